This design comes from an exercise in tuning for small area on the open sky130 flow, not from production work.
At most, simulation tests tie the RTL to the original design; equivalence was not proved.
Order is by start time. A run may have started before the one above it ended, and the first run may already hold edits.
The series may have gaps, and a smaller design here may also do less where the tests do not look.
Only the layout flow was run in runs 6 and 7; the RTL was not checked for function there.
In runs 4 to 10 and 12 to 18 the design's own scripts or RTL, not TritonCTS, make the clock network.
The clock port is modelled as an ideal driver, which makes a skipped or thinned clock tree look cheaper than it is; a real chip needs a root buffer or a tree.

**flow/config.mk**
```make
export PLATFORM = sky130hd
export DESIGN_NAME = top
export DESIGN_NICKNAME = top
export VERILOG_FILES = /design/flow/design.v
export SDC_FILE = /design/flow/constraint.sdc
export NUM_CORES = 4
export LEC_CHECK = 0
export CAP_MARGIN = 20
export CORE_MARGIN = 2
export CORE_UTILIZATION = 40
export SLEW_MARGIN = 20
```
**flow/constraint.sdc**
```tcl
create_clock -name core_clock -period 10.0 [get_ports {clk}]
set_input_delay 2.0000 -clock core_clock [delete_from_list [all_inputs] [get_ports {clk}]]
set_output_delay 2.0000 -clock core_clock [all_outputs]
set_load 0.01 [all_outputs]
```
**flow/design.v**
```verilog
module baud #(parameter N = 100_000_000) (
    input clk ,
    input rst ,
    input [1:0] baud_fix,
    output reg clk_out1,
    output reg clk_out2 
);
 parameter  baud_rate_tx_9600 =N /9600;
 parameter baud_rate_rx_9600  =N/(9600*16);
 parameter  baud_rate_tx_19200 =N /19200;
 parameter baud_rate_rx_19200  =N/(19200*16);
 parameter  baud_rate_tx_57600 =N /57600;
 parameter baud_rate_rx_57600  =N/(57600*16);
 parameter  baud_rate_tx_115200 =N /115200;
 parameter baud_rate_rx_115200  =N/(115200*16);
 reg [31:0] baud_rate_tx;
 reg [31:0]baud_rate_rx;
always @(posedge clk )
begin
  case (baud_fix)
  2'b00 :begin
       baud_rate_tx =  baud_rate_tx_9600;
       baud_rate_rx =  baud_rate_rx_9600;
  end
  2'b01 : begin
    baud_rate_tx =  baud_rate_tx_19200;
    baud_rate_rx =  baud_rate_rx_19200;
  end
  2'b10 : begin
    baud_rate_tx =  baud_rate_tx_57600;
    baud_rate_rx =  baud_rate_rx_57600;
  end
  2'b11 : begin
    baud_rate_tx =  baud_rate_tx_115200;
    baud_rate_rx =  baud_rate_rx_115200;
  end
  endcase
end
  reg [31:0] counter1 ;
  reg [31:0] counter2 ;
  always @(posedge clk or posedge rst )
  begin
    if (rst)
    begin
      counter1 <= 0;
      clk_out1 <= 1'b0;
    end
    else if(counter1 == (baud_rate_tx-1))
    begin
      counter1 <= 0;
       clk_out1 <= 1'b1;
    end
    else 
    begin
     counter1 <= counter1+1'b1;
     clk_out1 <= 1'b0;
    end
  end
always @(posedge clk or posedge rst)
  begin
     if (rst)
    begin
      counter2 <= 0;
      clk_out2 <= 1'b0;
     end
   else if(counter2 == (baud_rate_rx -1))
    begin
      counter2 <= 0;
       clk_out2 <= 1'b1;
    end
    else 
    begin
     counter2 <= counter2+1'b1;
     clk_out2 <= 1'b0;
    end
  end
endmodule
module tx (
    input clk,
    input rst,
    input clk_out1,
    input [7:0] data_in,
    input sbtn,
    output reg tx,
    output reg tx_busy
);
parameter idle = 2'b00;
parameter start = 2'b01;
parameter data = 2'b10;
parameter stop = 2'b11; 
reg [7:0] shift_reg ;
reg [2:0] bitpos ;
reg [1:0] state;
always @(posedge clk or posedge rst )
begin
  if (rst)
  begin
      tx <=1'b1;
      state <= idle;
      tx_busy <= 1'b0;
      shift_reg <= 8'b0;
      bitpos <= 3'b0;
  end
  else 
  begin
    case (state)
      idle : begin
        tx <= 1'b1;
        tx_busy <= 1'b0;
        if(sbtn)
        begin
            state <= start ;
            shift_reg <= data_in;
            tx_busy <= 1'b1;
        end
        else 
        state <= idle ;
      end
      start : begin
        if ((clk_out1)&&(!sbtn))
        begin
            tx <= 1'b0;
            state <= data ;
            bitpos <= 3'b0;
        end
        else 
        begin
        tx <= 1'b1;
        state <= start;
        end
      end
      data : begin
        if (clk_out1)
        begin
            tx <= shift_reg [bitpos];
            if(bitpos == 3'd7)
            begin
                state <= stop;
            end
            else 
            begin
                bitpos <=bitpos + 1'b1;
            end
        end
      end
      stop :begin
        if(clk_out1)
        begin
            state <= idle ;
            tx <= 1'b1;
            tx_busy <= 1'b0;
        end
      end
      default :begin
        tx <= 1'b1;
        state <= idle ;
        tx_busy <= 1'b0;
      end
    endcase
  end
end
endmodule
module rx (
    input clk,
    input clk_out2,
    input rx,
    input rst,
    output reg rx_done,
    output reg [7:0] data_out
);
  reg [2:0]bit_pos ;
  reg [3:0] samp_cnt ;
  reg [1:0] state;
  reg [7:0] shift;
parameter rx_idle = 2'b00;
parameter rx_start = 2'b01;
parameter rx_data = 2'b10;
parameter rx_stop = 2'b11;  
always @(posedge clk or posedge rst)
begin
if (rst)
begin
     rx_done <=0;
     data_out <= 0;
     bit_pos <=0;
     samp_cnt <= 0;
     state <= rx_idle;
     shift <=0;
end
else 
begin
    rx_done <=1'b0;
    if (clk_out2)
    begin
       case(state)
           rx_idle :begin
                if(!rx)
                begin
                    state <= rx_start;
                    samp_cnt <= 1'b0;
                end
           end
           rx_start :begin
                if (samp_cnt == 4'd7)
                begin
                    if (!rx)
                begin
                     samp_cnt<=4'b0;
                     state <= rx_data;
                     bit_pos <= 3'b0;
                end
                else begin
                    state <= rx_idle;
                    samp_cnt <= 4'b0;
                end
                end
                else 
                begin
                    samp_cnt <= samp_cnt +1'b1;
                end
           end
           rx_data :begin
             if (samp_cnt == 4'd15) 
             begin
                   samp_cnt <=4'b0;
                   shift[bit_pos] <= rx;
                if (bit_pos == 3'd7)
                   begin
                      state <= rx_stop ;
                      bit_pos <= 3'b0;
                   end
                else 
                   begin
                       bit_pos <= bit_pos + 1'b1;
                   end
             end 
             else 
             begin
                samp_cnt <= samp_cnt +1'b1;
             end
           end
           rx_stop : begin
            if (samp_cnt == 4'd15)
            begin
                if (rx)
            begin
                data_out <= shift ;
                rx_done <= 1'b1;
            end
               state <= rx_idle; 
                samp_cnt <= 4'b0;
            end
            else 
             begin
                samp_cnt <= samp_cnt +1'b1;
             end
           end
           default : begin
            state <= rx_idle;
           end
       endcase
    end
end
end
endmodule
module top (
    input clk,
    input rst,
    input [1:0]baud_fix,
    input [7:0] data_in,
    input sbtn,
    input rx_pin,
    input loopback_en,     
    output tx,
    output [7:0] data_out
);
wire  clk_out1;
wire  clk_out2;
wire  rx_done;
wire  tx_busy;
wire  rx_int;
assign rx_int = loopback_en ? tx : rx_pin;
tx inst1 ( .clk(clk),
    .rst(rst),
    .clk_out1(clk_out1),
    .data_in(data_in),
    .sbtn(sbtn),
    .tx(tx),
    .tx_busy(tx_busy));
rx inst2 ( .clk(clk),
    .rst(rst),
    .clk_out2(clk_out2),
    .rx(rx_int),
    .rx_done(rx_done),
    .data_out(data_out))  ;
 baud inst3 (.clk(clk) ,
    .rst(rst) ,
    .baud_fix(baud_fix),
    .clk_out1(clk_out1),
    .clk_out2(clk_out2) )  ;   
endmodule
```
**flow/run.sh**
```bash
#!/bin/bash
# synth_recipe.tcl (not shown) runs the flow's synth.tcl, then flattens the netlist and writes it again
# the make line also repeats each setting of config.mk as NAME=value (left out here)
make -C /OpenROAD-flow-scripts/flow DESIGN_CONFIG=/design/flow/config.mk WORK_HOME=/design/flow/orfs CLKGATE_MAP_FILE= SYNTH_SCRIPT=/design/flow/synth_recipe.tcl finish
```
==> summary.txt, run 1 <==
================================================================================
Number of maximum-capacitance violations                                       0
FF/Latch Area                                                          2810 um^2
Antenna diode count                                                            0
Data required, critical path                                            10.28 ns
Area used by multi-input combinational logic                           3340 um^2
Min-Delay Path Class                                                register to register
Total overflow reported by the global router                                   0
Height of the chip                                                        130 um
Least-Margin Pin Slew                                                   0.864 ns
Number of antenna violations at the first check in global routing              0
Setup TNS                                                                   0 ns
Net Count, Synth                                                             701
Avg Inst Size Synth                                                    9.57 um^2
HPWL after detailed placement                                            9.16 mm
Cell at the root of the clock tree                                  sky130_fd_sc_hd__clkbuf_16
First drt pass iteration count                                                 4
Gpl congestion                                                             0.879
Layout Utilization                                                         0.472
Final critical path time including I/O delays and setup                  4.18 ns
Gr usage total                                                             0.168
Hold Crit Start                                                     inst3.counter1[0]$_DFF_PP0_
Final setup violation count                                                    0
Worst R2R End                                                       inst3.counter1[18]$_DFF_PP0_
Combined area of all synthesized cells                                 6350 um^2
Net count, final                                                             726
Wire length of the first global-routing pass                             22.5 mm
Clock buffer count from CTS                                                   17
Routed Wire Length                                                       13.0 mm
Worst Setup Slack post-DPL                                               5.74 ns
Post-synthesis to final-layout area growth                                 16.8%
Max Slew Vio Count                                                             0
Number of global-route vias before repair                                   4690
Largest net degree at the start of global routing                             82
Number of gates resized after CTS                                              0
Path depth of the worst reg2reg path                                          10
Row cnt                                                                       46
Clock Sinks                                                                  114
Hold Path Depth                                                                1
Register-to-register setup slack                                         5.82 ns
Leading cell type in the layout, fill and taps excluded             sky130_fd_sc_hd__dfrtp_1
Clock Skews                                                           0.00815 ns
Post-cts hold buffer count                                                     0
Post-CTS setup-driven buffer insertion count                                   0
Final critical-path setup slack                                          5.82 ns
DR vias/cell                                                                5.23
Fmax                                                                     239 MHz
Count of distinct cell types in the synthesized netlist                       56
Final worst path period share                                              0.418
Cells after Synth                                                            663
Fillcell total                                                              1454
Element type at the critical path end                                   register
Most used cells in the layout excluding fill and tap cells          sky130_fd_sc_hd__dfrtp_1 (104), sky130_fd_sc_hd__nor2_1 (93), sky130_fd_sc_hd__nand2_1 (52)
Final hold violation count                                                     0
Critical path type                                                  register to register
Crit path arrival time                                                   4.47 ns
Post-detailed-route count of antenna-violating nets                            0
Portion of the post-synthesis area used by sequential elements             0.443
Number of port buffers                                                        23
Routed wire length per instance                                          14.2 um
Status                                                              complete, no violations
Placeable core region                                                 15700 um^2
Critical R2R Launch                                                 inst3.baud_rate_tx[8]$_DFF_P_
Initial Util                                                               0.404
Launching element type of the critical path                             register
Seq cells post-synth                                                         114
Most common flop cell mapped by yosys                               sky130_fd_sc_hd__dfrtp_1
Number of synthesized flops with an enable pin                                 0
Clk Latency, worst-skew pair                                             0.41 ns
Iteration-0 DRC Markers                                                      298
Die boundary width                                                        130 um
Total die area                                                        16900 um^2
Proportion of layout cells with a drive suffix above 1                     0.100
Asr flop ratio synth                                                       0.921
Relative slew margins                                                      0.419
TritonCTS clock tree                                                        done
Number of remaining DRC errors                                                 0
Warnings, synthesis                                                            3
Maximum level of the CTS H-tree                                                4
Clock buffer depth                                                             2
Endpoint with the worst hold slack                                  inst3.counter1[0]$_DFF_PP0_
Worst-path clk slew                                                      0.05 ns
Io pins                                                                       24
Setup repair after global routing missed its margin                        false
CP Max Fanout                                                                 23
Via count                                                                   4792
================================================================================
[worst max path at each step]
stage                                        startpoint                             to  slack (ns)  cells after the start
after floorplan                                     rst                      async pin        5.24                      1
after detailed placement                    loopback_en  inst2.data_out[4]$_DFFE_PP0P_        5.74                      4
final                     inst3.baud_rate_tx[8]$_DFF_P_   inst3.counter1[18]$_DFF_PP0_        5.82                     10
after global routing      inst3.baud_rate_tx[8]$_DFF_P_   inst3.counter1[12]$_DFF_PP0_        5.47                     10
after global placement                      loopback_en  inst2.data_out[0]$_DFFE_PP0P_        5.84                      4
after CTS                 inst3.baud_rate_tx[8]$_DFF_P_   inst3.counter1[12]$_DFF_PP0_        5.80                     10
[layer usage]
metal	GRT usage	up-vias	routed length (um)
li1	-	2368	-
met1	0.224	2328	6250
met2	0.269	84	6180
met3	0.0332	12	397
met4	0.0715	0	171
met5	0	-	0
[synth_stat cells (3+ instances only)]
cell type,instances,area [um^2]
sky130_fd_sc_hd__dfrtp_1,104,2600
sky130_fd_sc_hd__nor2_1,93,349
sky130_fd_sc_hd__nand2_1,52,195
sky130_fd_sc_hd__xor2_1,48,420
sky130_fd_sc_hd__xnor2_1,36,315
sky130_fd_sc_hd__nand3_1,33,165
sky130_fd_sc_hd__nand4_1,29,181
sky130_fd_sc_hd__nor3_1,27,135
sky130_fd_sc_hd__inv_1,26,97.6
sky130_fd_sc_hd__ha_1,23,288
sky130_fd_sc_hd__mux2_2,19,214
sky130_fd_sc_hd__o21ai_0,18,90.1
sky130_fd_sc_hd__clkbuf_1,16,60.1
sky130_fd_sc_hd__nor4_1,15,93.8
sky130_fd_sc_hd__a21oi_1,14,70.1
sky130_fd_sc_hd__and3_1,13,81.3
sky130_fd_sc_hd__dfxtp_1,9,180
sky130_fd_sc_hd__or3_1,7,43.8
sky130_fd_sc_hd__a22o_1,6,52.6
sky130_fd_sc_hd__mux2i_1,6,60.1
sky130_fd_sc_hd__nand2b_1,6,37.5
sky130_fd_sc_hd__a31oi_1,5,31.3
sky130_fd_sc_hd__nor2b_1,5,31.3
sky130_fd_sc_hd__or2_2,5,31.3
sky130_fd_sc_hd__buf_6,4,45.0
sky130_fd_sc_hd__nand3b_1,3,22.5
sky130_fd_sc_hd__o41ai_1,3,26.3
sky130_fd_sc_hd__xnor3_1,3,67.6
[cells by family after synthesis]
logic type / after synthesis / synth area share
and+or+nand+nor: 303 / 0.239
AOI/OAI and AO/OA: 61 / 0.0633
muxes: 27 / 0.0503
xor gates and xnor gates: 87 / 0.127
DFF: 114 / 0.443
adders and majority gates: 23 / 0.0453
buffers and inverters: 48 / 0.0333
[area by class of cell]
cell class                 instances  share of cell area
clock buffer                      22              0.0667
tap                              216              0.0365
timing repair buffer              28              0.0366
multi-input combinational        501               0.450
clock inverter                     9              0.0172
sequential                       114               0.379
inverter                          26              0.0135
[metrics by stage]
step / std cells / hold slack (ns) / cell area [um^2]
2_1_floorplan: 663 / 0.444 / 6350
3_3_place_gp: 885 / 0.471 / 6780
3_5_place_dp: 885 / 0.473 / 6780
4_1_cts: 916 / 0.480 / 7400
5_1_grt: 916 / 0.517 / 7410
6_report: 916 / 0.476 / 7410
[worst max-delay path: stages, from the launching register on]
cell	delay, ns
sky130_fd_sc_hd__dfxtp_1	0.41
sky130_fd_sc_hd__or4_1	0.71
sky130_fd_sc_hd__nor3_1	0.51
sky130_fd_sc_hd__ha_1	0.34
sky130_fd_sc_hd__xor2_1	0.14
sky130_fd_sc_hd__nand3_1	0.11
sky130_fd_sc_hd__a2111o_1	0.35
sky130_fd_sc_hd__or4b_4	0.49
sky130_fd_sc_hd__nor4b_4	0.54
sky130_fd_sc_hd__buf_4	0.36
sky130_fd_sc_hd__nor2_1	0.09
Power of run 1 is not shown: the default activity estimate is doubtful for this run.
==> run 2, diff against run 1 <==
==> flow/design.v (replaced) <==
module baud (
    input clk,
    input rst,
    input [1:0] baud_fix,
    output reg clk_out1,
    output reg clk_out2
);
  reg [13:0] counter1;
  reg [9:0]  counter2;
  reg [13:0] last1;
  reg [9:0]  last2;
  always @* begin
    case (baud_fix)
      2'b00: begin last1 = 14'd10415; last2 = 10'd650; end
      2'b01: begin last1 = 14'd5207;  last2 = 10'd324; end
      2'b10: begin last1 = 14'd1735;  last2 = 10'd107; end
      default: begin last1 = 14'd867; last2 = 10'd53; end
    endcase
  end
  wire end1 = &(counter1 | ~last1);
  wire end2 = &(counter2 | ~last2);
  always @(posedge clk) begin
    if (rst | end1) counter1 <= 14'd0;
    else            counter1 <= counter1 + 14'd1;
    clk_out1 <= ~rst & end1;
  end
  always @(posedge clk) begin
    if (rst | end2) counter2 <= 10'd0;
    else            counter2 <= counter2 + 10'd1;
    clk_out2 <= ~rst & end2;
  end
endmodule
module tx (
    input clk,
    input rst,
    input clk_out1,
    input [7:0] data_in,
    input sbtn,
    output reg tx
);
  reg [7:0] shift_reg;
  reg [2:0] bitpos;
  reg [1:0] state;
  always @(posedge clk) begin
    if (state == 2'b00) shift_reg <= data_in;
  end
  always @(posedge clk) begin
    if (rst) begin
      state  <= 2'b00;
      bitpos <= 3'd0;
    end else begin
      case (state)
        2'b00: if (sbtn) state <= 2'b01;
        2'b01: if (clk_out1 & ~sbtn) state <= 2'b10;
        2'b10: if (clk_out1) begin
                 bitpos <= bitpos + 3'd1;
                 if (bitpos == 3'd7) state <= 2'b11;
               end
        2'b11: if (clk_out1) state <= 2'b00;
      endcase
    end
  end
  always @(posedge clk or posedge rst) begin
    if (rst) tx <= 1'b1;
    else if (clk_out1)
      case (state)
        2'b01: tx <= sbtn;
        2'b10: tx <= shift_reg[bitpos];
        default: tx <= 1'b1;
      endcase
  end
endmodule
module rx (
    input clk,
    input clk_out2,
    input rx,
    input rst,
    output reg [7:0] data_out
);
  reg [7:0] cnt;
  reg [7:0] shift;
  wire check = (cnt[7:4] == 4'd0) & (cnt[2:0] == 3'd0);
  wire stop  = cnt[7] & cnt[4] & cnt[3];
  wire samp  = (cnt[3:0] == 4'd8);
  always @(posedge clk) begin
    if (rst) cnt <= 8'd0;
    else if (clk_out2) begin
      if ((check & rx) | stop) cnt <= 8'd0;
      else                     cnt <= cnt + 8'd1;
    end
  end
  always @(posedge clk) begin
    if (clk_out2 & samp) shift <= {rx, shift[7:1]};
  end
  always @(posedge clk or posedge rst) begin
    if (rst) data_out <= 8'd0;
    else if (clk_out2 & stop & rx) data_out <= shift;
  end
endmodule
module top (
    input clk,
    input rst,
    input [1:0] baud_fix,
    input [7:0] data_in,
    input sbtn,
    input rx_pin,
    input loopback_en,
    output tx,
    output [7:0] data_out
);
  wire clk_out1;
  wire clk_out2;
  wire rx_int = loopback_en ? tx : rx_pin;
  tx inst1 (.clk(clk), .rst(rst), .clk_out1(clk_out1), .data_in(data_in),
            .sbtn(sbtn), .tx(tx));
  rx inst2 (.clk(clk), .rst(rst), .clk_out2(clk_out2), .rx(rx_int),
            .data_out(data_out));
  baud inst3 (.clk(clk), .rst(rst), .baud_fix(baud_fix),
              .clk_out1(clk_out1), .clk_out2(clk_out2));
endmodule
--- a/flow/config.mk
+++ b/flow/config.mk
@@ -7,2 +7,3 @@
 export LEC_CHECK = 0
+export ABC_AREA = 1
 export CAP_MARGIN = 20
==> run 2 against run 1 <==
  * Still clean on timing, DRC and antenna
  * Worst setup slack improved by 0.65 ns
  * Sequential cell count decreased by 50
  * Wire length decreased by 60%
  * Clock skew increased by 0.00089 ns
  * Synthesized cell count decreased by 48%
  * Utilization increased by 1.3 points
  * Critical path type is now primary input to register
==> summary.txt, run 2 <==
================================================================================
Proportion of layout cells with a drive suffix above 1                    0.0725   was 0.100
Net count, final                                                             411   was 726
Row cnt                                                                       31   was 46
TritonCTS clock tree                                                        done   unchanged
Asr flop ratio synth                                                       0.141   was 0.921
Number of port buffers                                                        23   unchanged
Max Slew Vio Count                                                             0   unchanged
Launching element type of the critical path                         primary input   was register
Most used cells in the layout excluding fill and tap cells          sky130_fd_sc_hd__nand2_1 (70), sky130_fd_sc_hd__nor2_1 (58), sky130_fd_sc_hd__inv_1 (50)   was sky130_fd_sc_hd__dfrtp_1 (104), sky130_fd_sc_hd__nor2_1 (93), sky130_fd_sc_hd__nand2_1 (52)
Maximum level of the CTS H-tree                                                3   was 4
Data required, critical path                                            10.21 ns   was 10.28 ns
Io pins                                                                       24   unchanged
Leading cell type in the layout, fill and taps excluded             sky130_fd_sc_hd__nand2_1   was sky130_fd_sc_hd__dfrtp_1
Slowest cell delay on critical path                                      0.56 ns   was 0.71 ns
Crit path arrival time                                                   3.75 ns   was 4.47 ns
Element type at the critical path end                                   register   unchanged
Library cell with the highest instance count after synthesis        sky130_fd_sc_hd__nand2_1   was sky130_fd_sc_hd__dfrtp_1
Top post-synthesis cells by area                                    sky130_fd_sc_hd__dfxtp_1 (26%), sky130_fd_sc_hd__edfxtp_1 (16%), sky130_fd_sc_hd__nand2_1 (8.9%)   was sky130_fd_sc_hd__dfrtp_1 (41%), sky130_fd_sc_hd__xor2_1 (6.6%), sky130_fd_sc_hd__nor2_1 (5.5%)
Cell at the root of the clock tree                                  sky130_fd_sc_hd__clkbuf_8   was sky130_fd_sc_hd__clkbuf_16
Clock Skews                                                           0.00904 ns   was 0.00815 ns
Placeable core region                                                  7180 um^2   was 15700 um^2
Routed Wire Length                                                       5.13 mm   was 13.0 mm
Clock Sinks                                                                   64   was 114
Min-Delay Path Class                                                register to register   unchanged
Gpl congestion                                                             0.800   was 0.879
Final worst path period share                                              0.354   was 0.418
Avg Inst Size Synth                                                    8.47 um^2   was 9.57 um^2
Final hold violation count                                                     0   unchanged
Antenna diode count                                                            0   unchanged
Seq cells post-synth                                                          64   was 114
Number of synthesized flops with an enable pin                                16   was 0
Final critical-path setup slack                                          6.46 ns   was 5.82 ns
Post-cts hold buffer count                                                     0   unchanged
Number of global-route vias before repair                                   2110   was 4690
Clock buffer depth                                                             2   unchanged
Die boundary width                                                       89.8 um   was 130 um
Post-synthesis to final-layout area growth                                 17.9%   was 16.8%
Cells after Synth                                                            348   was 663
Clock buffer count from CTS                                                    9   was 17
Kind of cell adding the most delay to the critical path             simple AND/OR/NAND/NOR gates   unchanged
Routed wire length per instance                                          10.6 um   was 14.2 um
Fraction of synthesized cell area taken by the top area cell type          0.265   was 0.410
Via count                                                                   2152   was 4792
Iteration-0 DRC Markers                                                       71   was 298
Layout Utilization                                                         0.484   was 0.472
Final critical path time including I/O delays and setup                  3.54 ns   was 4.18 ns
Warnings, synthesis                                                            3   unchanged
Number of remaining DRC errors                                                 0   unchanged
Final setup violation count                                                    0   unchanged
Wire length of the first global-routing pass                             9.10 mm   was 22.5 mm
Fmax                                                                     283 MHz   was 239 MHz
Register with the most flip-flops                                   inst3.counter1
Post-CTS setup-driven buffer insertion count                                   0   unchanged
Clk Latency, worst-skew pair                                             0.34 ns   was 0.41 ns
Smallest hold slack                                                     0.456 ns   was 0.476 ns
Number of antenna violations at the first check in global routing              0   unchanged
Combined area of all synthesized cells                                 2950 um^2   was 6350 um^2
Portion of the post-synthesis area used by sequential elements             0.505   was 0.443
Net Count, Synth                                                             378   was 701
Crit path cell chain                                                clkdlybuf4s50_1 > inv_1 > ha_1 > nand2_1 > o21ai_1 > nor3b_1 > nand2_1 > nand2_2 > nor2_1   was or4_1 > nor3_1 > ha_1 > xor2_1 > nand3_1 > a2111o_1 > or4b_4 > nor4b_4 > buf_4 > nor2_1
Least-Margin Pin Slew                                                   0.597 ns   was 0.864 ns
Number of gates resized after CTS                                              0   unchanged
CP Max Fanout                                                                 14   was 23
Post-detailed-route count of antenna-violating nets                            0   unchanged
Setup repair after global routing missed its margin                        false   unchanged
Critical path buffer and inverter count                                        2   was 1
Total die area                                                         8070 um^2   was 16900 um^2
Initial Util                                                               0.411   was 0.404
Number of flip-flops under the largest register name                          14
Worst-path clk slew                                                      0.07 ns   was 0.05 ns
Gr usage total                                                             0.139   was 0.168
Master of the slowest instance on the critical path                 sky130_fd_sc_hd__clkdlybuf4s50_1   was sky130_fd_sc_hd__or4_1
Worst Setup Slack post-DPL                                               6.11 ns   was 5.74 ns
Cell taking the most area after synthesis                           sky130_fd_sc_hd__dfxtp_1   was sky130_fd_sc_hd__dfrtp_1
Cell repeated most along the worst path                             sky130_fd_sc_hd__nand2_1
Largest net degree at the start of global routing                             18   was 82
DR vias/cell                                                                4.44   was 5.23
Status                                                              complete, no violations   unchanged
Most common flop cell mapped by yosys                               sky130_fd_sc_hd__dfxtp_1   was sky130_fd_sc_hd__dfrtp_1
Count of distinct cell types in the synthesized netlist                       30   was 56
First drt pass iteration count                                                 4   unchanged
Total overflow reported by the global router                                   0   unchanged
Height of the chip                                                       89.8 um   was 130 um
Critical path type                                                  primary input to register   was register to register
Relative slew margins                                                      0.600   was 0.419
Top cells by count, synth                                           sky130_fd_sc_hd__nand2_1 (70), sky130_fd_sc_hd__nor2_1 (58), sky130_fd_sc_hd__inv_1 (50)   was sky130_fd_sc_hd__dfrtp_1 (104), sky130_fd_sc_hd__nor2_1 (93), sky130_fd_sc_hd__nand2_1 (52)
HPWL after detailed placement                                            3.71 mm   was 9.16 mm
Setup TNS                                                                   0 ns   unchanged
Number of maximum-capacitance violations                                       0   unchanged
================================================================================
[run 2: stage by stage]
stage,instances,instance area [um^2]
2_1_floorplan,348,2950
3_3_place_gp,469,3290
3_5_place_dp,469,3290
4_1_cts,485,3470
5_1_grt,485,3470
6_report,485,3470
[run 2: final timing paths]
path	start	endpoint	slack, ns	cells past startpoint
min in group asynchronous	rst	inst2.data_out[3]$_DFFE_PP0P_	2.07	2
worst max-delay path	baud_fix[0]	inst3.counter1[6]$_SDFF_PP0_	6.46	9
worst min-delay path	inst2.shift[2]$_DFFE_PP_	inst2.shift[1]$_DFFE_PP_	0.46	0
max in group asynchronous	rst	inst1.tx$_DFFE_PP1P_	7.59	2
worst min register to register	inst2.shift[2]$_DFFE_PP_	inst2.shift[1]$_DFFE_PP_	0.46	0
worst max register to register	inst1.state[0]$_SDFFE_PP0P_	inst1.state[0]$_SDFFE_PP0P_	8.44	9
[run 2: cells by family (layout without fill, tap and decap cells)]
family,after synthesis,after routing,synth area share
flip-flops,64,64,0.505
XOR/XNOR,22,22,0.0654
adder cells (fa/ha/maj),15,15,0.0637
AO/OA/AOI/OAI,28,28,0.0501
AND/OR/NAND/NOR,164,164,0.241
buffers and inverters,55,93,0.0751
[run 2: final cells by class]
type / count / area, um^2
clock buffer: 10 / 128
clock inverter: 6 / 60.1
fill: 716 / 3700
inverter: 53 / 199
multi-input combinational: 229 / 1240
sequential: 64 / 1490
tap: 99 / 124
timing repair buffer: 24 / 238
[run 2: routing by layer]
| metal | vias to the layer above | GRT usage | wire length, um |
|---|---|---|---|
| met4 | 0 | 0.0808 | 76 |
| met2 | 25 | 0.223 | 2370 |
| met3 | 5 | 0.0310 | 161 |
| li1 | 1158 | - | - |
| met1 | 964 | 0.172 | 2530 |
| met5 | - | 0 | 0 |
Power of run 2 is not shown: the default activity estimate is doubtful for this run.
==> run 3, diff against run 2 <==
==> flow/flow/run.sh (new file) <==
#!/bin/bash
# Standard ORFS layout, with plain buf_1 port buffers and a clock tree
# without dummy balancing loads. Each step's full output goes to its own log here.
set -euo pipefail
cd "$(dirname "$0")/.."
bash standard.sh \
  BUFFER_PORTS_ARGS="-buffer_cell sky130_fd_sc_hd__buf_1" \
  CTS_ARGS="-sink_clustering_enable -repair_clock_nets -dont_use_dummy_load" \
  finish > flow_make.log 2>&1
==> flow/standard.sh (new file) <==
#!/bin/bash
# synth_recipe.tcl (not shown) runs the flow's synth.tcl, then flattens the netlist and writes it again
# the make line also repeats each setting of config.mk as NAME=value (left out here)
make -C /OpenROAD-flow-scripts/flow DESIGN_CONFIG=/design/flow/config.mk WORK_HOME=/design/flow/orfs CLKGATE_MAP_FILE= SYNTH_SCRIPT=/design/flow/synth_recipe.tcl "${@:-finish}"
removed: flow/run.sh
==> run 3 against run 2 <==
  * Clock skew is 0.0035 ns higher
  * Largest cell class unchanged
  * Worst hold slack got worse by 0.0083 ns
  * Critical endpoint is now inst3.counter2[1]$_SDFF_PP0_
  * First-iteration DRC count down 21%
  * Highest routed layer unchanged
  * Still clean on timing, DRC and antenna
  * Utilization decreased by 2.9 points
  * Via count fell by 1.4%
  * Critical path depth is the same
  * Worst setup slack gained 0.39 ns
  * Wire length down 1.7%
==> summary.txt, run 3 <==
================================================================================
Status                                                              complete, no violations   unchanged
Hold Crit Start                                                     inst2.shift[6]$_DFFE_PP_   was inst2.shift[2]$_DFFE_PP_
TritonCTS clock tree                                                        done   unchanged
Hold Path Depth                                                                0   unchanged
Final critical path time including I/O delays and setup                  3.15 ns   was 3.54 ns
Post-CTS setup-driven buffer insertion count                                   0   unchanged
Die boundary width                                                       89.8 um   unchanged
Clock buffer count from CTS                                                    9   unchanged
Number of gates resized after CTS                                              0   unchanged
Min-Delay Path Class                                                register to register   unchanged
Io pins                                                                       24   unchanged
Number of port buffers                                                        23   unchanged
Total die area                                                         8070 um^2   unchanged
Critical R2R Launch                                                 inst1.state[0]$_SDFFE_PP0P_   unchanged
Worst R2R End                                                       inst1.state[1]$_SDFFE_PP0P_   was inst1.state[0]$_SDFFE_PP0P_
Count of distinct cell types in the synthesized netlist                       30   unchanged
Worst-path clk slew                                                      0.07 ns   about the same
Element type at the critical path end                                   register   unchanged
Area used by multi-input combinational logic                           1240 um^2   unchanged
Register with the most flip-flops                                   inst3.counter1   unchanged
Gr usage total                                                             0.143   was 0.139
Fmax                                                                     318 MHz   was 283 MHz
Launching element type of the critical path                         primary input   unchanged
Post-synthesis to final-layout area growth                                 10.8%   was 17.9%
Combined area of all synthesized cells                                 2950 um^2   unchanged
FF/Latch Area                                                          1490 um^2   unchanged
Final setup violation count                                                    0   unchanged
Clock Skews                                                            0.0125 ns   was 0.00904 ns
Number of maximum-capacitance violations                                       0   unchanged
Setup repair after global routing missed its margin                        false   unchanged
DR vias/cell                                                                4.44   about the same
Number of remaining DRC errors                                                 0   unchanged
Proportion of layout cells with a drive suffix above 1                    0.0580   was 0.0725
Fraction of synthesized cell area taken by the top area cell type          0.265   unchanged
Relative slew margins                                                      0.641   was 0.600
Number of global-route vias before repair                                   2144   was 2110
Placeable core region                                                  7180 um^2   unchanged
Row cnt                                                                       31   unchanged
Least-Margin Pin Slew                                                   0.535 ns   was 0.597 ns
Top post-synthesis cells by area                                    sky130_fd_sc_hd__dfxtp_1 (26%), sky130_fd_sc_hd__edfxtp_1 (16%), sky130_fd_sc_hd__nand2_1 (8.9%)   unchanged
Post-layout instance count excluding filler cells                            478   was 485
Iteration-0 DRC Markers                                                       56   was 71
Dpl cell area                                                          3140 um^2   was 3290 um^2
Antenna diode count                                                            0   unchanged
Clk Latency, worst-skew pair                                             0.33 ns   was 0.34 ns
Register-to-register setup slack                                         8.47 ns   was 8.44 ns
Final critical-path setup slack                                          6.85 ns   was 6.46 ns
Top cells by count, synth                                           sky130_fd_sc_hd__nand2_1 (70), sky130_fd_sc_hd__nor2_1 (58), sky130_fd_sc_hd__inv_1 (50)   unchanged
Warnings, synthesis                                                            3   unchanged
Maximum level of the CTS H-tree                                                3   unchanged
Cell taking the most area after synthesis                           sky130_fd_sc_hd__dfxtp_1   unchanged
Via count                                                                   2122   was 2152
Routed wire length per instance                                          10.6 um   about the same
Max Slew Vio Count                                                             0   unchanged
Gpl congestion                                                             0.794   was 0.800
Leading cell type in the layout, fill and taps excluded             sky130_fd_sc_hd__nand2_1   unchanged
Endpoint with the worst hold slack                                  inst2.shift[5]$_DFFE_PP_   was inst2.shift[1]$_DFFE_PP_
Number of antenna violations at the first check in global routing              0   unchanged
Clock Sinks                                                                   64   unchanged
Largest net degree at the start of global routing                             18   unchanged
CP Max Fanout                                                                 10   was 14
Number of synthesized flops with an enable pin                                16   unchanged
Portion of the post-synthesis area used by sequential elements             0.505   unchanged
Most used cells in the layout excluding fill and tap cells          sky130_fd_sc_hd__nand2_1 (70), sky130_fd_sc_hd__nor2_1 (58), sky130_fd_sc_hd__inv_1 (50)   unchanged
Worst Setup Slack post-DPL                                               6.47 ns   was 6.11 ns
Initial Util                                                               0.411   unchanged
Crit path arrival time                                                   3.35 ns   was 3.75 ns
Height of the chip                                                       89.8 um   unchanged
Routed Wire Length                                                       5.05 mm   was 5.13 mm
Final hold violation count                                                     0   unchanged
HPWL after detailed placement                                            3.78 mm   was 3.71 mm
Setup TNS                                                                   0 ns   unchanged
Final worst path period share                                              0.315   was 0.354
Data required, critical path                                            10.20 ns   was 10.21 ns
Library cell with the highest instance count after synthesis        sky130_fd_sc_hd__nand2_1   unchanged
Avg Inst Size Synth                                                    8.47 um^2   unchanged
Asr flop ratio synth                                                       0.141   unchanged
First drt pass iteration count                                                 4   unchanged
Net count, final                                                             411   unchanged
Number of flip-flops under the largest register name                          14   unchanged
Post-detailed-route count of antenna-violating nets                            0   unchanged
Cell at the root of the clock tree                                  sky130_fd_sc_hd__clkbuf_8   unchanged
Most common flop cell mapped by yosys                               sky130_fd_sc_hd__dfxtp_1   unchanged
Critical path type                                                  primary input to register   unchanged
Post-cts hold buffer count                                                     0   unchanged
Path depth of the worst reg2reg path                                           8   was 9
Net Count, Synth                                                             378   unchanged
Total instance count after detailed placement                                469   unchanged
Finished Cell Area                                                     3270 um^2   was 3470 um^2
Wire length of the first global-routing pass                             9.21 mm   was 9.10 mm
Cells after Synth                                                            348   unchanged
Total overflow reported by the global router                                   0   unchanged
Seq cells post-synth                                                          64   unchanged
Fillcell total                                                               724   was 716
Clock buffer depth                                                             2   unchanged
================================================================================
==> run 3: cell type report <==
class | count | share of cell area
sequential | 64 | 0.455
multi-input combinational | 229 | 0.379
clock buffer | 9 | 0.0379
inverter | 53 | 0.0609
tap | 99 | 0.0379
timing repair buffer | 24 | 0.0287
==> run 3: worst max path at each step <==
stage,start,endpoint,slack (ns),cells past startpoint
after floorplan,baud_fix[0],inst3.counter1[12]$_SDFF_PP0_,6.88,9
after global placement,baud_fix[0],inst3.counter2[0]$_SDFF_PP0_,6.53,9
after detailed placement,baud_fix[0],inst3.counter2[1]$_SDFF_PP0_,6.47,9
after CTS,baud_fix[0],inst3.counter2[1]$_SDFF_PP0_,6.83,9
after global routing,baud_fix[0],inst3.counter1[6]$_SDFF_PP0_,6.60,9
final,baud_fix[0],inst3.counter2[1]$_SDFF_PP0_,6.85,9
==> run 3: critical path, cell delays in order <==
cell,delay [ns]
sky130_fd_sc_hd__buf_1,0.17
sky130_fd_sc_hd__inv_1,0.12
sky130_fd_sc_hd__ha_1,0.34
sky130_fd_sc_hd__inv_1,0.06
sky130_fd_sc_hd__o21ai_0,0.06
sky130_fd_sc_hd__nor2_1,0.10
sky130_fd_sc_hd__nand4_1,0.13
sky130_fd_sc_hd__nand2_1,0.29
sky130_fd_sc_hd__nor2_1,0.08
==> run 3: cell families after synthesis <==
group	after synthesis	share of synthesized area
fa+ha+maj	15	0.0637
buf+inv	55	0.0751
compound gates	28	0.0501
flops	64	0.505
xor+xnor	22	0.0654
simple gates	164	0.241
==> run 3: per-layer routing <==
layer / vias to the layer above / GRT usage / share of wire
met5: - / 0 / 0
li1: 1150 / - / -
met2: 28 / 0.241 / 0.48
met4: 0 / 0.0692 / 0.024
met3: 13 / 0.0444 / 0.040
met1: 931 / 0.165 / 0.46
==> run 3: stage by stage <==
| step | hold slack, ns | utilization |
|---|---|---|
| 5_1_grt | 0.452 | 0.455 |
| 4_1_cts | 0.451 | 0.455 |
| 6_report | 0.448 | 0.455 |
| 3_3_place_gp | 0.436 | 0.438 |
| 3_5_place_dp | 0.438 | 0.438 |
| 2_1_floorplan | 0.423 | - |
Power of run 3 is not shown: the default activity estimate is doubtful for this run.
==> run 4, diff against run 3 <==
==> flow/flow/run.sh (replaced) <==
#!/bin/bash
# Own layout flow: the standard ORFS flow (standard.sh) with
#  - synthesis: the standard flow's script, but abc maps with an area-oriented script,
#  - port buffers: sky130_fd_sc_hd__buf_1,
#  - clock: a few hand-placed clock buffers instead of TritonCTS's tree.
# make's full output goes to flow_make.log here; each ORFS step also keeps
# its own log under orfs/logs/.
set -euo pipefail
F="$(cd "$(dirname "$0")" && pwd)"
cd "$F/.."
bash standard.sh \
  SYNTH_SCRIPT="$F/synth.tcl" \
  BUFFER_PORTS_ARGS="-buffer_cell sky130_fd_sc_hd__buf_1" \
  PRE_CTS_TCL="$F/cts_pre.tcl" \
  MANUAL_CLKBUF_COUNT=4 MANUAL_CLKBUF_CELL=sky130_fd_sc_hd__clkbuf_8 \
  finish > flow_make.log 2>&1
==> flow/flow/abc_min.script (new file) <==
strash
&get -n
&deepsyn -T 30
&put
dch -f
amap
topo
==> flow/flow/clkbuf.tcl (new file) <==
# Drive the clock's register pins through CLKBUF_K buffers of type CLKBUF_CELL,
# one per cluster of registers (k-means on their positions), each placed
# at its cluster's centre; the clock port then drives only those buffers.
proc my_manual_clock_buffers {k cell} {
  set block [ord::get_db_block]
  set master [[ord::get_db] findMaster $cell]
  set clk [$block findNet clk]
  set pts {}
  set iterms {}
  foreach iterm [$clk getITerms] {
    set bb [[$iterm getInst] getBBox]
    lappend pts [list [expr {([$bb xMin] + [$bb xMax]) / 2.0}] [expr {([$bb yMin] + [$bb yMax]) / 2.0}]]
    lappend iterms $iterm
  }
  set n [llength $pts]
  # initial centres: spread along sorted x+y order
  set order [lsort -real -indices [lmap p $pts {expr {[lindex $p 0] + [lindex $p 1]}}]]
  set cs {}
  for {set j 0} {$j < $k} {incr j} {
    lappend cs [lindex $pts [lindex $order [expr {int(($j + 0.5) * $n / $k)}]]]
  }
  for {set it 0} {$it < 50} {incr it} {
    set asg {}
    foreach p $pts {
      set best 0; set bd 1e30
      for {set j 0} {$j < $k} {incr j} {
        set c [lindex $cs $j]
        set d [expr {abs([lindex $p 0] - [lindex $c 0]) + abs([lindex $p 1] - [lindex $c 1])}]
        if {$d < $bd} { set bd $d; set best $j }
      }
      lappend asg $best
    }
    set ncs {}
    for {set j 0} {$j < $k} {incr j} {
      set sx 0.0; set sy 0.0; set m 0
      foreach p $pts a $asg { if {$a == $j} { set sx [expr {$sx + [lindex $p 0]}]; set sy [expr {$sy + [lindex $p 1]}]; incr m } }
      if {$m > 0} { lappend ncs [list [expr {$sx / $m}] [expr {$sy / $m}]] } else { lappend ncs [lindex $cs $j] }
    }
    set cs $ncs
  }
  for {set j 0} {$j < $k} {incr j} {
    set inst [odb::dbInst_create $block $master clkbuf_manual_$j]
    set net [odb::dbNet_create $block clknet_manual_$j]
    $net setSigType CLOCK
    foreach iterm $iterms a $asg { if {$a == $j} { $iterm disconnect; $iterm connect $net } }
    [$inst findITerm A] connect $clk
    [$inst findITerm X] connect $net
    set c [lindex $cs $j]
    $inst setLocation [expr {int([lindex $c 0])}] [expr {int([lindex $c 1])}]
    $inst setPlacementStatus PLACED
  }
}
==> flow/flow/cts_pre.tcl (new file) <==
# Clock tree: instead of TritonCTS's H-tree, the clock port drives a few
# buffers, each feeding one cluster of registers (see clkbuf.tcl).
source [file join [file dirname [info script]] clkbuf.tcl]
my_manual_clock_buffers $::env(MANUAL_CLKBUF_COUNT) $::env(MANUAL_CLKBUF_CELL)
rename clock_tree_synthesis ""
proc clock_tree_synthesis {args} { puts "clock_tree_synthesis skipped: clock buffers placed by hand" }
==> flow/flow/synth.tcl (new file) <==
# The standard flow's synthesis script, with abc's mapping script replaced by the
# area-oriented one in abc_min.script beside this file.
proc synth {args} { yosys synth -nofsm -noshare {*}$args }
set ::my_abc_script [file join [file dirname [info script]] abc_min.script]
if {[info exists ::env(ABC_SCRIPT_OVERRIDE)]} { set ::my_abc_script $::env(ABC_SCRIPT_OVERRIDE) }
proc abc {args} {
  set i [lsearch -exact $args -script]
  if {$i >= 0} { lset args [expr {$i + 1}] $::my_abc_script }
  yosys abc {*}$args
}
source $::env(SCRIPTS_DIR)/synth.tcl
# left out here: clear keep_hierarchy, flatten, clean up, hide names made inside functions, write 1_2_yosys.v
==> run 4 against run 3 <==
  * Fmax decreased by 18%
  * Sequential share of layout area grew 6.8 points
  * Cell count shrank 24%
  * Utilization decreased by 0.48 points
  * Global-route usage is 1.2 points lower
  * Worst hold slack improved by 0.015 ns
  * Clock skew increased by 0.015 ns
  * First-iteration DRC count shrank 23%
  * Critical path depth decreased by 1
  * Synthesized area fell by 12%
  * Via count fell by 12%
  * Sequential cell count unchanged
==> summary.txt, run 4 <==
================================================================================
Status                                                              complete, no violations   unchanged
Asr flop ratio synth                                                       0.141   unchanged
Slowest cell delay on critical path                                      0.44 ns   was 0.34 ns
Clock Skews                                                            0.0273 ns   was 0.0125 ns
Top post-synthesis cells by area                                    sky130_fd_sc_hd__dfxtp_1 (30%), sky130_fd_sc_hd__edfxtp_1 (18%), sky130_fd_sc_hd__dfrtp_1 (7.7%)   was sky130_fd_sc_hd__dfxtp_1 (26%), sky130_fd_sc_hd__edfxtp_1 (16%), sky130_fd_sc_hd__nand2_1 (8.9%)
Worst R2R End                                                       inst3.counter1[13]$_SDFF_PP0_   was inst1.state[1]$_SDFFE_PP0P_
Master of the slowest instance on the critical path                 sky130_fd_sc_hd__a2111oi_0   was sky130_fd_sc_hd__ha_1
Number of flip-flops under the largest register name                          14   unchanged
Crit path arrival time                                                   3.88 ns   was 3.35 ns
Launching element type of the critical path                         primary input   unchanged
Final hold violation count                                                     0   unchanged
HPWL after detailed placement                                            3.40 mm   was 3.78 mm
Most used cells in the layout excluding fill and tap cells          sky130_fd_sc_hd__dfxtp_1 (39), sky130_fd_sc_hd__nor2_1 (38), sky130_fd_sc_hd__clkinv_1 (31)   was sky130_fd_sc_hd__nand2_1 (70), sky130_fd_sc_hd__nor2_1 (58), sky130_fd_sc_hd__inv_1 (50)
Seq cells post-synth                                                          64   unchanged
Total overflow reported by the global router                                   0   unchanged
Antenna diode count                                                            0   unchanged
Wire length of the first global-routing pass                             8.07 mm   was 9.21 mm
DR vias/cell                                                                5.18   was 4.44
Fraction of synthesized cell area taken by the top area cell type          0.300   was 0.265
Cell repeated most along the worst path                             sky130_fd_sc_hd__clkinv_1
Final critical path time including I/O delays and setup                  3.86 ns   was 3.15 ns
Number of synthesized flops with an enable pin                                16   unchanged
Largest net degree at the start of global routing                             22   was 18
Count of distinct cell types in the synthesized netlist                       28   was 30
Final worst path period share                                              0.386   was 0.315
Leading cell type in the layout, fill and taps excluded             sky130_fd_sc_hd__dfxtp_1   was sky130_fd_sc_hd__nand2_1
Setup TNS                                                                   0 ns   unchanged
Final setup violation count                                                    0   unchanged
Crit path cell chain                                                buf_1 > clkinv_1 > ha_1 > clkinv_1 > a2111oi_0 > o2111ai_1 > nand2_1 > a211oi_1   was buf_1 > inv_1 > ha_1 > inv_1 > o21ai_0 > nor2_1 > nand4_1 > nand2_1 > nor2_1
Total die area                                                         7160 um^2   was 8070 um^2
Number of maximum-capacitance violations                                       0   unchanged
Fillcell total                                                               631   was 724
Die boundary width                                                       84.6 um   was 89.8 um
Iteration-0 DRC Markers                                                       43   was 56
Clk Latency, worst-skew pair                                             0.17 ns   was 0.33 ns
Element type at the critical path end                                   register   unchanged
Worst-path clk slew                                                      0.12 ns   was 0.07 ns
Setup repair after global routing missed its margin                        false   unchanged
Gr usage total                                                             0.131   was 0.143
Number of global-route vias before repair                                   1752   was 2144
Warnings, synthesis                                                            3   unchanged
Register-to-register setup slack                                         8.07 ns   was 8.47 ns
Number of port buffers                                                        23   unchanged
Combined area of all synthesized cells                                 2600 um^2   was 2950 um^2
Critical R2R Launch                                                 inst3.counter1[2]$_SDFF_PP0_   was inst1.state[0]$_SDFFE_PP0P_
First drt pass iteration count                                                 4   unchanged
Height of the chip                                                       84.6 um   was 89.8 um
Io pins                                                                       24   unchanged
CP Max Fanout                                                                 14   was 10
Path depth of the worst reg2reg path                                          12   was 8
Post-CTS setup-driven buffer insertion count                                   0   unchanged
Proportion of layout cells with a drive suffix above 1                    0.0211   was 0.0580
Endpoint with the worst hold slack                                  inst3.counter1[0]$_SDFF_PP0_   was inst2.shift[5]$_DFFE_PP_
Top cells by count, synth                                           sky130_fd_sc_hd__dfxtp_1 (39), sky130_fd_sc_hd__nor2_1 (38), sky130_fd_sc_hd__clkinv_1 (31)   was sky130_fd_sc_hd__nand2_1 (70), sky130_fd_sc_hd__nor2_1 (58), sky130_fd_sc_hd__inv_1 (50)
Cells after Synth                                                            257   was 348
Data required, critical path                                            10.03 ns   was 10.20 ns
Net count, final                                                             316   was 411
Max Slew Vio Count                                                             0   unchanged
Number of remaining DRC errors                                                 0   unchanged
Number of gates resized after CTS                                              0   unchanged
Placeable core region                                                  6310 um^2   was 7180 um^2
Least-Margin Pin Slew                                                   0.625 ns   was 0.535 ns
Post-cts hold buffer count                                                     0   unchanged
Library cell with the highest instance count after synthesis        sky130_fd_sc_hd__dfxtp_1   was sky130_fd_sc_hd__nand2_1
Routed wire length per instance                                          12.7 um   was 10.6 um
Cell taking the most area after synthesis                           sky130_fd_sc_hd__dfxtp_1   unchanged
Hold Path Depth                                                                1   was 0
Portion of the post-synthesis area used by sequential elements             0.572   was 0.505
Via count                                                                   1869   was 2122
Fmax                                                                     259 MHz   was 318 MHz
Register with the most flip-flops                                   inst3.counter1   unchanged
Gpl congestion                                                             0.775   was 0.794
Post-synthesis to final-layout area growth                                 9.33%   was 10.8%
Routed Wire Length                                                       4.59 mm   was 5.05 mm
Post-detailed-route count of antenna-violating nets                            0   unchanged
Net Count, Synth                                                             287   was 378
Row cnt                                                                       29   was 31
Relative slew margins                                                      0.581   was 0.641
Number of antenna violations at the first check in global routing              0   unchanged
Critical path type                                                  primary input to register   unchanged
Min-Delay Path Class                                                register to register   unchanged
Avg Inst Size Synth                                                    10.1 um^2   was 8.47 um^2
Most common flop cell mapped by yosys                               sky130_fd_sc_hd__dfxtp_1   unchanged
Hold Crit Start                                                     inst3.counter1[0]$_SDFF_PP0_   was inst2.shift[6]$_DFFE_PP_
Initial Util                                                               0.412   was 0.411
================================================================================
-- run 4: metal layers --
layer	share of wire	GRT usage
met1	0.49	0.191
met2	0.45	0.220
met3	0.037	0.00885
met4	0.017	0.0173
met5	0	0
-- run 4: logic make-up after synthesis --
kind of cell | count (synthesis) | share of synthesized area
buffers and inverters | 31 | 0.0447
flip-flops | 64 | 0.572
AO/OA/AOI/OAI | 65 | 0.176
AND/OR/NAND/NOR | 82 | 0.136
adder cells (fa/ha/maj) | 15 | 0.0722
-- run 4: through the flow --
stage	setup slack, ns	util	hold WS, ns	std cells	area (um^2)
6_report	6.14	0.450	0.463	361	2840
5_1_grt	5.79	0.450	0.476	361	2840
4_1_cts	5.97	0.450	0.440	361	2840
3_5_place_dp	5.97	0.441	0.444	357	2780
3_3_place_gp	6.07	0.441	0.429	357	2780
2_1_floorplan	6.48	-	0.403	257	2600
-- run 4: how the worst max path moves through the flow --
| stage | start | endpoint |
|---|---|---|
| floorplan | baud_fix[0] | inst3.counter1[10]$_SDFF_PP0_ |
| global placement | baud_fix[0] | inst3.counter1[10]$_SDFF_PP0_ |
| detailed placement | baud_fix[0] | inst3.counter1[10]$_SDFF_PP0_ |
| CTS | baud_fix[0] | inst3.counter1[10]$_SDFF_PP0_ |
| global route | baud_fix[0] | inst3.counter1[7]$_SDFF_PP0_ |
| finish | baud_fix[0] | inst3.counter1[7]$_SDFF_PP0_ |
-- run 4: layout make-up --
class,instances,area [um^2],area share
buffer,4,55.1,0.0194
inverter,31,116,0.0409
timing repair buffer,23,86.3,0.0304
tap,77,96.3,0.0339
multi-input combinational,162,1000,0.352
sequential,64,1490,0.523
-- run 4: worst max-delay path: cells and delay by family --
family	cells	cell delay, ns
adders and majority gates	1	0.31
AOI/OAI and AO/OA	3	0.74
buffers and inverters	3	0.40
and+or+nand+nor	1	0.43
Power of run 4 is not shown: the default activity estimate is doubtful for this run.
==> run 5, diff against run 4 <==
--- a/flow/flow/run.sh
+++ b/flow/flow/run.sh
@@ -14,3 +14,3 @@
   PRE_CTS_TCL="$F/cts_pre.tcl" \
-  MANUAL_CLKBUF_COUNT=4 MANUAL_CLKBUF_CELL=sky130_fd_sc_hd__clkbuf_8 \
+  MANUAL_CLKBUF_COUNT=3 MANUAL_CLKBUF_CELL=sky130_fd_sc_hd__clkbuf_16 \
   finish > flow_make.log 2>&1
==> run 5 against run 4 <==
  * Cell count shrank 0.28%
  * Via count shrank 0.54%
  * Wire length shrank 0.22%
  * First-iteration DRC count grew 93%
  * Cell area grew 0.70%
  * Highest routed layer unchanged
  * Critical endpoint is now inst3.counter1[10]$_SDFF_PP0_
  * Synthesized cell count is the same
  * Sequential cell count is the same
  * Worst setup slack gained 0.019 ns
  * Fmax grew 0.49%
==> summary.txt, run 5 <==
================================================================================
Net count, final                                                             315   was 316
Placeable core region                                                  6310 um^2   unchanged
Height of the chip                                                       84.6 um   unchanged
Worst-path clk slew                                                      0.09 ns   was 0.12 ns
Gr usage total                                                             0.132   was 0.131
Clk Latency, worst-skew pair                                             0.15 ns   was 0.17 ns
Initial Util                                                               0.412   unchanged
Seq cells post-synth                                                          64   unchanged
Library cell with the highest instance count after synthesis        sky130_fd_sc_hd__dfxtp_1   unchanged
Dpl cell area                                                          2780 um^2   unchanged
Total die area                                                         7160 um^2   unchanged
Die boundary width                                                       84.6 um   unchanged
Number of flip-flops under the largest register name                          14   unchanged
Post-detailed-route count of antenna-violating nets                            0   unchanged
Most common flop cell mapped by yosys                               sky130_fd_sc_hd__dfxtp_1   unchanged
Routed Wire Length                                                       4.58 mm   was 4.59 mm
Asr flop ratio synth                                                       0.141   unchanged
Fillcell total                                                               630   was 631
Proportion of layout cells with a drive suffix above 1                    0.0177   was 0.0211
Crit path arrival time                                                   3.87 ns   was 3.88 ns
Setup repair after global routing missed its margin                        false   unchanged
Critical path type                                                  primary input to register   unchanged
Setup TNS                                                                   0 ns   unchanged
HPWL after detailed placement                                            3.40 mm   unchanged
Area used by multi-input combinational logic                           1000 um^2   unchanged
Min-Delay Path Class                                                register to register   unchanged
Gpl congestion                                                             0.775   unchanged
Element type at the critical path end                                   register   unchanged
FF/Latch Area                                                          1490 um^2   unchanged
Number of port buffers                                                        23   unchanged
Register with the most flip-flops                                   inst3.counter1   unchanged
Portion of the post-synthesis area used by sequential elements             0.572   unchanged
Post-cts hold buffer count                                                     0   unchanged
Most used cells in the layout excluding fill and tap cells          sky130_fd_sc_hd__dfxtp_1 (39), sky130_fd_sc_hd__nor2_1 (38), sky130_fd_sc_hd__clkinv_1 (31)   unchanged
Number of maximum-capacitance violations                                       0   unchanged
Top cells by count, synth                                           sky130_fd_sc_hd__dfxtp_1 (39), sky130_fd_sc_hd__nor2_1 (38), sky130_fd_sc_hd__clkinv_1 (31)   unchanged
Count of distinct cell types in the synthesized netlist                       28   unchanged
Cells after Synth                                                            257   unchanged
CP Max Fanout                                                                 14   unchanged
Post-synthesis to final-layout area growth                                 10.1%   was 9.33%
Warnings, synthesis                                                            3   unchanged
Net Count, Synth                                                             287   unchanged
Number of global-route vias before repair                                   1744   was 1752
Iteration-0 DRC Markers                                                       83   was 43
Top post-synthesis cells by area                                    sky130_fd_sc_hd__dfxtp_1 (30%), sky130_fd_sc_hd__edfxtp_1 (18%), sky130_fd_sc_hd__dfrtp_1 (7.7%)   unchanged
Cell taking the most area after synthesis                           sky130_fd_sc_hd__dfxtp_1   unchanged
Final worst path period share                                              0.384   was 0.386
Antenna diode count                                                            0   unchanged
Combined area of all synthesized cells                                 2600 um^2   unchanged
Launching element type of the critical path                         primary input   unchanged
Relative slew margins                                                      0.586   was 0.581
Max Slew Vio Count                                                             0   unchanged
Least-Margin Pin Slew                                                   0.617 ns   was 0.625 ns
Number of antenna violations at the first check in global routing              0   unchanged
Finished Cell Area                                                     2860 um^2   was 2840 um^2
Wire length of the first global-routing pass                             8.10 mm   was 8.07 mm
DR vias/cell                                                                5.16   was 5.18
Data required, critical path                                            10.03 ns   about the same
Post-CTS setup-driven buffer insertion count                                   0   unchanged
Total overflow reported by the global router                                   0   unchanged
First drt pass iteration count                                                 4   unchanged
Number of gates resized after CTS                                              0   unchanged
Final hold violation count                                                     0   unchanged
Status                                                              complete, no violations   unchanged
Io pins                                                                       24   unchanged
Smallest hold slack                                                     0.454 ns   was 0.463 ns
Routed wire length per instance                                          12.7 um   about the same
Number of remaining DRC errors                                                 0   unchanged
Leading cell type in the layout, fill and taps excluded             sky130_fd_sc_hd__dfxtp_1   unchanged
Fmax                                                                     261 MHz   was 259 MHz
Row cnt                                                                       29   unchanged
Avg Inst Size Synth                                                    10.1 um^2   unchanged
Fraction of synthesized cell area taken by the top area cell type          0.300   unchanged
Number of synthesized flops with an enable pin                                16   unchanged
Final setup violation count                                                    0   unchanged
Largest net degree at the start of global routing                             24   was 22
Final critical path time including I/O delays and setup                  3.84 ns   was 3.86 ns
Via count                                                                   1859   was 1869
Clock Skews                                                            0.0100 ns   was 0.0273 ns
================================================================================
==> run 5: cell count changes in the layout (fill, tap and decap cells not counted) <==
cell	before	now
sky130_fd_sc_hd__clkbuf_16	0	3
sky130_fd_sc_hd__clkbuf_8	4	0
==> run 5: cell type report <==
cell class / instances / area share
plain buffers: 3 / 0.0262
inverters: 31 / 0.0406
multi-input cells: 162 / 0.350
flip-flops and latches: 64 / 0.519
well taps: 77 / 0.0336
repair buffers: 23 / 0.0301
==> run 5: per-stage QoR <==
stage               utilization  std cells  setup WS (ns)
detailed placement        0.441        357           5.97
global route              0.454        360           5.77
global placement          0.441        357           6.07
floorplan                     -        257           6.48
CTS                       0.453        360           5.97
finish                    0.454        360           6.16
==> run 5: metal layers <==
| metal | track usage | vias up | wire [um] |
|---|---|---|---|
| li1 | - | 978 | - |
| met1 | 0.195 | 848 | 2280 |
| met2 | 0.218 | 29 | 2070 |
| met3 | 0.0128 | 4 | 169 |
| met4 | 0.0115 | 0 | 51 |
| met5 | 0 | - | 0 |
==> run 5: worst max-delay path: stages <==
cell and delay (ns):
sky130_fd_sc_hd__buf_1 0.15, sky130_fd_sc_hd__clkinv_1 0.16, sky130_fd_sc_hd__ha_1 0.31, sky130_fd_sc_hd__clkinv_1 0.09, sky130_fd_sc_hd__a2111oi_0 0.42, sky130_fd_sc_hd__o2111ai_1 0.20, sky130_fd_sc_hd__nand2_1 0.42, sky130_fd_sc_hd__nor3_1 0.11
==> run 5: worst paths after layout <==
check                                        startpoint                       endpoint  slack, ns  depth (start not counted)
hold / removal             inst3.counter1[0]$_SDFF_PP0_   inst3.counter1[0]$_SDFF_PP0_       0.45                          1
hold reg to reg            inst3.counter1[0]$_SDFF_PP0_   inst3.counter1[0]$_SDFF_PP0_       0.45                          1
setup reg to reg           inst3.counter1[0]$_SDFF_PP0_  inst3.counter1[12]$_SDFF_PP0_       8.09                         12
setup / recovery                            baud_fix[0]  inst3.counter1[10]$_SDFF_PP0_       6.16                          8
min in group asynchronous                           rst  inst2.data_out[7]$_DFFE_PP0P_       1.91                          2
max in group asynchronous                           rst           inst1.tx$_DFFE_PP1P_       7.79                          2
==> run 5: cells by family (layout without fill, tap and decap cells) <==
kind of cell    after synthesis  after routing  synth area share
flops                        64             64             0.572
buf+inv                      31             57            0.0447
fa+ha+maj                    15             15            0.0722
compound gates               65             65             0.176
simple gates                 82             82             0.136
Power of run 5 is not shown: the default activity estimate is doubtful for this run.
==> run 6, diff against run 5 <==
--- a/flow/design.v
+++ b/flow/design.v
@@ -4,28 +4,36 @@
     input [1:0] baud_fix,
-    output reg clk_out1,
-    output reg clk_out2
+    output clk_out1,
+    output clk_out2
 );
-  reg [13:0] counter1;
-  reg [9:0]  counter2;
-  reg [13:0] last1;
-  reg [9:0]  last2;
+  reg [13:0] lfsr1;
+  reg [13:0] lfsr1_end;
   always @* begin
     case (baud_fix)
-      2'b00: begin last1 = 14'd10415; last2 = 10'd650; end
-      2'b01: begin last1 = 14'd5207;  last2 = 10'd324; end
-      2'b10: begin last1 = 14'd1735;  last2 = 10'd107; end
-      default: begin last1 = 14'd867; last2 = 10'd53; end
+      2'b00: lfsr1_end = 14'd2097;
+      2'b01: lfsr1_end = 14'd7697;
+      2'b10: lfsr1_end = 14'd3616;
+      default: lfsr1_end = 14'd7168;
     endcase
   end
-  wire end1 = &(counter1 | ~last1);
-  wire end2 = &(counter2 | ~last2);
+  assign clk_out1 = (lfsr1 == lfsr1_end);
   always @(posedge clk) begin
-    if (rst | end1) counter1 <= 14'd0;
-    else            counter1 <= counter1 + 14'd1;
-    clk_out1 <= ~rst & end1;
+    if (rst)        lfsr1 <= 14'd447;
+    else if (clk_out1) lfsr1 <= 14'd895;
+    else            lfsr1 <= {lfsr1[12:0], ~(lfsr1[13] ^ lfsr1[1] ^ lfsr1[6] ^ lfsr1[8])};
   end
+  reg [9:0] lfsr2;
+  reg [9:0] lfsr2_end;
+  always @* begin
+    case (baud_fix)
+      2'b00: lfsr2_end = 10'd850;
+      2'b01: lfsr2_end = 10'd840;
+      2'b10: lfsr2_end = 10'd338;
+      default: lfsr2_end = 10'd268;
+    endcase
+  end
+  assign clk_out2 = (lfsr2 == lfsr2_end);
   always @(posedge clk) begin
-    if (rst | end2) counter2 <= 10'd0;
-    else            counter2 <= counter2 + 10'd1;
-    clk_out2 <= ~rst & end2;
+    if (rst)        lfsr2 <= 10'd5;
+    else if (clk_out2) lfsr2 <= 10'd11;
+    else            lfsr2 <= {lfsr2[8:0], (lfsr2[9] ^ lfsr2[2])};
   end
--- a/flow/flow/run.sh
+++ b/flow/flow/run.sh
@@ -14,3 +14,3 @@
   PRE_CTS_TCL="$F/cts_pre.tcl" \
-  MANUAL_CLKBUF_COUNT=3 MANUAL_CLKBUF_CELL=sky130_fd_sc_hd__clkbuf_16 \
+  MANUAL_CLKBUF_COUNT=4 MANUAL_CLKBUF_CELL=sky130_fd_sc_hd__clkbuf_8 \
   finish > flow_make.log 2>&1
--- a/flow/config.mk
+++ b/flow/config.mk
@@ -7,6 +7,5 @@
 export LEC_CHECK = 0
-export ABC_AREA = 1
 export CAP_MARGIN = 20
 export CORE_MARGIN = 2
-export CORE_UTILIZATION = 40
+export CORE_UTILIZATION = 65
 export SLEW_MARGIN = 20
==> run 6 against run 5 <==
  * Still clean on timing, DRC and antenna
  * Cell area fell by 7.5%
  * Wire length decreased by 13%
  * Synthesized area is 6.4% lower
  * Global-route usage up 7.0 points
  * Die area fell by 41%
==> summary.txt, run 6 <==
================================================================================
Status                                                              complete, no violations   unchanged
Post-cts hold buffer count                                                     0   unchanged
Critical path type                                                  primary input to register   unchanged
Via count                                                                   1700   was 1859
Most common flop cell mapped by yosys                               sky130_fd_sc_hd__dfxtp_1   unchanged
Library cell with the highest instance count after synthesis        sky130_fd_sc_hd__clkinv_1   was sky130_fd_sc_hd__dfxtp_1
Fillcell total                                                               275   was 630
Final worst path period share                                              0.461   was 0.384
First drt pass iteration count                                                 4   unchanged
HPWL after detailed placement                                            3.01 mm   was 3.40 mm
Top cells by count, synth                                           sky130_fd_sc_hd__clkinv_1 (38), sky130_fd_sc_hd__dfxtp_1 (37), sky130_fd_sc_hd__nor2_1 (33)   was sky130_fd_sc_hd__dfxtp_1 (39), sky130_fd_sc_hd__nor2_1 (38), sky130_fd_sc_hd__clkinv_1 (31)
Proportion of layout cells with a drive suffix above 1                    0.0266   was 0.0177
Wire length of the first global-routing pass                             6.94 mm   was 8.10 mm
Number of antenna violations at the first check in global routing              0   unchanged
Clk Latency, worst-skew pair                                             0.15 ns   about the same
Net count, final                                                             292   was 315
Data required, critical path                                            10.07 ns   was 10.03 ns
Slowest cell delay on critical path                                      0.50 ns   was 0.42 ns
Seq cells post-synth                                                          62   was 64
Antenna diode count                                                            0   unchanged
Crit path cell chain                                                buf_1 > clkinv_1 > ha_1 > or2_0 > a221oi_1 > o221ai_1 > nor3_1 > or4b_1 > a221o_1 > a211oi_1   was buf_1 > clkinv_1 > ha_1 > clkinv_1 > a2111oi_0 > o2111ai_1 > nand2_1 > nor3_1
Post-synthesis to final-layout area growth                                 8.89%   was 10.1%
Final setup violation count                                                    0   unchanged
Fraction of synthesized cell area taken by the top area cell type          0.304   was 0.300
Final critical path time including I/O delays and setup                  4.61 ns   was 3.84 ns
Count of distinct cell types in the synthesized netlist                       35   was 28
Post-detailed-route count of antenna-violating nets                            0   unchanged
Number of maximum-capacitance violations                                       0   unchanged
Cell taking the most area after synthesis                           sky130_fd_sc_hd__dfxtp_1   unchanged
Io pins                                                                       24   unchanged
Fmax                                                                     217 MHz   was 261 MHz
Post-layout instance count excluding filler cells                            311   was 360
Master of the slowest instance on the critical path                 sky130_fd_sc_hd__or4b_1   was sky130_fd_sc_hd__a2111oi_0
Largest net degree at the start of global routing                             19   was 24
Launching element type of the critical path                         primary input   unchanged
Warnings, synthesis                                                            3   unchanged
Total overflow reported by the global router                                   0   unchanged
Setup TNS                                                                   0 ns   unchanged
Total die area                                                         4250 um^2   was 7160 um^2
Most used cells in the layout excluding fill and tap cells          sky130_fd_sc_hd__clkinv_1 (38), sky130_fd_sc_hd__dfxtp_1 (37), sky130_fd_sc_hd__nor2_1 (33)   was sky130_fd_sc_hd__dfxtp_1 (39), sky130_fd_sc_hd__nor2_1 (38), sky130_fd_sc_hd__clkinv_1 (31)
Number of port buffers                                                        23   unchanged
DR vias/cell                                                                5.47   was 5.16
Row cnt                                                                       22   was 29
Kind of cell adding the most delay to the critical path             compound AO/OA/AOI/OAI gates   unchanged
Setup repair after global routing missed its margin                        false   unchanged
Die boundary width                                                       65.2 um   was 84.6 um
Min-Delay Path Class                                                register to register   unchanged
Post-CTS setup-driven buffer insertion count                                   0   unchanged
Height of the chip                                                       65.2 um   was 84.6 um
Dpl cell area                                                          2590 um^2   was 2780 um^2
Clock Skews                                                            0.0110 ns   was 0.0100 ns
Number of remaining DRC errors                                                 0   unchanged
Net Count, Synth                                                             261   was 287
Cells after Synth                                                            234   was 257
Element type at the critical path end                                   register   unchanged
Initial Util                                                               0.670   was 0.412
Gr usage total                                                             0.201   was 0.132
Avg Inst Size Synth                                                    10.4 um^2   was 10.1 um^2
Final hold violation count                                                     0   unchanged
Crit path arrival time                                                   4.68 ns   was 3.87 ns
Asr flop ratio synth                                                       0.145   was 0.141
Portion of the post-synthesis area used by sequential elements             0.595   was 0.572
Number of synthesized flops with an enable pin                                16   unchanged
Number of global-route vias before repair                                   1596   was 1744
Critical path buffer and inverter count                                        2   was 3
Number of flip-flops under the largest register name                          14   unchanged
Gpl congestion                                                             0.867   was 0.775
Placeable core region                                                  3630 um^2   was 6310 um^2
Routed Wire Length                                                       3.98 mm   was 4.58 mm
Smallest hold slack                                                     0.434 ns   was 0.454 ns
Number of gates resized after CTS                                              0   unchanged
Max Slew Vio Count                                                             0   unchanged
Top post-synthesis cells by area                                    sky130_fd_sc_hd__dfxtp_1 (30%), sky130_fd_sc_hd__edfxtp_1 (20%), sky130_fd_sc_hd__dfrtp_1 (8.2%)   was sky130_fd_sc_hd__dfxtp_1 (30%), sky130_fd_sc_hd__edfxtp_1 (18%), sky130_fd_sc_hd__dfrtp_1 (7.7%)
Least-Margin Pin Slew                                                   0.755 ns   was 0.617 ns
Leading cell type in the layout, fill and taps excluded             sky130_fd_sc_hd__clkinv_1   was sky130_fd_sc_hd__dfxtp_1
Register with the most flip-flops                                    inst3.lfsr1   was inst3.counter1
Relative slew margins                                                      0.491   was 0.586
Routed wire length per instance                                          12.8 um   was 12.7 um
CP Max Fanout                                                                  5   was 14
Combined area of all synthesized cells                                 2430 um^2   was 2600 um^2
Total instance count after detailed placement                                307   was 357
Iteration-0 DRC Markers                                                      100   was 83
Finished Cell Area                                                     2650 um^2   was 2860 um^2
Worst-path clk slew                                                      0.09 ns   about the same
================================================================================
## run 6: cell count changes after synthesis, moves of 5 or more
cell | before | now
sky130_fd_sc_hd__a21oi_1 | 12 | 3
sky130_fd_sc_hd__o22a_1 | 9 | 0
sky130_fd_sc_hd__a22o_1 | 0 | 8
sky130_fd_sc_hd__a211oi_1 | 14 | 7
sky130_fd_sc_hd__clkinv_1 | 31 | 38
sky130_fd_sc_hd__a221oi_1 | 0 | 5
sky130_fd_sc_hd__nand2_1 | 20 | 15
sky130_fd_sc_hd__nor2_1 | 38 | 33
## run 6: worst min-delay path: cells and delay by family, from the launching register on
kind / cells / cell delay (ns)
simple gates: 1 / 0.04
flops: 1 / 0.31
buf+inv: 1 / 0.04
## run 6: path summary, 6_finish.rpt
check / endpoint / slack (ns) / depth (start not counted) / start
min in group asynchronous: inst2.data_out[5]$_DFFE_PP0P_ / 2.08 / 2 / rst
max reg2reg: inst2.data_out[2]$_DFFE_PP0P_ / 7.19 / 10 / inst3.lfsr2[8]$_SDFF_PP0_
min reg2reg: inst3.lfsr2[9]$_SDFF_PP0_ / 0.43 / 2 / inst3.lfsr2[8]$_SDFF_PP0_
min: inst3.lfsr2[9]$_SDFF_PP0_ / 0.43 / 2 / inst3.lfsr2[8]$_SDFF_PP0_
max: inst1.state[1]$_SDFFE_PP0P_ / 5.39 / 10 / baud_fix[0]
max in group asynchronous: inst1.tx$_DFFE_PP1P_ / 7.59 / 2 / rst
## run 6: logic make-up after synthesis
kind of cell	synth area share
simple gates	0.139
flops	0.595
compound gates	0.146
buf+inv	0.0586
fa+ha+maj	0.0617
## run 6: cell type report
type	instances	area, um^2	area share
sequential	62	1450	0.546
tap	48	60.1	0.0227
inverter	38	143	0.0538
buffer	4	55.1	0.0208
multi-input combinational	134	843	0.318
timing repair buffer	25	101	0.0382
## run 6: stage by stage
| stage | util | setup WS, ns |
|---|---|---|
| after detailed placement | 0.714 | 5.27 |
| after floorplan | - | 5.17 |
| final | 0.729 | 5.39 |
| after CTS | 0.729 | 5.24 |
| after global placement | 0.714 | 5.27 |
| after global routing | 0.729 | 4.92 |
## run 6: layer usage
metal,part of all wire,vias to the layer above,GRT usage
met5,0,-,0
met4,0.0060,0,0.0182
met3,0.038,2,0.0171
met2,0.45,33,0.347
met1,0.50,778,0.290
li1,-,887,-
Power of run 6 is not shown: the default activity estimate is doubtful for this run.
==> run 7, diff against run 6 <==
--- a/flow/config.mk
+++ b/flow/config.mk
@@ -9,3 +9,3 @@
 export CORE_MARGIN = 2
-export CORE_UTILIZATION = 65
+export CORE_UTILIZATION = 40
 export SLEW_MARGIN = 20
==> run 7 against run 6 <==
  * Still clean on timing, DRC and antenna
  * Worst hold slack barely moved
  * Register-to-register slack barely moved
  * Utilization fell by 27 points
  * Die area rose by 58%
  * Global-route usage fell by 8.1 points
  * Clock skew rose by 0.0077 ns
  * Critical path depth did not move
  * Synthesized area did not move
  * Critical path type unchanged
  * Largest cell class unchanged
==> summary.txt, run 7 <==
================================================================================
Final critical path time including I/O delays and setup                  4.57 ns   was 4.61 ns
Cell taking the most area after synthesis                           sky130_fd_sc_hd__dfxtp_1   unchanged
Met2 track utilization from global routing                                 0.185   was 0.347
Combined area of all synthesized cells                                 2430 um^2   unchanged
Worst-path clk slew                                                      0.10 ns   was 0.09 ns
Min-Delay Path Class                                                register to register   unchanged
Max Slew Vio Count                                                             0   unchanged
Number of antenna violations at the first check in global routing              0   unchanged
Layout Utilization                                                         0.456   was 0.729
Final setup violation count                                                    0   unchanged
Kind of cell adding the most delay to the critical path             compound AO/OA/AOI/OAI gates   unchanged
Status                                                              complete, no violations   unchanged
Crit path arrival time                                                   4.64 ns   was 4.68 ns
Number of global-route vias before repair                                   1473   was 1596
Most used cells in the layout excluding fill and tap cells          sky130_fd_sc_hd__clkinv_1 (38), sky130_fd_sc_hd__dfxtp_1 (37), sky130_fd_sc_hd__nor2_1 (33)   unchanged
Fmax                                                                     219 MHz   was 217 MHz
First drt pass iteration count                                                 4   unchanged
FF/Latch Area                                                          1450 um^2   unchanged
Count of distinct cell types in the synthesized netlist                       35   unchanged
Final hold violation count                                                     0   unchanged
Launching element type of the critical path                         primary input   unchanged
Asr flop ratio synth                                                       0.145   unchanged
Dpl cell area                                                          2630 um^2   was 2590 um^2
Seq cells post-synth                                                          62   unchanged
Avg Inst Size Synth                                                    10.4 um^2   unchanged
Number of remaining DRC errors                                                 0   unchanged
Finished Cell Area                                                     2680 um^2   was 2650 um^2
Post-cts hold buffer count                                                     0   unchanged
Largest net degree at the start of global routing                             19   unchanged
Setup TNS                                                                   0 ns   unchanged
Met3 Resource Use GR                                                      0.0143   was 0.0171
Initial Util                                                               0.413   was 0.670
Critical path type                                                  primary input to register   unchanged
Iteration-0 DRC Markers                                                       65   was 100
Via count                                                                   1662   was 1700
Critical path buffer and inverter count                                        2   unchanged
Warnings, synthesis                                                            3   unchanged
Area used by multi-input combinational logic                            843 um^2   unchanged
Cells after Synth                                                            234   unchanged
Global route hottest layer                                                  met2   unchanged
Clock Skews                                                            0.0187 ns   was 0.0110 ns
Routed Wire Length                                                       4.10 mm   was 3.98 mm
Post-synthesis to final-layout area growth                                 10.3%   was 8.89%
Library cell with the highest instance count after synthesis        sky130_fd_sc_hd__clkinv_1   unchanged
Io pins                                                                       24   unchanged
Met1 capacity usage during global routing                                  0.184   was 0.290
Top cells by count, synth                                           sky130_fd_sc_hd__clkinv_1 (38), sky130_fd_sc_hd__dfxtp_1 (37), sky130_fd_sc_hd__nor2_1 (33)   unchanged
Setup repair after global routing missed its margin                        false   unchanged
Placeable core region                                                  5890 um^2   was 3630 um^2
Number of synthesized flops with an enable pin                                16   unchanged
Number of gates resized after CTS                                              0   unchanged
Clk Latency, worst-skew pair                                             0.16 ns   was 0.15 ns
Portion of the post-synthesis area used by sequential elements             0.595   unchanged
Number of port buffers                                                        23   unchanged
Leading cell type in the layout, fill and taps excluded             sky130_fd_sc_hd__clkinv_1   unchanged
Wire length of the first global-routing pass                             6.54 mm   was 6.94 mm
Net count, final                                                             292   unchanged
Fillcell total                                                               579   was 275
Register with the most flip-flops                                    inst3.lfsr1   unchanged
Row cnt                                                                       28   was 22
Slowest cell delay on critical path                                      0.49 ns   was 0.50 ns
Total overflow reported by the global router                                   0   unchanged
DR vias/cell                                                                4.92   was 5.47
Number of flip-flops under the largest register name                          14   unchanged
Gpl congestion                                                             0.791   was 0.867
Top post-synthesis cells by area                                    sky130_fd_sc_hd__dfxtp_1 (30%), sky130_fd_sc_hd__edfxtp_1 (20%), sky130_fd_sc_hd__dfrtp_1 (8.2%)   unchanged
Element type at the critical path end                                   register   unchanged
Die boundary width                                                         82 um   was 65.2 um
Fraction of synthesized cell area taken by the top area cell type          0.304   unchanged
Data required, critical path                                            10.07 ns   about the same
Total die area                                                         6720 um^2   was 4250 um^2
Post-detailed-route count of antenna-violating nets                            0   unchanged
Height of the chip                                                         82 um   was 65.2 um
Proportion of layout cells with a drive suffix above 1                    0.0266   unchanged
Gr usage total                                                             0.120   was 0.201
Antenna diode count                                                            0   unchanged
HPWL after detailed placement                                            3.10 mm   was 3.01 mm
Final worst path period share                                              0.457   was 0.461
Routed wire length per instance                                          12.1 um   was 12.8 um
Least-Margin Pin Slew                                                   0.675 ns   was 0.755 ns
Master of the slowest instance on the critical path                 sky130_fd_sc_hd__or4b_1   unchanged
Most common flop cell mapped by yosys                               sky130_fd_sc_hd__dfxtp_1   unchanged
CP Max Fanout                                                                  5   unchanged
Crit path cell chain                                                buf_1 > clkinv_1 > ha_1 > or2_0 > a221oi_1 > o221ai_1 > nor3_1 > or4b_1 > a221o_1 > a211oi_1   unchanged
Post-CTS setup-driven buffer insertion count                                   0   unchanged
Number of maximum-capacitance violations                                       0   unchanged
Net Count, Synth                                                             261   unchanged
Relative slew margins                                                      0.545   was 0.491
================================================================================
## run 7: per-stage QoR
step | cells | hold WS (ns) | setup WS [ns]
floorplan | 234 | 0.398 | 5.17
global placement | 334 | 0.423 | 5.24
detailed placement | 334 | 0.416 | 5.25
CTS | 338 | 0.421 | 5.24
global route | 338 | 0.458 | 5.18
finish | 338 | 0.434 | 5.43
## run 7: cell families after synthesis
kind of cell,Yosys count,share of synthesized area
and+or+nand+nor,75,0.139
DFF,62,0.595
AOI/OAI and AO/OA,47,0.146
buffers and inverters,38,0.0586
adders and majority gates,12,0.0617
## run 7: path summary, 6_finish.rpt
check | from | to | slack, ns | depth (start not counted)
setup / recovery | baud_fix[0] | inst1.state[1]$_SDFFE_PP0P_ | 5.43 | 10
hold / removal | inst3.lfsr2[8]$_SDFF_PP0_ | inst3.lfsr2[9]$_SDFF_PP0_ | 0.43 | 2
setup reg to reg | inst3.lfsr2[8]$_SDFF_PP0_ | inst2.data_out[0]$_DFFE_PP0P_ | 7.20 | 10
hold reg to reg | inst3.lfsr2[8]$_SDFF_PP0_ | inst3.lfsr2[9]$_SDFF_PP0_ | 0.43 | 2
max in group asynchronous | rst | inst1.tx$_DFFE_PP1P_ | 7.55 | 2
min in group asynchronous | rst | inst2.data_out[0]$_DFFE_PP0P_ | 2.11 | 2
## run 7: final cells by class
type	instances	share of cell area
multi-input cells	134	0.314
plain buffers	4	0.0205
inverters	38	0.0531
flip-flops and latches	62	0.539
well taps	75	0.0350
repair buffers	25	0.0378
## run 7: routing by layer
metal	up-vias	share of wire
met1	746	0.54
met4	0	0.012
met2	20	0.41
li1	893	-
met3	3	0.037
met5	-	0
## run 7: worst reg2reg max path, cell delays in order (launching register included)
cell and delay, ns:
sky130_fd_sc_hd__dfxtp_1 0.33, sky130_fd_sc_hd__clkinv_1 0.07, sky130_fd_sc_hd__or4_1 0.54, sky130_fd_sc_hd__nor3_1 0.21, sky130_fd_sc_hd__o21ai_0 0.29, sky130_fd_sc_hd__clkinv_1 0.22
sky130_fd_sc_hd__nand2_1 0.12, sky130_fd_sc_hd__nor4_1 0.24, sky130_fd_sc_hd__buf_4 0.21, sky130_fd_sc_hd__clkinv_1 0.20, sky130_fd_sc_hd__a22o_1 0.29
Power of run 7 is not shown: the default activity estimate is doubtful for this run.
==> run 8, diff against run 7 <==
--- a/flow/design.v
+++ b/flow/design.v
@@ -48,23 +48,18 @@
 );
+  localparam [3:0] IDLE = 4'b0000, START = 4'b0001, STOP = 4'b0010;
   reg [7:0] shift_reg;
-  reg [2:0] bitpos;
-  reg [1:0] state;
+  reg [3:0] state;
   always @(posedge clk) begin
-    if (state == 2'b00) shift_reg <= data_in;
+    if (state == IDLE) shift_reg <= data_in;
   end
   always @(posedge clk) begin
-    if (rst) begin
-      state  <= 2'b00;
-      bitpos <= 3'd0;
-    end else begin
-      case (state)
-        2'b00: if (sbtn) state <= 2'b01;
-        2'b01: if (clk_out1 & ~sbtn) state <= 2'b10;
-        2'b10: if (clk_out1) begin
-                 bitpos <= bitpos + 3'd1;
-                 if (bitpos == 3'd7) state <= 2'b11;
-               end
-        2'b11: if (clk_out1) state <= 2'b00;
-      endcase
-    end
+    if (rst) state <= IDLE;
+    else if (state[3]) begin
+      if (clk_out1) state <= (state == 4'b1111) ? STOP : state + 4'd1;
+    end else case (state)
+      IDLE:  if (sbtn) state <= START;
+      START: if (clk_out1 & ~sbtn) state <= 4'b1000;
+      STOP:  if (clk_out1) state <= IDLE;
+      default: state <= IDLE;
+    endcase
   end
@@ -72,8 +67,7 @@
     if (rst) tx <= 1'b1;
-    else if (clk_out1)
-      case (state)
-        2'b01: tx <= sbtn;
-        2'b10: tx <= shift_reg[bitpos];
-        default: tx <= 1'b1;
-      endcase
+    else if (clk_out1) begin
+      if (state[3])           tx <= shift_reg[state[2:0]];
+      else if (state == START) tx <= sbtn;
+      else                     tx <= 1'b1;
+    end
   end
--- a/flow/config.mk
+++ b/flow/config.mk
@@ -9,3 +9,3 @@
 export CORE_MARGIN = 2
-export CORE_UTILIZATION = 40
+export CORE_UTILIZATION = 65
 export SLEW_MARGIN = 20
==> run 8 against run 7 <==
  * Wire length shrank 1.6%
  * Sequential cell count shrank 1
  * Synthesized cell count grew 0.85%
  * Still clean on timing, DRC and antenna
  * Cell count shrank 7.1%
  * Fmax shrank 4.5%
  * Critical path depth grew 2
  * First-iteration DRC count grew 94%
  * Cell area shrank 1.8%
  * Die area shrank 38%
  * Worst hold slack lost 0.0062 ns
  * Via count grew 5.0%
  * Utilization grew 28 points
  * Largest cell class unchanged
  * Critical path type unchanged
==> summary.txt, run 8 <==
================================================================================
Status                                                              complete, no violations   unchanged
Net Count, Synth                                                             261   unchanged
Number of remaining DRC errors                                                 0   unchanged
Number of gates resized after CTS                                              0   unchanged
DR vias/cell                                                                5.56   was 4.92
Finished Cell Area                                                     2640 um^2   was 2680 um^2
Number of antenna violations at the first check in global routing              0   unchanged
Element type at the critical path end                                   register   unchanged
Critical path buffer and inverter count                                        5   was 2
Row cnt                                                                       22   was 28
Data required, critical path                                            10.10 ns   was 10.07 ns
Seq cells post-synth                                                          61   was 62
Cell repeated most along the worst path                             sky130_fd_sc_hd__clkinv_1
Post-synthesis to final-layout area growth                                 9.68%   was 10.3%
Clk Latency, worst-skew pair                                             0.16 ns   about the same
Worst-path clk slew                                                      0.11 ns   was 0.10 ns
Register with the most flip-flops                                    inst3.lfsr1   unchanged
CP Max Fanout                                                                  9   was 5
Number of flip-flops under the largest register name                          14   unchanged
Cells after Synth                                                            236   was 234
Post-cts hold buffer count                                                     0   unchanged
Die boundary width                                                       64.8 um   was 82 um
Relative slew margins                                                      0.481   was 0.545
Fmax                                                                     209 MHz   was 219 MHz
Crit path cell chain                                                buf_1 > clkinv_1 > ha_1 > clkinv_1 > a221o_1 > or4_1 > a2111oi_1 > buf_4 > clkinv_1 > nor4b_1 > nor2_1 > o22ai_1   was buf_1 > clkinv_1 > ha_1 > or2_0 > a221oi_1 > o221ai_1 > nor3_1 > or4b_1 > a221o_1 > a211oi_1
Dpl cell area                                                          2570 um^2   was 2630 um^2
Clock Skews                                                            0.0519 ns   was 0.0187 ns
Post-CTS setup-driven buffer insertion count                                   0   unchanged
Top post-synthesis cells by area                                    sky130_fd_sc_hd__dfxtp_1 (30%), sky130_fd_sc_hd__edfxtp_1 (20%), sky130_fd_sc_hd__dfrtp_1 (8.3%)   was sky130_fd_sc_hd__dfxtp_1 (30%), sky130_fd_sc_hd__edfxtp_1 (20%), sky130_fd_sc_hd__dfrtp_1 (8.2%)
Placeable core region                                                  3610 um^2   was 5890 um^2
Initial Util                                                               0.667   was 0.413
Gpl congestion                                                             0.851   was 0.791
Top cells by count, synth                                           sky130_fd_sc_hd__nor2_1 (40), sky130_fd_sc_hd__clkinv_1 (39), sky130_fd_sc_hd__dfxtp_1 (36)   was sky130_fd_sc_hd__clkinv_1 (38), sky130_fd_sc_hd__dfxtp_1 (37), sky130_fd_sc_hd__nor2_1 (33)
Routed wire length per instance                                          12.9 um   was 12.1 um
Final hold violation count                                                     0   unchanged
Register-to-register setup slack                                         6.98 ns   was 7.20 ns
Crit path arrival time                                                   4.88 ns   was 4.64 ns
Kind of cell adding the most delay to the critical path             simple AND/OR/NAND/NOR gates   was compound AO/OA/AOI/OAI gates
Fillcell total                                                               299   was 579
Launching element type of the critical path                         primary input   unchanged
Most used cells in the layout excluding fill and tap cells          sky130_fd_sc_hd__nor2_1 (40), sky130_fd_sc_hd__clkinv_1 (39), sky130_fd_sc_hd__dfxtp_1 (36)   was sky130_fd_sc_hd__clkinv_1 (38), sky130_fd_sc_hd__dfxtp_1 (37), sky130_fd_sc_hd__nor2_1 (33)
Final worst path period share                                              0.479   was 0.457
Met2 track utilization from global routing                                 0.371   was 0.185
Most common flop cell mapped by yosys                               sky130_fd_sc_hd__dfxtp_1   unchanged
Setup repair after global routing missed its margin                        false   unchanged
Count of distinct cell types in the synthesized netlist                       30   was 35
Met1 capacity usage during global routing                                  0.281   was 0.184
Master of the slowest instance on the critical path                 sky130_fd_sc_hd__or4_1   was sky130_fd_sc_hd__or4b_1
Min-Delay Path Class                                                register to register   unchanged
Total instance count after detailed placement                                310   was 334
Final critical-path setup slack                                          5.21 ns   was 5.43 ns
Height of the chip                                                       64.8 um   was 82 um
Cell taking the most area after synthesis                           sky130_fd_sc_hd__dfxtp_1   unchanged
Antenna diode count                                                            0   unchanged
Wire length of the first global-routing pass                             7.13 mm   was 6.54 mm
Number of maximum-capacitance violations                                       0   unchanged
Final setup violation count                                                    0   unchanged
Slowest cell delay on critical path                                      0.53 ns   was 0.49 ns
Via count                                                                   1745   was 1662
Routed Wire Length                                                       4.04 mm   was 4.10 mm
FF/Latch Area                                                          1430 um^2   was 1450 um^2
Asr flop ratio synth                                                       0.148   was 0.145
Portion of the post-synthesis area used by sequential elements             0.594   was 0.595
Proportion of layout cells with a drive suffix above 1                    0.0338   was 0.0266
Total overflow reported by the global router                                   0   unchanged
Met3 Resource Use GR                                                      0.0226   was 0.0143
Iteration-0 DRC Markers                                                      126   was 65
Leading cell type in the layout, fill and taps excluded             sky130_fd_sc_hd__nor2_1   was sky130_fd_sc_hd__clkinv_1
Setup TNS                                                                   0 ns   unchanged
First drt pass iteration count                                                 4   unchanged
Library cell with the highest instance count after synthesis        sky130_fd_sc_hd__nor2_1   was sky130_fd_sc_hd__clkinv_1
Global route hottest layer                                                  met2   unchanged
Avg Inst Size Synth                                                    10.2 um^2   was 10.4 um^2
Post-detailed-route count of antenna-violating nets                            0   unchanged
HPWL after detailed placement                                            2.98 mm   was 3.10 mm
Final critical path time including I/O delays and setup                  4.79 ns   was 4.57 ns
Fraction of synthesized cell area taken by the top area cell type          0.300   was 0.304
Max Slew Vio Count                                                             0   unchanged
Post-layout instance count excluding filler cells                            314   was 338
Worst Setup Slack post-DPL                                               4.81 ns   was 5.25 ns
Combined area of all synthesized cells                                 2400 um^2   was 2430 um^2
Area used by multi-input combinational logic                            838 um^2   was 843 um^2
Gr usage total                                                             0.209   was 0.120
Least-Margin Pin Slew                                                   0.771 ns   was 0.675 ns
Number of synthesized flops with an enable pin                                16   unchanged
Net count, final                                                             293   was 292
Critical path type                                                  primary input to register   unchanged
Largest net degree at the start of global routing                             23   was 19
Number of global-route vias before repair                                   1651   was 1473
Total die area                                                         4200 um^2   was 6720 um^2
Warnings, synthesis                                                            3   unchanged
Number of port buffers                                                        23   unchanged
Io pins                                                                       24   unchanged
================================================================================
[run 8: cell count changes after synthesis, sizes merged, moves of 5 or more]
cell,delta
a21oi,+6
a221oi,-5
a22o,-8
nand2,-7
nor2,+7
o22a,+8
[run 8: metrics by stage]
| stage | hold WS, ns | util |
|---|---|---|
| finish | 0.428 | 0.731 |
| global route | 0.447 | 0.731 |
| CTS | 0.411 | 0.729 |
| detailed placement | 0.411 | 0.714 |
| global placement | 0.408 | 0.714 |
| floorplan | 0.396 | - |
[run 8: final timing paths]
check	from	endpoint	cells past startpoint
min in group asynchronous	rst	inst2.data_out[5]$_DFFE_PP0P_	3
worst max register to register	inst3.lfsr1[2]$_SDFF_PP1_	inst1.state[3]$_SDFF_PP0_	9
worst min-delay path	inst3.lfsr1[3]$_SDFF_PP1_	inst3.lfsr1[4]$_SDFF_PP1_	1
max in group asynchronous	rst	inst1.tx$_DFFE_PP1N_	3
worst max-delay path	baud_fix[0]	inst1.state[3]$_SDFF_PP0_	12
worst min register to register	inst3.lfsr1[3]$_SDFF_PP1_	inst3.lfsr1[4]$_SDFF_PP1_	1
[run 8: final cells by class]
class	instances	area share
Sequential cell	61	0.542
Multi-Input combinational cell	136	0.318
Inverter	39	0.0555
Timing Repair Buffer	26	0.0413
Tap cell	48	0.0228
Buffer	4	0.0209
[run 8: cell families (layout without fill, tap and decap cells)]
group           after synthesis  in the layout  share of synthesized area
compound gates               49             49                      0.145
simple gates                 77             77                      0.148
buf+inv                      39             69                     0.0609
flops                        61             61                      0.594
fa+ha+maj                    10             10                     0.0521
[run 8: routing by layer]
| metal | up-vias | part of all wire |
|---|---|---|
| li1 | 905 | - |
| met1 | 808 | 0.49 |
| met2 | 28 | 0.46 |
| met3 | 4 | 0.038 |
| met4 | 0 | 0.0089 |
| met5 | - | 0 |
Power of run 8 is not shown: the default activity estimate is doubtful for this run.
==> run 9, diff against run 8 <==
--- a/flow/design.v
+++ b/flow/design.v
@@ -8,12 +8,13 @@
   reg [13:0] lfsr1;
-  reg [13:0] lfsr1_end;
+  reg [13:0] lfsr1_end;    
+  reg [13:0] lfsr1_care;   
   always @* begin
     case (baud_fix)
-      2'b00: lfsr1_end = 14'd2097;
-      2'b01: lfsr1_end = 14'd7697;
-      2'b10: lfsr1_end = 14'd3616;
-      default: lfsr1_end = 14'd7168;
+      2'b00: begin lfsr1_end = 14'b00100000110001; lfsr1_care = 14'b10110111111111; end   
+      2'b01: begin lfsr1_end = 14'b00101000010001; lfsr1_care = 14'b10101111011111; end   
+      2'b10: begin lfsr1_end = 14'b00100000100000; lfsr1_care = 14'b10100101111110; end   
+      default: begin lfsr1_end = 14'b00100000000000; lfsr1_care = 14'b10100101011110; end   
     endcase
   end
-  assign clk_out1 = (lfsr1 == lfsr1_end);
+  assign clk_out1 = ~|((lfsr1 ^ lfsr1_end) & lfsr1_care);
   always @(posedge clk) begin
@@ -24,16 +25,17 @@
   reg [9:0] lfsr2;
-  reg [9:0] lfsr2_end;
+  reg [9:0] lfsr2_end;    
+  reg [9:0] lfsr2_care;   
   always @* begin
     case (baud_fix)
-      2'b00: lfsr2_end = 10'd850;
-      2'b01: lfsr2_end = 10'd840;
-      2'b10: lfsr2_end = 10'd338;
-      default: lfsr2_end = 10'd268;
+      2'b00: begin lfsr2_end = 10'b0010010010; lfsr2_care = 10'b1111111010; end   
+      2'b01: begin lfsr2_end = 10'b1110000010; lfsr2_care = 10'b1111011010; end   
+      2'b10: begin lfsr2_end = 10'b0110000000; lfsr2_care = 10'b1111001000; end   
+      default: begin lfsr2_end = 10'b0110000010; lfsr2_care = 10'b1111000010; end   
     endcase
   end
-  assign clk_out2 = (lfsr2 == lfsr2_end);
+  assign clk_out2 = ~|((lfsr2 ^ lfsr2_end) & lfsr2_care);
   always @(posedge clk) begin
-    if (rst)        lfsr2 <= 10'd5;
-    else if (clk_out2) lfsr2 <= 10'd11;
-    else            lfsr2 <= {lfsr2[8:0], (lfsr2[9] ^ lfsr2[2])};
+    if (rst)        lfsr2 <= 10'd0;
+    else if (clk_out2) lfsr2 <= 10'd1;
+    else            lfsr2 <= {lfsr2[8:0], ~(lfsr2[9] ^ lfsr2[2])};
   end
@@ -51,4 +53,7 @@
   reg [3:0] state;
+  wire [2:0] q_next = {state[1:0], state[2] ^ state[0] ^ (state[1:0] == 2'b00)};
   always @(posedge clk) begin
-    if (state == IDLE) shift_reg <= data_in;
+    if (state == IDLE)
+      shift_reg <= {data_in[3], data_in[4], data_in[5], data_in[7],
+                    data_in[2], data_in[6], data_in[1], data_in[0]};
   end
@@ -57,3 +62,3 @@
     else if (state[3]) begin
-      if (clk_out1) state <= (state == 4'b1111) ? STOP : state + 4'd1;
+      if (clk_out1) state <= (state[2:0] == 3'b100) ? STOP : {1'b1, q_next};
     end else case (state)
@@ -68,3 +73,3 @@
     else if (clk_out1) begin
-      if (state[3])           tx <= shift_reg[state[2:0]];
+      if (state[3])            tx <= shift_reg[state[2:0]];
       else if (state == START) tx <= sbtn;
@@ -81,12 +86,25 @@
 );
-  reg [7:0] cnt;
+  reg [3:0] lo;
+  reg [3:0] hi;
   reg [7:0] shift;
-  wire check = (cnt[7:4] == 4'd0) & (cnt[2:0] == 3'd0);
-  wire stop  = cnt[7] & cnt[4] & cnt[3];
-  wire samp  = (cnt[3:0] == 4'd8);
+  wire lo_mid  = (lo == 4'd10);                  
+  wire lo_wrap = (lo == 4'd8);                   
+  wire hi_0    = ~hi[0] & ~hi[2];                
+  wire hi_9    = hi[3] & ~hi[2] & ~hi[1];        
+  wire check   = hi_0 & (lo_mid | (lo == 4'd0));
+  wire stop    = hi_9 & lo_mid;
+  wire [3:0] lo_next = {lo[2:0], lo[3] ^ lo[2] ^ (lo[2:0] == 3'd0)};
+  wire [3:0] hi_next = {hi[2:0], ~(hi[3] ^ hi[2])};
   always @(posedge clk) begin
-    if (rst) cnt <= 8'd0;
-    else if (clk_out2) begin
-      if ((check & rx) | stop) cnt <= 8'd0;
-      else                     cnt <= cnt + 8'd1;
+    if (rst) begin
+      lo <= 4'd0;
+      hi <= 4'd0;
+    end else if (clk_out2) begin
+      if ((check & rx) | stop) begin
+        lo <= 4'd0;
+        hi <= 4'd0;
+      end else begin
+        lo <= lo_next;
+        if (lo_wrap) hi <= hi_next;
+      end
     end
@@ -94,3 +112,3 @@
   always @(posedge clk) begin
-    if (clk_out2 & samp) shift <= {rx, shift[7:1]};
+    if (clk_out2 & lo_mid) shift <= {rx, shift[7:1]};
   end
==> run 9 against run 8 <==
  * Critical path depth fell by 2
  * Largest cell class unchanged
  * Critical endpoint is now inst2.data_out[2]$_DFFE_PP0P_
  * Utilization is 0.36 points higher
  * Clock skew shrank 0.033 ns
==> summary.txt, run 9 <==
================================================================================
Status                                                              complete, no violations   unchanged
Gr usage total                                                             0.208   was 0.209
Number of flip-flops under the largest register name                          14   unchanged
Portion of the post-synthesis area used by sequential elements             0.643   was 0.594
Critical path buffer and inverter count                                        3   was 5
Master of the slowest instance on the critical path                 sky130_fd_sc_hd__nor3_1   was sky130_fd_sc_hd__or4_1
Top cells by count, synth                                           sky130_fd_sc_hd__clkinv_1 (38), sky130_fd_sc_hd__dfxtp_1 (36), sky130_fd_sc_hd__nor2_1 (25)   was sky130_fd_sc_hd__nor2_1 (40), sky130_fd_sc_hd__clkinv_1 (39), sky130_fd_sc_hd__dfxtp_1 (36)
Proportion of layout cells with a drive suffix above 1                    0.0293   was 0.0338
Number of antenna violations at the first check in global routing              0   unchanged
Hold Path Depth                                                                2   was 1
Fraction of synthesized cell area taken by the top area cell type          0.325   was 0.300
Number of port buffers                                                        23   unchanged
Seq cells post-synth                                                          61   unchanged
Number of global-route vias before repair                                   1536   was 1651
Net Count, Synth                                                             229   was 261
Number of remaining DRC errors                                                 0   unchanged
Element type at the critical path end                                   register   unchanged
Cell repeated most along the worst path                             sky130_fd_sc_hd__clkinv_1   unchanged
Initial Util                                                               0.671   was 0.667
Post-synthesis to final-layout area growth                                 9.52%   was 9.68%
Total instance count after detailed placement                                281   was 310
Clk Latency, worst-skew pair                                             0.15 ns   was 0.16 ns
Number of synthesized flops with an enable pin                                16   unchanged
First drt pass iteration count                                                 4   unchanged
Die boundary width                                                       62.5 um   was 64.8 um
Final worst path period share                                              0.474   was 0.479
Relative slew margins                                                      0.371   was 0.481
Data required, critical path                                            10.05 ns   was 10.10 ns
Clock Skews                                                            0.0185 ns   was 0.0519 ns
Worst Setup Slack post-DPL                                               5.12 ns   was 4.81 ns
Avg Inst Size Synth                                                    10.5 um^2   was 10.2 um^2
Warnings, synthesis                                                            3   unchanged
Routed Wire Length                                                       3.79 mm   was 4.04 mm
CP Max Fanout                                                                 10   was 9
Post-layout instance count excluding filler cells                            285   was 314
Fmax                                                                     211 MHz   was 209 MHz
Hold Crit Start                                                     inst3.lfsr2[6]$_SDFF_PP0_   was inst3.lfsr1[3]$_SDFF_PP1_
Min-Delay Path Class                                                register to register   unchanged
Most common flop cell mapped by yosys                               sky130_fd_sc_hd__dfxtp_1   unchanged
Final critical-path setup slack                                          5.26 ns   was 5.21 ns
Net count, final                                                             259   was 293
Worst R2R End                                                       inst2.data_out[2]$_DFFE_PP0P_   was inst1.state[3]$_SDFF_PP0_
Path depth of the worst reg2reg path                                          10   was 9
Slowest cell delay on critical path                                      0.65 ns   was 0.53 ns
Register with the most flip-flops                                    inst3.lfsr1   unchanged
Io pins                                                                       24   unchanged
Gpl congestion                                                             0.891   was 0.851
Critical R2R Launch                                                 inst3.lfsr2[8]$_SDFF_PP0_   was inst3.lfsr1[2]$_SDFF_PP1_
Number of maximum-capacitance violations                                       0   unchanged
Launching element type of the critical path                         primary input   unchanged
Count of distinct cell types in the synthesized netlist                       33   was 30
Endpoint with the worst hold slack                                  inst3.lfsr2[7]$_SDFF_PP0_   was inst3.lfsr1[4]$_SDFF_PP1_
Iteration-0 DRC Markers                                                       92   was 126
Top post-synthesis cells by area                                    sky130_fd_sc_hd__dfxtp_1 (32%), sky130_fd_sc_hd__edfxtp_1 (22%), sky130_fd_sc_hd__dfrtp_1 (9.0%)   was sky130_fd_sc_hd__dfxtp_1 (30%), sky130_fd_sc_hd__edfxtp_1 (20%), sky130_fd_sc_hd__dfrtp_1 (8.3%)
Setup TNS                                                                   0 ns   unchanged
Cells after Synth                                                            211   was 236
Largest net degree at the start of global routing                             20   was 23
Leading cell type in the layout, fill and taps excluded             sky130_fd_sc_hd__clkinv_1   was sky130_fd_sc_hd__nor2_1
Post-detailed-route count of antenna-violating nets                            0   unchanged
Final hold violation count                                                     0   unchanged
Via count                                                                   1568   was 1745
Routed wire length per instance                                          13.3 um   was 12.9 um
Final setup violation count                                                    0   unchanged
Row cnt                                                                       21   was 22
Library cell with the highest instance count after synthesis        sky130_fd_sc_hd__clkinv_1   was sky130_fd_sc_hd__nor2_1
Post-CTS setup-driven buffer insertion count                                   0   unchanged
Total die area                                                         3900 um^2   was 4200 um^2
Cell taking the most area after synthesis                           sky130_fd_sc_hd__dfxtp_1   unchanged
Register-to-register setup slack                                         6.86 ns   was 6.98 ns
Final critical path time including I/O delays and setup                  4.74 ns   was 4.79 ns
Kind of cell adding the most delay to the critical path             simple AND/OR/NAND/NOR gates   unchanged
DR vias/cell                                                                5.50   was 5.56
HPWL after detailed placement                                            2.93 mm   was 2.98 mm
Layout Utilization                                                         0.735   was 0.731
Setup repair after global routing missed its margin                        false   unchanged
Most used cells in the layout excluding fill and tap cells          sky130_fd_sc_hd__clkinv_1 (38), sky130_fd_sc_hd__dfxtp_1 (36), sky130_fd_sc_hd__nor2_1 (25)   was sky130_fd_sc_hd__nor2_1 (40), sky130_fd_sc_hd__clkinv_1 (39), sky130_fd_sc_hd__dfxtp_1 (36)
Combined area of all synthesized cells                                 2220 um^2   was 2400 um^2
Asr flop ratio synth                                                       0.148   unchanged
Height of the chip                                                       62.5 um   was 64.8 um
Total overflow reported by the global router                                   0   unchanged
Antenna diode count                                                            0   unchanged
Max Slew Vio Count                                                             0   unchanged
Placeable core region                                                  3310 um^2   was 3610 um^2
Crit path cell chain                                                buf_1 > nor2b_1 > o22ai_1 > nor4_1 > o21ai_0 > nor2_1 > clkinv_1 > nor3_1 > clkinv_1 > a22o_1   was buf_1 > clkinv_1 > ha_1 > clkinv_1 > a221o_1 > or4_1 > a2111oi_1 > buf_4 > clkinv_1 > nor4b_1 > nor2_1 > o22ai_1
Critical path type                                                  primary input to register   unchanged
Wire length of the first global-routing pass                             6.76 mm   was 7.13 mm
Crit path arrival time                                                   4.78 ns   was 4.88 ns
Post-cts hold buffer count                                                     0   unchanged
Worst-path clk slew                                                      0.09 ns   was 0.11 ns
Critical path launch point                                           baud_fix[0]   unchanged
Number of gates resized after CTS                                              0   unchanged
Least-Margin Pin Slew                                                   0.933 ns   was 0.771 ns
================================================================================
-- run 9: cells by family after synthesis --
family	Yosys count	synth area share
XOR/XNOR	1	0.00394
flip-flops	61	0.643
buffers and inverters	38	0.0642
adder cells (fa/ha/maj)	3	0.0169
AND/OR/NAND/NOR	59	0.120
AO/OA/AOI/OAI	49	0.152
-- run 9: final cells by class --
| cell class | instances | area [um^2] |
|---|---|---|
| repair buffers | 24 | 93.8 |
| fillers | 258 | 878 |
| well taps | 46 | 57.6 |
| plain buffers | 4 | 55.1 |
| inverters | 38 | 143 |
| multi-input cells | 112 | 656 |
| flip-flops and latches | 61 | 1430 |
-- run 9: how the worst max path moves through the flow --
| stage | slack, ns | endpoint | cells after the start |
|---|---|---|---|
| floorplan | 5.75 | inst2.data_out[0]$_DFFE_PP0P_ | 9 |
| global placement | 5.31 | inst2.data_out[4]$_DFFE_PP0P_ | 10 |
| detailed placement | 5.12 | inst2.data_out[2]$_DFFE_PP0P_ | 10 |
| CTS | 5.11 | inst2.data_out[2]$_DFFE_PP0P_ | 10 |
| global route | 4.94 | inst2.data_out[6]$_DFFE_PP0P_ | 10 |
| finish | 5.26 | inst2.data_out[2]$_DFFE_PP0P_ | 10 |
-- run 9: routing by layer --
metal | track usage | up-vias | part of all wire
li1 | - | 796 | -
met2 | 0.372 | 22 | 0.51
met3 | 0.0180 | 3 | 0.035
met4 | 0.0194 | 0 | 0.0092
met1 | 0.289 | 747 | 0.44
met5 | 0 | - | 0
-- run 9: worst register-to-register path, cell delays in order, from the launching register on --
cell	delay, ns
sky130_fd_sc_hd__dfxtp_1	0.37
sky130_fd_sc_hd__clkinv_1	0.10
sky130_fd_sc_hd__nor2_1	0.13
sky130_fd_sc_hd__o22ai_1	0.09
sky130_fd_sc_hd__nor4_1	0.21
sky130_fd_sc_hd__o21ai_0	0.38
sky130_fd_sc_hd__nor2_1	0.26
sky130_fd_sc_hd__clkinv_1	0.11
sky130_fd_sc_hd__nor3_1	0.65
sky130_fd_sc_hd__clkinv_1	0.41
sky130_fd_sc_hd__a22o_1	0.32
-- run 9: stage by stage --
step                instance area (um^2)  hold WS, ns
floorplan                           2220        0.401
global placement                    2370        0.409
detailed placement                  2370        0.411
CTS                                 2430        0.411
global route                        2430        0.444
finish                              2430        0.420
Power of run 9 is not shown: the default activity estimate is doubtful for this run.
==> run 10, diff against run 9 <==
--- a/flow/design.v
+++ b/flow/design.v
@@ -48,5 +48,5 @@
     input sbtn,
-    output reg tx
+    output tx
 );
-  localparam [3:0] IDLE = 4'b0000, START = 4'b0001, STOP = 4'b0010;
+  localparam [3:0] IDLE = 4'b0000, START = 4'b0001, SBIT = 4'b0010;
   reg [7:0] shift_reg;
@@ -59,10 +59,10 @@
   end
-  always @(posedge clk) begin
+  always @(posedge clk or posedge rst) begin
     if (rst) state <= IDLE;
     else if (state[3]) begin
-      if (clk_out1) state <= (state[2:0] == 3'b100) ? STOP : {1'b1, q_next};
+      if (clk_out1) state <= (state[2:0] == 3'b100) ? IDLE : {1'b1, q_next};
     end else case (state)
       IDLE:  if (sbtn) state <= START;
-      START: if (clk_out1 & ~sbtn) state <= 4'b1000;
-      STOP:  if (clk_out1) state <= IDLE;
+      START: if (clk_out1 & ~sbtn) state <= SBIT;
+      SBIT:  if (clk_out1) state <= 4'b1000;
       default: state <= IDLE;
@@ -70,10 +70,3 @@
   end
-  always @(posedge clk or posedge rst) begin
-    if (rst) tx <= 1'b1;
-    else if (clk_out1) begin
-      if (state[3])            tx <= shift_reg[state[2:0]];
-      else if (state == START) tx <= sbtn;
-      else                     tx <= 1'b1;
-    end
-  end
+  assign tx = state[3] ? shift_reg[state[2:0]] : ~state[1];
 endmodule
==> flow/flow/abc_min1.script (new file) <==
strash
&get -n
&deepsyn -T 20 -S 3
&put
dch -f
amap
topo
==> flow/flow/abc_min2.script (new file) <==
strash
&get -n
&deepsyn -T 20 -S 3
&put
amap
topo
==> flow/flow/abc_min3.script (new file) <==
strash
&get -n
&deepsyn -T 20 -S 1
&put
dch -f
amap
topo
==> flow/flow/abc_min4.script (new file) <==
strash
&get -n
&deepsyn -T 20 -S 1
&put
amap
topo
==> flow/flow/synth.tcl (replaced) <==
# The standard flow's synthesis script, with abc's mapping script replaced: abc maps
# the logic once with each area-oriented script abc_min*.script beside this
# file, and the smallest result is kept.
proc synth {args} { yosys synth -nofsm -noshare {*}$args }
set ::my_abc_scripts [lsort [glob [file join [file dirname [info script]] abc_min*.script]]]
proc my_area {} {
  set libargs {}
  foreach lib $::env(LIB_FILES) { lappend libargs -liberty $lib }
  set s [tee -q -s result.string stat {*}$libargs]
  if {[regexp {Chip area for module[^:]*:\s*([0-9.]+)} $s -> a]} { return $a }
  return 1e30
}
proc abc {args} {
  set i [lsearch -exact $args -script]
  yosys design -save my_pre_abc
  set best 1e30
  foreach sc $::my_abc_scripts {
    yosys design -load my_pre_abc
    lset args [expr {$i + 1}] $sc
    if {[catch {yosys abc {*}$args} err]} {
      puts "abc script [file tail $sc] failed: $err"
      continue
    }
    set a [my_area]
    puts "abc script [file tail $sc]: area $a"
    if {$a < $best} { set best $a; yosys design -save my_best_abc }
  }
  if {$best >= 1e30} { error "no abc script succeeded" }
  yosys design -load my_best_abc
  puts "abc: kept area $best"
}
source $::env(SCRIPTS_DIR)/synth.tcl
# left out here: clear keep_hierarchy, flatten, clean up, hide names made inside functions, write 1_2_yosys.v
removed: flow/flow/abc_min.script
==> run 10 against run 9 <==
  * Still clean on timing, DRC and antenna
  * Clock skew increased by 0.0016 ns
  * Sequential cell count decreased by 1
  * Critical path depth decreased by 3
  * Worst hold slack improved by 0.012 ns
  * Global-route usage decreased by 0.53 points
  * Wire length about the same
  * Synthesized cell count decreased by 4.7%
==> summary.txt, run 10 <==
================================================================================
Status                                                              complete, no violations   unchanged
Number of synthesized flops with an enable pin                                16   unchanged
Total overflow reported by the global router                                   0   unchanged
Max Slew Vio Count                                                             0   unchanged
Worst Setup Slack post-DPL                                               5.87 ns   was 5.12 ns
Leading cell type in the layout, fill and taps excluded             sky130_fd_sc_hd__clkinv_1   unchanged
Most used cells in the layout excluding fill and tap cells          sky130_fd_sc_hd__clkinv_1 (35), sky130_fd_sc_hd__dfxtp_1 (32), sky130_fd_sc_hd__buf_1 (23)   was sky130_fd_sc_hd__clkinv_1 (38), sky130_fd_sc_hd__dfxtp_1 (36), sky130_fd_sc_hd__nor2_1 (25)
Proportion of layout cells with a drive suffix above 1                    0.0218   was 0.0293
Warnings, synthesis                                                            3   unchanged
Number of antenna violations at the first check in global routing              0   unchanged
Metal-1 WL                                                               1.69 mm   was 1.67 mm
Final setup violation count                                                    0   unchanged
Setup repair after global routing missed its margin                        false   unchanged
Number of port buffers                                                        23   unchanged
Fmax                                                                     249 MHz   was 211 MHz
Number of gates resized after CTS                                              0   unchanged
Post-synthesis to final-layout area growth                                 9.39%   was 9.52%
Routed wire length on met2                                               1.96 mm   was 1.95 mm
Routed wire length per instance                                          13.8 um   was 13.3 um
Relative slew margins                                                      0.545   was 0.371
CP Max Fanout                                                                 10   unchanged
Seq cells post-synth                                                          60   was 61
Largest net degree at the start of global routing                             20   unchanged
Cell taking the most area after synthesis                           sky130_fd_sc_hd__dfxtp_1   unchanged
Number of flip-flops under the largest register name                          14   unchanged
Element type at the critical path end                                   register   unchanged
Launching element type of the critical path                         primary input   unchanged
Net count, final                                                             249   was 259
Post-CTS setup-driven buffer insertion count                                   0   unchanged
Initial Util                                                               0.670   was 0.671
Final hold violation count                                                     0   unchanged
Fraction of synthesized cell area taken by the top area cell type          0.291   was 0.325
First drt pass iteration count                                                 4   unchanged
Post-cts hold buffer count                                                     0   unchanged
Clock Skews                                                            0.0201 ns   was 0.0185 ns
Io pins                                                                       24   unchanged
Asr flop ratio synth                                                       0.200   was 0.148
Routed Wire Length                                                       3.79 mm   about the same
Final critical-path setup slack                                          5.99 ns   was 5.26 ns
Count of distinct cell types in the synthesized netlist                       35   was 33
Smallest hold slack                                                     0.432 ns   was 0.420 ns
Register-to-register setup slack                                         7.38 ns   was 6.86 ns
Most common flop cell mapped by yosys                               sky130_fd_sc_hd__dfxtp_1   unchanged
Min-Delay Path Class                                                register to register   unchanged
Crit path arrival time                                                   4.03 ns   was 4.78 ns
Top post-synthesis cells by area                                    sky130_fd_sc_hd__dfxtp_1 (29%), sky130_fd_sc_hd__edfxtp_1 (22%), sky130_fd_sc_hd__dfrtp_1 (14%)   was sky130_fd_sc_hd__dfxtp_1 (32%), sky130_fd_sc_hd__edfxtp_1 (22%), sky130_fd_sc_hd__dfrtp_1 (9.0%)
DR vias/cell                                                                5.63   was 5.50
Antenna diode count                                                            0   unchanged
Height of the chip                                                       62.2 um   was 62.5 um
Library cell with the highest instance count after synthesis        sky130_fd_sc_hd__clkinv_1   unchanged
Total die area                                                         3870 um^2   was 3900 um^2
Critical path type                                                  primary input to register   unchanged
Net Count, Synth                                                             219   was 229
Post-detailed-route count of antenna-violating nets                            0   unchanged
Least-Margin Pin Slew                                                   0.680 ns   was 0.933 ns
Worst-path clk slew                                                      0.08 ns   was 0.09 ns
Wire length of the first global-routing pass                             6.53 mm   was 6.76 mm
Final critical path time including I/O delays and setup                  4.01 ns   was 4.74 ns
Final worst path period share                                              0.401   was 0.474
Number of remaining DRC errors                                                 0   unchanged
Routed wire length on met3                                                 91 um   was 131 um
Iteration-0 DRC Markers                                                       73   was 92
Placeable core region                                                  3280 um^2   was 3310 um^2
Cells after Synth                                                            201   was 211
Number of global-route vias before repair                                   1499   was 1536
Gpl congestion                                                             0.900   was 0.891
HPWL after detailed placement                                            2.81 mm   was 2.93 mm
Top cells by count, synth                                           sky130_fd_sc_hd__clkinv_1 (35), sky130_fd_sc_hd__dfxtp_1 (32), sky130_fd_sc_hd__nor2_1 (22)   was sky130_fd_sc_hd__clkinv_1 (38), sky130_fd_sc_hd__dfxtp_1 (36), sky130_fd_sc_hd__nor2_1 (25)
Clk Latency, worst-skew pair                                             0.15 ns   about the same
DR top layer                                                                met4   unchanged
Avg Inst Size Synth                                                    10.9 um^2   was 10.5 um^2
Data required, critical path                                            10.03 ns   was 10.05 ns
Die boundary width                                                       62.2 um   was 62.5 um
Portion of the post-synthesis area used by sequential elements             0.646   was 0.643
Combined area of all synthesized cells                                 2200 um^2   was 2220 um^2
Setup TNS                                                                   0 ns   unchanged
Number of maximum-capacitance violations                                       0   unchanged
Gr usage total                                                             0.203   was 0.208
Row cnt                                                                       21   unchanged
Register with the most flip-flops                                    inst3.lfsr1   unchanged
Via count                                                                   1549   was 1568
================================================================================
[run 10: path summary, 6_finish.rpt]
check / from / to / cells past startpoint
worst min-delay path: inst3.lfsr1[11]$_SDFF_PP0_ / inst3.lfsr1[12]$_SDFF_PP0_ / 2
max in group asynchronous: rst / inst2.data_out[6]$_DFFE_PP0P_ / 2
worst min register to register: inst3.lfsr1[11]$_SDFF_PP0_ / inst3.lfsr1[12]$_SDFF_PP0_ / 2
min in group asynchronous: rst / inst2.data_out[7]$_DFFE_PP0P_ / 2
worst max register to register: inst1.state[2]$_DFFE_PP0P_ / inst2.hi[3]$_SDFFE_PP0P_ / 10
worst max-delay path: baud_fix[0] / inst2.data_out[4]$_DFFE_PP0P_ / 7
[run 10: per-layer routing]
metal,up-vias,track usage
met5,-,0
met4,0,0.0278
met3,5,0.00906
met2,19,0.374
met1,742,0.276
li1,783,-
[run 10: worst max-delay path, cell delays in order]
cell,delay (ns)
sky130_fd_sc_hd__buf_1,0.22
sky130_fd_sc_hd__a211oi_1,0.13
sky130_fd_sc_hd__o2111ai_1,0.59
sky130_fd_sc_hd__clkinv_1,0.24
sky130_fd_sc_hd__nand3_1,0.33
sky130_fd_sc_hd__clkinv_1,0.29
sky130_fd_sc_hd__o22a_1,0.23
[run 10: cells by family (layout without fill, tap and decap cells)]
family          Yosys count  count (layout)  share of synthesized area
flops                    60              60                      0.646
fa+ha+maj                 3               3                     0.0171
buf+inv                  35              63                     0.0597
simple gates             51              51                      0.110
compound gates           52              52                      0.167
[run 10: stage by stage]
stage,utilization,instance area [um^2],std cells
after CTS,0.733,2410,275
after global placement,0.716,2350,271
after floorplan,-,2200,201
after detailed placement,0.716,2350,271
after global routing,0.733,2410,275
final,0.733,2410,275
[run 10: area by class of cell]
cell class	count	area (um^2)
plain buffers	4	55.1
fillers	251	878
inverters	35	131
multi-input cells	106	647
flip-flops and latches	60	1420
well taps	46	57.6
repair buffers	24	93.8
Power of run 10 is not shown: the default activity estimate is doubtful for this run.
==> run 11, diff against run 10 <==
--- a/flow/flow/run.sh
+++ b/flow/flow/run.sh
@@ -14,3 +14,3 @@
   PRE_CTS_TCL="$F/cts_pre.tcl" \
-  MANUAL_CLKBUF_COUNT=4 MANUAL_CLKBUF_CELL=sky130_fd_sc_hd__clkbuf_8 \
+  MANUAL_CLKBUF_COUNT=2 MANUAL_CLKBUF_CELL=sky130_fd_sc_hd__clkbuf_16 \
   finish > flow_make.log 2>&1
--- a/flow/config.mk
+++ b/flow/config.mk
@@ -9,3 +9,3 @@
 export CORE_MARGIN = 2
-export CORE_UTILIZATION = 65
+export CORE_UTILIZATION = 85
 export SLEW_MARGIN = 20
==> run 11 against run 10 <==
  * The flow now stops in clock tree synthesis
  * Synthesized cell count unchanged
  * Synthesized area unchanged
==> summary.txt, run 11 <==
================================================================================
Cell taking the most area after synthesis                           sky130_fd_sc_hd__dfxtp_1   unchanged
Cells after Synth                                                            201   unchanged
Count of distinct cell types in the synthesized netlist                       35   unchanged
Io pins                                                                       24   unchanged
Number of port buffers                                                        23   unchanged
Asr flop ratio synth                                                       0.200   unchanged
Library cell with the highest instance count after synthesis        sky130_fd_sc_hd__clkinv_1   unchanged
Total instance count after detailed placement                                255   was 271
Combined area of all synthesized cells                                 2200 um^2   unchanged
Gpl congestion                                                             0.929   was 0.900
Tool error                                                          [ERROR DPL-0033] detailed placement checks failed during check placement.
Top cells by count, synth                                           sky130_fd_sc_hd__clkinv_1 (35), sky130_fd_sc_hd__dfxtp_1 (32), sky130_fd_sc_hd__nor2_1 (22)   unchanged
Top post-synthesis cells by area                                    sky130_fd_sc_hd__dfxtp_1 (29%), sky130_fd_sc_hd__edfxtp_1 (22%), sky130_fd_sc_hd__dfrtp_1 (14%)   unchanged
Avg Inst Size Synth                                                    10.9 um^2   unchanged
Post-CTS setup-driven buffer insertion count                                   0   unchanged
Number of gates resized after CTS                                              0   unchanged
Height of the chip                                                       54.9 um   was 62.2 um
Net Count, Synth                                                             219   unchanged
HPWL after detailed placement                                            4.09 mm   was 2.81 mm
Post-cts hold buffer count                                                     0   unchanged
Number of synthesized flops with an enable pin                                16   unchanged
Fraction of synthesized cell area taken by the top area cell type          0.291   unchanged
Initial Util                                                               0.896   was 0.670
Die boundary width                                                       54.9 um   was 62.2 um
Warnings, synthesis                                                            3   unchanged
Row cnt                                                                       18   was 21
Status                                                              did not finish   was complete, no violations
Stage at which the run stopped                                      clock tree synthesis
Portion of the post-synthesis area used by sequential elements             0.646   unchanged
Most common flop cell mapped by yosys                               sky130_fd_sc_hd__dfxtp_1   unchanged
Seq cells post-synth                                                          60   unchanged
================================================================================
run 11: cells by family after synthesis:
logic type,share of synthesized area
DFF,0.646
AOI/OAI and AO/OA,0.167
and+or+nand+nor,0.110
buffers and inverters,0.0597
adders and majority gates,0.0171
run 11: worst min-delay path by stage:
stage | endpoint | slack [ns] | cells after the start
2_1_floorplan | inst3.lfsr1[12]$_SDFF_PP0_ | 0.40 | 2
3_5_place_dp | inst3.lfsr1[12]$_SDFF_PP0_ | 0.43 | 2
3_3_place_gp | inst3.lfsr1[4]$_SDFF_PP1_ | 0.41 | 1
run 11: stage by stage:
| step | worst slack (ns) | area, um^2 |
|---|---|---|
| 3_3_place_gp | 6.07 | 2330 |
| 3_5_place_dp | 5.77 | 2330 |
| 2_1_floorplan | 6.39 | 2200 |
==> run 12, diff against run 11 <==
--- a/flow/flow/run.sh
+++ b/flow/flow/run.sh
@@ -14,3 +14,3 @@
   PRE_CTS_TCL="$F/cts_pre.tcl" \
-  MANUAL_CLKBUF_COUNT=2 MANUAL_CLKBUF_CELL=sky130_fd_sc_hd__clkbuf_16 \
+  MANUAL_CLKBUF_COUNT=4 MANUAL_CLKBUF_CELL=sky130_fd_sc_hd__clkbuf_8 \
   finish > flow_make.log 2>&1
==> flow/flow/abc_min_1.script (new file) <==
strash
&get -n
&deepsyn -T 60 -S 1
&put
dch -f
amap
topo
==> flow/flow/abc_min_2.script (new file) <==
strash
&get -n
&deepsyn -T 60 -S 2
&put
dch -f
amap
topo
==> flow/flow/abc_min_3.script (new file) <==
strash
&get -n
&deepsyn -T 60 -S 3
&put
dch -f
amap
topo
==> flow/flow/abc_min_4.script (new file) <==
strash
&get -n
&deepsyn -T 60 -S 4
&put
dch -f
amap
topo
==> flow/flow/abc_min_5.script (new file) <==
strash
&get -n
&deepsyn -T 60 -S 5
&put
dch -f
amap
topo
==> flow/flow/abc_min_6.script (new file) <==
strash
&get -n
&deepsyn -T 60 -S 6
&put
dch -f
amap
topo
--- a/flow/config.mk
+++ b/flow/config.mk
@@ -9,3 +9,3 @@
 export CORE_MARGIN = 2
-export CORE_UTILIZATION = 85
+export CORE_UTILIZATION = 65
 export SLEW_MARGIN = 20
removed: flow/flow/abc_min1.script
removed: flow/flow/abc_min2.script
removed: flow/flow/abc_min3.script
removed: flow/flow/abc_min4.script
==> run 12 against run 11 <==
  * The run now finishes clean
  * Synthesized cell count is 0.50% lower
  * Synthesized area decreased by 0.63%
==> summary.txt, run 12 <==
================================================================================
Number of global-route vias before repair                                   1532
Wire length of the first global-routing pass                             6.39 mm
Io pins                                                                       24   unchanged
CP Max Fanout                                                                 10
Combined area of all synthesized cells                                 2190 um^2   was 2200 um^2
Master of the slowest instance on the critical path                 sky130_fd_sc_hd__nor3_1
Final hold violation count                                                     0
Number of gates resized after CTS                                              0   unchanged
Library cell with the highest instance count after synthesis        sky130_fd_sc_hd__dfxtp_1   was sky130_fd_sc_hd__clkinv_1
Fillcell total                                                               240
Final worst path period share                                              0.453
Placeable core region                                                  3280 um^2
Status                                                              complete, no violations   was did not finish
Height of the chip                                                       62.0 um   was 54.9 um
Fmax                                                                     221 MHz
Worst-path clk slew                                                      0.09 ns
Portion of the post-synthesis area used by sequential elements             0.650   was 0.646
Least-Margin Pin Slew                                                   0.857 ns
Number of flip-flops under the largest register name                          14
Top cells by count, synth                                           sky130_fd_sc_hd__dfxtp_1 (32), sky130_fd_sc_hd__clkinv_1 (31), sky130_fd_sc_hd__nor2_1 (22)   was sky130_fd_sc_hd__clkinv_1 (35), sky130_fd_sc_hd__dfxtp_1 (32), sky130_fd_sc_hd__nor2_1 (22)
Setup TNS                                                                   0 ns
Net Count, Synth                                                             218   was 219
Data required, critical path                                            10.03 ns
Die boundary width                                                       62.0 um   was 54.9 um
Cell taking the most area after synthesis                           sky130_fd_sc_hd__dfxtp_1   unchanged
Total die area                                                         3840 um^2
Clk Latency, worst-skew pair                                             0.16 ns
Via count                                                                   1549
Critical path type                                                  primary input to register
Final setup violation count                                                    0
Slowest cell delay on critical path                                      0.75 ns
FF/Latch Area                                                          1420 um^2
Routed Wire Length                                                       3.82 mm
Fraction of synthesized cell area taken by the top area cell type          0.293   was 0.291
Post-detailed-route count of antenna-violating nets                            0
Row cnt                                                                       21   was 18
Most common flop cell mapped by yosys                               sky130_fd_sc_hd__dfxtp_1   unchanged
Post-synthesis to final-layout area growth                                 9.44%
Min-Delay Path Class                                                register to register
Setup repair after global routing missed its margin                        false
Relative slew margins                                                      0.424
DR vias/cell                                                                5.65
Kind of cell adding the most delay to the critical path             simple AND/OR/NAND/NOR gates
Critical path buffer and inverter count                                        3
Max Slew Vio Count                                                             0
Area used by multi-input combinational logic                            648 um^2
Number of remaining DRC errors                                                 0
Final critical path time including I/O delays and setup                  4.53 ns
Iteration-0 DRC Markers                                                       86
Post-cts hold buffer count                                                     0   unchanged
HPWL after detailed placement                                            2.95 mm   was 4.09 mm
Count of distinct cell types in the synthesized netlist                       30   was 35
Path depth of the worst reg2reg path                                           9
Stages on the worst setup path                                                 8
Most used cells in the layout excluding fill and tap cells          sky130_fd_sc_hd__dfxtp_1 (32), sky130_fd_sc_hd__clkinv_1 (31), sky130_fd_sc_hd__buf_1 (23)
Cell repeated most along the worst path                             sky130_fd_sc_hd__clkinv_1
Top post-synthesis cells by area                                    sky130_fd_sc_hd__dfxtp_1 (29%), sky130_fd_sc_hd__edfxtp_1 (22%), sky130_fd_sc_hd__dfrtp_1 (14%)   unchanged
Initial Util                                                               0.666   was 0.896
Gr usage total                                                             0.216
Hold Path Depth                                                                2
Leading cell type in the layout, fill and taps excluded             sky130_fd_sc_hd__dfxtp_1
Gpl congestion                                                             0.810   was 0.929
Launching element type of the critical path                         primary input
Post-CTS setup-driven buffer insertion count                                   0   unchanged
Avg Inst Size Synth                                                    10.9 um^2   about the same
Seq cells post-synth                                                          60   unchanged
Warnings, synthesis                                                            3   unchanged
Routed wire length per instance                                          13.9 um
Number of antenna violations at the first check in global routing              0
Total overflow reported by the global router                                   0
First drt pass iteration count                                                 4
Net count, final                                                             248
Number of synthesized flops with an enable pin                                16   unchanged
Crit path cell chain                                                buf_1 > clkinv_1 > o21ai_0 > a31oi_1 > or3_1 > nor3_1 > clkinv_1 > a22o_1
Crit path arrival time                                                   4.56 ns
Antenna diode count                                                            0
Register with the most flip-flops                                    inst3.lfsr1
Clock Skews                                                            0.0339 ns
Number of maximum-capacitance violations                                       0
Proportion of layout cells with a drive suffix above 1                    0.0219
Register-to-register setup slack                                         6.82 ns
Element type at the critical path end                                   register
Asr flop ratio synth                                                       0.200   unchanged
Largest net degree at the start of global routing                             22
Cells after Synth                                                            200   was 201
Number of port buffers                                                        23   unchanged
================================================================================
## run 12: kinds of logic after synthesis
kind of cell / Yosys count / synth area share
compound gates: 49 / 0.155
fa+ha+maj: 3 / 0.0172
buf+inv: 31 / 0.0532
flops: 60 / 0.650
simple gates: 57 / 0.125
## run 12: layout make-up
| cell class | instances | share of cell area |
|---|---|---|
| flip-flops and latches | 60 | 0.594 |
| repair buffers | 24 | 0.0392 |
| multi-input cells | 109 | 0.271 |
| plain buffers | 4 | 0.0230 |
| inverters | 31 | 0.0486 |
| well taps | 46 | 0.0241 |
## run 12: through the flow
stage / util / hold WS (ns) / instance area (um^2) / setup slack (ns) / std cells
finish: 0.728 / 0.433 / 2390 / 5.47 / 274
detailed placement: 0.712 / 0.420 / 2340 / 5.31 / 270
global placement: 0.712 / 0.416 / 2340 / 5.52 / 270
CTS: 0.728 / 0.420 / 2390 / 5.31 / 274
floorplan: - / 0.401 / 2190 / 5.92 / 200
global route: 0.728 / 0.454 / 2390 / 5.21 / 274
## run 12: worst paths after layout
| path | startpoint | to |
|---|---|---|
| worst max register to register | inst1.state[2]$_DFFE_PP0P_ | inst2.data_out[7]$_DFFE_PP0P_ |
| worst max-delay path | baud_fix[1] | inst2.data_out[7]$_DFFE_PP0P_ |
| worst min-delay path | inst3.lfsr1[11]$_SDFF_PP0_ | inst3.lfsr1[12]$_SDFF_PP0_ |
| max in group asynchronous | rst | inst1.state[2]$_DFFE_PP0P_ |
| worst min register to register | inst3.lfsr1[11]$_SDFF_PP0_ | inst3.lfsr1[12]$_SDFF_PP0_ |
| min in group asynchronous | rst | inst2.data_out[4]$_DFFE_PP0P_ |
## run 12: worst reg2reg max path: stages, from the launching register on
cell	delay [ns]
sky130_fd_sc_hd__dfrtp_1	0.48
sky130_fd_sc_hd__clkinv_1	0.18
sky130_fd_sc_hd__or2_0	0.30
sky130_fd_sc_hd__nor2b_1	0.13
sky130_fd_sc_hd__a2111oi_0	0.07
sky130_fd_sc_hd__o21ai_0	0.24
sky130_fd_sc_hd__o22ai_1	0.19
sky130_fd_sc_hd__nor3_1	0.69
sky130_fd_sc_hd__clkinv_1	0.44
sky130_fd_sc_hd__a22o_1	0.36
## run 12: metal layers
layer / wire, um / share of wire / vias up / global-route usage
li1: - / - / 774 / -
met1: 1710 / 0.45 / 723 / 0.269
met2: 1890 / 0.49 / 43 / 0.397
met3: 149 / 0.039 / 9 / 0.0228
met4: 69 / 0.018 / 0 / 0.0547
met5: 0 / 0 / - / 0
Power of run 12 is not shown: the default activity estimate is doubtful for this run.
==> run 13, diff against run 12 <==
--- a/flow/flow/run.sh
+++ b/flow/flow/run.sh
@@ -14,3 +14,3 @@
   PRE_CTS_TCL="$F/cts_pre.tcl" \
-  MANUAL_CLKBUF_COUNT=4 MANUAL_CLKBUF_CELL=sky130_fd_sc_hd__clkbuf_8 \
+  MANUAL_CLKBUF_COUNT=2 MANUAL_CLKBUF_CELL=sky130_fd_sc_hd__clkbuf_16 \
   finish > flow_make.log 2>&1
==> run 13 against run 12 <==
  * Still clean
  * Sequential share of layout area grew 0.12 points
  * Sequential cell count is the same
  * Global-route usage shrank 0.12 points
  * Die area is the same
  * Via count shrank 0.77%
  * First-iteration DRC count grew 21%
==> summary.txt, run 13 <==
================================================================================
Status                                                              complete, no violations   unchanged
Die boundary width                                                       62.0 um   unchanged
Total overflow reported by the global router                                   0   unchanged
Final hold violation count                                                     0   unchanged
Number of maximum-capacitance violations                                       0   unchanged
Critical path type                                                  primary input to register   unchanged
Hold Crit Start                                                     inst3.lfsr1[11]$_SDFF_PP0_   unchanged
Warnings, synthesis                                                            3   unchanged
CP Max Fanout                                                                 10   unchanged
Kind of cell adding the most delay to the critical path             simple AND/OR/NAND/NOR gates   unchanged
Largest net degree at the start of global routing                             33   was 22
Post-synthesis to final-layout area growth                                 9.22%   was 9.44%
Io pins                                                                       24   unchanged
First drt pass iteration count                                                 5   was 4
Relative slew margins                                                      0.418   was 0.424
Avg Inst Size Synth                                                    10.9 um^2   unchanged
Number of synthesized flops with an enable pin                                16   unchanged
Cells after Synth                                                            200   unchanged
Proportion of layout cells with a drive suffix above 1                    0.0133   was 0.0219
Fraction of synthesized cell area taken by the top area cell type          0.293   unchanged
FF/Latch Area                                                          1420 um^2   unchanged
Number of antenna violations at the first check in global routing              0   unchanged
Via count                                                                   1537   was 1549
Setup repair after global routing missed its margin                        false   unchanged
Launching element type of the critical path                         primary input   unchanged
Number of port buffers                                                        23   unchanged
Number of remaining DRC errors                                                 0   unchanged
Top post-synthesis cells by area                                    sky130_fd_sc_hd__dfxtp_1 (29%), sky130_fd_sc_hd__edfxtp_1 (22%), sky130_fd_sc_hd__dfrtp_1 (14%)   unchanged
Clock Skews                                                           0.00823 ns   was 0.0339 ns
Count of distinct cell types in the synthesized netlist                       30   unchanged
Gpl congestion                                                             0.810   unchanged
Number of flip-flops under the largest register name                          14   unchanged
HPWL after detailed placement                                            2.95 mm   unchanged
Crit path arrival time                                                   4.56 ns   about the same
Routed wire length per instance                                          14.1 um   was 13.9 um
Placeable core region                                                  3280 um^2   unchanged
Combined area of all synthesized cells                                 2190 um^2   unchanged
Portion of the post-synthesis area used by sequential elements             0.650   unchanged
Master of the slowest instance on the critical path                 sky130_fd_sc_hd__nor3_1   unchanged
Wire length of the first global-routing pass                             6.32 mm   was 6.39 mm
Clk Latency, worst-skew pair                                             0.16 ns   about the same
Asr flop ratio synth                                                       0.200   unchanged
Initial Util                                                               0.666   unchanged
Final worst path period share                                              0.450   was 0.453
Routed Wire Length                                                       3.82 mm   about the same
Total die area                                                         3840 um^2   unchanged
Critical R2R Launch                                                 inst1.state[2]$_DFFE_PP0P_   unchanged
Data required, critical path                                            10.06 ns   was 10.03 ns
Layout Utilization                                                         0.727   was 0.728
Most common flop cell mapped by yosys                               sky130_fd_sc_hd__dfxtp_1   unchanged
Net Count, Synth                                                             218   unchanged
Register with the most flip-flops                                    inst3.lfsr1   unchanged
Post-detailed-route count of antenna-violating nets                            0   unchanged
Crit path cell chain                                                buf_1 > clkinv_1 > o21ai_0 > a31oi_1 > or3_1 > nor3_1 > clkinv_1 > a22o_1   unchanged
Fmax                                                                     222 MHz   was 221 MHz
Net count, final                                                             246   was 248
Final critical path time including I/O delays and setup                  4.50 ns   was 4.53 ns
Element type at the critical path end                                   register   unchanged
Antenna diode count                                                            0   unchanged
Final setup violation count                                                    0   unchanged
Top cells by count, synth                                           sky130_fd_sc_hd__dfxtp_1 (32), sky130_fd_sc_hd__clkinv_1 (31), sky130_fd_sc_hd__nor2_1 (22)   unchanged
Gr usage total                                                             0.215   was 0.216
Cell taking the most area after synthesis                           sky130_fd_sc_hd__dfxtp_1   unchanged
Critical path launch point                                           baud_fix[1]   unchanged
Cell repeated most along the worst path                             sky130_fd_sc_hd__clkinv_1   unchanged
Area used by multi-input combinational logic                            648 um^2   unchanged
Worst-path clk slew                                                      0.10 ns   was 0.09 ns
Most used cells in the layout excluding fill and tap cells          sky130_fd_sc_hd__dfxtp_1 (32), sky130_fd_sc_hd__clkinv_1 (31), sky130_fd_sc_hd__buf_1 (23)   unchanged
Post-CTS setup-driven buffer insertion count                                   0   unchanged
Slowest cell delay on critical path                                      0.75 ns   about the same
Critical path buffer and inverter count                                        3   unchanged
Row cnt                                                                       21   unchanged
Height of the chip                                                       62.0 um   unchanged
Number of gates resized after CTS                                              0   unchanged
Number of global-route vias before repair                                   1488   was 1532
DR vias/cell                                                                5.65   about the same
Fillcell total                                                               238   was 240
Seq cells post-synth                                                          60   unchanged
Max Slew Vio Count                                                             0   unchanged
Library cell with the highest instance count after synthesis        sky130_fd_sc_hd__dfxtp_1   unchanged
Iteration-0 DRC Markers                                                      104   was 86
Smallest hold slack                                                     0.434 ns   was 0.433 ns
Least-Margin Pin Slew                                                   0.866 ns   was 0.857 ns
Setup TNS                                                                   0 ns   unchanged
Post-cts hold buffer count                                                     0   unchanged
Leading cell type in the layout, fill and taps excluded             sky130_fd_sc_hd__dfxtp_1   unchanged
Min-Delay Path Class                                                register to register   unchanged
================================================================================
[run 13: cell counts after synthesis]
Identical to the previous run, type by type.
[run 13: final timing paths]
| path | endpoint | slack, ns | depth (start not counted) |
|---|---|---|---|
| worst max-delay path | inst2.data_out[7]$_DFFE_PP0P_ | 5.50 | 8 |
| worst min-delay path | inst3.lfsr1[12]$_SDFF_PP0_ | 0.43 | 2 |
| worst max register to register | inst2.data_out[7]$_DFFE_PP0P_ | 6.79 | 9 |
| worst min register to register | inst3.lfsr1[12]$_SDFF_PP0_ | 0.43 | 2 |
| max in group asynchronous | inst2.data_out[6]$_DFFE_PP0P_ | 7.65 | 2 |
| min in group asynchronous | inst1.state[0]$_DFFE_PP0P_ | 2.05 | 2 |
[run 13: worst min-delay path: cells and delay by family, from the launching register on]
family	cells	cell delay (ns)
flip-flops	1	0.31
buffers and inverters	1	0.05
AND/OR/NAND/NOR	1	0.04
[run 13: final cells by class]
| class | count | share of cell area |
|---|---|---|
| Tap cell | 46 | 0.0241 |
| Sequential cell | 60 | 0.595 |
| Buffer | 2 | 0.0210 |
| Multi-Input combinational cell | 109 | 0.271 |
| Inverter | 31 | 0.0487 |
| Timing Repair Buffer | 24 | 0.0393 |
[run 13: cell families (layout without fill, tap and decap cells)]
group / after synthesis / in the layout / synth area share
buf+inv: 31 / 57 / 0.0532
simple gates: 57 / 57 / 0.125
compound gates: 49 / 49 / 0.155
fa+ha+maj: 3 / 3 / 0.0172
flops: 60 / 60 / 0.650
[run 13: per-stage QoR]
stage | std cells | instance area, um^2 | setup slack [ns]
3_3_place_gp | 270 | 2340 | 5.52
2_1_floorplan | 200 | 2190 | 5.92
4_1_cts | 272 | 2390 | 5.31
3_5_place_dp | 270 | 2340 | 5.31
5_1_grt | 272 | 2390 | 5.25
6_report | 272 | 2390 | 5.50
[run 13: layer usage]
layer,vias up,wire [um],track usage
li1,769,-,-
met1,705,1720,0.283
met2,54,1860,0.381
met3,9,161,0.0166
met4,0,77,0.0578
met5,-,0,0
Power of run 13 is not shown: the default activity estimate is doubtful for this run.
==> run 14, diff against run 13 <==
--- a/flow/design.v
+++ b/flow/design.v
@@ -7,3 +7,5 @@
 );
-  reg [13:0] lfsr1;
+  reg [13:0] lfsr1_q;    
+  wire [13:0] lfsr1 = lfsr1_q ^ 14'd10922;
+  reg [13:0] lfsr1_d;
   reg [13:0] lfsr1_end;    
@@ -19,8 +21,11 @@
   assign clk_out1 = ~|((lfsr1 ^ lfsr1_end) & lfsr1_care);
-  always @(posedge clk) begin
-    if (rst)        lfsr1 <= 14'd447;
-    else if (clk_out1) lfsr1 <= 14'd895;
-    else            lfsr1 <= {lfsr1[12:0], ~(lfsr1[13] ^ lfsr1[1] ^ lfsr1[6] ^ lfsr1[8])};
+  always @* begin
+    if (rst)        lfsr1_d = 14'd447;
+    else if (clk_out1) lfsr1_d = 14'd895;
+    else            lfsr1_d = {lfsr1[12:0], ~(lfsr1[13] ^ lfsr1[1] ^ lfsr1[6] ^ lfsr1[8])};
   end
-  reg [9:0] lfsr2;
+  always @(posedge clk) lfsr1_q <= lfsr1_d ^ 14'd10922;
+  reg [9:0] lfsr2_q;    
+  wire [9:0] lfsr2 = lfsr2_q ^ 10'd341;
+  reg [9:0] lfsr2_d;
   reg [9:0] lfsr2_end;    
@@ -29,6 +34,6 @@
     case (baud_fix)
-      2'b00: begin lfsr2_end = 10'b0010010010; lfsr2_care = 10'b1111111010; end   
-      2'b01: begin lfsr2_end = 10'b1110000010; lfsr2_care = 10'b1111011010; end   
-      2'b10: begin lfsr2_end = 10'b0110000000; lfsr2_care = 10'b1111001000; end   
-      default: begin lfsr2_end = 10'b0110000010; lfsr2_care = 10'b1111000010; end   
+      2'b00: begin lfsr2_end = 10'b0111001010; lfsr2_care = 10'b0111111110; end   
+      2'b01: begin lfsr2_end = 10'b0110001011; lfsr2_care = 10'b0110111111; end   
+      2'b10: begin lfsr2_end = 10'b0110100010; lfsr2_care = 10'b0110110110; end   
+      default: begin lfsr2_end = 10'b0010100011; lfsr2_care = 10'b0010110011; end   
     endcase
@@ -36,7 +41,8 @@
   assign clk_out2 = ~|((lfsr2 ^ lfsr2_end) & lfsr2_care);
-  always @(posedge clk) begin
-    if (rst)        lfsr2 <= 10'd0;
-    else if (clk_out2) lfsr2 <= 10'd1;
-    else            lfsr2 <= {lfsr2[8:0], ~(lfsr2[9] ^ lfsr2[2])};
+  always @* begin
+    if (rst)        lfsr2_d = 10'd703;
+    else if (clk_out2) lfsr2_d = 10'd383;
+    else            lfsr2_d = {lfsr2[8:0], ~(lfsr2[9] ^ lfsr2[2])};
   end
+  always @(posedge clk) lfsr2_q <= lfsr2_d ^ 10'd341;
 endmodule
==> run 14 against run 13 <==
  * Still clean
  * Cell area decreased by 2.1%
  * Synthesized area decreased by 1.9%
  * Utilization increased by 2.6 points
  * Critical path type unchanged
  * Critical endpoint is now inst2.data_out[4]$_DFFE_PP0P_
  * Largest cell class unchanged
  * Highest routed layer unchanged
==> summary.txt, run 14 <==
================================================================================
Data required, critical path                                            10.05 ns   was 10.06 ns
Setup repair after global routing missed its margin                        false   unchanged
Setup TNS                                                                   0 ns   unchanged
CP Max Fanout                                                                  9   was 10
Routed wire length on met2                                               1.86 mm   about the same
Leading cell type in the layout, fill and taps excluded             sky130_fd_sc_hd__dfxtp_1   unchanged
Total die area                                                         3770 um^2   was 3840 um^2
Net Count, Synth                                                             216   was 218
Number of maximum-capacitance violations                                       0   unchanged
XOR/XNOR share of the synthesized area                                         0   unchanged
Post-CTS setup-driven buffer insertion count                                   0   unchanged
Combined area of all synthesized cells                                 2140 um^2   was 2190 um^2
Critical path type                                                  primary input to register   unchanged
Count of distinct cell types in the synthesized netlist                       27   was 30
Metal-1 WL                                                               1.67 mm   was 1.72 mm
Largest net degree at the start of global routing                             32   was 33
DR vias/cell                                                                5.64   was 5.65
Status                                                              complete, no violations   unchanged
Routed wire length per instance                                          13.8 um   was 14.1 um
Number of port buffers                                                        23   unchanged
Gpl congestion                                                             0.829   was 0.810
Worst-path clk slew                                                      0.11 ns   was 0.10 ns
Cell taking the most area after synthesis                           sky130_fd_sc_hd__dfxtp_1   unchanged
Min-Delay Path Class                                                register to register   unchanged
Crit path arrival time                                                   4.51 ns   was 4.56 ns
Smallest hold slack                                                     0.385 ns   was 0.434 ns
Largest family of logic cells by synthesized area                   compound AO/OA/AOI/OAI gates   unchanged
Warnings, synthesis                                                            3   unchanged
Launching element type of the critical path                         primary input   unchanged
Total overflow reported by the global router                                   0   unchanged
Clk Latency, worst-skew pair                                             0.17 ns   was 0.16 ns
Final setup violation count                                                    0   unchanged
Placeable core region                                                  3100 um^2   was 3280 um^2
Final hold violation count                                                     0   unchanged
Row cnt                                                                       20   was 21
Routed Wire Length                                                       3.68 mm   was 3.82 mm
Gr usage total                                                             0.203   was 0.215
Iteration-0 DRC Markers                                                       90   was 104
Via count                                                                   1507   was 1537
Initial Util                                                               0.691   was 0.666
Hold Path Depth                                                                1   was 2
Least-Margin Pin Slew                                                   0.954 ns   was 0.866 ns
Number of global-route vias before repair                                   1405   was 1488
Relative slew margins                                                      0.359   was 0.418
First drt pass iteration count                                                 4   was 5
Most used cells in the layout excluding fill and tap cells          sky130_fd_sc_hd__dfxtp_1 (32), sky130_fd_sc_hd__clkinv_1 (28), sky130_fd_sc_hd__buf_1 (23)   was sky130_fd_sc_hd__dfxtp_1 (32), sky130_fd_sc_hd__clkinv_1 (31), sky130_fd_sc_hd__buf_1 (23)
Element type at the critical path end                                   register   unchanged
Net count, final                                                             243   was 246
Number of antenna violations at the first check in global routing              0   unchanged
Post-detailed-route count of antenna-violating nets                            0   unchanged
Antenna diode count                                                            0   unchanged
Asr flop ratio synth                                                       0.200   unchanged
Cells after Synth                                                            198   was 200
Wire length of the first global-routing pass                             5.95 mm   was 6.32 mm
Die boundary width                                                       61.4 um   was 62.0 um
Number of gates resized after CTS                                              0   unchanged
Number of flip-flops under the largest register name                          14   unchanged
Top cells by count, synth                                           sky130_fd_sc_hd__dfxtp_1 (32), sky130_fd_sc_hd__clkinv_1 (28), sky130_fd_sc_hd__nor2_1 (22)   was sky130_fd_sc_hd__dfxtp_1 (32), sky130_fd_sc_hd__clkinv_1 (31), sky130_fd_sc_hd__nor2_1 (22)
Seq cells post-synth                                                          60   unchanged
Fraction of synthesized cell area taken by the top area cell type          0.299   was 0.293
Portion of netlist area occupied by mux cells                                  0   unchanged
Most common flop cell mapped by yosys                               sky130_fd_sc_hd__dfxtp_1   unchanged
Number of remaining DRC errors                                                 0   unchanged
Portion of the post-synthesis area used by sequential elements             0.663   was 0.650
Simple-gate area share of the yosys netlist                                0.121   was 0.125
Area share of fa/ha/maj cells after synthesis                             0.0175   was 0.0172
HPWL after detailed placement                                            2.84 mm   was 2.95 mm
Routed wire length on met3                                                122 um   was 161 um
Final critical path time including I/O delays and setup                  4.46 ns   was 4.50 ns
Avg Inst Size Synth                                                    10.8 um^2   was 10.9 um^2
Path depth of the worst reg2reg path                                          10   was 9
Register with the most flip-flops                                   inst3.lfsr1_q   was inst3.lfsr1
Max Slew Vio Count                                                             0   unchanged
Fmax                                                                     224 MHz   was 222 MHz
Top post-synthesis cells by area                                    sky130_fd_sc_hd__dfxtp_1 (30%), sky130_fd_sc_hd__edfxtp_1 (22%), sky130_fd_sc_hd__dfrtp_1 (14%)   was sky130_fd_sc_hd__dfxtp_1 (29%), sky130_fd_sc_hd__edfxtp_1 (22%), sky130_fd_sc_hd__dfrtp_1 (14%)
Number of synthesized flops with an enable pin                                16   unchanged
Post-cts hold buffer count                                                     0   unchanged
Clock Skews                                                            0.0108 ns   was 0.00823 ns
Proportion of layout cells with a drive suffix above 1                   0.00897   was 0.0133
Io pins                                                                       24   unchanged
Height of the chip                                                       61.4 um   was 62.0 um
Post-synthesis to final-layout area growth                                 8.93%   was 9.22%
Final worst path period share                                              0.446   was 0.450
Compound-Gate Fraction of Synth Area                                       0.149   was 0.155
Library cell with the highest instance count after synthesis        sky130_fd_sc_hd__dfxtp_1   unchanged
DR top layer                                                                met4   unchanged
================================================================================
-- run 14: cell type report --
class	instances	area, um^2
sequential	60	1420
tap	44	55.1
inverter	28	105
buffer	2	50.0
multi-input combinational	110	618
timing repair buffer	23	86.3
fill	236	767
-- run 14: critical path: stages --
cell and delay [ns]:
sky130_fd_sc_hd__buf_1 0.11, sky130_fd_sc_hd__clkinv_1 0.11, sky130_fd_sc_hd__a221oi_1 0.25, sky130_fd_sc_hd__nand2_1 0.08, sky130_fd_sc_hd__nor2_1 0.27, sky130_fd_sc_hd__clkinv_1 0.20
sky130_fd_sc_hd__nor3_1 0.75, sky130_fd_sc_hd__clkinv_1 0.46, sky130_fd_sc_hd__o22a_1 0.28
-- run 14: cells by family after synthesis --
logic type | count (synthesis)
buffers and inverters | 28
and+or+nand+nor | 60
AOI/OAI and AO/OA | 47
adders and majority gates | 3
DFF | 60
-- run 14: layer usage --
metal	vias up	GRT usage
li1	755	-
met4	0	0.0243
met5	-	0
met1	707	0.272
met3	5	0.0147
met2	40	0.375
-- run 14: stage by stage --
stage                     setup slack [ns]   util  area [um^2]  instances
final                                 5.54  0.753         2340        267
after global routing                  5.22  0.753         2340        267
after CTS                             5.35  0.753         2340        267
after detailed placement              5.36  0.737         2290        265
after global placement                5.52  0.737         2290        265
after floorplan                       5.97      -         2140        198
-- run 14: final timing paths --
kind	to	startpoint	slack, ns
min	inst3.lfsr1_q[13]$_DFF_P_	inst3.lfsr1_q[12]$_SDFF_PP0_	0.39
max reg2reg	inst2.data_out[4]$_DFFE_PP0P_	inst1.state[2]$_DFFE_PP0P_	6.84
max	inst2.data_out[4]$_DFFE_PP0P_	baud_fix[1]	5.54
max in group asynchronous	inst2.data_out[3]$_DFFE_PP0P_	rst	7.71
min in group asynchronous	inst1.state[1]$_DFFE_PP0P_	rst	1.99
min reg2reg	inst3.lfsr1_q[13]$_DFF_P_	inst3.lfsr1_q[12]$_SDFF_PP0_	0.39
Power of run 14 is not shown: the default activity estimate is doubtful for this run.
==> run 15, diff against run 14 <==
--- a/flow/design.v
+++ b/flow/design.v
@@ -85,4 +85,9 @@
 );
-  reg [3:0] lo;
-  reg [3:0] hi;
+  localparam [3:0] LO_POL = 4'b0101, HI_POL = 4'b0101;
+  reg [3:0] lo_q;
+  reg [3:0] hi_q;
+  wire [3:0] lo = lo_q ^ LO_POL;
+  wire [3:0] hi = hi_q ^ HI_POL;
+  reg [3:0] lo_d;
+  reg [3:0] hi_d;
   reg [7:0] shift;
@@ -96,15 +101,21 @@
   wire [3:0] hi_next = {hi[2:0], ~(hi[3] ^ hi[2])};
-  always @(posedge clk) begin
+  always @* begin
+    lo_d = lo;
+    hi_d = hi;
     if (rst) begin
-      lo <= 4'd0;
-      hi <= 4'd0;
+      lo_d = 4'd0;
+      hi_d = 4'd0;
     end else if (clk_out2) begin
       if ((check & rx) | stop) begin
-        lo <= 4'd0;
-        hi <= 4'd0;
+        lo_d = 4'd0;
+        hi_d = 4'd0;
       end else begin
-        lo <= lo_next;
-        if (lo_wrap) hi <= hi_next;
+        lo_d = lo_next;
+        if (lo_wrap) hi_d = hi_next;
       end
     end
+  end
+  always @(posedge clk) begin
+    lo_q <= lo_d ^ LO_POL;
+    hi_q <= hi_d ^ HI_POL;
   end
==> run 15 against run 14 <==
  * Clock skew decreased by 0.0049 ns
  * Worst setup slack improved by 0.12 ns
  * Worst hold slack got worse by 0.0072 ns
  * Via count fell by 0.86%
  * First-iteration DRC count up 94%
  * Register-to-register slack better by 0.43 ns
  * Largest cell class unchanged
  * Highest routed layer unchanged
==> summary.txt, run 15 <==
================================================================================
Status                                                              complete, no violations   unchanged
Die boundary width                                                       61.1 um   was 61.4 um
Gr usage total                                                             0.211   was 0.203
Endpoint with the worst hold slack                                  inst3.lfsr1_q[13]$_DFF_P_   unchanged
Proportion of layout cells with a drive suffix above 1                    0.0183   was 0.00897
Critical path launch point                                           baud_fix[1]   unchanged
Number of gates resized after CTS                                              0   unchanged
Relative slew margins                                                      0.589   was 0.359
Final worst path period share                                              0.433   was 0.446
Fraction of synthesized cell area taken by the top area cell type          0.303   was 0.299
Iteration-0 DRC Markers                                                      175   was 90
Fillcell total                                                               217   was 236
Post-layout instance count excluding filler cells                            263   was 267
Leading cell type in the layout, fill and taps excluded             sky130_fd_sc_hd__dfxtp_1   unchanged
Seq cells post-synth                                                          60   unchanged
Setup TNS                                                                   0 ns   unchanged
Min-Delay Path Class                                                register to register   unchanged
Routed wire length per instance                                          13.7 um   was 13.8 um
Top post-synthesis cells by area                                    sky130_fd_sc_hd__dfxtp_1 (30%), sky130_fd_sc_hd__edfxtp_1 (23%), sky130_fd_sc_hd__dfrtp_1 (14%)   was sky130_fd_sc_hd__dfxtp_1 (30%), sky130_fd_sc_hd__edfxtp_1 (22%), sky130_fd_sc_hd__dfrtp_1 (14%)
Most common flop cell mapped by yosys                               sky130_fd_sc_hd__dfxtp_1   unchanged
Largest net degree at the start of global routing                             32   unchanged
CP Max Fanout                                                                  9   unchanged
Worst Setup Slack post-DPL                                               5.07 ns   was 5.36 ns
Routed wire length on met3                                                149 um   was 122 um
Initial Util                                                               0.687   was 0.691
Post-synthesis to final-layout area growth                                 9.64%   was 8.93%
Area used by multi-input combinational logic                            609 um^2   was 618 um^2
Count of distinct cell types in the synthesized netlist                       26   was 27
Wire length of the first global-routing pass                             6.05 mm   was 5.95 mm
Portion of the post-synthesis area used by sequential elements             0.672   was 0.663
Path depth of the worst reg2reg path                                           9   was 10
Antenna diode count                                                            0   unchanged
Number of global-route vias before repair                                   1373   was 1405
Data required, critical path                                            10.05 ns   about the same
Final setup violation count                                                    0   unchanged
Most used cells in the layout excluding fill and tap cells          sky130_fd_sc_hd__dfxtp_1 (32), sky130_fd_sc_hd__nor2_1 (25), sky130_fd_sc_hd__clkinv_1 (24)   was sky130_fd_sc_hd__dfxtp_1 (32), sky130_fd_sc_hd__clkinv_1 (28), sky130_fd_sc_hd__buf_1 (23)
Total overflow reported by the global router                                   0   unchanged
Number of synthesized flops with an enable pin                                16   unchanged
Max Slew Vio Count                                                             0   unchanged
Total instance count after detailed placement                                261   was 265
Gpl congestion                                                             0.912   was 0.829
Routed wire length on met2                                               1.84 mm   was 1.86 mm
Critical R2R Launch                                                 inst1.state[0]$_DFFE_PP0P_   was inst1.state[2]$_DFFE_PP0P_
Asr flop ratio synth                                                       0.200   unchanged
Net Count, Synth                                                             211   was 216
Clk Latency, worst-skew pair                                             0.17 ns   about the same
Hold Path Depth                                                                1   unchanged
Cell taking the most area after synthesis                           sky130_fd_sc_hd__dfxtp_1   unchanged
Crit path arrival time                                                   4.39 ns   was 4.51 ns
Routed Wire Length                                                       3.61 mm   was 3.68 mm
Net count, final                                                             239   was 243
Row cnt                                                                       20   unchanged
Top cells by count, synth                                           sky130_fd_sc_hd__dfxtp_1 (32), sky130_fd_sc_hd__nor2_1 (25), sky130_fd_sc_hd__clkinv_1 (24)   was sky130_fd_sc_hd__dfxtp_1 (32), sky130_fd_sc_hd__clkinv_1 (28), sky130_fd_sc_hd__nor2_1 (22)
Critical path type                                                  primary input to register   unchanged
Io pins                                                                       24   unchanged
HPWL after detailed placement                                            2.80 mm   was 2.84 mm
Register with the most flip-flops                                   inst3.lfsr1_q   unchanged
Number of flip-flops under the largest register name                          14   unchanged
First drt pass iteration count                                                 5   was 4
Launching element type of the critical path                         primary input   unchanged
Metal-1 WL                                                               1.57 mm   was 1.67 mm
Least-Margin Pin Slew                                                   0.613 ns   was 0.954 ns
Number of port buffers                                                        23   unchanged
Library cell with the highest instance count after synthesis        sky130_fd_sc_hd__dfxtp_1   unchanged
Number of antenna violations at the first check in global routing              0   unchanged
Avg Inst Size Synth                                                    11.0 um^2   was 10.8 um^2
Final critical-path setup slack                                          5.67 ns   was 5.54 ns
Height of the chip                                                       61.1 um   was 61.4 um
Combined area of all synthesized cells                                 2120 um^2   was 2140 um^2
Final hold violation count                                                     0   unchanged
Element type at the critical path end                                   register   unchanged
Placeable core region                                                  3080 um^2   was 3100 um^2
Warnings, synthesis                                                            3   unchanged
Clock Skews                                                           0.00594 ns   was 0.0108 ns
DR vias/cell                                                                5.68   was 5.64
Post-CTS setup-driven buffer insertion count                                   0   unchanged
Cells after Synth                                                            193   was 198
Setup repair after global routing missed its margin                        false   unchanged
Number of maximum-capacitance violations                                       0   unchanged
Register-to-register setup slack                                         7.27 ns   was 6.84 ns
Total die area                                                         3730 um^2   was 3770 um^2
DR top layer                                                                met4   unchanged
Worst-path clk slew                                                      0.10 ns   was 0.11 ns
FF/Latch Area                                                          1420 um^2   unchanged
Fmax                                                                     231 MHz   was 224 MHz
Post-detailed-route count of antenna-violating nets                            0   unchanged
Worst R2R End                                                       inst2.data_out[1]$_DFFE_PP0P_   was inst2.data_out[4]$_DFFE_PP0P_
Number of remaining DRC errors                                                 0   unchanged
Post-cts hold buffer count                                                     0   unchanged
Hold Crit Start                                                     inst3.lfsr1_q[12]$_SDFF_PP0_   unchanged
Final critical path time including I/O delays and setup                  4.33 ns   was 4.46 ns
Via count                                                                   1494   was 1507
================================================================================
run 15: how the worst max path moves through the flow:
| stage | depth (start not counted) | slack (ns) | end |
|---|---|---|---|
| 3_5_place_dp | 9 | 5.07 | inst2.data_out[1]$_DFFE_PP0P_ |
| 2_1_floorplan | 8 | 5.71 | inst2.data_out[0]$_DFFE_PP0P_ |
| 4_1_cts | 9 | 5.11 | inst2.data_out[1]$_DFFE_PP0P_ |
| 6_report | 9 | 5.67 | inst2.data_out[1]$_DFFE_PP0P_ |
| 5_1_grt | 9 | 5.22 | inst2.data_out[3]$_DFFE_PP0P_ |
| 3_3_place_gp | 9 | 5.28 | inst2.data_out[2]$_DFFE_PP0P_ |
run 15: kinds of logic after synthesis:
group | count (synthesis) | share of synthesized area
flops | 60 | 0.672
simple gates | 59 | 0.117
compound gates | 47 | 0.151
buf+inv | 24 | 0.0426
fa+ha+maj | 3 | 0.0177
run 15: metrics by stage:
step	hold slack, ns	util	instance area (um^2)
2_1_floorplan	0.343	-	2120
6_report	0.378	0.754	2320
5_1_grt	0.394	0.754	2320
3_3_place_gp	0.349	0.736	2260
4_1_cts	0.358	0.752	2310
3_5_place_dp	0.358	0.736	2260
run 15: critical path: stages:
cell and delay [ns]:
sky130_fd_sc_hd__buf_1 0.07, sky130_fd_sc_hd__clkinv_1 0.10, sky130_fd_sc_hd__a221oi_1 0.30, sky130_fd_sc_hd__nand2_1 0.13
sky130_fd_sc_hd__nor3_2 0.53, sky130_fd_sc_hd__nand3_1 0.18, sky130_fd_sc_hd__nor2_1 0.47, sky130_fd_sc_hd__clkinv_1 0.35
sky130_fd_sc_hd__o22a_1 0.26
run 15: per-layer routing:
| metal | track usage | vias to the layer above |
|---|---|---|
| li1 | - | 736 |
| met2 | 0.381 | 51 |
| met5 | 0 | - |
| met4 | 0.0311 | 0 |
| met3 | 0.0105 | 5 |
| met1 | 0.290 | 702 |
run 15: area by class of cell:
class / count / area share
Sequential cell: 60 / 0.613
Multi-Input combinational cell: 109 / 0.263
Buffer: 2 / 0.0216
Inverter: 24 / 0.0388
Timing Repair Buffer: 24 / 0.0405
Tap cell: 44 / 0.0237
Power of run 15 is not shown: the default activity estimate is doubtful for this run.
==> run 16, diff against run 15 <==
==> flow/flow/abc_min_01.script (new file) <==
strash
&get -n
&deepsyn -T 60 -S 1
&put
dch -f
amap
topo
==> flow/flow/abc_min_02.script (new file) <==
strash
&get -n
&deepsyn -T 60 -S 2
&put
dch -f
amap
topo
==> flow/flow/abc_min_03.script (new file) <==
strash
&get -n
&deepsyn -T 60 -S 3
&put
dch -f
amap
topo
==> flow/flow/abc_min_04.script (new file) <==
strash
&get -n
&deepsyn -T 60 -S 4
&put
dch -f
amap
topo
==> flow/flow/abc_min_05.script (new file) <==
strash
&get -n
&deepsyn -T 60 -S 5
&put
dch -f
amap
topo
==> flow/flow/abc_min_06.script (new file) <==
strash
&get -n
&deepsyn -T 60 -S 6
&put
dch -f
amap
topo
==> flow/flow/abc_min_07.script (new file) <==
strash
&get -n
&deepsyn -T 60 -S 7
&put
dch -f
amap
topo
==> flow/flow/abc_min_08.script (new file) <==
strash
&get -n
&deepsyn -T 60 -S 8
&put
dch -f
amap
topo
==> flow/flow/abc_min_09.script (new file) <==
strash
&get -n
&deepsyn -T 60 -S 9
&put
dch -f
amap
topo
==> flow/flow/abc_min_10.script (new file) <==
strash
&get -n
&deepsyn -T 60 -S 10
&put
dch -f
amap
topo
==> flow/flow/abc_min_11.script (new file) <==
strash
&get -n
&deepsyn -T 60 -S 11
&put
dch -f
amap
topo
==> flow/flow/abc_min_12.script (new file) <==
strash
&get -n
&deepsyn -T 60 -S 12
&put
dch -f
amap
topo
removed: flow/flow/abc_min_1.script
removed: flow/flow/abc_min_2.script
removed: flow/flow/abc_min_3.script
removed: flow/flow/abc_min_4.script
removed: flow/flow/abc_min_5.script
removed: flow/flow/abc_min_6.script
==> run 16 against run 15 <==
  * Worst hold slack better by 0.0060 ns
  * Wire length increased by 6.0%
  * Cell area decreased by 0.70%
  * Via count decreased by 0.20%
  * Sequential cell count is the same
  * Clock skew grew 0.0071 ns
  * Sequential share of layout area rose by 0.43 points
==> summary.txt, run 16 <==
================================================================================
Status                                                              complete, no violations   unchanged
Most used cells in the layout excluding fill and tap cells          sky130_fd_sc_hd__dfxtp_1 (32), sky130_fd_sc_hd__clkinv_1 (24), sky130_fd_sc_hd__nor2_1 (23), sky130_fd_sc_hd__buf_1 (23), sky130_fd_sc_hd__nand2_1 (20)   was sky130_fd_sc_hd__dfxtp_1 (32), sky130_fd_sc_hd__nor2_1 (25), sky130_fd_sc_hd__clkinv_1 (24)
Critical path buffer and inverter count                                        4   was 3
Met3 Resource Use GR                                                      0.0149   was 0.0105
Top post-synthesis cells by area                                    sky130_fd_sc_hd__dfxtp_1 (30%), sky130_fd_sc_hd__edfxtp_1 (23%), sky130_fd_sc_hd__dfrtp_1 (14%)   unchanged
Kind of cell adding the most delay to the critical path             simple AND/OR/NAND/NOR gates   unchanged
Met1 capacity usage during global routing                                  0.272   was 0.290
Post-synthesis to final-layout area growth                                 9.45%   was 9.64%
Via count                                                                   1491   was 1494
Worst Setup Slack post-DPL                                               5.63 ns   was 5.07 ns
Height of the chip                                                       60.9 um   was 61.1 um
Number of remaining DRC errors                                                 0   unchanged
DR vias/cell                                                                5.69   was 5.68
Critical path launch point                                           baud_fix[1]   unchanged
Register-to-register setup slack                                         7.42 ns   was 7.27 ns
Critical path endpoint                                              inst2.data_out[7]$_DFFE_PP0P_   was inst2.data_out[1]$_DFFE_PP0P_
Cells after Synth                                                            192   was 193
Total die area                                                         3710 um^2   was 3730 um^2
Fraction of synthesized cell area taken by the top area cell type          0.304   was 0.303
Critical path type                                                  primary input to register   unchanged
Setup TNS                                                                   0 ns   unchanged
Setup repair after global routing missed its margin                        false   unchanged
Io pins                                                                       24   unchanged
Smallest hold slack                                                     0.384 ns   was 0.378 ns
HPWL after detailed placement                                            2.93 mm   was 2.80 mm
Net count, final                                                             238   was 239
Critical R2R Launch                                                 inst3.lfsr2_q[7]$_SDFF_PP1_   was inst1.state[0]$_DFFE_PP0P_
Final critical path time including I/O delays and setup                  4.22 ns   was 4.33 ns
Leading cell type in the layout, fill and taps excluded             sky130_fd_sc_hd__dfxtp_1   unchanged
Antenna diode count                                                            0   unchanged
Die boundary width                                                       60.9 um   was 61.1 um
Proportion of layout cells with a drive suffix above 1                    0.0138   was 0.0183
Wire length of the first global-routing pass                             6.35 mm   was 6.05 mm
Number of maximum-capacitance violations                                       0   unchanged
Final worst path period share                                              0.422   was 0.433
Clock Skews                                                            0.0130 ns   was 0.00594 ns
Routed Wire Length                                                       3.82 mm   was 3.61 mm
Routed wire length per instance                                          14.6 um   was 13.7 um
Seq cells post-synth                                                          60   unchanged
Met2 track utilization from global routing                                 0.433   was 0.381
First drt pass iteration count                                                 4   was 5
Data required, critical path                                            10.05 ns   about the same
Slowest cell delay on critical path                                      0.49 ns   was 0.53 ns
Largest net degree at the start of global routing                             32   unchanged
Post-CTS setup-driven buffer insertion count                                   0   unchanged
Worst-path clk slew                                                      0.10 ns   about the same
Iteration-0 DRC Markers                                                       57   was 175
Master of the slowest instance on the critical path                 sky130_fd_sc_hd__nor2_1   was sky130_fd_sc_hd__nor3_2
Number of antenna violations at the first check in global routing              0   unchanged
Fillcell total                                                               219   was 217
Post-cts hold buffer count                                                     0   unchanged
Launching element type of the critical path                         primary input   unchanged
Portion of the post-synthesis area used by sequential elements             0.675   was 0.672
Top cells by count, synth                                           sky130_fd_sc_hd__dfxtp_1 (32), sky130_fd_sc_hd__clkinv_1 (24), sky130_fd_sc_hd__nor2_1 (23)   was sky130_fd_sc_hd__dfxtp_1 (32), sky130_fd_sc_hd__nor2_1 (25), sky130_fd_sc_hd__clkinv_1 (24)
Number of global-route vias before repair                                   1425   was 1373
Net Count, Synth                                                             210   was 211
Cell repeated most along the worst path                             sky130_fd_sc_hd__clkinv_1   unchanged
Most common flop cell mapped by yosys                               sky130_fd_sc_hd__dfxtp_1   unchanged
Post-detailed-route count of antenna-violating nets                            0   unchanged
Gr usage total                                                             0.225   was 0.211
Number of flip-flops under the largest register name                          14   unchanged
Path depth of the worst reg2reg path                                           9   unchanged
Max Slew Vio Count                                                             0   unchanged
Crit path cell chain                                                buf_1 > clkinv_1 > a221oi_1 > nand2_1 > nor3_1 > buf_4 > nand3_1 > nor2_1 > clkinv_1 > o22a_1   was buf_1 > clkinv_1 > a221oi_1 > nand2_1 > nor3_2 > nand3_1 > nor2_1 > clkinv_1 > o22a_1
Count of distinct cell types in the synthesized netlist                       22   was 26
Total overflow reported by the global router                                   0   unchanged
Global route hottest layer                                                  met2   unchanged
Clk Latency, worst-skew pair                                             0.17 ns   about the same
Library cell with the highest instance count after synthesis        sky130_fd_sc_hd__dfxtp_1   unchanged
Fmax                                                                     237 MHz   was 231 MHz
Worst R2R End                                                       inst2.data_out[7]$_DFFE_PP0P_   was inst2.data_out[1]$_DFFE_PP0P_
Number of gates resized after CTS                                              0   unchanged
Final setup violation count                                                    0   unchanged
Combined area of all synthesized cells                                 2100 um^2   was 2120 um^2
Warnings, synthesis                                                            3   unchanged
CP Max Fanout                                                                  9   unchanged
Final critical-path setup slack                                          5.78 ns   was 5.67 ns
Least-Margin Pin Slew                                                   0.643 ns   was 0.613 ns
Number of port buffers                                                        23   unchanged
Gpl congestion                                                             0.846   was 0.912
Stages on the worst setup path                                                10   was 9
Asr flop ratio synth                                                       0.200   unchanged
Placeable core region                                                  3080 um^2   unchanged
Register with the most flip-flops                                   inst3.lfsr1_q   unchanged
Cell taking the most area after synthesis                           sky130_fd_sc_hd__dfxtp_1   unchanged
Row cnt                                                                       20   unchanged
Min-Delay Path Class                                                register to register   unchanged
Element type at the critical path end                                   register   unchanged
Number of synthesized flops with an enable pin                                16   unchanged
Avg Inst Size Synth                                                    11.0 um^2   about the same
Final hold violation count                                                     0   unchanged
Initial Util                                                               0.684   was 0.687
Crit path arrival time                                                   4.28 ns   was 4.39 ns
Relative slew margins                                                      0.570   was 0.589
================================================================================
[run 16: metrics by stage]
stage | instance area, um^2 | util | cells
detailed placement | 2250 | 0.732 | 260
global placement | 2250 | 0.732 | 260
CTS | 2300 | 0.748 | 262
global route | 2300 | 0.748 | 262
finish | 2300 | 0.748 | 262
floorplan | 2100 | - | 192
[run 16: routing by layer]
| layer | wire, um | up-vias | share of wire |
|---|---|---|---|
| li1 | - | 732 | - |
| met1 | 1500 | 697 | 0.39 |
| met2 | 2060 | 52 | 0.54 |
| met3 | 156 | 10 | 0.041 |
| met4 | 102 | 0 | 0.027 |
| met5 | 0 | - | 0 |
[run 16: final cells by class]
cell class	instances	area [um^2]	share of cell area
buffer	2	50.0	0.0217
multi-input combinational	108	593	0.257
sequential	60	1420	0.617
timing repair buffer	24	93.8	0.0407
inverter	24	90.1	0.0391
tap	44	55.1	0.0239
[run 16: how the worst min path moves through the flow]
stage	depth (start not counted)	slack, ns	endpoint	from
3_5_place_dp	1	0.36	inst3.lfsr1_q[13]$_DFF_P_	inst3.lfsr1_q[12]$_SDFF_PP0_
5_1_grt	1	0.40	inst3.lfsr1_q[13]$_DFF_P_	inst3.lfsr1_q[12]$_SDFF_PP0_
6_report	1	0.38	inst3.lfsr1_q[13]$_DFF_P_	inst3.lfsr1_q[12]$_SDFF_PP0_
3_3_place_gp	1	0.35	inst3.lfsr1_q[13]$_DFF_P_	inst3.lfsr1_q[12]$_SDFF_PP0_
4_1_cts	1	0.36	inst3.lfsr1_q[13]$_DFF_P_	inst3.lfsr1_q[12]$_SDFF_PP0_
2_1_floorplan	1	0.34	inst3.lfsr1_q[13]$_DFF_P_	inst3.lfsr1_q[12]$_SDFF_PP0_
[run 16: cell families after synthesis]
family                     count (synthesis)  synth area share
buffers and inverters                     24            0.0428
AOI/OAI and AO/OA                         50             0.157
DFF                                       60             0.675
and+or+nand+nor                           55             0.107
adders and majority gates                  3            0.0178
[run 16: worst register-to-register path, delay by kind of cell, from the launching register on]
family                 cells  cell delay [ns]
buffers and inverters      2             0.58
AO/OA/AOI/OAI              2             0.51
flip-flops                 1             0.37
AND/OR/NAND/NOR            5             1.00
Power of run 16 is not shown: the default activity estimate is doubtful for this run.
==> run 17, diff against run 16 <==
--- a/flow/config.mk
+++ b/flow/config.mk
@@ -7,5 +7,5 @@
 export LEC_CHECK = 0
-export CAP_MARGIN = 20
+export CAP_MARGIN = 0
 export CORE_MARGIN = 2
 export CORE_UTILIZATION = 65
-export SLEW_MARGIN = 20
+export SLEW_MARGIN = 0
==> run 17 against run 16 <==
  * Still clean on timing, DRC and antenna
  * First-iteration DRC count unchanged
  * Die area unchanged
  * Clock skew unchanged
  * Utilization unchanged
  * Worst hold slack unchanged
  * Sequential cell count unchanged
==> summary.txt, run 17 <==
================================================================================
Final critical path time including I/O delays and setup                  4.22 ns   unchanged
Total overflow reported by the global router                                   0   unchanged
Cells after Synth                                                            192   unchanged
Number of flip-flops under the largest register name                          14   unchanged
Asr flop ratio synth                                                       0.200   unchanged
Largest net degree at the start of global routing                             32   unchanged
Final worst path period share                                              0.422   unchanged
Number of port buffers                                                        23   unchanged
DR vias/cell                                                                5.69   unchanged
CP Max Fanout                                                                  9   unchanged
Max Slew Vio Count                                                             0   unchanged
Data required, critical path                                            10.05 ns   about the same
Register with the most flip-flops                                   inst3.lfsr1_q   unchanged
Post-detailed-route count of antenna-violating nets                            0   unchanged
Leading cell type in the layout, fill and taps excluded             sky130_fd_sc_hd__dfxtp_1   unchanged
Element type at the critical path end                                   register   unchanged
Fillcell total                                                               219   unchanged
Status                                                              complete, no violations   unchanged
Gpl congestion                                                             0.846   unchanged
Fmax                                                                     237 MHz   unchanged
Fraction of synthesized cell area taken by the top area cell type          0.304   unchanged
Top post-synthesis cells by area                                    sky130_fd_sc_hd__dfxtp_1 (30%), sky130_fd_sc_hd__edfxtp_1 (23%), sky130_fd_sc_hd__dfrtp_1 (14%)   unchanged
Number of antenna violations at the first check in global routing              0   unchanged
Worst-path clk slew                                                      0.10 ns   about the same
Portion of the post-synthesis area used by sequential elements             0.675   unchanged
Warnings, synthesis                                                            3   unchanged
Io pins                                                                       24   unchanged
Iteration-0 DRC Markers                                                       57   unchanged
Post-synthesis to final-layout area growth                                 9.45%   unchanged
Launching element type of the critical path                         primary input   unchanged
Row cnt                                                                       20   unchanged
Final hold violation count                                                     0   unchanged
Net Count, Synth                                                             210   unchanged
Combined area of all synthesized cells                                 2100 um^2   unchanged
Relative slew margins                                                      0.570   unchanged
Final critical-path setup slack                                          5.78 ns   unchanged
Antenna diode count                                                            0   unchanged
Seq cells post-synth                                                          60   unchanged
Worst Setup Slack post-DPL                                               5.63 ns   unchanged
Post-CTS setup-driven buffer insertion count                                   0   unchanged
Number of synthesized flops with an enable pin                                16   unchanged
Initial Util                                                               0.684   unchanged
Number of gates resized after CTS                                              0   unchanged
Hold Crit Start                                                     inst3.lfsr1_q[12]$_SDFF_PP0_   unchanged
First drt pass iteration count                                                 4   unchanged
Top cells by count, synth                                           sky130_fd_sc_hd__dfxtp_1 (32), sky130_fd_sc_hd__clkinv_1 (24), sky130_fd_sc_hd__nor2_1 (23)   unchanged
Register-to-register setup slack                                         7.42 ns   about the same
Avg Inst Size Synth                                                    11.0 um^2   unchanged
Crit path arrival time                                                   4.28 ns   about the same
Total die area                                                         3710 um^2   unchanged
Proportion of layout cells with a drive suffix above 1                    0.0138   unchanged
Worst R2R End                                                       inst2.data_out[7]$_DFFE_PP0P_   unchanged
Post-cts hold buffer count                                                     0   unchanged
Clock Skews                                                            0.0130 ns   unchanged
Setup repair after global routing missed its margin                        false   unchanged
Number of remaining DRC errors                                                 0   unchanged
Most common flop cell mapped by yosys                               sky130_fd_sc_hd__dfxtp_1   unchanged
Count of distinct cell types in the synthesized netlist                       22   unchanged
Placeable core region                                                  3080 um^2   unchanged
Cell taking the most area after synthesis                           sky130_fd_sc_hd__dfxtp_1   unchanged
Number of global-route vias before repair                                   1425   unchanged
Clk Latency, worst-skew pair                                             0.17 ns   about the same
HPWL after detailed placement                                            2.93 mm   unchanged
Height of the chip                                                       60.9 um   unchanged
Routed Wire Length                                                       3.82 mm   unchanged
Routed wire length per instance                                          14.6 um   unchanged
Wire length of the first global-routing pass                             6.35 mm   unchanged
Endpoint with the worst hold slack                                  inst3.lfsr1_q[13]$_DFF_P_   unchanged
Number of maximum-capacitance violations                                       0   unchanged
Most used cells in the layout excluding fill and tap cells          sky130_fd_sc_hd__dfxtp_1 (32), sky130_fd_sc_hd__clkinv_1 (24), sky130_fd_sc_hd__nor2_1 (23), sky130_fd_sc_hd__buf_1 (23), sky130_fd_sc_hd__nand2_1 (20)   unchanged
Critical R2R Launch                                                 inst3.lfsr2_q[7]$_SDFF_PP1_   unchanged
Critical path type                                                  primary input to register   unchanged
Setup TNS                                                                   0 ns   unchanged
Hold Path Depth                                                                1   unchanged
Least-Margin Pin Slew                                                   0.643 ns   unchanged
Library cell with the highest instance count after synthesis        sky130_fd_sc_hd__dfxtp_1   unchanged
Via count                                                                   1491   unchanged
Gr usage total                                                             0.225   unchanged
Net count, final                                                             238   unchanged
Path depth of the worst reg2reg path                                           9   unchanged
Min-Delay Path Class                                                register to register   unchanged
Final setup violation count                                                    0   unchanged
Die boundary width                                                       60.9 um   unchanged
================================================================================
[run 17: cell counts after synthesis]
No cell type changed its count.
[run 17: area by class of cell]
| class | instances | area, um^2 | share of cell area |
|---|---|---|---|
| inverter | 24 | 90.1 | 0.0391 |
| sequential | 60 | 1420 | 0.617 |
| tap | 44 | 55.1 | 0.0239 |
| timing repair buffer | 24 | 93.8 | 0.0407 |
| multi-input combinational | 108 | 593 | 0.257 |
| buffer | 2 | 50.0 | 0.0217 |
[run 17: per-layer routing]
| layer | vias to the layer above | routed length [um] | track usage |
|---|---|---|---|
| met4 | 0 | 102 | 0.0559 |
| met1 | 697 | 1500 | 0.272 |
| li1 | 732 | - | - |
| met3 | 10 | 156 | 0.0149 |
| met5 | - | 0 | 0 |
| met2 | 52 | 2060 | 0.433 |
[run 17: cell families (layout without fill, tap and decap cells)]
group | Yosys count | after routing | synth area share
compound gates | 50 | 50 | 0.157
fa+ha+maj | 3 | 3 | 0.0178
buf+inv | 24 | 50 | 0.0428
flops | 60 | 60 | 0.675
simple gates | 55 | 55 | 0.107
[run 17: how the worst max path moves through the flow]
stage | slack [ns] | cells past startpoint | start | to
final | 5.78 | 10 | baud_fix[1] | inst2.data_out[7]$_DFFE_PP0P_
after global routing | 5.55 | 10 | baud_fix[1] | inst2.data_out[7]$_DFFE_PP0P_
after CTS | 5.56 | 10 | baud_fix[1] | inst2.data_out[7]$_DFFE_PP0P_
after detailed placement | 5.63 | 10 | baud_fix[1] | inst2.data_out[0]$_DFFE_PP0P_
after global placement | 5.81 | 10 | baud_fix[1] | inst2.data_out[2]$_DFFE_PP0P_
after floorplan | 5.73 | 8 | baud_fix[1] | inst2.data_out[0]$_DFFE_PP0P_
[run 17: worst max-delay path: stages]
cell and delay, ns:
sky130_fd_sc_hd__buf_1 0.12, sky130_fd_sc_hd__clkinv_1 0.12, sky130_fd_sc_hd__a221oi_1 0.29, sky130_fd_sc_hd__nand2_1 0.10, sky130_fd_sc_hd__nor3_1 0.17, sky130_fd_sc_hd__buf_4 0.20, sky130_fd_sc_hd__nand3_1 0.12, sky130_fd_sc_hd__nor2_1 0.49
sky130_fd_sc_hd__clkinv_1 0.38, sky130_fd_sc_hd__o22a_1 0.27
[run 17: metrics by stage]
step | hold WS, ns | cell area [um^2] | utilization | cells
after floorplan | 0.343 | 2100 | - | 192
after global placement | 0.351 | 2250 | 0.732 | 260
after detailed placement | 0.357 | 2250 | 0.732 | 260
after CTS | 0.364 | 2300 | 0.748 | 262
after global routing | 0.404 | 2300 | 0.748 | 262
final | 0.384 | 2300 | 0.748 | 262
Power of run 17 is not shown: the default activity estimate is doubtful for this run.
==> run 18, diff against run 17 <==
--- a/flow/config.mk
+++ b/flow/config.mk
@@ -7,5 +7,6 @@
 export LEC_CHECK = 0
-export CAP_MARGIN = 0
+export CAP_MARGIN = 20
 export CORE_MARGIN = 2
 export CORE_UTILIZATION = 65
-export SLEW_MARGIN = 0
+export GPL_TIMING_DRIVEN = 0
+export SLEW_MARGIN = 20
==> run 18 against run 17 <==
  * Worst hold slack got worse by 0.0065 ns
  * Synthesized area did not move
  * Register-to-register slack got worse by 0.36 ns
  * Worst setup slack got worse by 0.44 ns
  * Die area did not move
  * Sequential cell count did not move
  * Utilization fell by 0.081 points
  * Wire length fell by 5.4%
  * Via count fell by 4.0%
  * Fmax fell by 9.5%
  * Synthesized cell count did not move
  * Cell area fell by 0.11%
  * Critical endpoint is now inst2.data_out[4]$_DFFE_PP0P_
==> summary.txt, run 18 <==
================================================================================
Status                                                              complete, no violations   unchanged
DR vias/cell                                                                5.48   was 5.69
Least-Margin Pin Slew                                                   0.680 ns   was 0.643 ns
Final hold violation count                                                     0   unchanged
Dpl cell area                                                          2250 um^2   about the same
Fillcell total                                                               226   was 219
Number of antenna violations at the first check in global routing              0   unchanged
Top post-synthesis cells by area                                    sky130_fd_sc_hd__dfxtp_1 (30%), sky130_fd_sc_hd__edfxtp_1 (23%), sky130_fd_sc_hd__dfrtp_1 (14%)   unchanged
Gpl congestion                                                             0.842   was 0.846
Number of gates resized after CTS                                              0   unchanged
Portion of netlist area occupied by mux cells                                  0   unchanged
Simple-gate area share of the yosys netlist                                0.107   unchanged
Height of the chip                                                       60.9 um   unchanged
Net count, final                                                             237   was 238
Crit path arrival time                                                   4.72 ns   was 4.28 ns
Cell taking the most area after synthesis                           sky130_fd_sc_hd__dfxtp_1   unchanged
Crit path cell chain                                                buf_1 > clkinv_1 > a221oi_1 > nand2_1 > nor3_2 > nand3_1 > nor2_1 > clkinv_1 > o22a_1   was buf_1 > clkinv_1 > a221oi_1 > nand2_1 > nor3_1 > buf_4 > nand3_1 > nor2_1 > clkinv_1 > o22a_1
Post-CTS setup-driven buffer insertion count                                   0   unchanged
Max Slew Vio Count                                                             0   unchanged
Slowest cell delay on critical path                                      0.58 ns   was 0.49 ns
Path depth of the worst reg2reg path                                           8   was 9
Iteration-0 DRC Markers                                                       58   was 57
Io pins                                                                       24   unchanged
Critical path endpoint                                              inst2.data_out[4]$_DFFE_PP0P_   was inst2.data_out[7]$_DFFE_PP0P_
Asr flop ratio synth                                                       0.200   unchanged
Row cnt                                                                       20   unchanged
Compound-Gate Fraction of Synth Area                                       0.157   unchanged
XOR/XNOR share of the synthesized area                                         0   unchanged
Total die area                                                         3710 um^2   unchanged
Routed wire length per instance                                          13.9 um   was 14.6 um
Net Count, Synth                                                             210   unchanged
Largest net degree at the start of global routing                             33   was 32
Most common flop cell mapped by yosys                               sky130_fd_sc_hd__dfxtp_1   unchanged
Top cells by count, synth                                           sky130_fd_sc_hd__dfxtp_1 (32), sky130_fd_sc_hd__clkinv_1 (24), sky130_fd_sc_hd__nor2_1 (23)   unchanged
Number of remaining DRC errors                                                 0   unchanged
Post-cts hold buffer count                                                     0   unchanged
Proportion of layout cells with a drive suffix above 1                    0.0138   about the same
Leading cell type in the layout, fill and taps excluded             sky130_fd_sc_hd__dfxtp_1   unchanged
Critical path launch point                                           baud_fix[1]   unchanged
Master of the slowest instance on the critical path                 sky130_fd_sc_hd__nor3_2   was sky130_fd_sc_hd__nor2_1
Launching element type of the critical path                         primary input   unchanged
Routed Wire Length                                                       3.62 mm   was 3.82 mm
Critical R2R Launch                                                 inst3.lfsr2_q[7]$_SDFF_PP1_   unchanged
Number of synthesized flops with an enable pin                                16   unchanged
Area share of fa/ha/maj cells after synthesis                             0.0178   unchanged
First drt pass iteration count                                                 4   unchanged
Area used by multi-input combinational logic                            598 um^2   was 593 um^2
Avg Inst Size Synth                                                    11.0 um^2   unchanged
Initial Util                                                               0.684   unchanged
Number of global-route vias before repair                                   1359   was 1425
Data required, critical path                                            10.06 ns   was 10.05 ns
Setup repair after global routing missed its margin                        false   unchanged
Final critical path time including I/O delays and setup                  4.66 ns   was 4.22 ns
Register with the most flip-flops                                   inst3.lfsr1_q   unchanged
Combined area of all synthesized cells                                 2100 um^2   unchanged
Placeable core region                                                  3080 um^2   unchanged
Worst R2R End                                                       inst2.data_out[4]$_DFFE_PP0P_   was inst2.data_out[7]$_DFFE_PP0P_
Setup TNS                                                                   0 ns   unchanged
Worst-path clk slew                                                      0.11 ns   was 0.10 ns
Min-Delay Path Class                                                register to register   unchanged
Warnings, synthesis                                                            3   unchanged
Largest family of logic cells by synthesized area                   compound AO/OA/AOI/OAI gates   unchanged
Register-to-register setup slack                                         7.06 ns   was 7.42 ns
Post-detailed-route count of antenna-violating nets                            0   unchanged
Final setup violation count                                                    0   unchanged
Antenna diode count                                                            0   unchanged
Die boundary width                                                       60.9 um   unchanged
Most used cells in the layout excluding fill and tap cells          sky130_fd_sc_hd__dfxtp_1 (32), sky130_fd_sc_hd__clkinv_1 (24), sky130_fd_sc_hd__nor2_1 (23), sky130_fd_sc_hd__buf_1 (23), sky130_fd_sc_hd__nand2_1 (20)   unchanged
Smallest hold slack                                                     0.378 ns   was 0.384 ns
Relative slew margins                                                      0.544   was 0.570
Clk Latency, worst-skew pair                                             0.17 ns   about the same
Gr usage total                                                             0.203   was 0.225
Number of maximum-capacitance violations                                       0   unchanged
Critical path buffer and inverter count                                        3   was 4
Portion of the post-synthesis area used by sequential elements             0.675   unchanged
Critical path type                                                  primary input to register   unchanged
Clock Skews                                                            0.0133 ns   was 0.0130 ns
Final worst path period share                                              0.466   was 0.422
Count of distinct cell types in the synthesized netlist                       22   unchanged
Number of port buffers                                                        23   unchanged
Cell repeated most along the worst path                             sky130_fd_sc_hd__clkinv_1   unchanged
Kind of cell adding the most delay to the critical path             simple AND/OR/NAND/NOR gates   unchanged
Cells after Synth                                                            192   unchanged
Stages on the worst setup path                                                 9   was 10
Number of flip-flops under the largest register name                          14   unchanged
HPWL after detailed placement                                            2.67 mm   was 2.93 mm
Fraction of synthesized cell area taken by the top area cell type          0.304   unchanged
Wire length of the first global-routing pass                             5.86 mm   was 6.35 mm
Finished Cell Area                                                     2300 um^2   about the same
Total overflow reported by the global router                                   0   unchanged
Library cell with the highest instance count after synthesis        sky130_fd_sc_hd__dfxtp_1   unchanged
Fmax                                                                     214 MHz   was 237 MHz
Post-synthesis to final-layout area growth                                 9.33%   was 9.45%
Via count                                                                   1431   was 1491
CP Max Fanout                                                                  9   unchanged
Seq cells post-synth                                                          60   unchanged
Element type at the critical path end                                   register   unchanged
FF/Latch Area                                                          1420 um^2   unchanged
================================================================================
[run 18: cell count changes in the layout (fill, tap and decap cells not counted)]
cell / change
sky130_fd_sc_hd__nor3_2: +1
sky130_fd_sc_hd__nor3_1: -1
sky130_fd_sc_hd__buf_4: -1
[run 18: worst min-delay path by stage]
stage,startpoint,cells past startpoint,to
2_1_floorplan,inst3.lfsr1_q[12]$_SDFF_PP0_,1,inst3.lfsr1_q[13]$_DFF_P_
3_3_place_gp,inst3.lfsr1_q[12]$_SDFF_PP0_,1,inst3.lfsr1_q[13]$_DFF_P_
3_5_place_dp,inst3.lfsr1_q[12]$_SDFF_PP0_,1,inst3.lfsr1_q[13]$_DFF_P_
4_1_cts,inst3.lfsr1_q[12]$_SDFF_PP0_,1,inst3.lfsr1_q[13]$_DFF_P_
5_1_grt,inst3.lfsr1_q[12]$_SDFF_PP0_,1,inst3.lfsr1_q[13]$_DFF_P_
6_report,inst3.lfsr1_q[12]$_SDFF_PP0_,1,inst3.lfsr1_q[13]$_DFF_P_
[run 18: metal layers]
| layer | track usage | routed length, um | vias to the layer above |
|---|---|---|---|
| met5 | 0 | 0 | - |
| met4 | 0.0217 | 26 | 0 |
| met3 | 0.0128 | 110 | 3 |
| met2 | 0.395 | 1860 | 25 |
| met1 | 0.254 | 1620 | 674 |
| li1 | - | - | 729 |
[run 18: kinds of logic (layout without fill, tap and decap cells)]
logic type / after synthesis / in the layout
AO/OA/AOI/OAI: 50 / 50
buffers and inverters: 24 / 49
AND/OR/NAND/NOR: 55 / 55
flip-flops: 60 / 60
adder cells (fa/ha/maj): 3 / 3
[run 18: layout make-up]
type / count / area share
Sequential cell: 60 / 0.618
Multi-Input combinational cell: 108 / 0.260
Timing Repair Buffer: 23 / 0.0375
Inverter: 24 / 0.0392
Tap cell: 44 / 0.0239
Buffer: 2 / 0.0218
[run 18: per-stage QoR]
step	setup slack, ns	utilization	std cells
after CTS	4.68	0.746	261
after detailed placement	4.72	0.730	259
final	5.34	0.748	261
after global routing	5.04	0.748	261
after floorplan	5.73	-	192
after global placement	4.94	0.730	259
Power of run 18 is not shown: the default activity estimate is doubtful for this run.

[afterwards: timing with drivers on the ports]
In the flow no input, the clock included, has a driving cell. The finished layouts below were timed again as built, in two steps. Step 1 (the two cells are an assumption about what drives the block):
set clk [get_ports {clk}]
set_driving_cell -lib_cell sky130_fd_sc_hd__clkbuf_16 $clk
set_driving_cell -lib_cell sky130_fd_sc_hd__buf_2 [delete_from_list [all_inputs] $clk]
Step 2 also shifts input and output timing later by t, the mid clock arrival at the registers, as if the neighbouring blocks saw the same clock. a / b / c = ideal / step 1 / step 2; a / b = the first two.
run | shift t [ns] | slack for setup (ns) | hold slack, ns | latest minus earliest clock arrival (ns)
run 1 | 0.445 | 5.818 / 5.818 / 5.812 | 0.476 / 0.476 / 0.476 | 0.009 / 0.008
run 2 | 0.360 | 6.463 / 6.470 / 6.110 | 0.456 / 0.456 / 0.456 | 0.010 / 0.009
run 3 | 0.362 | 6.853 / 6.862 / 6.500 | 0.448 / 0.448 / 0.448 | 0.022 / 0.022
run 4 | 0.218 | 6.143 / 6.180 / 5.963 | 0.463 / 0.463 / 0.463 | 0.028 / 0.029
run 5 | 0.210 | 6.161 / 6.201 / 5.990 | 0.454 / 0.454 / 0.454 | 0.011 / 0.011
run 6 | 0.196 | 5.388 / 5.413 / 5.218 | 0.434 / 0.434 / 0.434 | 0.011 / 0.011
run 7 | 0.207 | 5.429 / 5.462 / 5.256 | 0.434 / 0.434 / 0.434 | 0.023 / 0.023
run 8 | 0.195 | 5.213 / 5.243 / 5.049 | 0.428 / 0.428 / 0.428 | 0.057 / 0.057
run 9 | 0.199 | 5.265 / 5.297 / 5.098 | 0.420 / 0.420 / 0.420 | 0.019 / 0.018
run 10 | 0.196 | 5.991 / 6.015 / 5.819 | 0.432 / 0.432 / 0.432 | 0.021 / 0.020
run 12 | 0.195 | 5.471 / 5.497 / 5.302 | 0.433 / 0.433 / 0.433 | 0.034 / 0.034
run 13 | 0.207 | 5.497 / 5.521 / 5.314 | 0.434 / 0.434 / 0.434 | 0.009 / 0.008
run 14 | 0.206 | 5.541 / 5.562 / 5.357 | 0.385 / 0.385 / 0.385 | 0.011 / 0.011
run 15 | 0.206 | 5.666 / 5.686 / 5.480 | 0.378 / 0.378 / 0.378 | 0.006 / 0.006
run 16 | 0.207 | 5.778 / 5.796 / 5.589 | 0.384 / 0.384 / 0.384 | 0.013 / 0.013
run 17 | 0.207 | 5.778 / 5.796 / 5.589 | 0.384 / 0.384 / 0.384 | 0.013 / 0.013
run 18 | 0.209 | 5.337 / 5.358 / 5.149 | 0.378 / 0.378 / 0.378 | 0.013 / 0.014
After both steps setup and hold are still met in every run listed.
